This is an optimization exercise on Yosys and OpenROAD, whose aim is small area, a short achievable clock period and few clock cycles, not a production implementation.
RTL that was checked went through simulation tests only; none was proved equivalent to the original.
The runs stand in the order in which they began. Some may have run side by side, so a run need not build on the results above it, and the first need not be the original design.
Not every run is shown, and edits may drop behaviour that the tests do not exercise.
Only the layout flow was run in runs 5, 6 and 10; the RTL was not checked for function there.
Power is estimated from default activity; no workload was simulated.

File: flow/config.mk
export PLATFORM = sky130hd
export DESIGN_NAME = TopModule
export DESIGN_NICKNAME = TopModule
export VERILOG_FILES = /design/flow/design.v
export SDC_FILE = /design/flow/constraint.sdc
export NUM_CORES = 4
export LEC_CHECK = 0
export CAP_MARGIN = 20
export CORE_MARGIN = 2
export CORE_UTILIZATION = 40
export SETUP_SLACK_MARGIN = 1.0
export SLEW_MARGIN = 20
File: flow/constraint.sdc
create_clock -name core_clock -period 26.0 [get_ports {clk}]
set_input_delay 5.2000 -clock core_clock [delete_from_list [all_inputs] [get_ports {clk}]]
set_output_delay 5.2000 -clock core_clock [all_outputs]
set_load 0.01 [all_outputs]
File: flow/design.v
module b32adder(input [31:0] a,b, output reg [31:0] out);
    assign out = a+ b;
endmodule
module b32regen(input [31:0] in, input clk, rst, enable, output reg [31:0] out);
  reg [31:0] a;
  always@(posedge clk, posedge rst) begin
    if(rst)
      out <= 31'b0;
  else begin
    if(enable)
          out <= in;
    end
    end
endmodule
module ALU (
  input [31:0] A, B,
  input [3:0] EXE_CMD,
  input cin,
  output reg [3:0] status,
  output reg [31:0] out
);
  reg [32:0] temp;
  assign out = temp[31:0];
  always @ (*) begin	 
	 case(EXE_CMD)
		4'b0001: begin 
			temp = B;
			status = {temp[31], (temp == 32'b0), 1'b0, 1'b0};
		end
		4'b1001: begin 
			temp = ~B;
			status = {temp[31], (temp == 32'b0), 1'b0, 1'b0};
		end
		4'b0010: begin 
			temp = {A[31],A} + {B[31],B};
			status = {temp[31], (temp == 32'b0), temp[32], temp[31]^temp[32]};
		end
		4'b0011: begin 
			temp = {A[31],A} + {B[31],B} + cin;
			status = {temp[31], (temp == 32'b0), temp[32], temp[31]^temp[32]};
		end
		4'b0100: begin 
			temp = {A[31],A} - {B[31],B};
			status = {temp[31], (temp == 32'b0), temp[32], temp[31]^temp[32]};
		end
		4'b0101: begin 
			temp = {A[31],A} - {B[31],B} - cin;
			status = {temp[31], (temp == 32'b0), temp[32], temp[31]^temp[32]};
		end
		4'b0110: begin 
			temp = A & B;
			status = {temp[31], (temp == 32'b0), 1'b0, 1'b0};
		end
		4'b0111: begin 
			temp = A | B;
			status = {temp[31], (temp == 32'b0), 1'b0, 1'b0};
		end
		4'b1000: begin 
			temp = A ^ B;
			status = {temp[31], (temp == 32'b0), 1'b0, 1'b0};
		end
		default: begin
			temp = 0;
			status = {temp[31], (temp == 32'b0), 1'b0, 1'b0};
	 	end
	endcase
  end
endmodule
module ControlUnit(
	input[1:0] mode,
	input[3:0] op_code,
	input S_in,
	output reg [3:0] execute_command,
	output reg mem_write, mem_read, WB_Enable, B, S
);
always@(*)begin
	if(mode == 2'b00)begin
		case(op_code)
		4'b1101: begin 
			execute_command = 4'b0001;
			S = S_in;
			mem_read = 0; mem_write = 0; B = 0; WB_Enable = 1;
		end
		4'b1111: begin 
			execute_command = 4'b1001;
			S = S_in;
			mem_read = 0; mem_write = 0; B = 0; WB_Enable = 1;
		end
		4'b0100: begin 
			execute_command = 4'b0010;
			S = S_in;
			mem_read = 0; mem_write = 0; B = 0; WB_Enable = 1;
		end
		4'b0101: begin 
			execute_command = 4'b0011;
			S = S_in;
			mem_read = 0; mem_write = 0; B = 0; WB_Enable = 1;
		end
		4'b0010: begin 
			execute_command = 4'b0100;
			S = S_in;
			mem_read = 0; mem_write = 0; B = 0; WB_Enable = 1;
		end
		4'b0110: begin 
			execute_command = 4'b0101;
			S = S_in;
			mem_read = 0; mem_write = 0; B = 0; WB_Enable = 1;
		end
		4'b0000: begin 
			execute_command = 4'b0110;
			S = S_in;
			mem_read = 0; mem_write = 0; B = 0; WB_Enable = 1;
		end
		4'b1100: begin 
			execute_command = 4'b0111;
			S = S_in;
			mem_read = 0; mem_write = 0; B = 0; WB_Enable = 1;
		end
		4'b0001: begin  
			execute_command = 4'b1000;
			S = S_in;
			mem_read = 0; mem_write = 0; B = 0; WB_Enable = 1;
		end
		4'b1010: begin  
			execute_command = 4'b0100;
			S = 1;
			mem_read = 0; mem_write = 0; B = 0; WB_Enable = 0;
		end
		4'b1000: begin 
			execute_command = 4'b0110;
			S = 1;
			mem_read = 0; mem_write = 0; B = 0; WB_Enable = 0;
		end
		default:begin
			execute_command = 4'b0000;
			mem_read = 1'b0 ;S = 0; mem_write = 0; B = 0; WB_Enable = 0;
			end
		endcase
	end
	else
		if(mode == 2'b01)begin
			if(S_in == 1'b1)
				if(op_code == 4'b0100)begin
					execute_command = 4'b0010;
					S = 0;
					mem_read = 1'b1; mem_write = 1'b0; B = 1'b0; WB_Enable = 1'b1;
				end
				else begin
					execute_command = 4'b0000;
					mem_read = 0; S = 0; mem_write = 0; B = 0; WB_Enable = 0;
				end
			else
				if(op_code == 4'b0100)begin
					execute_command = 4'b0010;
					S = 0;
					mem_read = 1'b0; mem_write = 1'b1; B = 1'b0; WB_Enable = 1'b0;
				end
				else begin
					execute_command = 4'b0000;
					mem_read = 0; S = 0; mem_write = 0; B = 0; WB_Enable = 0;
				end
		end
	else
	if(mode == 2'b10)begin
		execute_command = 4'b0000; 
		S = 0;
		mem_read = 0; mem_write = 0; B = 1'b1; WB_Enable = 1'b0;
	end
	else begin
		execute_command = 4'b0000;
		S = 0;
		mem_read = 0; mem_write = 0; B = 1'b1; WB_Enable = 1'b0;
	end
end
endmodule
module ConditionCheck(
	input[3:0] cond,
	input [3:0] status,
	output reg out);
logic z,n,c,v;
assign n = status[3];
assign z = status[2];
assign c = status[1];
assign v = status[0];
always @(*) begin
  if(cond == 4'b0000) 
    if(z == 1'b1)
      out = 1'b1;
	  else
		  out = 1'b0;
  else
  if(cond == 4'b0001) 
    if(z == 1'b0)
      out = 1'b1;
    else
		out = 0;
  else
  if(cond == 4'b0010) 
    if(c)
      out = 1'b1;
	 else
		out = 0;
  else
  if(cond == 4'b0011) 
    if(~c)
      out = 1'b1;
    else
		out = 0;
  else
  if(cond == 4'b0100) 
    if(n)
      out = 1'b1;
	 else
		out = 0;
  else
  if(cond == 4'b0101) 
    if(~n)
      out = 1'b1;
	 else
		out = 0;
  else   
  if(cond == 4'b0110) 
    if(v)
      out = 1'b1;
	 else
		out = 0;
  else
  if(cond == 4'b0111) 
    if(~v)
      out = 1'b1;
	 else
		out = 0;
  else
  if(cond == 4'b1000) 
    if(c & ~z)
      out = 1'b1;
	 else
		out = 0;
  else
  if(cond == 4'b1001) 
    if(~c | z)
      out = 1'b1;
    else
		out = 0;
  else
  if(cond == 4'b1010) 
    if(n == v)
      out = 1'b1;
	 else
		out = 0;
  else
  if(cond == 4'b1011) 
    if(n != v)
      out = 1'b1;
	 else
		out = 0;
  else
  if(cond == 4'b1100) 
    if((n == v) & (z == 0))
      out = 1'b1;
	 else
		out = 0;
  else
  if(cond == 4'b1101) 
    if((n != v) & (z == 1))
      out = 1'b1;
	 else
		out = 0;
	else
	if(cond == 4'b1110) 
    out = 1'b1;
  else
		out = 0;
end
endmodule
module Val2_Generate(
  input [31:0] val_Rm_in,
  input imm, mem_en,
  input [11:0] shift_oprand,
  output [31:0] out
  );
reg [31:0] val2;
assign out = val2;
integer counter;
always@(*) begin
  if(mem_en)
    val2 = {{20{shift_oprand[11]}}, shift_oprand};
  else begin
    if(imm == 0)begin
        case(shift_oprand[6:5])
        2'b00:begin 
             val2 = val_Rm_in;
              for(counter = 0; counter < 31; counter = counter + 1)if(counter < shift_oprand[11:7])begin
                 val2 = {val2[30:0] , 1'b0}; 
              end
        end
      2'b01:begin 
            val2 = val_Rm_in;
              for(counter = 0; counter < 31; counter = counter + 1)if(counter < shift_oprand[11:7])begin
                 val2 = {1'b0, val2[31:1]}; 
              end
        end
        2'b10:begin 
            val2 = val_Rm_in;
              for(counter = 0; counter < 31; counter = counter + 1)if(counter < shift_oprand[11:7])begin
                 val2 = {val2[31], val2[31:1]};  
              end
        end
        2'b11:begin  
            val2 = val_Rm_in;
              for(counter = 0; counter < 31; counter = counter + 1)if(counter < shift_oprand[11:7])begin
                 val2 = {val2[0], val2[31:1]}; 
             end
        end
        endcase
    end
    else begin
      val2 = shift_oprand[7:0];
      for(counter = 0; counter < 15; counter = counter + 1)if(counter < shift_oprand[11:8])begin
        val2 = {val2[1:0], val2[31:2]};
      end
    end
  end
end
endmodule
module RegisterFile(
	input clk, rst,
	input[3:0] src1, src2, Dest_wb,
	input[31:0] Result_WB,
	input writeBackEn,
	output[31:0] reg1, reg2 
);
  reg [31:0] Registers[0:15];
  integer i;
  assign reg1 = Registers[src1];
  assign reg2 = Registers[src2];
  always @(negedge clk, posedge rst)begin
    if(rst) begin
      for (i = 0; i < 16; i = i + 1) begin
         Registers[i] = i;
      end
    end
    else
	  if (writeBackEn)
	    Registers[Dest_wb] <= Result_WB;
  end
endmodule
module Status_Reg(
  input clk, rst,
  input Load,
  input [3:0] status_in,
  output reg [3:0] status
  );
  always @ (negedge clk)begin
    if(rst)
      status <= 4'b0;
    else
      if(Load)begin
        status <= status_in;
		  end
  end
endmodule
module ForwardingUnit(
  input[3:0] src1, src2,
  input MEM_WB_EN, 
  input [3:0] MEM_Dest,
  input WB_WB_EN,
  input [3:0] WB_Dest,
  output reg [1:0] AInputSelector, BInputSelector
  );
  always@(*)begin
	if((MEM_Dest == src1) & (MEM_WB_EN))begin
			AInputSelector = 2'b01;
	end
	else begin
		if((WB_Dest == src1) & (WB_WB_EN))begin
			AInputSelector = 2'b10;
		end
		else begin
			AInputSelector = 2'b00;
		end
	end
	if((MEM_Dest == src2) & (MEM_WB_EN))begin
       BInputSelector = 2'b01;
	end
	else begin
		if((WB_Dest == src2) & (WB_WB_EN))begin
			BInputSelector = 2'b10;
		end
		else begin
			BInputSelector = 2'b00;
		end
	end
  end
endmodule
module Hazard_Unit(
    input rst,
    input [3:0] src1, src2, EXE_Dest,
    input EXE_WB_EN,
    input [3:0] Mem_Dest,
    input MEM_WB_EN,
          EXE_MEM_R_EN,  
          two_src,
          is_forwarding,  
    output hazard_detection
);
  reg out;
  assign hazard_detection = out;
  always@(*)begin  
    if(rst)
      out = 0;
    else begin
        if(is_forwarding == 1'b0) begin
			     if(two_src) begin
				      if(((EXE_WB_EN & (src2 == EXE_Dest)) | (MEM_WB_EN & (src2 == Mem_Dest)) | (MEM_WB_EN & (src1 == Mem_Dest)) | (EXE_WB_EN & (src1 == EXE_Dest))))begin
					       out = 1'b1;
				      end
				      else
				         out = 0;
			     end
	       	 else begin
				      if(((MEM_WB_EN & (src1 == Mem_Dest)) | (EXE_WB_EN & (src1 == EXE_Dest))))begin
					       out = 1'b1;
				      end
				      else
				        out = 0;
			     end
      end
      else begin
    		    if(EXE_MEM_R_EN == 1'b1)
              out = (src1 == EXE_Dest)? 1'b1: ((src2 == EXE_Dest) ? 1'b1 : 1'b0);
			    else
				    out = 0;
      end
	  end
	 end
endmodule
module IF( input clk, rst, freeze, BranchTaken,
              input [31:0]  BranchAddr,               
              input [31:0]  imem_data,
              output [31:0] imem_addr,
              output [31:0] PC, Instruction);
  wire [31:0] n4 = 32'd4;
  logic [31:0] pcin ,pcout,
              addout,instmem_out;
  assign pcin = (BranchTaken == 1'b1) ? BranchAddr : addout;
  b32regen PCReg(pcin, clk, rst, ~freeze, pcout);
  assign imem_addr = pcout;
  assign instmem_out = imem_data;
  b32adder A1(n4, pcout, addout);
  assign PC = addout;
  assign Instruction = instmem_out;
endmodule
module IF_ID(input clk, rst, flush, freeze,
            input [31:0] instruction_in, pcin,
             output reg [31:0] Instruction, PC);
  always@(posedge clk, posedge rst ) begin
    if(rst)
      {Instruction, PC} = 64'b0;
    else begin
       if(flush)
        {Instruction, PC} = 64'b0;
       else begin
         if (~freeze) begin
            Instruction <= instruction_in;
            PC <= pcin;  
         end
     end
   end
  end
endmodule
module ID(
    input clk, rst,
    input [31:0] PC_in, Instruction,
    input [31:0] Result_WB,
    input writeBackEn,
    input [3:0] Dest_wb,
    input hazard,
    input [3:0] Status,
    output [8:0] control_out,
    output [31:0] PC, Val_Rn ,Val_Rm,
    output imm,
    output [11:0] shift_op,
    output [23:0] signed_imm_24,
    output [3:0] Dest,
    output [3:0] src1, src2,
    output two_src
);
    logic[3:0] reg2;
    logic CC_Out,
          C_mem_write, C_mem_read, C_WB_Enable, C_B, C_S,
          CUO_Selector;
    logic[3:0] C_execute_command;
	  assign PC = PC_in; 
    assign reg2 = C_mem_write ? Instruction[15:12] : Instruction[3:0];
    assign src2 = reg2;
    assign src1 = Instruction[19:16];
    assign CUO_Selector = ~CC_Out | hazard;
    assign control_out = CUO_Selector ? 9'b0 : {C_S, C_B, C_execute_command, C_mem_write, C_mem_read, C_WB_Enable}; 
    assign imm = Instruction[25];
    assign shift_op = Instruction[11:0];
    assign signed_imm_24 = Instruction[23:0];
    assign Dest = Instruction[15:12];
    assign two_src = C_mem_write | ~Instruction[25]; 
    ControlUnit CU(Instruction[27:26], Instruction[24:21], Instruction[20],
	               C_execute_command, C_mem_write, C_mem_read, C_WB_Enable, C_B, C_S);
    ConditionCheck CC(Instruction[31:28], Status, CC_Out);
    RegisterFile RF(clk, rst, Instruction[19:16], reg2 , Dest_wb,Result_WB,
                writeBackEn, Val_Rn, Val_Rm);
endmodule
module ID_EX(
    input clk, rst, flush,
    input WB_EN_in, MEM_W_EN_in, MEM_R_EN_in, imm_in,
     B_in, S_in,
    input [3:0] EXE_CMD_in,
    input [31:0] PC_in, Val_Rn_in, Val_Rm_in,
    input [11:0] shift_op_in,
    input [23:0] signed_imm_24_in,
    input [3:0] Dest_in, src1_in, src2_in,
    input  C_in,
    output reg [3:0] src1, src2,
    output reg [31:0] PC,
    output reg WB_EN, MEM_W_EN, MEM_R_EN, B, S, imm,
    output reg [3:0] EXE_CMD,
    output reg [31:0] val_Rn, val_Rm,
    output reg [11:0] shift_oprand,
    output reg [23:0] signed_imm_24,
    output reg [3:0] Dest,
    output reg  C);
always@(posedge rst, posedge clk)begin
  if (rst) begin
    {src1, src2, PC, WB_EN, MEM_W_EN, MEM_R_EN, B, S, imm, EXE_CMD, val_Rn, val_Rm, shift_oprand, signed_imm_24, Dest, C} <= 0;
  end
  else
    if(flush)begin
      {src1, src2, PC, WB_EN, MEM_W_EN, MEM_R_EN, B, S, imm, EXE_CMD, val_Rn, val_Rm, shift_oprand, signed_imm_24, Dest, C} <= 0; 
    end
    else begin
    src1 <= src1_in;
    src2 <= src2_in;
    PC <= PC_in;
    WB_EN <= WB_EN_in;
    MEM_W_EN <= MEM_W_EN_in;
    MEM_R_EN <= MEM_R_EN_in;
    B <= B_in;
    S <= S_in;
    imm <= imm_in;
    EXE_CMD <= EXE_CMD_in;
    val_Rn <= Val_Rn_in;
    val_Rm <= Val_Rm_in;
    shift_oprand <= shift_op_in;
    signed_imm_24 <= signed_imm_24_in;
    Dest <= Dest_in;
    C <= C_in;
  end
end
endmodule
module EXE(
    input clk, rst,
    input [3:0] EXE_CMD,
    input MEM_R_EN, MEM_W_EN, WB_EN, 
    input [31:0] PC,
    input [31:0] val_Rn, val_Rm, ALU_Res, WB_Val,
    input imm, 
    input [11:0] shift_oprand,
    input [23:0] signed_imm_24,
    input C_in,
    input [3:0] Dest,
    input [1:0] Sel_src1, Sel_src2,
    output [31:0] PC_out, ALU_result, Br_addr, val_Rm_out,
    output [3:0] status,
    output [3:0] Dest_out,
    output WB_EN_out, MEM_W_EN_out, MEM_R_EN_out
);
 logic mem_en;
 logic[31:0] val1, val2, val_gen_in;
 assign val1 = (Sel_src1 == 2'b00) ? val_Rn : ((Sel_src1 == 2'b01) ? ALU_Res : ((Sel_src1 == 2'b10) ? WB_Val : 32'b0));
 assign val_gen_in = (Sel_src2 == 2'b00) ? val_Rm : ((Sel_src2 == 2'b01) ? ALU_Res : ((Sel_src2 == 2'b10) ? WB_Val : 32'b0));
 assign mem_en = MEM_R_EN | MEM_W_EN;
 assign val_Rm_out = val_gen_in;
 assign Dest_out = Dest;
 assign WB_EN_out = WB_EN;
 assign MEM_W_EN_out = MEM_W_EN;
 assign MEM_R_EN_out = MEM_R_EN;
 assign PC_out = PC;
 Val2_Generate V2G(val_gen_in, imm, mem_en, shift_oprand, val2);
 ALU alu(val1, val2, EXE_CMD, C_in, status, ALU_result);
 b32adder adder(PC, {{{8{signed_imm_24[23]}}, signed_imm_24}<<2},Br_addr);
endmodule
module EXE_MEM(
    input clk, 
    input rst,
    input [31:0] PC, ALU_Result, Val_Rm ,
    input WB_EN, MEM_R_EN, MEM_W_EN,
    input [3:0] Dest,
    output reg [31:0] PC_out, ALU_res_out, Val_Rm_out,
    output reg WB_EN_out, MEM_R_EN_out, MEM_W_EN_out, 
    output reg [3:0]Dest_out
);
always@(posedge clk, posedge rst)
  if (rst) begin
    {PC_out, ALU_res_out, Val_Rm_out, WB_EN_out, MEM_R_EN_out, MEM_W_EN_out, Dest_out} <= 0;
  end
  else begin
    PC_out <= PC;
    ALU_res_out <= ALU_Result;
    Val_Rm_out <= Val_Rm;
    WB_EN_out <= WB_EN;
    MEM_R_EN_out <= MEM_R_EN;
    MEM_W_EN_out <= MEM_W_EN;
    Dest_out <= Dest;
  end
endmodule
module MEM(
    input clk, rst, 
    input MEM_W_EN, MEM_R_EN, WB_EN,
    input [31:0] ALU_result_in,
    input [31:0] PC, val_Rm,
    input [3:0] Dest_in,
    input [31:0] dmem_rdata,
    output [3:0] Dest_out,
    output WB_EN_out, MEM_R_EN_out, 
    output [31:0] PC_out, data, ALU_result,
    output [31:0] dmem_addr, dmem_wdata,
    output dmem_we, dmem_re
);
  logic [31:0] address;
  assign PC_out = PC;
  assign ALU_result = ALU_result_in;
  assign Dest_out = Dest_in;
  assign address = ALU_result_in - 32'd1024;
  assign WB_EN_out = WB_EN;
  assign MEM_R_EN_out = MEM_R_EN;
  assign dmem_addr = address;
  assign dmem_wdata = val_Rm;
  assign dmem_we = MEM_W_EN;
  assign dmem_re = MEM_R_EN;
  assign data = MEM_R_EN ? dmem_rdata : 32'b0;
endmodule
module MEM_WB(
    input clk, rst,
    input [31:0] PC,
    input WB_EN, MEM_R_EN,
    input [31:0] ALU_result, data,
    input [3:0] Dest,
    output reg WB_EN_out, MEM_R_EN_out, 
    output reg [3:0] Dest_out,
    output reg [31:0] ALU_result_out, data_out, PC_out
);
always@(posedge clk, posedge rst)
  if (rst) begin
    {WB_EN_out, MEM_R_EN_out, Dest_out, ALU_result_out, data_out, PC_out} <= 0;
  end
  else begin
    WB_EN_out <= WB_EN;
    MEM_R_EN_out <= MEM_R_EN;
    Dest_out <= Dest;
    ALU_result_out <= ALU_result;
    data_out <= data;
    PC_out <= PC;
  end
endmodule
module WB(
    input clk, rst, 
    input [3:0] WB_Dest,
    input WB_EN, MEM_R_EN,
    input [31:0] ALU_result, data, PC,
    output [3:0] WB_Dest_out,
    output WB_EN_out,
    output [31:0] WB_Value
);
assign WB_Dest_out = WB_Dest;
assign WB_EN_out = WB_EN;
assign WB_Value = MEM_R_EN ? data : ALU_result;
endmodule
module TopModule(input clk, rst,
  output [31:0] imem_addr,
  input  [31:0] imem_data,
  output [31:0] dmem_addr, dmem_wdata,
  output        dmem_we, dmem_re,
  input  [31:0] dmem_rdata);
  wire is_forwarding = 1'b1;
  logic       hazard, imm, two_src, B, S, 
              EX_WB_EN, EX_MEM_W_EN, EX_MEM_R_EN, EX_imm, EX_C,
              EX_WB_EN_out, EX_MEM_W_EN_out, EX_MEM_R_EN_out,
              MEM_WB_EN, MEM_MEM_R_EN, MEM_MEM_W_EN,
              MEM_WB_EN_out, MEM_MEM_R_EN_out,
              WB_WB_EN, WB_MEM_R_EN, WB_EN;
  logic[1:0]  Sel_src1, Sel_src2;          
  logic[3:0]  status, Dest_wb,
              Dest, src1, src2,
              EXE_CMD, EX_Dest, EX_src1_in, EX_src2_in,
              status_in, EX_Dest_out,
              MEM_Dest, MEM_Dest_out,
              WB_Dest;
  logic [8:0] control_out;
  logic[11:0] shift_op,
              EX_shift_oprand;
  logic[23:0] signed_imm_24,
              EX_signed_imm_24;
  logic[31:0] BranchAddr, Val_Rn ,Val_Rm, ALU_result, ALU_result_out,
              IF_PC_out,IF_instruction_out,
              ID_PC_in, ID_PC_out, ID_instruction_in, 
              EX_PC_in, EX_PC_out, EX_val_Rn, EX_val_Rm, EX_Val_Rm_out,
              MEM_PC_in, MEM_PC_out, MEM_data, MEM_ALU_result, MEM_Val_Rm,
              WB_PC_in, Result_WB, WB_data, WB_ALU_result;
  IF If(clk, rst, hazard, B, BranchAddr, imem_data, imem_addr, IF_PC_out, IF_instruction_out);
  IF_ID if_id(clk, rst, B, hazard, IF_instruction_out, IF_PC_out, ID_instruction_in, ID_PC_in);
 ID id(clk, rst, ID_PC_in, ID_instruction_in, Result_WB , WB_EN,
    Dest_wb, hazard, status, control_out, ID_PC_out, Val_Rn , Val_Rm,
    imm, shift_op, signed_imm_24, Dest, src1 , src2, two_src); 
 ID_EX id_ex(clk, rst, B, control_out[0], control_out[2], control_out[1], imm,
     	     control_out[7], control_out[8], control_out[6:3],
    	     ID_PC_out, Val_Rn, Val_Rm, shift_op, signed_imm_24, Dest, src1, src2, status[1], 
	     EX_src1_in, EX_src2_in, EX_PC_in, EX_WB_EN, EX_MEM_W_EN, EX_MEM_R_EN, B, S, EX_imm, EXE_CMD, EX_val_Rn, 
	     EX_val_Rm, EX_shift_oprand, EX_signed_imm_24, EX_Dest, EX_C);
 Hazard_Unit HU(rst, src1, src2, EX_Dest, EX_WB_EN, MEM_Dest, MEM_WB_EN, EX_MEM_R_EN, two_src, is_forwarding, hazard);
 EXE exe(clk, rst, EXE_CMD, EX_MEM_R_EN, EX_MEM_W_EN, EX_WB_EN, EX_PC_in, EX_val_Rn, 
	       EX_val_Rm, ALU_result_out, Result_WB, EX_imm, EX_shift_oprand, EX_signed_imm_24, EX_C, EX_Dest,
         Sel_src1, Sel_src2, EX_PC_out, ALU_result, BranchAddr, EX_Val_Rm_out,
         status_in, EX_Dest_out, EX_WB_EN_out, EX_MEM_W_EN_out, EX_MEM_R_EN_out);
 EXE_MEM exe_mem(clk, rst, EX_PC_out, ALU_result, EX_Val_Rm_out, EX_WB_EN_out, 
		 EX_MEM_R_EN_out, EX_MEM_W_EN_out, EX_Dest_out,
		 MEM_PC_in,  ALU_result_out, MEM_Val_Rm, MEM_WB_EN, 
		 MEM_MEM_R_EN, MEM_MEM_W_EN, MEM_Dest);
 Status_Reg SR(clk, rst, S, status_in, status);
 ForwardingUnit FU(EX_src1_in, EX_src2_in, MEM_WB_EN, MEM_Dest,
                  WB_EN, Dest_wb, Sel_src1, Sel_src2);
 MEM mem(clk, rst, MEM_MEM_W_EN, MEM_MEM_R_EN, MEM_WB_EN,
    	 ALU_result_out, MEM_PC_in, MEM_Val_Rm, MEM_Dest, dmem_rdata,
 	 MEM_Dest_out, MEM_WB_EN_out, MEM_MEM_R_EN_out, 
    	 MEM_PC_out, MEM_data, MEM_ALU_result,
    	 dmem_addr, dmem_wdata, dmem_we, dmem_re); 
 MEM_WB mem_wb(clk, rst, MEM_PC_out, MEM_WB_EN_out, MEM_MEM_R_EN_out,
    	      MEM_ALU_result, MEM_data, MEM_Dest_out, 
	       WB_WB_EN, WB_MEM_R_EN, WB_Dest, 
	       WB_ALU_result, WB_data, WB_PC_in);
 WB wb(clk, rst, WB_Dest, WB_WB_EN, WB_MEM_R_EN,
       WB_ALU_result, WB_data, WB_PC_in,
       Dest_wb, WB_EN, Result_WB);
endmodule
File: flow/run.sh
#!/bin/bash
# synth_recipe.tcl (not shown) runs the flow's synth.tcl, then flattens the netlist and writes it again
# the make line also repeats each setting of config.mk as NAME=value (left out here)
make -C /OpenROAD-flow-scripts/flow DESIGN_CONFIG=/design/flow/config.mk WORK_HOME=/design/flow/orfs CLKGATE_MAP_FILE= SYNTH_SCRIPT=/design/flow/synth_recipe.tcl finish
==> flow_metrics.env, run 1 <==
export IMPL_boundaryPins=164
export IMPL_max_stage_delay_ns=0.52
export IMPL_cp_arrival_ns=12.45
export IMPL_required_ns=13.62
export IMPL_start_kind="register"
export IMPL_path_clk_slew_ns=0.06
export IMPL_ctsRootBufferMaster="clkbuf_16"
export IMPL_critPathTopFamily="compound AO/OA/AOI/OAI gates"
export IMPL_skew_ns=0.0755
export IMPL_cts_inserted_buffers=90
export IMPL_vias_per_cell=7.05
export IMPL_slew_violations=0
export IMPL_drc=0
export IMPL_maxSlewHeadroom_pct=10.1
export IMPL_synth_edf_count=0
export IMPL_hold_depth=0
export IMPL_grt_pass1_vias=72900
export IMPL_nets=8906
export IMPL_dieHeight_um=404
export IMPL_ant_nets=0
export IMPL_critPathCaptureType="register"
export IMPL_numClockSinks=888
export IMPL_yosysUniqueCellTypes=113
export IMPL_r2r_cells=48
export IMPL_hold_class="reg2reg"
export IMPL_synth_area_um2=64100
export IMPL_hp_start="id_ex.WB_EN$_DFF_PP0_"
export IMPL_numPortBuffers=163
export IMPL_clock_latency_ns=0.73
export IMPL_reg2reg_slack_ns=1.17
export IMPL_drv_cap=0
export IMPL_multi_input_area_um2=39700
export IMPL_grt_overflow_total=0
export IMPL_grt_use_total_pct=48.1
export IMPL_synth_avg_cell_area_um2=7.89
export IMPL_hpwl_um=279000
export IMPL_p_per_area_nw_per_um2=137
export IMPL_syn_to_final_growth_pct=21.4
export IMPL_h_tree_depth=3
export IMPL_worst_pin_slew_ns=1.34
export IMPL_crit_slowest_cell="or4_1"
export IMPL_ys_ff_latch=888
export IMPL_fp_dieArea_um2=163000
export IMPL_dr_pass1_iters=13
export IMPL_antenna_found_initial=28
export IMPL_synth_flop_cell="dfrtn_1"
export IMPL_syn_inst=8124
export IMPL_crit_top_cell="buf_4"
export IMPL_vias=76600
export IMPL_seqCellArea_um2=22300
export IMPL_setup_viol=0
export IMPL_grt_pass1_wl_um=564000
export IMPL_fin_total_pwr_mw=10.7
export IMPL_cts_buffer_depth=3
export IMPL_drive_gt1_share_pct=17.8
export IMPL_path_buf_inv=8
export IMPL_hold_path_end="exe_mem.WB_EN_out$_DFF_PP0_"
export IMPL_core_um2=159000
export IMPL_drt_wl_total_um=405000
export IMPL_rows=146
export IMPL_start_util_pct=40.4
export IMPL_post_drt_wl_per_cell_um=37.3
export IMPL_ir_drop_uv=75.7
export IMPL_grt_max_degree=204
export IMPL_async_flop_share_pct=99.5
export IMPL_r2r_start="mem_wb.Dest_out[3]$_DFF_PP0_"
export IMPL_finalWorstSetupSlack_ns=1.17
export IMPL_dr_first_iter_drc_count=11600
export IMPL_cts_hold_buffers=0
export IMPL_r2r_end="SR.status[2]$_SDFFE_NP0P_"
export IMPL_leakagePower_nw=32.7
export IMPL_yosys_warnings=16
export IMPL_pre_cts_slack_ns=0.557
export IMPL_fill_cells=15500
export IMPL_ys_seq_area_share_pct=34.7
export IMPL_rsz0062_at_grt="false"
export IMPL_crit_type="reg2reg"
export IMPL_cts_tree="built"
export IMPL_outcome="no timing/DRC/antenna violations"
export IMPL_gp_congestion=1.11
export IMPL_critPathMaxFanout=17
export IMPL_die_width_um=404
export IMPL_final_core_util_pct=49.0
export IMPL_finalHoldViolCount=0
==> synthesized netlist by cell type (22+ instances only) <==
cell | number | share of area, %
nand2_1 | 736 | 4.3
nand4_1 | 140 | 1.4
o21ai_0 | 615 | 4.8
dfrtp_1 | 372 | 15
dfstp_2 | 32 | 1.3
nand3_1 | 259 | 2.0
nand2b_1 | 41 | 0.40
a21o_1 | 24 | 0.28
a221o_1 | 23 | 0.36
o211ai_1 | 110 | 1.3
a21oi_1 | 927 | 7.2
or2_2 | 28 | 0.27
o31ai_1 | 72 | 0.84
o21bai_1 | 27 | 0.32
o21a_1 | 22 | 0.26
o2111ai_1 | 27 | 0.37
inv_1 | 133 | 0.78
buf_1 | 62 | 0.36
a211oi_1 | 113 | 1.3
mux2i_1 | 120 | 1.9
o221a_2 | 77 | 1.4
or3_1 | 28 | 0.27
dfrtn_1 | 480 | 19
nor3_1 | 149 | 1.2
nor2b_1 | 73 | 0.71
a31oi_1 | 78 | 0.76
a22o_1 | 73 | 1.0
nor2_1 | 955 | 5.6
nor4_1 | 55 | 0.54
xor2_1 | 90 | 1.2
o22ai_1 | 124 | 1.2
clkbuf_1 | 599 | 3.5
a22oi_1 | 416 | 4.9
ha_1 | 131 | 2.6
and2_1 | 62 | 0.61
and3_1 | 75 | 0.73
a221oi_1 | 135 | 1.8
xnor2_1 | 153 | 2.1
o221ai_1 | 69 | 0.94
==> placed cells by master (no fill, tap or decap), types with 110 or more instances in the layout <==
cell type / synthesis / final
buf_4: 12 / 968
a21oi_1: 927 / 918
nor2_1: 955 / 901
nand2_1: 736 / 731
o21ai_0: 615 / 598
dfrtn_1: 480 / 480
a22oi_1: 416 / 413
dfrtp_1: 372 / 364
nand3_1: 259 / 252
inv_1: 133 / 166
clkdlybuf4s50_1: 0 / 163
xnor2_1: 153 / 150
nand4_1: 140 / 140
nor3_1: 149 / 136
a221oi_1: 135 / 132
ha_1: 131 / 131
o22ai_1: 124 / 121
o211ai_1: 110 / 110
==> worst register-to-register path: cells and delay by family, from the launching register on <==
kind,cells,cell delay (ns)
simple gates,11,3.30
buf+inv,8,1.77
flops,1,0.49
mux,1,0.30
fa+ha+maj,1,0.20
compound gates,26,5.36
xor+xnor,1,0.33
==> logic make-up (layout without fill, tap and decap cells) <==
logic type               Yosys count  count (layout)  synth area share, %
multiplexers                     135             135                 2.17
XOR/XNOR                         243             243                 3.32
adder cells (fa/ha/maj)          135             135                 2.67
other                              0              19                    0
AND/OR/NAND/NOR                 2674            2677                 19.0
AO/OA/AOI/OAI                   3201            3201                 32.9
buffers and inverters            848            1502                 5.22
flip-flops                       888             888                 34.7
==> flip-flops by register name (all words and copies together), names as in the netlist, 11 cells and up <==
signal / cells
If.PCReg.out: 32
exe_mem.ALU_res_out: 32
exe_mem.Val_Rm_out: 32
id.RF.Registers: 512
id_ex.PC: 32
id_ex.shift_oprand: 11
id_ex.signed_imm_24: 13
id_ex.val_Rm: 32
id_ex.val_Rn: 32
if_id.Instruction: 32
if_id.PC: 32
mem_wb.ALU_result_out: 32
mem_wb.data_out: 32
==> layout make-up <==
type / count / share of cell area [%]
diodes: 19 / 0.0611
flip-flops and latches: 888 / 28.6
repair buffers: 1153 / 12.0
clock inverters: 73 / 0.862
multi-input cells: 6391 / 51.1
well taps: 2072 / 3.33
clock buffers: 130 / 3.37
inverters: 146 / 0.711
==> through the flow <==
stage,cell area [µm²],setup TNS [ns],hold WS [ns],std cells
after floorplan,64100,-1970.18,0.331,8124
after global placement,73500,0,0.335,10600
after detailed placement,73500,0,0.346,10600
after CTS,76900,0,0.360,10800
after global routing,77700,0,0.360,10900
final,77800,0,0.360,10900
==> per-layer routing <==
| layer | track usage (%) | up-vias | share of wire, % |
|---|---|---|---|
| li1 | - | 31500 | - |
| met1 | 56.7 | 36800 | 35 |
| met2 | 70.4 | 6232 | 42 |
| met3 | 15.6 | 2077 | 12 |
| met4 | 41.2 | 22 | 11 |
| met5 | 0 | - | 0.043 |
==> power breakdown <==
part / switching (mW) / internal, mW / total [mW]
logic: 4.46 / 2.57 / 7.03
clock network: 0.629 / 0.801 / 1.43
registers: 0.403 / 1.79 / 2.20
total: 5.49 / 5.16 / 10.7
==> how the worst max path moves through the flow <==
stage | startpoint | endpoint | cells after the start
finish | mem_wb.Dest_out[3]$_DFF_PP0_ | SR.status[2]$_SDFFE_NP0P_ | 48
global route | mem_wb.Dest_out[3]$_DFF_PP0_ | SR.status[2]$_SDFFE_NP0P_ | 50
CTS | mem_wb.Dest_out[3]$_DFF_PP0_ | SR.status[2]$_SDFFE_NP0P_ | 49
detailed placement | exe_mem.Dest_out[2]$_DFF_PP0_ | SR.status[2]$_SDFFE_NP0P_ | 49
global placement | mem_wb.Dest_out[0]$_DFF_PP0_ | SR.status[2]$_SDFFE_NP0P_ | 45
floorplan | rst | SR.status[2]$_SDFFE_NP0P_ | 7
==> timing repair <==
action                     4_1_cts  5_1_grt
setup buffers                    2       30
resized for setup               13      110
setup endpoints to repair        4        4
gates cloned                     0        3
pin swaps                        1       17
Testbench counts, summed over its fixed seeds: cycles 34,121.
==> run 2: changes to the inputs <==
==> flow/design.v (replaced) <==
module TopModule(input clk, rst,
  output [31:0] imem_addr,
  input  [31:0] imem_data,
  output [31:0] dmem_addr, dmem_wdata,
  output        dmem_we, dmem_re,
  input  [31:0] dmem_rdata);
  reg [29:0] pc;                  
  reg        d_v;                 
  reg [31:0] d_i;                 
  reg        e_wb, e_fl, e_ld, e_st, e_br, e_pt;
  reg        e_arith, e_inv, e_mem;
  reg [1:0]  e_cin, e_lop;
  reg        e_fa, e_fm;
  reg [3:0]  e_cond, e_dest;
  reg [11:0] e_f;
  reg [31:0] e_a, e_m;
  reg        m_wb, m_ld, m_st;
  reg [3:0]  m_dest;
  reg [31:0] m_res, m_wd;
  reg fN, fZ, fC, fV;
  reg [31:0] R [0:15];
  reg [15:0] rv;
  assign dmem_addr  = m_res;
  assign dmem_wdata = m_wd;
  assign dmem_we    = m_st;
  assign dmem_re    = m_ld;
  wire        w_en = m_wb | m_ld;
  wire [31:0] w_d  = m_ld ? dmem_rdata : m_res;
  assign imem_addr = {pc, 2'b00};
  wire [3:0] i_cond = d_i[31:28];
  wire [1:0] i_cls  = d_i[27:26];
  wire       i_I    = d_i[25];
  wire [3:0] i_op   = d_i[24:21];
  wire       i_S    = d_i[20];
  wire [3:0] i_rn   = d_i[19:16];
  wire [3:0] i_rd   = d_i[15:12];
  wire op_mov = i_op == 4'b1101, op_mvn = i_op == 4'b1111, op_add = i_op == 4'b0100,
       op_adc = i_op == 4'b0101, op_sub = i_op == 4'b0010, op_sbc = i_op == 4'b0110,
       op_and = i_op == 4'b0000, op_orr = i_op == 4'b1100, op_eor = i_op == 4'b0001,
       op_cmp = i_op == 4'b1010, op_tst = i_op == 4'b1000;
  wire i_dp   = i_cls == 2'b00;
  wire i_dpwb = i_dp & (op_mov | op_mvn | op_add | op_adc | op_sub | op_sbc | op_and | op_orr | op_eor);
  wire i_dpfl = i_dp & ((i_S & i_dpwb) | op_cmp | op_tst);
  wire i_mem  = (i_cls == 2'b01) & op_add;
  wire i_ld   = i_mem & i_S;
  wire i_st   = i_mem & ~i_S;
  wire i_br   = i_cls[1];
  wire i_al   = i_cond == 4'b1110;
  wire i_nv   = i_cond == 4'b1111;
  wire [3:0] i_ms  = i_st ? i_rd : d_i[3:0];
  wire i_urn = (i_dp & (op_add | op_adc | op_sub | op_sbc | op_and | op_orr | op_eor | op_cmp | op_tst)) | i_mem;
  wire i_um  = (i_dp & ~i_I & (i_dpwb | op_cmp | op_tst)) | i_st;
  wire [31:0] rfa = rv[i_rn] ? R[i_rn] : {28'd0, i_rn};
  wire [31:0] rfm = rv[i_ms] ? R[i_ms] : {28'd0, i_ms};
  wire [31:0] rda = (w_en & (m_dest == i_rn)) ? w_d : rfa;
  wire [31:0] rdm = (w_en & (m_dest == i_ms)) ? w_d : rfm;
  wire [29:0] i_tgt = pc + {{6{d_i[23]}}, d_i[23:0]};
  wire        i_pt  = i_br & (i_al | (d_i[23] & ~i_nv));    
  wire [29:0] i_alt = i_pt ? pc : i_tgt;                    
  wire [4:0]  i_amt  = d_i[11:7];
  wire [1:0]  i_typ  = d_i[6:5];
  wire [11:0] i_f = i_mem ? d_i[11:0] :
                    i_I   ? {d_i[11:8], 1'b0, 5'd0, 2'b11} :
                            {(i_typ == 2'b00) ? (5'd0 - i_amt) : i_amt, i_amt, i_typ};
  reg ex_exec;
  always @(*) begin
    case (e_cond)
      4'b0000: ex_exec = fZ;
      4'b0001: ex_exec = ~fZ;
      4'b0010: ex_exec = fC;
      4'b0011: ex_exec = ~fC;
      4'b0100: ex_exec = fN;
      4'b0101: ex_exec = ~fN;
      4'b0110: ex_exec = fV;
      4'b0111: ex_exec = ~fV;
      4'b1000: ex_exec = fC & ~fZ;
      4'b1001: ex_exec = ~fC | fZ;
      4'b1010: ex_exec = fN == fV;
      4'b1011: ex_exec = fN != fV;
      4'b1100: ex_exec = (fN == fV) & ~fZ;
      4'b1101: ex_exec = (fN != fV) & fZ;
      4'b1110: ex_exec = 1'b1;
      default: ex_exec = 1'b0;
    endcase
  end
  wire ex_redirect = e_br & (ex_exec != e_pt);
  wire [31:0] a  = (e_fa & m_wb) ? m_res : e_a;
  wire [31:0] mm = (e_fm & m_wb) ? m_res : e_m;
  wire [4:0]  s_r   = e_f[11:7];
  wire [4:0]  s_n   = e_f[6:2];
  wire [1:0]  s_t   = e_f[1:0];
  wire [31:0] s_r0 = s_r[0] ? {mm[0],     mm[31:1]}    : mm;
  wire [31:0] s_r1 = s_r[1] ? {s_r0[1:0],  s_r0[31:2]}  : s_r0;
  wire [31:0] s_r2 = s_r[2] ? {s_r1[3:0],  s_r1[31:4]}  : s_r1;
  wire [31:0] s_r3 = s_r[3] ? {s_r2[7:0],  s_r2[31:8]}  : s_r2;
  wire [31:0] s_rot = s_r[4] ? {s_r3[15:0], s_r3[31:16]} : s_r3;
  reg  [31:0] s_mask;
  integer j;
  always @(*) begin
    for (j = 0; j < 32; j = j + 1)
      case (s_t)
        2'b00:   s_mask[j] = j >= s_n;
        2'b11:   s_mask[j] = 1'b1;
        default: s_mask[j] = j + s_n <= 31;
      endcase
  end
  wire [31:0] sh = (s_rot & s_mask) | ({32{(s_t == 2'b10) & mm[31]}} & ~s_mask);
  wire [31:0] memoff = {{20{e_f[11] | ~e_f[10]}}, ~(e_f[11] ^ e_f[10]), ~e_f[10], e_f[9:0]};
  wire [31:0] b = e_mem ? memoff : sh;
  wire [31:0] y   = e_inv ? ~b : b;
  wire        cin = e_cin[1] ? (fC ^ e_cin[0]) : e_cin[0];
  wire [32:0] s33 = {a[31], a} + {y[31], y} + {32'd0, cin};
  reg  [31:0] lg;
  always @(*) begin
    case (e_lop)
      2'b00:   lg = a & y;
      2'b01:   lg = a | y;
      2'b10:   lg = a ^ y;
      default: lg = y;
    endcase
  end
  wire [31:0] res = e_arith ? s33[31:0] : lg;
  wire nN = res[31];
  wire nZ = e_arith ? (s33 == 33'd0) : ((lg == 32'd0) & ~e_inv);
  wire nC = e_arith & s33[32];
  wire nV = e_arith & (s33[31] ^ s33[32]);
  wire stall = d_v & e_ld & ex_exec &
               ((i_urn & (e_dest == i_rn)) | (i_um & (e_dest == i_ms)));
  wire id_redirect = d_v & i_pt;
  wire bubble = ~d_v | stall | ex_redirect | i_nv;
  always @(posedge clk or posedge rst) begin
    if (rst) begin
      pc <= 30'd0;
      d_v <= 1'b0;
      {e_wb, e_fl, e_ld, e_st, e_br} <= 5'd0;
      {m_wb, m_ld, m_st} <= 3'd0;
      {fN, fZ, fC, fV} <= 4'd0;
      rv <= 16'd0;
    end else begin
      if (ex_redirect)      pc <= e_a[31:2];
      else if (id_redirect) pc <= i_tgt;
      else if (!stall)      pc <= pc + 30'd1;
      if (ex_redirect | id_redirect) d_v <= 1'b0;
      else if (!stall)               d_v <= 1'b1;
      if (bubble) {e_wb, e_fl, e_ld, e_st, e_br} <= 5'd0;
      else begin
        e_wb <= i_dpwb;
        e_fl <= i_dpfl;
        e_ld <= i_ld;
        e_st <= i_st;
        e_br <= i_br & ~i_al;
      end
      m_wb <= e_wb & ex_exec;
      m_ld <= e_ld & ex_exec;
      m_st <= e_st & ex_exec;
      if (e_fl & ex_exec) {fN, fZ, fC, fV} <= {nN, nZ, nC, nV};
      if (w_en) rv[m_dest] <= 1'b1;
    end
  end
  always @(posedge clk) begin
    if (!stall) d_i <= imem_data;
    e_pt    <= i_pt;
    e_arith <= (i_dp & (op_add | op_adc | op_sub | op_sbc | op_cmp)) | i_mem;
    e_inv   <= i_dp & (op_sub | op_sbc | op_cmp | op_mvn);
    e_cin   <= op_adc ? 2'b10 : op_sbc ? 2'b11 : (op_sub | op_cmp) ? 2'b01 : 2'b00;
    e_lop   <= (op_and | op_tst) ? 2'b00 : op_orr ? 2'b01 : op_eor ? 2'b10 : 2'b11;
    e_mem   <= i_mem;
    e_fa    <= i_urn & e_wb & (e_dest == i_rn);
    e_fm    <= i_um & e_wb & (e_dest == i_ms);
    e_cond  <= i_cond;
    e_dest  <= i_rd;
    e_f     <= i_f;
    e_a     <= i_br ? {i_alt, 2'b00} : rda;
    e_m     <= (i_dp & i_I) ? {24'd0, d_i[7:0]} : rdm;
    m_dest <= e_dest;
    m_res  <= res;
    m_wd   <= mm;
    if (w_en) R[m_dest] <= w_d;
  end
endmodule
==> flow_metrics.env, run 2 <==
export IMPL_outcome="no timing/DRC/antenna violations"
export IMPL_vias_per_cell=6.44
export IMPL_ys_ff_latch=769
export IMPL_drv_cap=0
export IMPL_grt_max_degree=128
export IMPL_rows=123
export IMPL_crit_chain="buf_4 -> mux2_2 -> mux2i_1 -> a2bb2oi_1 -> o221ai_1 -> o221ai_1 -> o21ai_0 -> a21oi_1 -> xor2_1 -> inv_1 -> ha_1 -> nor2b_1 -> o32ai_1 -> a21oi_1 -> or4b_2 -> nor4_1 -> o211ai_1 -> a2111oi_0 -> o2111ai_1 -> nor4_1 -> nand4_1 -> o31a_1 -> o31ai_1"
export IMPL_cp_arrival_ns=8.43
export IMPL_cts_resized=0
export IMPL_dr_first_iter_drc_count=4902
export IMPL_core_um2=112000
export IMPL_slew_violations=0
export IMPL_async_flop_share_pct=7.67
export IMPL_required_ns=26.58
export IMPL_largest_reg_flops=512
export IMPL_start_util_pct=40.3
export IMPL_boundaryPins=164
export IMPL_yosysUniqueCellTypes=92
export IMPL_maxSlewHeadroom_pct=24.1
export IMPL_worst_pin_slew_ns=1.13
export IMPL_crit_type="reg2reg"
export IMPL_fin_crit_sh_pct=30.2
export IMPL_crit_slowest_cell="buf_4"
export IMPL_fmaxAchievable_mhz=127
export IMPL_max_stage_delay_ns=0.82
export IMPL_ant_nets=0
export IMPL_pre_cts_slack_ns=18.39
export IMPL_hp_start="d_i[29]$_DFFE_PN_"
export IMPL_h_tree_depth=3
export IMPL_post_drt_wl_per_cell_um=31.7
export IMPL_yosys_warnings=1
export IMPL_finalWorstSetupSlack_ns=18.16
export IMPL_tns_ns=0
export IMPL_layout_common_cells="544 x edfxtp_1, 351 x mux4_2, 281 x nand2_1, 237 x a21oi_1, 216 x nor2_1"
export IMPL_drt_wl_total_um=169000
export IMPL_grt_pass1_vias=32600
export IMPL_clock_latency_ns=0.70
export IMPL_nets=3930
export IMPL_numClockSinks=769
export IMPL_final_common_cell="edfxtp_1"
export IMPL_cts_inserted_buffers=84
export IMPL_grt_pass1_wl_um=240000
export IMPL_p_per_area_nw_per_um2=84.2
export IMPL_antenna_found_initial=16
export IMPL_leakagePower_nw=18.6
export IMPL_synth_top_cells_by_count="544 x edfxtp_1, 351 x mux4_2, 282 x nand2_1"
export IMPL_post_cts_buffers=0
export IMPL_ir_drop_uv=60.8
export IMPL_period_needed_ns=7.84
export IMPL_critPathCaptureType="register"
export IMPL_synth_edf_count=544
export IMPL_layout_cells_non_filler=5329
export IMPL_netlist_area_leader_share_pct=36.1
export IMPL_r2r_start="e_f[10]$_DFF_P_"
export IMPL_critPathLaunch="e_f[10]$_DFF_P_"
export IMPL_fp_dieArea_um2=116000
export IMPL_start_kind="register"
export IMPL_ctsRootBufferMaster="clkbuf_16"
export IMPL_finalHoldViolCount=0
export IMPL_fill_cells=10100
export IMPL_placed_cells_incl_taps=5165
export IMPL_setup_viol=0
export IMPL_skew_ns=0.0525
export IMPL_grt_overflow_total=0
export IMPL_ys_seq_area_share_pct=46.7
export IMPL_hpwl_um=115000
export IMPL_numPortBuffers=161
export IMPL_vias=34300
export IMPL_yosysTopAreaCell="edfxtp_1"
export IMPL_gp_congestion=1.02
export IMPL_synthTopCellsByArea="edfxtp_1 36%, mux4_2 17%, dfxtp_1 7.3%"
export IMPL_syn_to_final_growth_pct=13.7
export IMPL_synth_area_um2=45200
export IMPL_synth_flop_cell="edfxtp_1"
export IMPL_path_clk_slew_ns=0.07
export IMPL_dieHeight_um=340
export IMPL_cts_buffer_depth=3
export IMPL_synth_most_common_cell="edfxtp_1"
export IMPL_critPathTopFamily="compound AO/OA/AOI/OAI gates"
export IMPL_dr_pass1_iters=8
export IMPL_cts_tree="built"
export IMPL_path_buf_inv=2
export IMPL_final_core_util_pct=45.7
export IMPL_syn_inst=3687
export IMPL_drc=0
export IMPL_cts_hold_buffers=0
export IMPL_rsz0062_at_grt="false"
export IMPL_hold_class="reg2reg"
export IMPL_synth_avg_cell_area_um2=12.3
export IMPL_drive_gt1_share_pct=18.3
export IMPL_die_width_um=340
export IMPL_grt_use_total_pct=28.6
export IMPL_critPathMaxFanout=74
export IMPL_top_register="R"
export IMPL_fin_total_pwr_mw=4.33
run 2: path summary, 6_finish.rpt:
check,to,cells past startpoint,slack (ns)
setup / recovery,fZ$_DFFE_PP0P_,23,18.16
hold / removal,e_cond[1]$_DFF_P_,0,0.40
setup reg to reg,fZ$_DFFE_PP0P_,23,18.16
hold reg to reg,e_cond[1]$_DFF_P_,0,0.40
max in group asynchronous,m_ld$_DFF_PP0_,3,20.22
min in group asynchronous,pc[28]$_DFFE_PP0P_,3,5.12
run 2: metrics by stage:
stage | hold WS [ns] | cell area [µm²]
3_3_place_gp | 0.389 | 48400
4_1_cts | 0.403 | 51400
3_5_place_dp | 0.390 | 48400
2_1_floorplan | 0.348 | 45200
6_report | 0.396 | 51400
5_1_grt | 0.413 | 51400
run 2: metal layers:
metal  global-route usage (%)  vias to the layer above  part of all wire (%)
met1                     39.1                    17400                    39
met4                     12.6                        4                   4.8
li1                         -                    14500                     -
met5                        0                        -                 0.012
met3                     6.62                      338                    11
met2                     43.6                     2127                    45
run 2: worst reg2reg max path, stage by stage (launching register included):
cell	delay (ns)
dfxtp_4	0.33
buf_4	0.82
mux2_2	0.50
mux2i_1	0.52
a2bb2oi_1	0.33
o221ai_1	0.22
o221ai_1	0.18
o21ai_0	0.28
a21oi_1	0.40
xor2_1	0.23
inv_1	0.08
ha_1	0.25
nor2b_1	0.16
o32ai_1	0.60
a21oi_1	0.20
or4b_2	0.66
nor4_1	0.20
o211ai_1	0.13
a2111oi_0	0.41
o2111ai_1	0.19
nor4_1	0.42
nand4_1	0.24
o31a_1	0.30
o31ai_1	0.08
run 2: cell families after synthesis:
group | count (synthesis) | share of synthesized area, %
simple gates | 838 | 8.79
compound gates | 826 | 11.9
flops | 769 | 46.7
mux | 610 | 23.4
buf+inv | 404 | 3.53
xor+xnor | 126 | 2.44
fa+ha+maj | 113 | 3.18
other cells | 1 | 0.00829
run 2: final cells by class:
| type | count | area, µm² | area share, % |
|---|---|---|---|
| Clock inverter | 45 | 624 | 1.21 |
| Sequential cell | 769 | 21200 | 41.2 |
| Clock buffer | 112 | 2340 | 4.55 |
| Antenna cell | 7 | 17.5 | 0.0341 |
| Inverter | 140 | 526 | 1.02 |
| Timing Repair Buffer | 241 | 2240 | 4.35 |
| Multi-Input combinational cell | 2515 | 22600 | 44.0 |
| Tap cell | 1500 | 1880 | 3.65 |
run 2: power breakdown:
group,internal [mW],total (mW),switching (mW)
clock network,0.745,1.28,0.537
registers,1.47,1.68,0.213
logic,0.538,1.36,0.826
total,2.75,4.33,1.58
Testbench counts for the RTL of run 2, summed over its fixed seeds: cycles 33,203.
==> run 3: changes to the inputs <==
==> flow/design.v (replaced) <==
module TopModule(input clk, rst,
  output [31:0] imem_addr,
  input  [31:0] imem_data,
  output [31:0] dmem_addr, dmem_wdata,
  output        dmem_we, dmem_re,
  input  [31:0] dmem_rdata);
  reg [29:0] pc;                  
  reg        d_v;                 
  reg [31:0] d_i;                 
  reg        e_wb, e_fl, e_ld, e_st;
  reg        e_arith, e_inv, e_mem;
  reg [1:0]  e_cin, e_lop;
  reg        e_fa, e_fm;
  reg [3:0]  e_cond, e_dest;
  reg [11:0] e_off;
  reg [31:0] e_a, e_m;
  reg        m_wb, m_ld, m_st;
  reg [3:0]  m_dest;
  reg [31:0] m_res, m_wd;
  reg fN, fZ, fC, fV;
  reg [31:0] R [0:15];
  reg [15:0] rv;
  assign dmem_addr  = m_res;
  assign dmem_wdata = m_wd;
  assign dmem_we    = m_st;
  assign dmem_re    = m_ld;
  wire        w_en = m_wb | m_ld;
  wire [31:0] w_d  = m_ld ? dmem_rdata : m_res;
  assign imem_addr = {pc, 2'b00};
  wire [3:0] i_cond = d_i[31:28];
  wire [1:0] i_cls  = d_i[27:26];
  wire       i_I    = d_i[25];
  wire [3:0] i_op   = d_i[24:21];
  wire       i_S    = d_i[20];
  wire [3:0] i_rn   = d_i[19:16];
  wire [3:0] i_rd   = d_i[15:12];
  wire op_mov = i_op == 4'b1101, op_mvn = i_op == 4'b1111, op_add = i_op == 4'b0100,
       op_adc = i_op == 4'b0101, op_sub = i_op == 4'b0010, op_sbc = i_op == 4'b0110,
       op_and = i_op == 4'b0000, op_orr = i_op == 4'b1100, op_eor = i_op == 4'b0001,
       op_cmp = i_op == 4'b1010, op_tst = i_op == 4'b1000;
  wire i_dp   = i_cls == 2'b00;
  wire i_dpwb = i_dp & (op_mov | op_mvn | op_add | op_adc | op_sub | op_sbc | op_and | op_orr | op_eor);
  wire i_dpfl = i_dp & ((i_S & i_dpwb) | op_cmp | op_tst);
  wire i_mem  = (i_cls == 2'b01) & op_add;
  wire i_ld   = i_mem & i_S;
  wire i_st   = i_mem & ~i_S;
  wire i_br   = i_cls[1];
  wire [3:0] i_ms  = i_st ? i_rd : d_i[3:0];
  wire i_urn = (i_dp & (op_add | op_adc | op_sub | op_sbc | op_and | op_orr | op_eor | op_cmp | op_tst)) | i_mem;
  wire i_urm = i_dp & ~i_I & (i_dpwb | op_cmp | op_tst);
  wire i_um  = i_urm | i_st;
  reg  [31:0] rfa, rfm;
  integer k;
  always @(*) begin
    rfa = 32'd0; rfm = 32'd0;
    for (k = 0; k < 16; k = k + 1) begin
      rfa = rfa | ({32{(i_rn == k) & rv[k]}} & R[k]);
      rfm = rfm | ({32{(i_ms == k) & rv[k]}} & R[k]);
    end
    rfa[3:0] = rfa[3:0] | (i_rn & {4{~rv[i_rn]}});
    rfm[3:0] = rfm[3:0] | (i_ms & {4{~rv[i_ms]}});
  end
  wire byp_a  = w_en & (m_dest == i_rn);
  wire byp_mr = m_wb & (m_dest == i_ms);
  wire byp_ml = m_ld & (m_dest == i_ms);
  wire [31:0] rda = byp_a  ? w_d   : rfa;
  wire [31:0] rdm = byp_mr ? m_res : rfm;
  wire        i_imm = i_dp & i_I;
  wire [4:0]  s_amt = d_i[11:7];
  wire [1:0]  s_typ = (i_imm | ~i_dp) ? 2'b11 : d_i[6:5];
  wire [4:0]  s_r   = i_imm ? {d_i[11:8], 1'b0} : ~i_dp ? 5'd0 :
                      (s_typ == 2'b00) ? (5'd0 - s_amt) : s_amt;
  wire [31:0] s_in  = i_imm ? {24'd0, d_i[7:0]} : rdm;
  wire [31:0] s_r0 = s_r[0] ? {s_in[0],    s_in[31:1]}  : s_in;
  wire [31:0] s_r1 = s_r[1] ? {s_r0[1:0],  s_r0[31:2]}  : s_r0;
  wire [31:0] s_r2 = s_r[2] ? {s_r1[3:0],  s_r1[31:4]}  : s_r1;
  wire [31:0] s_r3 = s_r[3] ? {s_r2[7:0],  s_r2[31:8]}  : s_r2;
  wire [31:0] s_rot = s_r[4] ? {s_r3[15:0], s_r3[31:16]} : s_r3;
  reg  [31:0] s_mask;
  integer j;
  always @(*) begin
    for (j = 0; j < 32; j = j + 1)
      case (s_typ)
        2'b00:   s_mask[j] = j >= s_amt;
        2'b11:   s_mask[j] = 1'b1;
        default: s_mask[j] = j + s_amt <= 31;
      endcase
  end
  wire [31:0] sh = (s_rot & s_mask) | ({32{(s_typ == 2'b10) & s_in[31]}} & ~s_mask);
  wire i_shifted = s_amt != 5'd0;            
  wire [31:0] i_m = (byp_ml & ~i_imm) ? dmem_rdata : sh;
  function automatic cond_ok(input [3:0] c, input n, z, cc, v);
    case (c)
      4'b0000: cond_ok = z;
      4'b0001: cond_ok = ~z;
      4'b0010: cond_ok = cc;
      4'b0011: cond_ok = ~cc;
      4'b0100: cond_ok = n;
      4'b0101: cond_ok = ~n;
      4'b0110: cond_ok = v;
      4'b0111: cond_ok = ~v;
      4'b1000: cond_ok = cc & ~z;
      4'b1001: cond_ok = ~cc | z;
      4'b1010: cond_ok = n == v;
      4'b1011: cond_ok = n != v;
      4'b1100: cond_ok = (n == v) & ~z;
      4'b1101: cond_ok = (n != v) & z;
      4'b1110: cond_ok = 1'b1;
      default: cond_ok = 1'b0;
    endcase
  endfunction
  wire ex_exec = cond_ok(e_cond, fN, fZ, fC, fV);
  wire [31:0] a  = e_fa ? m_res : e_a;
  wire [31:0] mm = e_fm ? m_res : e_m;
  wire [31:0] memoff = {{20{e_off[11] | ~e_off[10]}}, ~(e_off[11] ^ e_off[10]), ~e_off[10], e_off[9:0]};
  wire [31:0] b = e_mem ? memoff : mm;
  wire [31:0] y   = e_inv ? ~b : b;
  wire        cin = e_cin[1] ? (fC ^ e_cin[0]) : e_cin[0];
  wire [32:0] s33 = {a[31], a} + {y[31], y} + {32'd0, cin};
  reg  [31:0] lg;
  always @(*) begin
    case (e_lop)
      2'b00:   lg = a & y;
      2'b01:   lg = a | y;
      2'b10:   lg = a ^ y;
      default: lg = y;
    endcase
  end
  wire [31:0] res = e_arith ? s33[31:0] : lg;
  wire [32:0] x33 = {a[31], a}, y33 = {y[31], y};
  wire [32:0] zp  = x33 ^ y33;
  wire [32:0] zk  = {x33[31:0] | y33[31:0], cin};
  wire nZ = e_arith ? (zp == zk) : ((lg == 32'd0) & ~e_inv);
  wire nN = res[31];
  wire nC = e_arith & s33[32];
  wire nV = e_arith & (s33[31] ^ s33[32]);
  wire ex_setfl = e_fl & ex_exec;
  wire [29:0] i_tgt = pc + {{6{d_i[23]}}, d_i[23:0]};
  wire i_zonly  = (i_cond[3:1] == 3'b000) | (i_cond[3:1] == 3'b111);    
  wire z_now    = ex_setfl ? nZ : fZ;
  wire br_wait  = i_br & ex_setfl & ~i_zonly;
  wire br_taken = i_br & cond_ok(i_cond, fN, z_now, fC, fV);
  wire ex_w = e_wb & ex_exec;       
  wire stall = d_v & (
        (e_ld & ex_exec & ((i_urn & (e_dest == i_rn)) | (i_um & (e_dest == i_ms))))
      | (i_urm & i_shifted & ((ex_w & (e_dest == i_ms)) | byp_ml))
      | br_wait);
  wire id_redirect = d_v & br_taken & ~stall;
  wire bubble = ~d_v | stall | i_br;
  wire [29:0] pc_inc = pc + 30'd1;
  wire [29:0] pc_next = ({30{id_redirect}} & i_tgt) | ({30{~id_redirect & ~stall}} & pc_inc) |
                        ({30{~id_redirect & stall}} & pc);
  always @(posedge clk or posedge rst) begin
    if (rst) begin
      pc <= 30'd0;
      d_v <= 1'b0;
      {e_wb, e_fl, e_ld, e_st} <= 4'd0;
      {m_wb, m_ld, m_st} <= 3'd0;
      {fN, fZ, fC, fV} <= 4'd0;
      rv <= 16'd0;
    end else begin
      pc <= pc_next;
      if (id_redirect) d_v <= 1'b0;
      else if (!stall) d_v <= 1'b1;
      if (bubble) {e_wb, e_fl, e_ld, e_st} <= 4'd0;
      else begin
        e_wb <= i_dpwb;
        e_fl <= i_dpfl;
        e_ld <= i_ld;
        e_st <= i_st;
      end
      m_wb <= ex_w;
      m_ld <= e_ld & ex_exec;
      m_st <= e_st & ex_exec;
      if (ex_setfl) {fN, fZ, fC, fV} <= {nN, nZ, nC, nV};
      if (w_en) rv[m_dest] <= 1'b1;
    end
  end
  always @(posedge clk) begin
    if (!stall) d_i <= imem_data;
    e_arith <= (i_dp & (op_add | op_adc | op_sub | op_sbc | op_cmp)) | i_mem;
    e_inv   <= i_dp & (op_sub | op_sbc | op_cmp | op_mvn);
    e_cin   <= op_adc ? 2'b10 : op_sbc ? 2'b11 : (op_sub | op_cmp) ? 2'b01 : 2'b00;
    e_lop   <= (op_and | op_tst) ? 2'b00 : op_orr ? 2'b01 : op_eor ? 2'b10 : 2'b11;
    e_mem   <= i_mem;
    e_fa    <= i_urn & ex_w & (e_dest == i_rn);
    e_fm    <= i_um & ex_w & (e_dest == i_ms);
    e_cond  <= i_cond;
    e_dest  <= i_rd;
    e_off   <= d_i[11:0];
    e_a     <= rda;
    e_m     <= i_m;
    m_dest <= e_dest;
    m_res  <= res;
    m_wd   <= mm;
    if (w_en) R[m_dest] <= w_d;
  end
endmodule
==> flow_metrics.env, run 3 <==
export IMPL_grt_pass1_wl_um=299000
export IMPL_maxSlewHeadroom_pct=18.4
export IMPL_drv_cap=0
export IMPL_rsz0062_at_grt="false"
export IMPL_cts_buffer_depth=3
export IMPL_async_flop_share_pct=7.60
export IMPL_synth_top_family_by_area="compound AO/OA/AOI/OAI gates"
export IMPL_synth_compound_area_share_pct=22.1
export IMPL_synth_area_um2=44700
export IMPL_grt_overflow_total=0
export IMPL_cts_inserted_buffers=87
export IMPL_grt_use_total_pct=36.3
export IMPL_fin_crit_sh_pct=27.7
export IMPL_tns_ns=0
export IMPL_leakagePower_nw=18.6
export IMPL_outcome="no timing/DRC/antenna violations"
export IMPL_clock_latency_ns=0.73
export IMPL_layout_common_cells="544 x edfxtp_1, 278 x o21ai_0, 265 x nor2_1, 243 x a22oi_1, 221 x nand2_1"
export IMPL_post_drt_wl_per_cell_um=36.0
export IMPL_critPathCaptureType="primary output"
export IMPL_boundaryPins=164
export IMPL_synthTopCellsByArea="edfxtp_1 37%, dfxtp_1 7.2%, a22oi_1 4.1%"
export IMPL_crit_slowest_cell="dfxtp_1"
export IMPL_cts_hold_buffers=0
export IMPL_rows=122
export IMPL_finalHoldViolCount=0
export IMPL_gp_congestion=1.01
export IMPL_ys_ff_latch=763
export IMPL_worst_pin_slew_ns=1.22
export IMPL_h_tree_depth=3
export IMPL_synth_xor_area_share_pct=3.25
export IMPL_dr_first_iter_drc_count=6941
export IMPL_dr_pass1_iters=9
export IMPL_netlist_area_leader_share_pct=36.6
export IMPL_required_ns=20.80
export IMPL_synth_flop_cell="edfxtp_1"
export IMPL_hpwl_um=142000
export IMPL_drive_gt1_share_pct=11.4
export IMPL_die_width_um=338
export IMPL_post_cts_buffers=0
export IMPL_start_util_pct=40.4
export IMPL_syn_inst=4367
export IMPL_final_cell_area_um2=51100
export IMPL_drt_wl_total_um=216000
export IMPL_max_stage_delay_ns=0.64
export IMPL_largest_reg_flops=512
export IMPL_p_per_area_nw_per_um2=71.2
export IMPL_cts_resized=0
export IMPL_synth_edf_count=544
export IMPL_synth_most_common_cell="edfxtp_1"
export IMPL_hold_class="reg2reg"
export IMPL_skew_ns=0.0596
export IMPL_core_um2=111000
export IMPL_crit_type="reg2out"
export IMPL_path_clk_slew_ns=0.06
export IMPL_synth_top_cells_by_count="544 x edfxtp_1, 292 x nor2_1, 278 x o21ai_0"
export IMPL_dieHeight_um=338
export IMPL_critPathTopFamily="flip-flops"
export IMPL_numClockSinks=763
export IMPL_vias=42100
export IMPL_nets=4625
export IMPL_slew_violations=0
export IMPL_yosysTopAreaCell="edfxtp_1"
export IMPL_place_area_um2=48200
export IMPL_yosysUniqueCellTypes=98
export IMPL_fp_dieArea_um2=114000
export IMPL_ir_drop_uv=50.8
export IMPL_grt_max_degree=59
export IMPL_drc=0
export IMPL_period_needed_ns=7.19
export IMPL_antenna_found_initial=16
export IMPL_ant_nets=0
export IMPL_ys_seq_area_share_pct=47.0
export IMPL_cp_arrival_ns=1.99
export IMPL_start_kind="register"
export IMPL_ctsRootBufferMaster="clkbuf_16"
export IMPL_synthMuxAreaShare_pct=5.90
export IMPL_setup_viol=0
export IMPL_final_common_cell="edfxtp_1"
export IMPL_yosys_warnings=1
export IMPL_synth_avg_cell_area_um2=10.2
export IMPL_cts_tree="built"
export IMPL_yosys_area_share_simple_pct=14.3
export IMPL_crit_chain="clkdlybuf4s50_1"
export IMPL_path_buf_inv=1
export IMPL_critPathMaxFanout=6
export IMPL_grt_pass1_vias=39500
export IMPL_fmaxAchievable_mhz=139
export IMPL_numPortBuffers=161
export IMPL_top_register="R"
export IMPL_synth_adder_area_share_pct=3.35
export IMPL_vias_per_cell=7.00
export IMPL_syn_to_final_growth_pct=14.4
run 3: changes by cell type after synthesis, sizes merged, moves of 74 or more:
cell    previous run  this run
clkbuf           184       258
a22oi             13       243
a221oi             8       137
and3              18        94
mux4             351        10
nand3             47       170
nor2             216       293
a22o               6       123
o21ai            164       280
run 3: through the flow:
| stage | hold WS [ns] | setup WS, ns | util, % | cells | total power, mW |
|---|---|---|---|---|---|
| after detailed placement | 0.385 | 19.39 | 43.5 | 5839 | 2.34 |
| after CTS | 0.375 | 18.81 | 46.1 | 5999 | 3.61 |
| final | 0.382 | 18.81 | 46.2 | 6011 | 3.64 |
| after global routing | 0.386 | 18.80 | 46.2 | 6001 | 3.74 |
| after floorplan | 0.346 | 19.37 | - | 4368 | 1.99 |
| after global placement | 0.383 | 19.40 | 43.5 | 5839 | 2.34 |
run 3: layer usage:
metal	global-route usage [%]	vias to the layer above	routed length, µm	share of wire [%]
met5	0	-	89	0.041
met4	26.7	12	20200	9.3
met3	13.8	1158	29700	14
met2	54.6	3580	91300	42
met1	42.2	20200	75100	35
li1	-	17100	-	-
run 3: power by group:
part           total [mW]  switching, mW  internal [mW]
clock                1.29          0.552          0.735
combinational       0.845          0.519          0.326
sequential           1.51          0.103           1.41
total                3.64           1.17           2.47
run 3: cells by family (layout without fill, tap and decap cells):
| kind of cell | count (synthesis) | after routing |
|---|---|---|
| adder cells (fa/ha/maj) | 118 | 118 |
| AND/OR/NAND/NOR | 1216 | 1216 |
| flip-flops | 763 | 763 |
| XOR/XNOR | 166 | 166 |
| multiplexers | 237 | 237 |
| AO/OA/AOI/OAI | 1406 | 1406 |
| buffers and inverters | 460 | 604 |
| other | 1 | 13 |
run 3: final timing paths:
check                                   from  slack [ns]  cells past startpoint                end
min in group asynchronous                rst        5.08                      3  rv[3]$_DFFE_PP0N_
max in group asynchronous                rst       20.32                      3     m_ld$_DFF_PP0_
max reg2reg                d_i[21]$_DFFE_PN_       19.68                     13    e_m[21]$_DFF_P_
max                        m_res[31]$_DFF_P_       18.81                      1      dmem_addr[31]
min reg2reg                e_dest[2]$_DFF_P_        0.38                      0  m_dest[2]$_DFF_P_
min                        e_dest[2]$_DFF_P_        0.38                      0  m_dest[2]$_DFF_P_
run 3: area by class of cell:
type,count,area (µm²)
Multi-Input combinational cell,3145,22100
Clock buffer,103,2300
Antenna cell,11,27.5
Tap cell,1488,1860
Timing Repair Buffer,310,2730
Inverter,134,503
Clock inverter,57,616
Fill cell,10200,59500
Sequential cell,763,21000
Testbench counts for the RTL of run 3, summed over its fixed seeds: cycles 32,103.
==> run 4: changes to the inputs <==
==> flow/flow/run.sh (new file) <==
#!/bin/bash
set -euo pipefail
bash standard.sh SETUP_SLACK_MARGIN=19.5 finish > make_finish.log 2>&1
==> flow/standard.sh (new file) <==
#!/bin/bash
# synth_recipe.tcl (not shown) runs the flow's synth.tcl, then flattens the netlist and writes it again
# the make line also repeats each setting of config.mk as NAME=value (left out here)
make -C /OpenROAD-flow-scripts/flow DESIGN_CONFIG=/design/flow/config.mk WORK_HOME=/design/flow/orfs CLKGATE_MAP_FILE= SYNTH_SCRIPT=/design/flow/synth_recipe.tcl "${@:-finish}"
removed: flow/run.sh
==> flow_metrics.env, run 4 <==
export IMPL_hold_depth=0
export IMPL_critPathTopFamily="flip-flops"
export IMPL_numPortBuffers=161
export IMPL_netlist_area_leader_share_pct=36.6
export IMPL_synth_most_common_cell="edfxtp_1"
export IMPL_crit_slowest_cell="dfxtp_4"
export IMPL_hpwl_um=147000
export IMPL_ant_nets=0
export IMPL_gr_usage_met1_pct=44.9
export IMPL_layout_common_cells="544 x edfxtp_1, 278 x o21ai_0, 262 x nor2_1, 243 x a22oi_1, 220 x nand2_1"
export IMPL_hold_class="reg2reg"
export IMPL_slew_violations=0
export IMPL_yosysTopAreaCell="edfxtp_1"
export IMPL_synth_area_um2=44700
export IMPL_rsz0062_at_grt="false"
export IMPL_hold_path_end="m_dest[2]$_DFF_P_"
export IMPL_synth_flop_cell="edfxtp_1"
export IMPL_tns_ns=0
export IMPL_cts_inserted_buffers=85
export IMPL_final_common_cell="edfxtp_1"
export IMPL_reg2reg_slack_ns=19.67
export IMPL_ys_seq_area_share_pct=47.0
export IMPL_grt_use_met2_pct=56.3
export IMPL_grt_pass1_vias=40400
export IMPL_critPathLaunch="m_res[25]$_DFF_P_"
export IMPL_pre_cts_slack_ns=19.31
export IMPL_start_util_pct=40.4
export IMPL_h_tree_depth=3
export IMPL_ir_drop_uv=41.2
export IMPL_finalHoldViolCount=0
export IMPL_rows=122
export IMPL_critPathCaptureType="primary output"
export IMPL_cts_buffer_depth=3
export IMPL_cp_arrival_ns=1.29
export IMPL_vias_per_cell=7.01
export IMPL_place_area_um2=48200
export IMPL_yosysUniqueCellTypes=98
export IMPL_top_register="R"
export IMPL_synth_top_cells_by_count="544 x edfxtp_1, 292 x nor2_1, 278 x o21ai_0"
export IMPL_drc=0
export IMPL_drv_cap=0
export IMPL_grt_overflow_total=0
export IMPL_ys_ff_latch=763
export IMPL_skew_ns=0.0418
export IMPL_required_ns=20.80
export IMPL_crit_chain="clkdlybuf4s15_2"
export IMPL_path_clk_slew_ns=0.07
export IMPL_grt_max_degree=62
export IMPL_fp_dieArea_um2=114000
export IMPL_grt_use_total_pct=37.7
export IMPL_syn_to_final_growth_pct=15.2
export IMPL_syn_inst=4367
export IMPL_ctsRootBufferMaster="clkbuf_16"
export IMPL_setup_viol=0
export IMPL_async_flop_share_pct=7.60
export IMPL_cts_hold_buffers=0
export IMPL_post_drt_wl_per_cell_um=37.0
export IMPL_dieHeight_um=338
export IMPL_start_kind="register"
export IMPL_critPathMaxFanout=2
export IMPL_crit_type="reg2out"
export IMPL_use_met3_pct=13.1
export IMPL_drive_gt1_share_pct=15.4
export IMPL_top_usage_layer="met2"
export IMPL_synth_edf_count=544
export IMPL_dr_pass1_iters=8
export IMPL_period_needed_ns=6.49
export IMPL_synthTopCellsByArea="edfxtp_1 37%, dfxtp_1 7.2%, a22oi_1 4.1%"
export IMPL_r2r_cells=15
export IMPL_path_buf_inv=1
export IMPL_leakagePower_nw=19.0
export IMPL_die_width_um=338
export IMPL_grt_pass1_wl_um=310000
export IMPL_final_core_util_pct=46.5
export IMPL_yosys_warnings=1
export IMPL_r2r_start="d_i[23]$_DFFE_PN_"
export IMPL_vias=42500
export IMPL_final_cell_area_um2=51500
export IMPL_dr_first_iter_drc_count=7733
export IMPL_worst_pin_slew_ns=1.29
export IMPL_p_per_area_nw_per_um2=71.5
export IMPL_outcome="no timing/DRC/antenna violations"
export IMPL_drt_wl_total_um=224000
export IMPL_fmaxAchievable_mhz=154
export IMPL_max_stage_delay_ns=0.37
export IMPL_finalWorstSetupSlack_ns=19.51
export IMPL_r2r_end="e_m[22]$_DFF_P_"
export IMPL_maxSlewHeadroom_pct=13.1
export IMPL_antenna_found_initial=15
export IMPL_core_um2=111000
export IMPL_gp_congestion=1.06
export IMPL_nets=4685
export IMPL_hp_start="e_dest[2]$_DFF_P_"
export IMPL_boundaryPins=164
export IMPL_fin_crit_sh_pct=25.0
export IMPL_numClockSinks=763
export IMPL_clock_latency_ns=0.70
export IMPL_synth_avg_cell_area_um2=10.2
export IMPL_cts_tree="built"
export IMPL_largest_reg_flops=512
-- run 4: layout make-up --
type	count	area (µm²)
clock inverters	55	703
repair buffers	372	2940
fillers	10200	59200
well taps	1488	1860
multi-input cells	3145	22100
clock buffers	101	2210
flip-flops and latches	763	21200
inverters	134	507
diodes	3	7.51
-- run 4: worst max path at each step --
stage	endpoint	slack, ns	cells after the start
final	dmem_addr[25]	19.51	1
after global routing	dmem_addr[25]	19.50	1
after CTS	dmem_addr[31]	19.37	1
after detailed placement	e_a[20]$_DFF_P_	19.31	3
after global placement	e_a[20]$_DFF_P_	19.33	3
after floorplan	e_a[18]$_DFF_P_	20.08	2
-- run 4: repair_timing --
item | 4_1_cts | 5_1_grt
resized for setup | 372 | 15
buffers inserted | 58 | 1
endpoints found under the setup margin | 96 | 18
-- run 4: cells by family (layout without fill, tap and decap cells) --
family | count (synthesis) | count (layout) | share of synthesized area (%)
flip-flops | 763 | 763 | 47.0
XOR/XNOR | 166 | 166 | 3.25
adder cells (fa/ha/maj) | 118 | 118 | 3.35
AND/OR/NAND/NOR | 1216 | 1216 | 14.3
AO/OA/AOI/OAI | 1406 | 1406 | 22.1
other | 1 | 5 | 0.00839
multiplexers | 237 | 237 | 5.90
buffers and inverters | 460 | 662 | 4.10
-- run 4: power by group --
group | total, mW | switching [mW] | internal (mW) | leakage [nW]
logic | 0.919 | 0.584 | 0.335 | 10.6
registers | 1.48 | 0.0657 | 1.41 | 7.05
clock network | 1.28 | 0.543 | 0.742 | 1.41
-- run 4: per-layer routing --
metal	up-vias	share of wire [%]
li1	17200	-
met1	20400	34
met2	3701	42
met3	1166	14
met4	20	9.4
met5	-	0.13
-- run 4: stage by stage --
step / power [mW] / hold WS (ns) / instances
5_1_grt: 3.78 / 0.406 / 6058
2_1_floorplan: 1.99 / 0.346 / 4368
6_report: 3.68 / 0.399 / 6061
4_1_cts: 3.64 / 0.398 / 6055
3_5_place_dp: 2.35 / 0.390 / 5841
3_3_place_gp: 2.35 / 0.386 / 5841
-- run 4: worst reg2reg max path, stage by stage, from the launching register on --
cell	delay, ns
edfxtp_1	0.61
nor4b_4	0.24
buf_4	0.24
nand2_2	0.08
buf_4	0.41
buf_4	0.69
mux2i_2	0.84
o2111ai_1	0.18
or4_1	0.69
o31ai_2	0.59
a21o_1	0.24
a211oi_1	0.15
o31ai_1	0.33
o22ai_1	0.12
mux2i_1	0.59
o21ai_0	0.20
==> run 5: changes to the inputs <==
==> flow/design.v (replaced) <==
module TopModule(input clk, rst,
  output [31:0] imem_addr,
  input  [31:0] imem_data,
  output [31:0] dmem_addr, dmem_wdata,
  output        dmem_we, dmem_re,
  input  [31:0] dmem_rdata);
  reg [29:0] pc;                  
  reg        d_v;                 
  reg [31:0] d_i;                 
  reg        e_wb, e_fl, e_ld, e_st;
  reg        e_arith, e_inv;
  reg [1:0]  e_cin, e_lop;
  reg [3:0]  e_cond, e_dest;
  reg [31:0] e_a, e_m;            
  reg fN, fZ, fC, fV;
  reg [31:0] R [0:15];
  reg [15:0] rv;
  function automatic cond_ok(input [3:0] c, input n, z, cc, v);
    case (c)
      4'b0000: cond_ok = z;
      4'b0001: cond_ok = ~z;
      4'b0010: cond_ok = cc;
      4'b0011: cond_ok = ~cc;
      4'b0100: cond_ok = n;
      4'b0101: cond_ok = ~n;
      4'b0110: cond_ok = v;
      4'b0111: cond_ok = ~v;
      4'b1000: cond_ok = cc & ~z;
      4'b1001: cond_ok = ~cc | z;
      4'b1010: cond_ok = n == v;
      4'b1011: cond_ok = n != v;
      4'b1100: cond_ok = (n == v) & ~z;
      4'b1101: cond_ok = (n != v) & z;
      4'b1110: cond_ok = 1'b1;
      default: cond_ok = 1'b0;
    endcase
  endfunction
  assign imem_addr = {pc, 2'b00};
  assign dmem_addr  = e_a;
  assign dmem_wdata = e_m;
  assign dmem_we    = e_st;
  assign dmem_re    = e_ld;
  wire ex_exec = cond_ok(e_cond, fN, fZ, fC, fV);
  wire [31:0] a   = e_a;
  wire [31:0] y   = e_inv ? ~e_m : e_m;
  wire        cin = e_cin[1] ? (fC ^ e_cin[0]) : e_cin[0];
  wire [32:0] s33 = {a[31], a} + {y[31], y} + {32'd0, cin};
  reg  [31:0] lg;
  always @(*) begin
    case (e_lop)
      2'b00:   lg = a & y;
      2'b01:   lg = a | y;
      2'b10:   lg = a ^ y;
      default: lg = y;
    endcase
  end
  wire [31:0] res = e_arith ? s33[31:0] : lg;
  wire [32:0] x33 = {a[31], a}, y33 = {y[31], y};
  wire [32:0] zp  = x33 ^ y33;
  wire [32:0] zk  = {x33[31:0] | y33[31:0], cin};
  wire nZ = e_arith ? (zp == zk) : ((lg == 32'd0) & ~e_inv);
  wire nN = res[31];
  wire nC = e_arith & s33[32];
  wire nV = e_arith & (s33[31] ^ s33[32]);
  wire ex_setfl = e_fl & ex_exec;
  wire ex_wr = e_wb & ex_exec;
  wire w_en  = ex_wr | e_ld;
  wire [31:0] w_d = e_ld ? dmem_rdata : res;
  wire [3:0] i_cond = d_i[31:28];
  wire [1:0] i_cls  = d_i[27:26];
  wire       i_I    = d_i[25];
  wire [3:0] i_op   = d_i[24:21];
  wire       i_S    = d_i[20];
  wire [3:0] i_rn   = d_i[19:16];
  wire [3:0] i_rd   = d_i[15:12];
  wire op_mov = i_op == 4'b1101, op_mvn = i_op == 4'b1111, op_add = i_op == 4'b0100,
       op_adc = i_op == 4'b0101, op_sub = i_op == 4'b0010, op_sbc = i_op == 4'b0110,
       op_and = i_op == 4'b0000, op_orr = i_op == 4'b1100, op_eor = i_op == 4'b0001,
       op_cmp = i_op == 4'b1010, op_tst = i_op == 4'b1000;
  wire i_dp   = i_cls == 2'b00;
  wire i_dpwb = i_dp & (op_mov | op_mvn | op_add | op_adc | op_sub | op_sbc | op_and | op_orr | op_eor);
  wire i_dpfl = i_dp & ((i_S & i_dpwb) | op_cmp | op_tst);
  wire i_mem  = (i_cls == 2'b01) & op_add;
  wire i_ld   = i_mem & i_S;
  wire i_st   = i_mem & ~i_S;
  wire i_br   = i_cls[1];
  wire i_imm  = i_dp & i_I;
  wire [3:0] i_ms  = i_st ? i_rd : d_i[3:0];
  wire i_urn = (i_dp & (op_add | op_adc | op_sub | op_sbc | op_and | op_orr | op_eor | op_cmp | op_tst)) | i_mem;
  wire i_urm = i_dp & ~i_I & (i_dpwb | op_cmp | op_tst);
  reg  [31:0] rfa, rfm;
  integer k;
  always @(*) begin
    rfa = 32'd0; rfm = 32'd0;
    for (k = 0; k < 16; k = k + 1) begin
      rfa = rfa | ({32{(i_rn == k) & rv[k]}} & R[k]);
      rfm = rfm | ({32{(i_ms == k) & rv[k]}} & R[k]);
    end
    rfa[3:0] = rfa[3:0] | (i_rn & {4{~rv[i_rn]}});
    rfm[3:0] = rfm[3:0] | (i_ms & {4{~rv[i_ms]}});
  end
  wire byp_a = w_en & (e_dest == i_rn);
  wire byp_m = w_en & (e_dest == i_ms);
  wire [4:0]  s_amt = d_i[11:7];
  wire [1:0]  s_typ = (i_imm | ~i_dp) ? 2'b11 : d_i[6:5];
  wire [4:0]  s_r   = i_imm ? {d_i[11:8], 1'b0} : ~i_dp ? 5'd0 :
                      (s_typ == 2'b00) ? (5'd0 - s_amt) : s_amt;
  wire [31:0] s_in  = i_imm ? {24'd0, d_i[7:0]} : rfm;
  wire [31:0] s_r0 = s_r[0] ? {s_in[0],    s_in[31:1]}  : s_in;
  wire [31:0] s_r1 = s_r[1] ? {s_r0[1:0],  s_r0[31:2]}  : s_r0;
  wire [31:0] s_r2 = s_r[2] ? {s_r1[3:0],  s_r1[31:4]}  : s_r1;
  wire [31:0] s_r3 = s_r[3] ? {s_r2[7:0],  s_r2[31:8]}  : s_r2;
  wire [31:0] s_rot = s_r[4] ? {s_r3[15:0], s_r3[31:16]} : s_r3;
  reg  [31:0] s_mask;
  integer j;
  always @(*) begin
    for (j = 0; j < 32; j = j + 1)
      case (s_typ)
        2'b00:   s_mask[j] = j >= s_amt;
        2'b11:   s_mask[j] = 1'b1;
        default: s_mask[j] = j + s_amt <= 31;
      endcase
  end
  wire [31:0] sh = (s_rot & s_mask) | ({32{(s_typ == 2'b10) & s_in[31]}} & ~s_mask);
  wire [31:0] memoff = {{20{d_i[11] | ~d_i[10]}}, ~(d_i[11] ^ d_i[10]), ~d_i[10], d_i[9:0]};
  wire [31:0] i_addr = rfa + memoff;
  wire        sel_ra = byp_a & ~e_ld & ~i_mem;       
  wire [31:0] a_pre  = i_mem ? i_addr : (byp_a & e_ld) ? dmem_rdata : rfa;
  wire [31:0] i_a    = sel_ra ? res : a_pre;
  wire        sel_rm = byp_m & ~e_ld & ~i_imm;
  wire [31:0] m_pre  = (byp_m & e_ld & ~i_imm) ? dmem_rdata : sh;
  wire [31:0] i_m    = sel_rm ? res : m_pre;
  wire [29:0] i_tgt = pc + {{6{d_i[23]}}, d_i[23:0]};
  wire i_zonly  = (i_cond[3:1] == 3'b000) | (i_cond[3:1] == 3'b111);    
  wire z_now    = ex_setfl ? nZ : fZ;
  wire i_ok     = cond_ok(i_cond, fN, z_now, fC, fV);
  wire fl_wait  = (i_br | i_mem) & ex_setfl & ~i_zonly;
  wire stall = d_v & (
        (i_mem & byp_a)                                    
      | (i_urm & (s_amt != 5'd0) & byp_m)                  
      | fl_wait);
  wire id_redirect = d_v & i_br & i_ok & ~stall;
  wire go = d_v & ~stall;
  wire [29:0] pc_inc  = pc + 30'd1;
  wire [29:0] pc_next = ({30{id_redirect}} & i_tgt) | ({30{~id_redirect & ~stall}} & pc_inc) |
                        ({30{~id_redirect & stall}} & pc);
  always @(posedge clk or posedge rst) begin
    if (rst) begin
      pc <= 30'd0;
      d_v <= 1'b0;
      {e_wb, e_fl, e_ld, e_st} <= 4'd0;
      {fN, fZ, fC, fV} <= 4'd0;
      rv <= 16'd0;
    end else begin
      pc <= pc_next;
      if (id_redirect) d_v <= 1'b0;
      else if (!stall) d_v <= 1'b1;
      e_wb <= go & i_dpwb;
      e_fl <= go & i_dpfl;
      e_ld <= go & i_ld & i_ok;
      e_st <= go & i_st & i_ok;
      if (ex_setfl) {fN, fZ, fC, fV} <= {nN, nZ, nC, nV};
      if (w_en) rv[e_dest] <= 1'b1;
    end
  end
  always @(posedge clk) begin
    if (!stall) d_i <= imem_data;
    e_arith <= (i_dp & (op_add | op_adc | op_sub | op_sbc | op_cmp));
    e_inv   <= i_dp & (op_sub | op_sbc | op_cmp | op_mvn);
    e_cin   <= op_adc ? 2'b10 : op_sbc ? 2'b11 : (op_sub | op_cmp) ? 2'b01 : 2'b00;
    e_lop   <= (op_and | op_tst) ? 2'b00 : op_orr ? 2'b01 : op_eor ? 2'b10 : 2'b11;
    e_cond  <= i_cond;
    e_dest  <= i_rd;
    e_a     <= i_a;
    e_m     <= i_m;
    if (w_en) R[e_dest] <= w_d;
  end
endmodule
==> flow/flow/run.sh (replaced) <==
#!/bin/bash
# The standard layout (standard.sh: the standard synthesis and ORFS steps),
# with two changes to how the layout is made; the SDC is left as it is:
#  - the setup repair steps are asked for more slack than the clock period
#    needs (SETUP_SLACK_MARGIN), so they size up the critical paths;
#  - the port buffers are buf_2 cells (repair sizes them as it needs).
# make's output goes to make_finish.log; ORFS keeps each step's log under orfs/logs.
set -euo pipefail
bash standard.sh SETUP_SLACK_MARGIN=19.6 "BUFFER_PORTS_ARGS=-buffer_cell sky130_fd_sc_hd__buf_2" finish > make_finish.log 2>&1
--- a/flow/config.mk
+++ b/flow/config.mk
@@ -5,8 +5,10 @@
 export SDC_FILE = /design/flow/constraint.sdc
 export NUM_CORES = 4
 export LEC_CHECK = 0
-export CAP_MARGIN = 20
+export ABC_AREA = 1
+export CAP_MARGIN = 30
 export CORE_MARGIN = 2
 export CORE_UTILIZATION = 40
-export SETUP_SLACK_MARGIN = 1.0
+export CTS_CLUSTER_DIAMETER = 120
+export CTS_CLUSTER_SIZE = 22
 export SLEW_MARGIN = 20
==> flow_metrics.env, run 5 <==
export IMPL_synth_most_common_cell="nand2_1"
export IMPL_netlist_area_leader_share_pct=38.9
export IMPL_h_tree_depth=2
export IMPL_leakagePower_nw=19.7
export IMPL_r2r_cells=25
export IMPL_antenna_found_initial=4
export IMPL_synth_flop_cell="edfxtp_1"
export IMPL_drv_cap=0
export IMPL_syn_inst=5243
export IMPL_place_area_um2=44700
export IMPL_yosysTopAreaCell="edfxtp_1"
export IMPL_cp_arrival_ns=1.23
export IMPL_die_width_um=328
export IMPL_post_drt_wl_per_cell_um=28.0
export IMPL_synth_edf_count=544
export IMPL_core_um2=104000
export IMPL_pre_cts_slack_ns=19.59
export IMPL_ys_ff_latch=677
export IMPL_numPortBuffers=161
export IMPL_boundaryPins=164
export IMPL_cts_tree="built"
export IMPL_hold_path_end="e_cond[3]$_DFF_P_"
export IMPL_rsz0062_at_grt="true"
export IMPL_worst_pin_slew_ns=1.10
export IMPL_gp_congestion=1.02
export IMPL_cts_buffer_depth=3
export IMPL_dieHeight_um=328
export IMPL_timing_hold_ws_ns=0.475
export IMPL_outcome="no timing/DRC/antenna violations"
export IMPL_dr_first_iter_drc_count=6107
export IMPL_met3WireLength_um=23300
export IMPL_skew_ns=0.0337
export IMPL_route_met2_wl_um=81700
export IMPL_r2r_start="d_i[23]$_DFFE_PN_"
export IMPL_ctsRootBufferMaster="clkbuf_16"
export IMPL_cts_inserted_buffers=38
export IMPL_reg2reg_slack_ns=19.94
export IMPL_synth_avg_cell_area_um2=8.02
export IMPL_grt_pass1_vias=38400
export IMPL_critPathCaptureType="primary output"
export IMPL_tns_ns=0
export IMPL_highest_layer="met5"
export IMPL_vias=41700
export IMPL_yosys_warnings=1
export IMPL_r2r_end="e_m[12]$_DFF_P_"
export IMPL_start_kind="register"
export IMPL_path_clk_slew_ns=0.09
export IMPL_finalWorstSetupSlack_ns=19.57
export IMPL_fp_dieArea_um2=108000
export IMPL_finalHoldViolCount=0
export IMPL_required_ns=20.80
export IMPL_ir_drop_uv=37.8
export IMPL_top_register="R"
export IMPL_period_needed_ns=6.43
export IMPL_drc=0
export IMPL_slew_violations=0
export IMPL_clock_latency_ns=0.64
export IMPL_synthTopCellsByArea="edfxtp_1 39%, nand2_1 13%, nand3_1 7.6%"
export IMPL_critPathTopFamily="flip-flops"
export IMPL_grt_max_degree=77
export IMPL_hold_depth=0
export IMPL_maxSlewHeadroom_pct=26.6
export IMPL_grt_pass1_wl_um=269000
export IMPL_hpwl_um=129000
export IMPL_largest_reg_flops=512
export IMPL_final_cell_area_um2=46500
export IMPL_synth_top_cells_by_count="1458 x nand2_1, 636 x nand3_1, 544 x edfxtp_1"
export IMPL_setup_viol=0
export IMPL_crit_slowest_cell="dfrtp_1"
export IMPL_layout_common_cells="1457 x nand2_1, 636 x nand3_1, 544 x edfxtp_1, 436 x inv_1, 356 x nor2_1"
export IMPL_grt_overflow_total=0
export IMPL_syn_to_final_growth_pct=10.8
export IMPL_path_buf_inv=1
export IMPL_drive_gt1_share_pct=10.6
export IMPL_fin_crit_sh_pct=24.7
export IMPL_met1_length_um=70500
export IMPL_grt_use_total_pct=34.3
export IMPL_fmaxAchievable_mhz=156
export IMPL_hold_class="reg2reg"
export IMPL_vias_per_cell=6.14
export IMPL_crit_type="reg2out"
export IMPL_start_util_pct=40.5
export IMPL_numClockSinks=677
export IMPL_p_per_area_nw_per_um2=65.9
export IMPL_dr_pass1_iters=8
export IMPL_synth_area_um2=42000
export IMPL_final_common_cell="nand2_1"
export IMPL_critPathMaxFanout=3
export IMPL_crit_chain="buf_2"
export IMPL_max_stage_delay_ns=0.43
export IMPL_final_core_util_pct=44.8
export IMPL_rows=118
export IMPL_nets=5610
export IMPL_ys_seq_area_share_pct=45.9
export IMPL_drt_wl_total_um=190000
export IMPL_ant_nets=0
export IMPL_hp_start="d_i[31]$_DFFE_PN_"
export IMPL_yosysUniqueCellTypes=61
export IMPL_async_flop_share_pct=8.12
## run 5: cell types whose count changed in the layout (fill, tap and decap cells not counted), sizes merged, moves of 78 or more
cell and delta:
inv +322, dfxtp -83, a22oi -228, mux2 -110
buf +78, nand2 +1256, nor2 +116, a22o -92
mux2i -117, nand3 +469, o21ai +97, and3 -94
## run 5: cells by family (layout without fill, tap and decap cells)
| kind of cell | after synthesis | count (layout) | synth area share [%] |
|---|---|---|---|
| simple gates | 2705 | 2705 | 27.6 |
| compound gates | 898 | 898 | 12.8 |
| buf+inv | 690 | 856 | 6.65 |
| flops | 677 | 677 | 45.9 |
| fa+ha+maj | 154 | 154 | 4.66 |
| xor+xnor | 118 | 118 | 2.46 |
| other cells | 1 | 6 | 0.00892 |
## run 5: where the power goes
part / internal [mW] / switching (mW) / leakage, nW
sequential: 1.27 / 0.0576 / 6.36
combinational: 0.354 / 0.713 / 12.8
clock: 0.281 / 0.390 / 0.538
total: 1.91 / 1.16 / 19.7
## run 5: layout make-up
| class | count | area, µm² |
|---|---|---|
| Fill cell | 10300 | 57200 |
| Multi-Input combinational cell | 3877 | 20200 |
| Sequential cell | 677 | 19400 |
| Timing Repair Buffer | 335 | 2300 |
| Inverter | 461 | 1730 |
| Tap cell | 1380 | 1730 |
| Clock buffer | 53 | 1010 |
| Clock inverter | 7 | 119 |
| Antenna cell | 4 | 10.0 |
## run 5: routing by layer
metal | vias up | global-route usage [%]
met5 | - | 0
met4 | 6 | 22.3
met3 | 712 | 8.80
met2 | 3021 | 52.3
met1 | 19700 | 43.2
li1 | 18300 | -
## run 5: worst reg2reg max path: cells and delay by family (launching register included)
family / cells / cell delay, ns
flops: 1 / 0.69
simple gates: 17 / 2.97
compound gates: 1 / 0.15
buf+inv: 7 / 2.20
## run 5: what timing repair did
item                                    in CTS  in global routing
hold buffers                                 0                  0
pin swaps                                    0                  1
setup buffers                               33                  8
gates resized for setup                     81                 40
hold endpoints to repair                     0                  0
gates cloned                                 0                  0
endpoints found under the setup margin      66                 71
## run 5: per-stage QoR
stage	power, mW	instances
after floorplan	1.93	5244
after global placement	2.30	6674
after detailed placement	2.31	6685
after CTS	3.01	6778
after global routing	3.18	6790
final	3.07	6794
## run 5: worst max-delay path by stage
| stage | from | end | slack, ns | cells past startpoint |
|---|---|---|---|---|
| final | pc[28]$_DFF_PP0_ | imem_addr[30] | 19.57 | 1 |
| after floorplan | dmem_rdata[14] | R[0][14]$_DFFE_PP_ | 19.69 | 2 |
| after detailed placement | dmem_rdata[3] | R[6][3]$_DFFE_PP_ | 19.59 | 3 |
| after CTS | pc[28]$_DFF_PP0_ | imem_addr[30] | 19.56 | 1 |
| after global routing | pc[28]$_DFF_PP0_ | imem_addr[30] | 19.54 | 1 |
| after global placement | dmem_rdata[9] | R[0][9]$_DFFE_PP_ | 19.41 | 3 |
==> run 6: changes to the inputs <==
--- a/flow/config.mk
+++ b/flow/config.mk
@@ -8,7 +8,7 @@
 export ABC_AREA = 1
 export CAP_MARGIN = 30
 export CORE_MARGIN = 2
-export CORE_UTILIZATION = 40
+export CORE_UTILIZATION = 55
 export CTS_CLUSTER_DIAMETER = 120
 export CTS_CLUSTER_SIZE = 22
 export SLEW_MARGIN = 20
==> flow_metrics.env, run 6 <==
export IMPL_outcome="no timing/DRC/antenna violations"
export IMPL_die_width_um=280
export IMPL_netlist_area_leader_share_pct=38.9
export IMPL_hpwl_um=126000
export IMPL_dieHeight_um=280
export IMPL_ant_nets=0
export IMPL_period_needed_ns=6.44
export IMPL_vias=42100
export IMPL_hold_path_end="e_cond[2]$_DFF_P_"
export IMPL_finalHoldViolCount=0
export IMPL_grt_max_degree=56
export IMPL_yosysUniqueCellTypes=61
export IMPL_synth_most_common_cell="nand2_1"
export IMPL_max_stage_delay_ns=0.47
export IMPL_start_util_pct=55.4
export IMPL_yosysTopAreaCell="edfxtp_1"
export IMPL_hold_class="reg2reg"
export IMPL_grt_pass1_wl_um=264000
export IMPL_layout_cells_non_filler=6387
export IMPL_crit_slowest_cell="dfrtp_2"
export IMPL_dr_first_iter_drc_count=6624
export IMPL_largest_reg_flops=512
export IMPL_critPathMaxFanout=5
export IMPL_final_core_util_pct=60.7
export IMPL_crit_chain="buf_6"
export IMPL_r2r_start="d_i[16]$_DFFE_PN_"
export IMPL_hp_start="d_i[30]$_DFFE_PN_"
export IMPL_ys_seq_area_share_pct=45.9
export IMPL_grt_overflow_total=0
export IMPL_hold_depth=0
export IMPL_synth_flop_cell="edfxtp_1"
export IMPL_synth_avg_cell_area_um2=8.02
export IMPL_skew_ns=0.0274
export IMPL_grt_pass1_vias=38500
export IMPL_boundaryPins=164
export IMPL_synth_area_um2=42000
export IMPL_required_ns=20.80
export IMPL_top_register="R"
export IMPL_r2r_cells=33
export IMPL_vias_per_cell=6.59
export IMPL_p_sw_mw=1.15
export IMPL_nets=5601
export IMPL_layout_common_cells="1457 x nand2_1, 636 x nand3_1, 544 x edfxtp_1, 435 x inv_1, 356 x nor2_1"
export IMPL_cts_tree="built"
export IMPL_cp_num_cells=1
export IMPL_path_clk_slew_ns=0.11
export IMPL_rsz0062_at_grt="true"
export IMPL_r2r_end="e_a[24]$_DFF_P_"
export IMPL_reg2reg_slack_ns=19.93
export IMPL_maxSlewHeadroom_pct=25.3
export IMPL_setup_viol=0
export IMPL_placed_cells_incl_taps=6269
export IMPL_timing_hold_ws_ns=0.523
export IMPL_p_per_area_nw_per_um2=66.1
export IMPL_numPortBuffers=161
export IMPL_gp_congestion=1.04
export IMPL_crit_type="reg2out"
export IMPL_post_drt_wl_per_cell_um=29.2
export IMPL_cts_inserted_buffers=36
export IMPL_leakagePower_nw=19.6
export IMPL_synth_top_cells_by_count="1458 x nand2_1, 636 x nand3_1, 544 x edfxtp_1"
export IMPL_drive_gt1_share_pct=10.7
export IMPL_async_flop_share_pct=8.12
export IMPL_ctsRootBufferMaster="clkbuf_16"
export IMPL_p_sw_share_pct=37.7
export IMPL_rows=101
export IMPL_antenna_found_initial=8
export IMPL_slew_violations=0
export IMPL_tns_ns=0
export IMPL_dr_pass1_iters=7
export IMPL_final_common_cell="nand2_1"
export IMPL_grt_use_total_pct=46.5
export IMPL_clkPwrFrac_pct=21.2
export IMPL_seqPwrFrac_pct=44.0
export IMPL_ir_drop_uv=66.6
export IMPL_cts_hold_buffers=0
export IMPL_yosys_warnings=1
export IMPL_numClockSinks=677
export IMPL_start_kind="register"
export IMPL_h_tree_depth=2
export IMPL_critPathTopFamily="flip-flops"
export IMPL_core_um2=75800
export IMPL_fin_crit_sh_pct=24.8
export IMPL_ys_ff_latch=677
export IMPL_drc=0
export IMPL_intPower_mw=1.89
export IMPL_drv_cap=0
export IMPL_critPathCaptureType="primary output"
export IMPL_syn_inst=5243
export IMPL_synth_edf_count=544
export IMPL_drt_wl_total_um=187000
export IMPL_synthTopCellsByArea="edfxtp_1 39%, nand2_1 13%, nand3_1 7.6%"
export IMPL_worst_pin_slew_ns=1.12
export IMPL_fmaxAchievable_mhz=155
export IMPL_fp_dieArea_um2=78600
export IMPL_syn_to_final_growth_pct=9.45
export IMPL_cp_arrival_ns=1.24
export IMPL_clock_latency_ns=0.64
export IMPL_cts_buffer_depth=3
export IMPL_pwr_share_comb_pct=34.8
export IMPL_path_buf_inv=1
==> run 6: cell counts after synthesis <==
No cell type changed its count.
==> run 6: worst max path at each step <==
| stage | to | startpoint | slack (ns) |
|---|---|---|---|
| final | imem_addr[13] | pc[11]$_DFF_PP0_ | 19.56 |
| after global routing | imem_addr[13] | pc[11]$_DFF_PP0_ | 19.53 |
| after CTS | dmem_re | e_ld$_DFF_PP0_ | 19.55 |
| after detailed placement | dmem_re | e_ld$_DFF_PP0_ | 19.56 |
| after global placement | R[2][5]$_DFFE_PP_ | dmem_rdata[5] | 19.31 |
| after floorplan | R[0][14]$_DFFE_PP_ | dmem_rdata[14] | 19.69 |
==> run 6: power groups by stage <==
stage	combinational [mW]	sequential [mW]	clock, mW
final	1.06	1.34	0.646
after CTS	0.996	1.33	0.638
after global placement	0.920	1.37	0
after floorplan	0.579	1.36	0
after detailed placement	0.928	1.37	0
after global routing	1.13	1.34	0.675
==> run 6: stage by stage <==
step / power, mW / cell area, µm² / setup WS [ns]
6_report: 3.04 / 46000 / 19.56
5_1_grt: 3.15 / 46000 / 19.53
4_1_cts: 2.97 / 45600 / 19.55
3_5_place_dp: 2.30 / 44100 / 19.56
3_3_place_gp: 2.29 / 44100 / 19.31
2_1_floorplan: 1.93 / 42000 / 19.69
==> run 6: logic make-up (layout without fill, tap and decap cells) <==
kind of cell	after synthesis	in the layout	synth area share, %
buffers and inverters	690	845	6.65
AOI/OAI and AO/OA	898	898	12.8
DFF	677	677	45.9
other	1	12	0.00892
xor gates and xnor gates	118	118	2.46
and+or+nand+nor	2705	2705	27.6
adders and majority gates	154	154	4.66
==> run 6: final cells by class <==
| class | instances | area [µm²] |
|---|---|---|
| flip-flops and latches | 677 | 19400 |
| fillers | 6915 | 29800 |
| clock inverters | 3 | 76.3 |
| repair buffers | 328 | 2280 |
| multi-input cells | 3877 | 20200 |
| clock buffers | 53 | 985 |
| well taps | 978 | 1220 |
| diodes | 10 | 25.0 |
| inverters | 461 | 1740 |
==> run 6: timing repair <==
item                       4_1_cts  5_1_grt
pin swaps                        0        2
gates resized for setup         86       37
setup endpoints to repair       80       61
gates cloned                     0        0
setup buffers                   33       14
==> run 6: metal layers <==
| layer | up-vias | wire length, µm | GRT usage, % |
|---|---|---|---|
| li1 | 18300 | - | - |
| met1 | 19500 | 64800 | 57.7 |
| met2 | 3416 | 78500 | 69.6 |
| met3 | 902 | 26400 | 13.2 |
| met4 | 4 | 16900 | 33.8 |
| met5 | - | 149 | 0 |
==> run 7: changes to the inputs <==
--- a/flow/design.v
+++ b/flow/design.v
@@ -85,7 +85,7 @@
   wire i_st   = i_mem & ~i_S;
   wire i_br   = i_cls[1];
   wire i_imm  = i_dp & i_I;
-  wire [3:0] i_ms  = i_st ? i_rd : d_i[3:0];
+  wire [3:0] i_ms  = d_i[26] ? i_rd : d_i[3:0];
   wire i_urn = (i_dp & (op_add | op_adc | op_sub | op_sbc | op_and | op_orr | op_eor | op_cmp | op_tst)) | i_mem;
   wire i_urm = i_dp & ~i_I & (i_dpwb | op_cmp | op_tst);
   reg  [31:0] rfa, rfm;
--- a/flow/config.mk
+++ b/flow/config.mk
@@ -8,7 +8,7 @@
 export ABC_AREA = 1
 export CAP_MARGIN = 30
 export CORE_MARGIN = 2
-export CORE_UTILIZATION = 55
+export CORE_UTILIZATION = 40
 export CTS_CLUSTER_DIAMETER = 120
 export CTS_CLUSTER_SIZE = 22
 export SLEW_MARGIN = 20
==> flow_metrics.env, run 7 <==
export IMPL_r2r_cells=26
export IMPL_fin_total_pwr_mw=3.10
export IMPL_synth_edf_count=544
export IMPL_fin_crit_sh_pct=24.7
export IMPL_boundaryPins=164
export IMPL_yosys_area_share_simple_pct=27.1
export IMPL_grt_use_total_pct=35.5
export IMPL_outcome="no timing/DRC/antenna violations"
export IMPL_gp_congestion=1.01
export IMPL_synth_top_family_by_area="simple AND/OR/NAND/NOR gates"
export IMPL_crit_slowest_cell="dfrtp_2"
export IMPL_max_stage_delay_ns=0.45
export IMPL_grt_pass1_wl_um=276000
export IMPL_cp_arrival_ns=1.21
export IMPL_fp_dieArea_um2=109000
export IMPL_period_needed_ns=6.41
export IMPL_dr_first_iter_drc_count=6594
export IMPL_drive_gt1_share_pct=10.9
export IMPL_synth_most_common_cell="nand2_1"
export IMPL_syn_to_final_growth_pct=10.4
export IMPL_drt_wl_total_um=198000
export IMPL_path_buf_inv=1
export IMPL_synth_xor_area_share_pct=2.61
export IMPL_cts_buffer_depth=3
export IMPL_numPortBuffers=161
export IMPL_ys_ff_latch=677
export IMPL_cts_inserted_buffers=37
export IMPL_grt_max_degree=66
export IMPL_cts_hold_buffers=0
export IMPL_yosys_warnings=1
export IMPL_die_width_um=330
export IMPL_hold_path_end="e_dest[3]$_DFF_P_"
export IMPL_slew_violations=0
export IMPL_async_flop_share_pct=8.12
export IMPL_synth_flop_cell="edfxtp_1"
export IMPL_r2r_start="d_i[19]$_DFFE_PN_"
export IMPL_rows=119
export IMPL_rsz0062_at_grt="true"
export IMPL_netlist_area_leader_share_pct=38.5
export IMPL_clock_latency_ns=0.64
export IMPL_layout_common_cells="1485 x nand2_1, 570 x nand3_1, 544 x edfxtp_1, 448 x inv_1, 388 x nor2_1"
export IMPL_reg2reg_slack_ns=19.80
export IMPL_maxSlewHeadroom_pct=23.5
export IMPL_vias=41900
export IMPL_path_clk_slew_ns=0.10
export IMPL_dr_pass1_iters=10
export IMPL_grt_overflow_total=0
export IMPL_synthTopCellsByArea="edfxtp_1 38%, nand2_1 13%, nand3_1 6.7%"
export IMPL_synthMuxAreaShare_pct=0.0236
export IMPL_tns_ns=0
export IMPL_fmaxAchievable_mhz=156
export IMPL_post_drt_wl_per_cell_um=28.9
export IMPL_h_tree_depth=2
export IMPL_synth_adder_area_share_pct=4.61
export IMPL_core_um2=105000
export IMPL_start_kind="register"
export IMPL_leakagePower_nw=19.7
export IMPL_dieHeight_um=330
export IMPL_pre_cts_slack_ns=19.53
export IMPL_crit_chain="buf_6"
export IMPL_synth_area_um2=42400
export IMPL_synth_compound_area_share_pct=13.4
export IMPL_vias_per_cell=6.12
export IMPL_ys_seq_area_share_pct=45.4
export IMPL_ir_drop_uv=46.6
export IMPL_numClockSinks=677
export IMPL_p_per_area_nw_per_um2=66.2
export IMPL_yosysUniqueCellTypes=73
export IMPL_final_core_util_pct=44.5
export IMPL_hold_class="reg2reg"
export IMPL_ctsRootBufferMaster="clkbuf_16"
export IMPL_top_register="R"
export IMPL_nets=5652
export IMPL_setup_viol=0
export IMPL_skew_ns=0.0317
export IMPL_critPathMaxFanout=2
export IMPL_critPathCaptureType="primary output"
export IMPL_timing_hold_ws_ns=0.484
export IMPL_hold_depth=0
export IMPL_fill_cells=10500
export IMPL_finalHoldViolCount=0
export IMPL_finalWorstSetupSlack_ns=19.59
export IMPL_start_util_pct=40.3
export IMPL_drc=0
export IMPL_cts_tree="built"
export IMPL_ant_nets=0
export IMPL_synth_top_cells_by_count="1486 x nand2_1, 572 x nand3_1, 544 x edfxtp_1"
export IMPL_yosysTopAreaCell="edfxtp_1"
export IMPL_r2r_end="e_a[25]$_DFF_P_"
export IMPL_hpwl_um=135000
export IMPL_critPathTopFamily="flip-flops"
export IMPL_antenna_found_initial=15
export IMPL_drv_cap=0
export IMPL_syn_inst=5304
export IMPL_crit_type="reg2out"
export IMPL_synth_avg_cell_area_um2=8.00
export IMPL_final_common_cell="nand2_1"
export IMPL_grt_pass1_vias=38300
export IMPL_largest_reg_flops=512
export IMPL_worst_pin_slew_ns=1.14
export IMPL_required_ns=20.80
export IMPL_hp_start="d_i[15]$_DFFE_PN_"
==> run 7: cell count changes after synthesis, moves of 12 or more <==
cell	before	now
nand3_1	636	572
xnor2_1	58	28
nand2_1	1458	1486
nor2_1	388	415
a21oi_1	236	258
nand4_1	85	63
xor2_1	60	78
inv_1	437	450
a22oi_1	15	27
==> run 7: cell families (layout without fill, tap and decap cells) <==
group           count (synthesis)  in the layout
other cells                     1              8
simple gates                 2693           2693
flops                         677            677
compound gates                954            954
mux                             1              1
fa+ha+maj                     154            154
xor+xnor                      117            117
buf+inv                       707            854
==> run 7: how the worst max path moves through the flow <==
stage | endpoint | start | cells past startpoint | slack (ns)
after detailed placement | R[0][25]$_DFFE_PP_ | dmem_rdata[25] | 3 | 19.53
after CTS | dmem_wdata[12] | e_m[12]$_DFF_P_ | 1 | 19.53
after global placement | R[11][10]$_DFFE_PP_ | dmem_rdata[10] | 3 | 19.34
after floorplan | R[0][11]$_DFFE_PP_ | dmem_rdata[11] | 2 | 19.69
final | imem_addr[22] | pc[20]$_DFF_PP0_ | 1 | 19.59
after global routing | imem_addr[24] | pc[22]$_DFF_PP0_ | 1 | 19.57
==> run 7: where the power goes <==
part / internal (mW) / switching, mW / total (mW)
clock: 0.282 / 0.378 / 0.659
sequential: 1.27 / 0.0694 / 1.34
combinational: 0.357 / 0.742 / 1.10
total: 1.91 / 1.19 / 3.10
==> run 7: per-layer routing <==
layer	wire, µm	up-vias	GRT usage, %
met4	16100	16	23.2
met5	157	-	0
li1	-	18400	-
met3	24600	795	8.55
met1	74300	19600	46.0
met2	82900	3070	52.8
==> run 7: what timing repair did <==
item                                    4_1_cts  5_1_grt
setup buffers                                31        3
resized for setup                           138       24
endpoints found under the setup margin       85       48
endpoints found under the hold margin         0        0
==> run 7: layout make-up <==
class / count / area, µm² / share of cell area [%]
diodes: 6 / 15.0 / 0.0320
clock buffers: 56 / 1040 / 2.22
clock inverters: 3 / 41.3 / 0.0881
inverters: 481 / 1820 / 3.88
multi-input cells: 3921 / 20500 / 43.8
flip-flops and latches: 677 / 19400 / 41.5
well taps: 1391 / 1740 / 3.71
repair buffers: 314 / 2240 / 4.79
==> run 7: per-stage QoR <==
stage / area, µm² / std cells
floorplan: 42400 / 5305
global route: 46800 / 6843
global placement: 44900 / 6740
detailed placement: 45000 / 6746
finish: 46900 / 6849
CTS: 46700 / 6836
Testbench counts for the RTL of run 7, summed over its fixed seeds: cycles 31,878.
==> run 8: changes to the inputs <==
--- a/flow/flow/run.sh
+++ b/flow/flow/run.sh
@@ -6,4 +6,4 @@
 #  - the port buffers are buf_2 cells (repair sizes them as it needs).
 # make's output goes to make_finish.log; ORFS keeps each step's log under orfs/logs.
 set -euo pipefail
-bash standard.sh SETUP_SLACK_MARGIN=19.6 "BUFFER_PORTS_ARGS=-buffer_cell sky130_fd_sc_hd__buf_2" finish > make_finish.log 2>&1
+bash standard.sh SETUP_SLACK_MARGIN=20.0 "BUFFER_PORTS_ARGS=-buffer_cell sky130_fd_sc_hd__buf_2" finish > make_finish.log 2>&1
==> flow_metrics.env, run 8 <==
export IMPL_netlist_area_leader_share_pct=38.5
export IMPL_synth_edf_count=544
export IMPL_fill_cells=10300
export IMPL_yosysTopAreaCell="edfxtp_1"
export IMPL_grt_overflow_total=0
export IMPL_dieHeight_um=330
export IMPL_met3WireLength_um=25000
export IMPL_met1_length_um=73600
export IMPL_die_width_um=330
export IMPL_outcome="no timing/DRC/antenna violations"
export IMPL_r2r_start="d_i[19]$_DFFE_PN_"
export IMPL_nets=5721
export IMPL_ys_seq_area_share_pct=45.4
export IMPL_yosysUniqueCellTypes=73
export IMPL_syn_inst=5304
export IMPL_timing_hold_ws_ns=0.459
export IMPL_seqCellArea_um2=19500
export IMPL_max_stage_delay_ns=0.45
export IMPL_leakagePower_nw=20.1
export IMPL_hold_class="reg2reg"
export IMPL_boundaryPins=164
export IMPL_worst_pin_slew_ns=1.03
export IMPL_ant_nets=0
export IMPL_crit_slowest_cell="dfrtp_2"
export IMPL_hold_depth=0
export IMPL_hpwl_um=136000
export IMPL_final_common_cell="nand2_1"
export IMPL_syn_to_final_growth_pct=12.6
export IMPL_rows=119
export IMPL_reg2reg_slack_ns=20.14
export IMPL_async_flop_share_pct=8.12
export IMPL_p_per_area_nw_per_um2=65.4
export IMPL_tns_ns=0
export IMPL_top_register="R"
export IMPL_grt_max_degree=83
export IMPL_skew_ns=0.0320
export IMPL_fp_dieArea_um2=109000
export IMPL_period_needed_ns=6.42
export IMPL_finalHoldViolCount=0
export IMPL_r2r_end="e_a[25]$_DFF_P_"
export IMPL_synth_area_um2=42400
export IMPL_maxSlewHeadroom_pct=31.0
export IMPL_fmaxAchievable_mhz=156
export IMPL_cts_hold_buffers=0
export IMPL_cp_num_cells=1
export IMPL_multi_input_area_um2=20600
export IMPL_ys_ff_latch=677
export IMPL_dr_first_iter_drc_count=6099
export IMPL_clock_latency_ns=0.64
export IMPL_start_util_pct=40.3
export IMPL_yosys_warnings=1
export IMPL_ctsRootBufferMaster="clkbuf_16"
export IMPL_numPortBuffers=161
export IMPL_slew_violations=0
export IMPL_dr_pass1_iters=6
export IMPL_layout_common_cells="1485 x nand2_1, 568 x nand3_1, 544 x edfxtp_1, 446 x inv_1, 386 x nor2_1"
export IMPL_hold_path_end="e_dest[3]$_DFF_P_"
export IMPL_post_drt_wl_per_cell_um=28.6
export IMPL_critPathTopFamily="flip-flops"
export IMPL_start_kind="register"
export IMPL_hp_start="d_i[15]$_DFFE_PN_"
export IMPL_final_cell_area_um2=47800
export IMPL_cts_tree="built"
export IMPL_synth_avg_cell_area_um2=8.00
export IMPL_synth_most_common_cell="nand2_1"
export IMPL_setup_viol=0
export IMPL_ir_drop_uv=43.9
export IMPL_fin_crit_sh_pct=24.7
export IMPL_drive_gt1_share_pct=12.2
export IMPL_grt_use_total_pct=35.5
export IMPL_synth_top_cells_by_count="1486 x nand2_1, 572 x nand3_1, 544 x edfxtp_1"
export IMPL_r2r_cells=26
export IMPL_antenna_found_initial=14
export IMPL_drc=0
export IMPL_drv_cap=0
export IMPL_numClockSinks=677
export IMPL_highest_layer="met5"
export IMPL_critPathCaptureType="primary output"
export IMPL_crit_type="reg2out"
export IMPL_required_ns=20.80
export IMPL_vias=41800
export IMPL_final_core_util_pct=45.4
export IMPL_core_um2=105000
export IMPL_critPathLaunch="pc[2]$_DFF_PP0_"
export IMPL_critPathMaxFanout=2
export IMPL_place_area_um2=45000
export IMPL_path_clk_slew_ns=0.10
export IMPL_synth_flop_cell="edfxtp_1"
export IMPL_rsz0062_at_grt="true"
export IMPL_cts_inserted_buffers=36
export IMPL_path_buf_inv=1
export IMPL_synthTopCellsByArea="edfxtp_1 38%, nand2_1 13%, nand3_1 6.7%"
export IMPL_grt_pass1_wl_um=276000
export IMPL_cp_arrival_ns=1.22
export IMPL_drt_wl_total_um=198000
export IMPL_vias_per_cell=6.04
export IMPL_cts_buffer_depth=3
export IMPL_crit_chain="buf_6"
export IMPL_h_tree_depth=2
export IMPL_largest_reg_flops=512
export IMPL_route_met2_wl_um=84200
export IMPL_gp_congestion=1.04
export IMPL_grt_pass1_vias=38500
-- run 8: worst max-delay path by stage --
stage                                      to  slack, ns
after floorplan            R[0][14]$_DFFE_PP_      20.01
after global placement    R[14][29]$_DFFE_PP_      19.38
after detailed placement   R[2][16]$_DFFE_PP_      19.55
after CTS                        imem_addr[3]      19.56
after global routing            imem_addr[30]      19.56
final                            imem_addr[4]      19.58
-- run 8: power by group --
| group | internal, mW | total, mW | switching, mW |
|---|---|---|---|
| sequential | 1.27 | 1.34 | 0.0656 |
| clock | 0.266 | 0.638 | 0.373 |
| combinational | 0.391 | 1.15 | 0.757 |
| total | 1.93 | 3.13 | 1.20 |
-- run 8: area by class of cell --
type                            instances  area share [%]
Clock buffer                           53            2.04
Inverter                              481            3.82
Sequential cell                       677            40.8
Tap cell                             1391            3.64
Antenna cell                            9          0.0471
Clock inverter                          4           0.105
Multi-Input combinational cell       3921            43.0
Timing Repair Buffer                  384            6.55
-- run 8: timing repair --
| item | CTS | global route |
|---|---|---|
| buffers inserted | 79 | 27 |
| cloned | 0 | 0 |
| endpoints found under the setup margin | 99 | 106 |
| gates resized for setup | 239 | 21 |
| pin swaps | 0 | 2 |
-- run 8: per-layer routing --
| metal | GRT usage, % | up-vias |
|---|---|---|
| met2 | 53.5 | 2918 |
| li1 | - | 18600 |
| met3 | 8.90 | 702 |
| met5 | 0.261 | - |
| met1 | 45.6 | 19600 |
| met4 | 22.1 | 10 |
-- run 8: metrics by stage --
| step | setup slack [ns] | total power [mW] | std cells |
|---|---|---|---|
| final | 19.58 | 3.13 | 6920 |
| after global routing | 19.56 | 3.25 | 6913 |
| after detailed placement | 19.55 | 2.34 | 6740 |
| after CTS | 19.56 | 3.07 | 6876 |
| after floorplan | 20.01 | 1.96 | 5305 |
| after global placement | 19.38 | 2.34 | 6736 |
-- run 8: cell families after synthesis --
family | Yosys count | share of synthesized area, %
AND/OR/NAND/NOR | 2693 | 27.1
AO/OA/AOI/OAI | 954 | 13.4
buffers and inverters | 707 | 6.78
flip-flops | 677 | 45.4
adder cells (fa/ha/maj) | 154 | 4.61
XOR/XNOR | 117 | 2.61
other | 1 | 0.00884
multiplexers | 1 | 0.0236
==> run 9: changes to the inputs <==
--- a/flow/flow/run.sh
+++ b/flow/flow/run.sh
@@ -6,4 +6,4 @@
 #  - the port buffers are buf_2 cells (repair sizes them as it needs).
 # make's output goes to make_finish.log; ORFS keeps each step's log under orfs/logs.
 set -euo pipefail
-bash standard.sh SETUP_SLACK_MARGIN=20.0 "BUFFER_PORTS_ARGS=-buffer_cell sky130_fd_sc_hd__buf_2" finish > make_finish.log 2>&1
+bash standard.sh SETUP_SLACK_MARGIN=19.5 "BUFFER_PORTS_ARGS=-buffer_cell sky130_fd_sc_hd__buf_2" finish > make_finish.log 2>&1
--- a/flow/config.mk
+++ b/flow/config.mk
@@ -9,6 +9,6 @@
 export CAP_MARGIN = 30
 export CORE_MARGIN = 2
 export CORE_UTILIZATION = 40
-export CTS_CLUSTER_DIAMETER = 120
-export CTS_CLUSTER_SIZE = 22
+export CTS_CLUSTER_DIAMETER = 130
+export CTS_CLUSTER_SIZE = 26
 export SLEW_MARGIN = 20
==> flow_metrics.env, run 9 <==
export IMPL_outcome="no timing/DRC/antenna violations"
export IMPL_syn_to_final_growth_pct=9.45
export IMPL_clock_latency_ns=0.70
export IMPL_dieHeight_um=330
export IMPL_p_per_area_nw_per_um2=65.0
export IMPL_worst_pin_slew_ns=1.09
export IMPL_path_buf_inv=1
export IMPL_cts_tree="built"
export IMPL_yosysTopAreaCell="edfxtp_1"
export IMPL_hold_class="reg2reg"
export IMPL_synth_area_um2=42400
export IMPL_h_tree_depth=1
export IMPL_ys_seq_area_share_pct=45.4
export IMPL_hpwl_um=135000
export IMPL_core_um2=105000
export IMPL_finalHoldViolCount=0
export IMPL_rows=119
export IMPL_grt_pass1_vias=38300
export IMPL_final_cell_area_um2=46400
export IMPL_vias=41900
export IMPL_ctsRootBufferMaster="clkbuf_16"
export IMPL_start_kind="register"
export IMPL_synth_top_cells_by_count="1486 x nand2_1, 572 x nand3_1, 544 x edfxtp_1"
export IMPL_netlist_area_leader_share_pct=38.5
export IMPL_critPathTopFamily="flip-flops"
export IMPL_skew_ns=0.0329
export IMPL_synth_compound_area_share_pct=13.4
export IMPL_vias_per_cell=6.13
export IMPL_grt_pass1_wl_um=276000
export IMPL_fmaxAchievable_mhz=154
export IMPL_crit_slowest_cell="dfxtp_2"
export IMPL_place_area_um2=45000
export IMPL_post_drt_wl_per_cell_um=28.9
export IMPL_numClockSinks=677
export IMPL_fill_cells=10500
export IMPL_ant_nets=0
export IMPL_grt_overflow_total=0
export IMPL_synth_flop_cell="edfxtp_1"
export IMPL_cts_inserted_buffers=30
export IMPL_period_needed_ns=6.51
export IMPL_critPathCaptureType="primary output"
export IMPL_nets=5645
export IMPL_crit_type="reg2out"
export IMPL_synth_edf_count=544
export IMPL_rsz0062_at_grt="false"
export IMPL_start_util_pct=40.3
export IMPL_largest_reg_flops=512
export IMPL_fp_dieArea_um2=109000
export IMPL_synth_adder_area_share_pct=4.61
export IMPL_synthTopCellsByArea="edfxtp_1 38%, nand2_1 13%, nand3_1 6.7%"
export IMPL_layout_cells_non_filler=6848
export IMPL_fin_crit_sh_pct=25.1
export IMPL_gp_congestion=1.01
export IMPL_yosysUniqueCellTypes=73
export IMPL_grt_use_total_pct=35.4
export IMPL_grt_max_degree=66
export IMPL_top_register="R"
export IMPL_crit_chain="clkbuf_4"
export IMPL_dr_first_iter_drc_count=6798
export IMPL_cts_buffer_depth=3
export IMPL_ys_ff_latch=677
export IMPL_synth_most_common_cell="nand2_1"
export IMPL_maxSlewHeadroom_pct=26.9
export IMPL_cp_arrival_ns=1.31
export IMPL_tns_ns=0
export IMPL_layout_common_cells="1486 x nand2_1, 571 x nand3_1, 544 x edfxtp_1, 448 x inv_1, 388 x nor2_1"
export IMPL_drive_gt1_share_pct=10.6
export IMPL_yosys_area_share_simple_pct=27.1
export IMPL_antenna_found_initial=17
export IMPL_synthMuxAreaShare_pct=0.0236
export IMPL_numPortBuffers=161
export IMPL_critPathMaxFanout=3
export IMPL_required_ns=20.80
export IMPL_path_clk_slew_ns=0.11
export IMPL_final_common_cell="nand2_1"
export IMPL_slew_violations=0
export IMPL_synth_avg_cell_area_um2=8.00
export IMPL_synth_top_family_by_area="simple AND/OR/NAND/NOR gates"
export IMPL_dr_pass1_iters=10
export IMPL_setup_viol=0
export IMPL_async_flop_share_pct=8.12
export IMPL_die_width_um=330
export IMPL_drv_cap=0
export IMPL_yosys_warnings=1
export IMPL_drc=0
export IMPL_syn_inst=5304
export IMPL_ir_drop_uv=62.8
export IMPL_drt_wl_total_um=198000
export IMPL_placed_cells_incl_taps=6746
export IMPL_max_stage_delay_ns=0.39
export IMPL_boundaryPins=164
export IMPL_leakagePower_nw=19.5
export IMPL_synth_xor_area_share_pct=2.61
==> run 9: cell types whose count changed in the layout (fill, tap and decap cells not counted), sizes merged <==
cell / change
buf: -73
bufinv: +1
clkbuf: +3
clkinv: -2
clkinvlp: -2
diode: -1
inv: +2
==> run 9: cell families after synthesis <==
group,count (synthesis)
mux,1
compound gates,954
xor+xnor,117
flops,677
other cells,1
simple gates,2693
buf+inv,707
fa+ha+maj,154
==> run 9: worst paths after layout <==
path	startpoint	slack, ns	cells past startpoint	endpoint
worst max-delay path	e_a[24]$_DFF_P_	19.49	1	dmem_addr[24]
worst min-delay path	d_i[15]$_DFFE_PN_	0.49	0	e_dest[3]$_DFF_P_
worst max register to register	d_i[19]$_DFFE_PN_	19.72	26	e_a[25]$_DFF_P_
worst min register to register	d_i[15]$_DFFE_PN_	0.49	0	e_dest[3]$_DFF_P_
max in group asynchronous	rst	20.66	3	pc[2]$_DFF_PP0_
min in group asynchronous	rst	4.74	3	pc[16]$_DFF_PP0_
==> run 9: metrics by stage <==
stage	power [mW]	worst slack, ns	hold WS (ns)	utilization, %
floorplan	1.96	19.69	0.346	-
global placement	2.34	19.34	0.462	42.7
detailed placement	2.34	19.53	0.464	42.8
CTS	2.97	19.48	0.488	43.9
global route	3.13	19.50	0.502	44.1
finish	3.02	19.49	0.488	44.1
==> run 9: cell type report <==
cell class | count | area [µm²] | area share, %
inverter | 481 | 1820 | 3.91
clock buffer | 53 | 858 | 1.85
antenna | 8 | 20.0 | 0.0431
clock inverter | 3 | 55.1 | 0.119
multi-input combinational | 3921 | 20500 | 44.2
timing repair buffer | 314 | 2080 | 4.47
sequential | 677 | 19400 | 41.7
tap | 1391 | 1740 | 3.75
==> run 9: where the power goes <==
| part | internal [mW] | leakage (nW) | switching [mW] |
|---|---|---|---|
| clock network | 0.238 | 0.436 | 0.365 |
| logic | 0.337 | 12.8 | 0.742 |
| registers | 1.27 | 6.33 | 0.0657 |
==> run 9: what timing repair did <==
action / CTS / global route
setup buffers: 30 / 2
pin swaps: 0 / 1
endpoints found under the setup margin: 79 / 16
resized for setup: 70 / 19
hold buffers: 0 / 0
==> run 9: per-layer routing <==
layer | global-route usage (%) | vias to the layer above | part of all wire [%] | wire [µm]
li1 | - | 18400 | - | -
met1 | 45.9 | 19600 | 37 | 74000
met2 | 53.0 | 3154 | 42 | 83400
met3 | 8.66 | 772 | 13 | 25300
met4 | 22.4 | 10 | 7.7 | 15200
met5 | 0 | - | 0.040 | 80
==> run 10: changes to the inputs <==
--- a/flow/design.v
+++ b/flow/design.v
@@ -6,6 +6,7 @@
   input  [31:0] dmem_rdata);
   reg [29:0] pc;                  
   reg        d_v;                 
+  reg        d_fold;              
   reg [31:0] d_i;                 
   reg        e_wb, e_fl, e_ld, e_st;
   reg        e_arith, e_inv;
@@ -36,6 +37,10 @@
     endcase
   endfunction
   assign imem_addr = {pc, 2'b00};
+  wire [31:0] f = imem_data;
+  wire [6:0]  f_lo = pc[6:0] + f[6:0] + 7'd1;
+  wire        f_fold = f[27] & f[23] & (&f[22:4]) & (f[31:28] != 4'b1111) & (pc[6:4] != 3'd0);
+  wire [29:0] f_tgt = {pc[29:7], f_lo};
   assign dmem_addr  = e_a;
   assign dmem_wdata = e_m;
   assign dmem_we    = e_st;
@@ -130,7 +135,8 @@
   wire        sel_rm = byp_m & ~e_ld & ~i_imm;
   wire [31:0] m_pre  = (byp_m & e_ld & ~i_imm) ? dmem_rdata : sh;
   wire [31:0] i_m    = sel_rm ? res : m_pre;
-  wire [29:0] i_tgt = pc + {{6{d_i[23]}}, d_i[23:0]};
+  wire [29:0] i_off = {{6{d_i[23]}}, d_i[23:0]};
+  wire [29:0] i_tgt = pc + (d_fold ? ~i_off : i_off) + {29'd0, d_fold};
   wire i_zonly  = (i_cond[3:1] == 3'b000) | (i_cond[3:1] == 3'b111);    
   wire z_now    = ex_setfl ? nZ : fZ;
   wire i_ok     = cond_ok(i_cond, fN, z_now, fC, fV);
@@ -139,11 +145,12 @@
         (i_mem & byp_a)                                    
       | (i_urm & (s_amt != 5'd0) & byp_m)                  
       | fl_wait);
-  wire id_redirect = d_v & i_br & i_ok & ~stall;
+  wire id_redirect = d_v & i_br & (i_ok ^ d_fold) & ~stall;
   wire go = d_v & ~stall;
   wire [29:0] pc_inc  = pc + 30'd1;
-  wire [29:0] pc_next = ({30{id_redirect}} & i_tgt) | ({30{~id_redirect & ~stall}} & pc_inc) |
-                        ({30{~id_redirect & stall}} & pc);
+  wire fold = f_fold & ~id_redirect & ~stall;
+  wire [29:0] pc_next = ({30{id_redirect}} & i_tgt) | ({30{~id_redirect & stall}} & pc) |
+                        ({30{fold}} & f_tgt) | ({30{~f_fold & ~id_redirect & ~stall}} & pc_inc);
   always @(posedge clk or posedge rst) begin
     if (rst) begin
       pc <= 30'd0;
@@ -164,7 +171,7 @@
     end
   end
   always @(posedge clk) begin
-    if (!stall) d_i <= imem_data;
+    if (!stall) begin d_i <= imem_data; d_fold <= fold; end
     e_arith <= (i_dp & (op_add | op_adc | op_sub | op_sbc | op_cmp));
     e_inv   <= i_dp & (op_sub | op_sbc | op_cmp | op_mvn);
     e_cin   <= op_adc ? 2'b10 : op_sbc ? 2'b11 : (op_sub | op_cmp) ? 2'b01 : 2'b00;
--- a/flow/flow/run.sh
+++ b/flow/flow/run.sh
@@ -6,4 +6,4 @@
 #  - the port buffers are buf_2 cells (repair sizes them as it needs).
 # make's output goes to make_finish.log; ORFS keeps each step's log under orfs/logs.
 set -euo pipefail
-bash standard.sh SETUP_SLACK_MARGIN=19.5 "BUFFER_PORTS_ARGS=-buffer_cell sky130_fd_sc_hd__buf_2" finish > make_finish.log 2>&1
+bash standard.sh SETUP_SLACK_MARGIN=19.6 "BUFFER_PORTS_ARGS=-buffer_cell sky130_fd_sc_hd__buf_2" finish > make_finish.log 2>&1
--- a/flow/config.mk
+++ b/flow/config.mk
@@ -9,6 +9,6 @@
 export CAP_MARGIN = 30
 export CORE_MARGIN = 2
 export CORE_UTILIZATION = 40
-export CTS_CLUSTER_DIAMETER = 130
-export CTS_CLUSTER_SIZE = 26
+export CTS_CLUSTER_DIAMETER = 120
+export CTS_CLUSTER_SIZE = 22
 export SLEW_MARGIN = 20
==> flow_metrics.env, run 10 <==
export IMPL_outcome="no timing/DRC/antenna violations"
export IMPL_grt_use_met2_pct=54.6
export IMPL_fmaxAchievable_mhz=154
export IMPL_async_flop_share_pct=8.11
export IMPL_yosysUniqueCellTypes=68
export IMPL_placed_cells_incl_taps=7024
export IMPL_leakagePower_nw=20.9
export IMPL_dr_first_iter_drc_count=6059
export IMPL_drc=0
export IMPL_hpwl_um=140000
export IMPL_rsz0062_at_grt="true"
export IMPL_grt_max_degree=66
export IMPL_ys_ff_latch=678
export IMPL_grt_overflow_total=0
export IMPL_pwr_share_comb_pct=35.6
export IMPL_r2r_cells=26
export IMPL_nets=5960
export IMPL_path_clk_slew_ns=0.10
export IMPL_ys_seq_area_share_pct=44.1
export IMPL_seqPwrFrac_pct=42.4
export IMPL_synth_flop_cell="edfxtp_1"
export IMPL_tns_ns=0
export IMPL_ir_drop_uv=52.9
export IMPL_clock_latency_ns=0.67
export IMPL_cp_arrival_ns=1.27
export IMPL_cp_num_cells=1
export IMPL_rows=121
export IMPL_netlist_area_leader_share_pct=37.4
export IMPL_final_core_util_pct=44.9
export IMPL_drv_cap=0
export IMPL_hold_class="reg2reg"
export IMPL_layout_common_cells="1405 x nand2_1, 649 x nand3_1, 545 x edfxtp_1, 517 x inv_1, 466 x nor2_1"
export IMPL_yosys_warnings=1
export IMPL_reg2reg_slack_ns=20.02
export IMPL_syn_to_final_growth_pct=11.5
export IMPL_ctsRootBufferMaster="clkbuf_16"
export IMPL_grt_pass1_wl_um=290000
export IMPL_dieHeight_um=335
export IMPL_p_sw_share_pct=38.5
export IMPL_use_met3_pct=9.52
export IMPL_layout_cells_non_filler=7174
export IMPL_vias=44100
export IMPL_clkPwrFrac_pct=22.0
export IMPL_hold_depth=0
export IMPL_numClockSinks=678
export IMPL_grt_use_total_pct=35.7
export IMPL_top_usage_layer="met2"
export IMPL_synth_area_um2=43800
export IMPL_fin_crit_sh_pct=24.9
export IMPL_die_width_um=335
export IMPL_drt_wl_total_um=206000
export IMPL_final_common_cell="nand2_1"
export IMPL_h_tree_depth=2
export IMPL_p_sw_mw=1.21
export IMPL_fill_cells=10800
export IMPL_cts_inserted_buffers=39
export IMPL_start_util_pct=40.3
export IMPL_synth_avg_cell_area_um2=7.85
export IMPL_numPortBuffers=161
export IMPL_intPower_mw=1.94
export IMPL_cts_buffer_depth=3
export IMPL_cts_tree="built"
export IMPL_worst_pin_slew_ns=1.09
export IMPL_critPathMaxFanout=2
export IMPL_crit_chain="buf_6"
export IMPL_yosysTopAreaCell="edfxtp_1"
export IMPL_p_per_area_nw_per_um2=64.6
export IMPL_crit_slowest_cell="dfxtp_4"
export IMPL_grt_pass1_vias=40700
export IMPL_slew_violations=0
export IMPL_synth_top_cells_by_count="1407 x nand2_1, 652 x nand3_1, 545 x edfxtp_1"
export IMPL_dr_pass1_iters=10
export IMPL_required_ns=20.80
export IMPL_vias_per_cell=6.14
export IMPL_largest_reg_flops=512
export IMPL_finalHoldViolCount=0
export IMPL_fp_dieArea_um2=112000
export IMPL_ant_nets=0
export IMPL_synth_edf_count=545
export IMPL_max_stage_delay_ns=0.49
export IMPL_crit_type="reg2out"
export IMPL_boundaryPins=164
export IMPL_start_kind="register"
export IMPL_critPathCaptureType="primary output"
export IMPL_gr_usage_met1_pct=44.6
export IMPL_path_buf_inv=1
export IMPL_top_register="R"
export IMPL_synth_most_common_cell="nand2_1"
export IMPL_cts_hold_buffers=0
export IMPL_antenna_found_initial=8
export IMPL_drive_gt1_share_pct=11.1
export IMPL_gp_congestion=1.04
export IMPL_post_drt_wl_per_cell_um=28.8
export IMPL_synthTopCellsByArea="edfxtp_1 37%, nand2_1 12%, nand3_1 7.5%"
export IMPL_period_needed_ns=6.47
export IMPL_skew_ns=0.0506
export IMPL_maxSlewHeadroom_pct=27.1
export IMPL_syn_inst=5575
export IMPL_critPathTopFamily="flip-flops"
export IMPL_core_um2=109000
export IMPL_setup_viol=0
==> run 10: power by group through the flow <==
stage	clock network (mW)	logic (mW)	registers [mW]
5_1_grt	0.726	1.21	1.34
6_report	0.694	1.12	1.34
3_5_place_dp	0	0.964	1.38
3_3_place_gp	0	0.958	1.38
4_1_cts	0.694	1.08	1.33
2_1_floorplan	0	0.612	1.35
==> run 10: what timing repair did <==
action | CTS | global route
cloned | 0 | 0
buffers inserted | 70 | 10
endpoints found under the setup margin | 120 | 71
resized for setup | 181 | 11
pin swaps | 0 | 2
==> run 10: cell families after synthesis <==
group	Yosys count	synth area share [%]
mux	1	0.0229
compound gates	965	13.1
flops	678	44.1
other cells	1	0.00857
buf+inv	802	7.41
xor+xnor	156	3.16
simple gates	2812	27.5
fa+ha+maj	160	4.66
==> run 10: through the flow <==
stage | hold slack (ns) | instance area (µm²) | setup slack (ns) | total power [mW]
floorplan | 0.346 | 43800 | 19.48 | 1.97
global placement | 0.413 | 46300 | 18.41 | 2.34
detailed placement | 0.413 | 46400 | 18.54 | 2.34
CTS | 0.435 | 48600 | 19.55 | 3.10
global route | 0.459 | 48800 | 19.52 | 3.27
finish | 0.429 | 48800 | 19.53 | 3.15
==> run 10: layout make-up <==
cell class                      instances  area [µm²]  area share, %
Multi-Input combinational cell       4096       21500           44.1
Inverter                              549        2080           4.25
Clock buffer                           51        1020           2.09
Tap cell                             1414        1770           3.63
Sequential cell                       678       19500           40.0
Antenna cell                            6        15.0         0.0308
Timing Repair Buffer                  370        2720           5.57
Clock inverter                         10         163          0.333
==> run 10: worst paths after layout <==
kind                                    from           endpoint
max in group asynchronous                rst   pc[16]$_DFF_PP0_
max reg2reg                d_i[18]$_DFFE_PN_    e_a[29]$_DFF_P_
min                        d_i[28]$_DFFE_PN_  e_cond[0]$_DFF_P_
min reg2reg                d_i[28]$_DFFE_PN_  e_cond[0]$_DFF_P_
min in group asynchronous                rst       fZ$_DFF_PP0_
max                          e_a[18]$_DFF_P_      dmem_addr[18]
==> run 10: metal layers <==
metal | wire length (µm) | up-vias | share of wire, %
met5 | 62 | - | 0.030
met4 | 15900 | 6 | 7.7
met3 | 27000 | 773 | 13
met2 | 89000 | 3160 | 43
met1 | 74300 | 20700 | 36
li1 | - | 19400 | -
==> run 11: changes to the inputs <==
--- a/flow/design.v
+++ b/flow/design.v
@@ -6,7 +6,6 @@
   input  [31:0] dmem_rdata);
   reg [29:0] pc;                  
   reg        d_v;                 
-  reg        d_fold;              
   reg [31:0] d_i;                 
   reg        e_wb, e_fl, e_ld, e_st;
   reg        e_arith, e_inv;
@@ -37,10 +36,6 @@
     endcase
   endfunction
   assign imem_addr = {pc, 2'b00};
-  wire [31:0] f = imem_data;
-  wire [6:0]  f_lo = pc[6:0] + f[6:0] + 7'd1;
-  wire        f_fold = f[27] & f[23] & (&f[22:4]) & (f[31:28] != 4'b1111) & (pc[6:4] != 3'd0);
-  wire [29:0] f_tgt = {pc[29:7], f_lo};
   assign dmem_addr  = e_a;
   assign dmem_wdata = e_m;
   assign dmem_we    = e_st;
@@ -135,8 +130,7 @@
   wire        sel_rm = byp_m & ~e_ld & ~i_imm;
   wire [31:0] m_pre  = (byp_m & e_ld & ~i_imm) ? dmem_rdata : sh;
   wire [31:0] i_m    = sel_rm ? res : m_pre;
-  wire [29:0] i_off = {{6{d_i[23]}}, d_i[23:0]};
-  wire [29:0] i_tgt = pc + (d_fold ? ~i_off : i_off) + {29'd0, d_fold};
+  wire [29:0] i_tgt = pc + {{6{d_i[23]}}, d_i[23:0]};
   wire i_zonly  = (i_cond[3:1] == 3'b000) | (i_cond[3:1] == 3'b111);    
   wire z_now    = ex_setfl ? nZ : fZ;
   wire i_ok     = cond_ok(i_cond, fN, z_now, fC, fV);
@@ -145,12 +139,11 @@
         (i_mem & byp_a)                                    
       | (i_urm & (s_amt != 5'd0) & byp_m)                  
       | fl_wait);
-  wire id_redirect = d_v & i_br & (i_ok ^ d_fold) & ~stall;
+  wire id_redirect = d_v & i_br & i_ok & ~stall;
   wire go = d_v & ~stall;
   wire [29:0] pc_inc  = pc + 30'd1;
-  wire fold = f_fold & ~id_redirect & ~stall;
-  wire [29:0] pc_next = ({30{id_redirect}} & i_tgt) | ({30{~id_redirect & stall}} & pc) |
-                        ({30{fold}} & f_tgt) | ({30{~f_fold & ~id_redirect & ~stall}} & pc_inc);
+  wire [29:0] pc_next = ({30{id_redirect}} & i_tgt) | ({30{~id_redirect & ~stall}} & pc_inc) |
+                        ({30{~id_redirect & stall}} & pc);
   always @(posedge clk or posedge rst) begin
     if (rst) begin
       pc <= 30'd0;
@@ -171,7 +164,7 @@
     end
   end
   always @(posedge clk) begin
-    if (!stall) begin d_i <= imem_data; d_fold <= fold; end
+    if (!stall) d_i <= imem_data;
     e_arith <= (i_dp & (op_add | op_adc | op_sub | op_sbc | op_cmp));
     e_inv   <= i_dp & (op_sub | op_sbc | op_cmp | op_mvn);
     e_cin   <= op_adc ? 2'b10 : op_sbc ? 2'b11 : (op_sub | op_cmp) ? 2'b01 : 2'b00;
--- a/flow/config.mk
+++ b/flow/config.mk
@@ -6,9 +6,9 @@
 export NUM_CORES = 4
 export LEC_CHECK = 0
 export ABC_AREA = 1
-export CAP_MARGIN = 30
+export CAP_MARGIN = 10
 export CORE_MARGIN = 2
 export CORE_UTILIZATION = 40
 export CTS_CLUSTER_DIAMETER = 120
 export CTS_CLUSTER_SIZE = 22
-export SLEW_MARGIN = 20
+export SLEW_MARGIN = 0
==> flow_metrics.env, run 11 <==
export IMPL_use_met3_pct=9.42
export IMPL_core_um2=105000
export IMPL_nets=5648
export IMPL_outcome="no timing/DRC/antenna violations"
export IMPL_clkPwrFrac_pct=21.3
export IMPL_path_clk_slew_ns=0.10
export IMPL_hold_path_end="e_dest[3]$_DFF_P_"
export IMPL_cts_hold_buffers=0
export IMPL_r2r_cells=26
export IMPL_post_drt_wl_per_cell_um=28.9
export IMPL_dr_first_iter_drc_count=6195
export IMPL_synth_area_um2=42400
export IMPL_rows=119
export IMPL_tns_ns=0
export IMPL_largest_reg_flops=512
export IMPL_yosys_warnings=1
export IMPL_p_sw_share_pct=38.3
export IMPL_vias=42100
export IMPL_boundaryPins=164
export IMPL_vias_per_cell=6.15
export IMPL_r2r_end="e_a[25]$_DFF_P_"
export IMPL_finalWorstSetupSlack_ns=19.58
export IMPL_top_usage_layer="met2"
export IMPL_crit_slowest_cell="dfrtp_2"
export IMPL_synthMuxAreaShare_pct=0.0236
export IMPL_ys_seq_area_share_pct=45.4
export IMPL_p_sw_mw=1.19
export IMPL_grt_overflow_total=0
export IMPL_synth_compound_area_share_pct=13.4
export IMPL_required_ns=20.80
export IMPL_fp_dieArea_um2=109000
export IMPL_setup_viol=0
export IMPL_slew_violations=0
export IMPL_fmaxAchievable_mhz=156
export IMPL_layout_common_cells="1485 x nand2_1, 569 x nand3_1, 544 x edfxtp_1, 448 x inv_1, 387 x nor2_1"
export IMPL_synth_top_family_by_area="simple AND/OR/NAND/NOR gates"
export IMPL_grt_use_met2_pct=52.8
export IMPL_final_common_cell="nand2_1"
export IMPL_synth_top_cells_by_count="1486 x nand2_1, 572 x nand3_1, 544 x edfxtp_1"
export IMPL_numClockSinks=677
export IMPL_worst_pin_slew_ns=1.28
export IMPL_hold_class="reg2reg"
export IMPL_cts_inserted_buffers=37
export IMPL_critPathTopFamily="flip-flops"
export IMPL_synth_flop_cell="edfxtp_1"
export IMPL_syn_inst=5304
export IMPL_yosys_area_share_simple_pct=27.1
export IMPL_drive_gt1_share_pct=10.9
export IMPL_clock_latency_ns=0.65
export IMPL_rsz0062_at_grt="true"
export IMPL_intPower_mw=1.92
export IMPL_synth_most_common_cell="nand2_1"
export IMPL_cts_tree="built"
export IMPL_skew_ns=0.0442
export IMPL_cp_arrival_ns=1.22
export IMPL_path_buf_inv=1
export IMPL_reg2reg_slack_ns=19.90
export IMPL_syn_to_final_growth_pct=10.2
export IMPL_synth_adder_area_share_pct=4.61
export IMPL_grt_pass1_vias=38500
export IMPL_gp_congestion=1.01
export IMPL_drv_cap=0
export IMPL_hpwl_um=135000
export IMPL_grt_pass1_wl_um=277000
export IMPL_ctsRootBufferMaster="clkbuf_16"
export IMPL_dieHeight_um=330
export IMPL_drt_wl_total_um=198000
export IMPL_netlist_area_leader_share_pct=38.5
export IMPL_cts_buffer_depth=3
export IMPL_fill_cells=10400
export IMPL_cp_num_cells=1
export IMPL_synth_edf_count=544
export IMPL_r2r_start="d_i[19]$_DFFE_PN_"
export IMPL_die_width_um=330
export IMPL_antenna_found_initial=13
export IMPL_pre_cts_slack_ns=19.26
export IMPL_gr_usage_met1_pct=45.3
export IMPL_crit_type="reg2out"
export IMPL_dr_pass1_iters=8
export IMPL_crit_chain="buf_6"
export IMPL_top_register="R"
export IMPL_grt_use_total_pct=35.5
export IMPL_leakagePower_nw=19.6
export IMPL_ant_nets=0
export IMPL_period_needed_ns=6.42
export IMPL_critPathCaptureType="primary output"
export IMPL_numPortBuffers=161
export IMPL_ys_ff_latch=677
export IMPL_fin_crit_sh_pct=24.7
export IMPL_yosysTopAreaCell="edfxtp_1"
export IMPL_hp_start="d_i[15]$_DFFE_PN_"
export IMPL_h_tree_depth=2
export IMPL_start_kind="register"
export IMPL_synth_avg_cell_area_um2=8.00
export IMPL_grt_max_degree=66
export IMPL_finalHoldViolCount=0
export IMPL_critPathMaxFanout=2
export IMPL_yosysUniqueCellTypes=73
export IMPL_pwr_share_comb_pct=35.4
export IMPL_drc=0
export IMPL_ir_drop_uv=43.9
export IMPL_hold_depth=0
export IMPL_synth_xor_area_share_pct=2.61
export IMPL_synthTopCellsByArea="edfxtp_1 38%, nand2_1 13%, nand3_1 6.7%"
export IMPL_start_util_pct=40.3
export IMPL_seqPwrFrac_pct=43.2
export IMPL_async_flop_share_pct=8.12
export IMPL_maxSlewHeadroom_pct=14.2
export IMPL_max_stage_delay_ns=0.45
export IMPL_p_per_area_nw_per_um2=66.4
==> run 11: cell types whose count changed after synthesis, moves of 10 or more <==
cell and change:
a21oi_1 +15, buf_2 -19, inv_1 -70, nand2_1 +79, nand3_1 -80, nand3b_1 +14
nand4_1 -66, nor2_1 -78, o21ai_1 -19, xnor2_1 -10, xor2_1 -38
==> run 11: cell type report <==
type,instances,area (µm²),area share (%)
clock buffer,55,1060,2.26
inverter,481,1820,3.89
multi-input combinational,3921,20500,43.8
timing repair buffer,310,2160,4.61
tap,1391,1740,3.72
clock inverter,4,41.3,0.0883
antenna,6,15.0,0.0321
sequential,677,19400,41.6
==> run 11: power by group through the flow <==
stage	combinational, mW	clock [mW]	sequential (mW)
floorplan	0.598	0	1.36
global placement	0.959	0	1.38
detailed placement	0.964	0	1.38
CTS	1.05	0.666	1.34
global route	1.18	0.699	1.35
finish	1.10	0.663	1.34
==> run 11: metrics by stage <==
stage | total power [mW] | hold slack, ns | instances | util, % | cell area, µm²
2_1_floorplan | 1.96 | 0.346 | 5305 | - | 42400
3_3_place_gp | 2.34 | 0.462 | 6740 | 42.7 | 44900
3_5_place_dp | 2.34 | 0.464 | 6740 | 42.7 | 44900
4_1_cts | 3.05 | 0.485 | 6831 | 44.3 | 46600
5_1_grt | 3.22 | 0.495 | 6839 | 44.4 | 46700
6_report | 3.11 | 0.487 | 6845 | 44.4 | 46800
==> run 11: cells by family (layout without fill, tap and decap cells) <==
logic type / count (synthesis) / after routing
buffers and inverters: 707 / 850
adders and majority gates: 154 / 154
other: 1 / 8
AOI/OAI and AO/OA: 954 / 954
xor gates and xnor gates: 117 / 117
and+or+nand+nor: 2693 / 2693
muxes: 1 / 1
DFF: 677 / 677
==> run 11: worst max path at each step <==
stage / startpoint / end / slack, ns
final: pc[20]$_DFF_PP0_ / imem_addr[22] / 19.58
after detailed placement: dmem_rdata[10] / R[9][10]$_DFFE_PP_ / 19.26
after floorplan: dmem_rdata[11] / R[0][11]$_DFFE_PP_ / 19.69
after CTS: e_m[12]$_DFF_P_ / dmem_wdata[12] / 19.53
after global placement: dmem_rdata[10] / R[11][10]$_DFFE_PP_ / 19.34
after global routing: pc[22]$_DFF_PP0_ / imem_addr[24] / 19.57
==> run 11: layer usage <==
metal | share of wire [%] | wire [µm]
met5 | 0.040 | 80
met2 | 42 | 82400
met1 | 37 | 73300
met3 | 13 | 25000
met4 | 8.7 | 17200
==> run 11: timing repair <==
action,4_1_cts,5_1_grt
setup endpoints to repair,86,39
setup buffers,32,4
resized for setup,133,26
Testbench counts for the RTL of run 11, summed over its fixed seeds: cycles 31,878.
==> run 12: changes to the inputs <==
--- a/flow/config.mk
+++ b/flow/config.mk
@@ -6,7 +6,7 @@
 export NUM_CORES = 4
 export LEC_CHECK = 0
 export ABC_AREA = 1
-export CAP_MARGIN = 10
+export CAP_MARGIN = 30
 export CORE_MARGIN = 2
 export CORE_UTILIZATION = 40
 export CTS_CLUSTER_DIAMETER = 120
==> flow_metrics.env, run 12 <==
export IMPL_outcome="no timing/DRC/antenna violations"
export IMPL_async_flop_share_pct=8.12
export IMPL_fill_cells=10500
export IMPL_synthTopCellsByArea="edfxtp_1 38%, nand2_1 13%, nand3_1 6.7%"
export IMPL_seqCellArea_um2=19400
export IMPL_ir_drop_uv=46.8
export IMPL_rows=119
export IMPL_antenna_found_initial=9
export IMPL_tns_ns=0
export IMPL_slew_violations=0
export IMPL_critPathCaptureType="primary output"
export IMPL_rsz0062_at_grt="true"
export IMPL_grt_max_degree=66
export IMPL_gp_congestion=1.01
export IMPL_ys_ff_latch=677
export IMPL_cts_buffer_depth=3
export IMPL_vias_per_cell=6.11
export IMPL_largest_reg_flops=512
export IMPL_synth_avg_cell_area_um2=8.00
export IMPL_layout_common_cells="1486 x nand2_1, 571 x nand3_1, 544 x edfxtp_1, 448 x inv_1, 387 x nor2_1"
export IMPL_cts_inserted_buffers=37
export IMPL_crit_type="reg2out"
export IMPL_top_register="R"
export IMPL_core_um2=105000
export IMPL_leakagePower_nw=19.7
export IMPL_die_width_um=330
export IMPL_drc=0
export IMPL_fin_crit_sh_pct=24.7
export IMPL_synth_most_common_cell="nand2_1"
export IMPL_period_needed_ns=6.42
export IMPL_max_stage_delay_ns=0.45
export IMPL_top_usage_layer="met2"
export IMPL_grt_pass1_vias=38300
export IMPL_finalHoldViolCount=0
export IMPL_crit_slowest_cell="dfrtp_2"
export IMPL_p_per_area_nw_per_um2=66.2
export IMPL_path_clk_slew_ns=0.10
export IMPL_timing_hold_ws_ns=0.481
export IMPL_cts_tree="built"
export IMPL_drv_cap=0
export IMPL_synth_flop_cell="edfxtp_1"
export IMPL_nets=5659
export IMPL_drt_wl_total_um=198000
export IMPL_worst_pin_slew_ns=1.11
export IMPL_yosysUniqueCellTypes=73
export IMPL_hpwl_um=135000
export IMPL_yosys_warnings=1
export IMPL_use_met3_pct=9.31
export IMPL_grt_pass1_wl_um=278000
export IMPL_post_drt_wl_per_cell_um=28.9
export IMPL_grt_use_met2_pct=52.9
export IMPL_final_core_util_pct=44.5
export IMPL_syn_inst=5304
export IMPL_clock_latency_ns=0.64
export IMPL_hold_class="reg2reg"
export IMPL_fin_total_pwr_mw=3.10
export IMPL_ctsRootBufferMaster="clkbuf_16"
export IMPL_numClockSinks=677
export IMPL_synth_top_cells_by_count="1486 x nand2_1, 572 x nand3_1, 544 x edfxtp_1"
export IMPL_grt_overflow_total=0
export IMPL_cp_arrival_ns=1.22
export IMPL_start_util_pct=40.3
export IMPL_layout_cells_non_filler=6855
export IMPL_dieHeight_um=330
export IMPL_drive_gt1_share_pct=10.9
export IMPL_skew_ns=0.0375
export IMPL_yosysTopAreaCell="edfxtp_1"
export IMPL_gr_usage_met1_pct=46.3
export IMPL_critPathTopFamily="flip-flops"
export IMPL_crit_chain="buf_6"
export IMPL_vias=41900
export IMPL_setup_viol=0
export IMPL_grt_use_total_pct=35.6
export IMPL_placed_cells_incl_taps=6749
export IMPL_start_kind="register"
export IMPL_h_tree_depth=2
export IMPL_netlist_area_leader_share_pct=38.5
export IMPL_critPathMaxFanout=2
export IMPL_ys_seq_area_share_pct=45.4
export IMPL_ant_nets=0
export IMPL_maxSlewHeadroom_pct=24.3
export IMPL_syn_to_final_growth_pct=10.4
export IMPL_dr_pass1_iters=6
export IMPL_boundaryPins=164
export IMPL_synth_area_um2=42400
export IMPL_path_buf_inv=1
export IMPL_dr_first_iter_drc_count=6382
export IMPL_required_ns=20.80
export IMPL_fmaxAchievable_mhz=156
export IMPL_multi_input_area_um2=20500
export IMPL_fp_dieArea_um2=109000
export IMPL_synth_edf_count=544
export IMPL_numPortBuffers=161
export IMPL_final_common_cell="nand2_1"
## run 12: cell counts after synthesis
No cell type changed its count.
## run 12: layer usage
layer	routed length (µm)	share of wire (%)
met1	73800	37
met3	26000	13
met4	15400	7.8
met2	83100	42
met5	80	0.040
## run 12: worst paths after layout
| path | start | end | slack [ns] | depth (start not counted) |
|---|---|---|---|---|
| setup / recovery | pc[19]$_DFF_PP0_ | imem_addr[21] | 19.58 | 1 |
| setup reg to reg | d_i[18]$_DFFE_PN_ | e_a[25]$_DFF_P_ | 19.89 | 26 |
| hold / removal | d_i[29]$_DFFE_PN_ | e_cond[1]$_DFF_P_ | 0.48 | 0 |
| min in group asynchronous | rst | pc[17]$_DFF_PP0_ | 4.80 | 3 |
| hold reg to reg | d_i[29]$_DFFE_PN_ | e_cond[1]$_DFF_P_ | 0.48 | 0 |
| max in group asynchronous | rst | pc[27]$_DFF_PP0_ | 20.56 | 3 |
## run 12: power breakdown
| group | total [mW] | internal (mW) | leakage [nW] | switching (mW) |
|---|---|---|---|---|
| registers | 1.34 | 1.27 | 6.34 | 0.0684 |
| logic | 1.10 | 0.357 | 12.8 | 0.745 |
| clock network | 0.657 | 0.281 | 0.520 | 0.376 |
| total | 3.10 | 1.91 | 19.7 | 1.19 |
## run 12: cell type report
cell class	instances	share of cell area (%)
Tap cell	1391	3.72
Clock buffer	55	2.21
Inverter	481	3.88
Clock inverter	4	0.0962
Multi-Input combinational cell	3921	43.8
Timing Repair Buffer	321	4.80
Antenna cell	5	0.0267
Sequential cell	677	41.5
## run 12: logic make-up after synthesis
group	after synthesis	synth area share (%)
and+or+nand+nor	2693	27.1
buffers and inverters	707	6.78
adders and majority gates	154	4.61
xor gates and xnor gates	117	2.61
muxes	1	0.0236
DFF	677	45.4
AOI/OAI and AO/OA	954	13.4
other	1	0.00884
## run 12: what timing repair did
item,CTS,global route
hold buffers,0,0
gates resized for setup,132,22
setup endpoints to repair,84,39
pin swaps,0,1
setup buffers,32,6
## run 12: metrics by stage
stage | area (µm²) | setup slack [ns]
2_1_floorplan | 42400 | 19.69
3_3_place_gp | 44900 | 19.34
3_5_place_dp | 45000 | 19.51
4_1_cts | 46700 | 19.53
5_1_grt | 46800 | 19.57
6_report | 46800 | 19.58

what the ideal ports hide:
Ports are ideal in the flow. The routed layouts listed here were re-timed in OpenROAD. Step 1, drivers: a clkbuf_16 drives clk and a buf_2 each remaining input, both assumed. Step 2 times the ports against the registers' clock, not the clock port: input delays grow and output delays shrink by t, the midpoint of the rising clock arrivals with the driver on. a / b / c = no drivers / after step 1 / after step 2; a / b = the first two.
run	shift t [ns]	setup slack, ns	worst setup path after step 2	clock arrival spread, ns	worst slew at a driven data input, ns
run 2	0.740	18.155 / 18.155 / 18.155	register to register	0.057 / 0.057	0.06
run 3	0.774	18.806 / 18.732 / 19.338	input to register	0.060 / 0.060	0.09
run 4	0.767	19.513 / 19.429 / 19.228	input to register	0.042 / 0.042	0.11
run 5	0.699	19.573 / 19.503 / 19.407	input to register	0.047 / 0.046	0.09
run 6	0.702	19.561 / 19.483 / 19.461	input to register	0.027 / 0.028	0.12
run 7	0.691	19.588 / 19.518 / 19.443	input to register	0.032 / 0.032	0.20
run 8	0.697	19.582 / 19.509 / 19.419	input to register	0.034 / 0.034	0.12
run 9	0.753	19.485 / 19.413 / 19.408	input to register	0.033 / 0.034	0.12
run 10	0.719	19.526 / 19.447 / 19.107	input to register	0.052 / 0.052	0.09
run 11	0.693	19.579 / 19.511 / 19.183	input to register	0.044 / 0.045	0.19
run 12	0.693	19.584 / 19.513 / 19.411	input to register	0.038 / 0.038	0.13
After both steps every run listed still meets setup and hold. The setup slack of run 10, which loses most, moves by -0.079 ns with the drivers and by -0.419 ns with both steps.
